What follows belongs to an exercise in optimizing a design on an open flow for small area, a short achievable clock period and few clock cycles; a production flow would make more cautious choices. RTL that was checked went through simulation tests only; none was proved equivalent to the original. Order is by start time. A run may have started before the one above it ended, and the first run may already hold edits. Not every run is shown, and edits may drop behaviour that the tests do not exercise. The RTL of run 4 was laid out without a check of its function.

==> flow/constraint.sdc <==
create_clock -name core_clock -period 19.0 [get_ports {clock}]
set_input_delay 3.8000 -clock core_clock [delete_from_list [all_inputs] [get_ports {clock}]]
set_output_delay 3.8000 -clock core_clock [all_outputs]
set_load 0.01 [all_outputs]
==> flow/config.mk <==
export PLATFORM = sky130hd
export DESIGN_NAME = cpu
export DESIGN_NICKNAME = cpu
export VERILOG_FILES = /design/flow/design.v
export SDC_FILE = /design/flow/constraint.sdc
export NUM_CORES = 4
export LEC_CHECK = 0
export CAP_MARGIN = 20
export CORE_MARGIN = 2
export CORE_UTILIZATION = 40
export SLEW_MARGIN = 20
==> flow/run.sh <==
#!/bin/bash
# synth_recipe.tcl (not shown) runs the flow's synth.tcl, then flattens the netlist and writes it again
# the make line also repeats each setting of config.mk as NAME=value (left out here)
make -C /OpenROAD-flow-scripts/flow DESIGN_CONFIG=/design/flow/config.mk WORK_HOME=/design/flow/orfs CLKGATE_MAP_FILE= SYNTH_SCRIPT=/design/flow/synth_recipe.tcl finish
==> flow/design.v <==
module ula32(
    input wire [31:0] A,
    input wire [31:0] B,
    input wire [2:0] Seletor,
    output reg [31:0] S,
    output wire Overflow,
    output wire Negativo,
    output wire z,
    output wire Igual,
    output wire Maior,
    output wire Menor
);
    reg [31:0] novo_B;
    wire [31:0] soma_temp;
    wire [31:0] carry_temp;
    wire overflow_temp;
    wire igual_temp;
    always @(*) begin
        case (Seletor)
            3'b001: novo_B = B;
            3'b100: novo_B = 32'd1;
            default: novo_B = ~B;
        endcase
    end
    assign soma_temp[0] = A[0] ^ novo_B[0] ^ Seletor[1];
    assign carry_temp[0] = (Seletor[1] & (A[0] | novo_B[0])) | (A[0] & novo_B[0]);
    genvar k;
    generate
        for (k = 1; k < 32; k = k + 1) begin : adder
            assign soma_temp[k] = A[k] ^ novo_B[k] ^ carry_temp[k-1];
            assign carry_temp[k] = (carry_temp[k-1] & (A[k] | novo_B[k])) | (A[k] & novo_B[k]);
        end
    endgenerate
    always @(*) begin
        case (Seletor)
            3'b000: S = A;
            3'b001: S = soma_temp;
            3'b010: S = soma_temp;
            3'b011: S = A & B;
            3'b110: S = A ^ B;
            3'b101: S = ~A;
            3'b100: S = soma_temp;
            default: S = 32'd0;
        endcase
    end
    assign Negativo = S[31];
    assign z = (S == 32'd0);
    assign overflow_temp = carry_temp[31] ^ carry_temp[30];
    assign Overflow = overflow_temp;
    assign igual_temp = (soma_temp == 32'd0) ? ~overflow_temp : 1'b0;
    assign Igual = igual_temp;
    assign Maior = ((~soma_temp[31] & ~overflow_temp) | (overflow_temp & ~A[31])) & ~igual_temp;
    assign Menor = (soma_temp[31] & ~overflow_temp) | (overflow_temp & A[31]);
endmodule
module Registrador(
    input wire Clk,
    input wire Reset,
    input wire Load,
    input wire [31:0] Entrada,
    output reg [31:0] Saida
);
    always @(posedge Clk) begin
        if (Reset)
            Saida <= 32'd0;
        else if (Load)
            Saida <= Entrada;
    end
endmodule
module Instr_Reg(
    input wire Clk,
    input wire Reset,
    input wire Load_ir,
    input wire [31:0] Entrada,
    output reg [5:0] Instr31_26,
    output reg [4:0] Instr25_21,
    output reg [4:0] Instr20_16,
    output reg [15:0] Instr15_0
);
    always @(posedge Clk) begin
        if (Reset) begin
            Instr31_26 <= 6'd0;
            Instr25_21 <= 5'd0;
            Instr20_16 <= 5'd0;
            Instr15_0 <= 16'd0;
        end else if (Load_ir) begin
            Instr31_26 <= Entrada[31:26];
            Instr25_21 <= Entrada[25:21];
            Instr20_16 <= Entrada[20:16];
            Instr15_0 <= Entrada[15:0];
        end
    end
endmodule
module Banco_reg(
    input wire Clk,
    input wire Reset,
    input wire RegWrite,
    input wire [4:0] ReadReg1,
    input wire [4:0] ReadReg2,
    input wire [4:0] WriteReg,
    input wire [31:0] WriteData,
    output wire [31:0] ReadData1,
    output wire [31:0] ReadData2
);
    reg [31:0] Cluster [0:31];
    integer i;
    assign ReadData1 = Cluster[ReadReg1];
    assign ReadData2 = Cluster[ReadReg2];
    always @(posedge Clk) begin
        if (Reset) begin
            for (i = 0; i < 32; i = i + 1)
                Cluster[i] <= 32'd0;
        end else if (RegWrite) begin
            Cluster[WriteReg] <= WriteData;
        end
    end
endmodule
module RegDesloc(
    input wire Clk,
    input wire Reset,
    input wire [2:0] Shift,
    input wire [4:0] N,
    input wire [31:0] Entrada,
    output wire [31:0] Saida
);
    reg [31:0] temp;
    reg [4:0] n_shift;
    assign Saida = temp;
    always @(posedge Clk) begin
        if (Reset) begin
            temp <= 32'd0;
        end else begin
            case (Shift)
                3'b001: begin
                    temp <= Entrada;
                    n_shift <= N;
                end
                3'b010: temp <= temp << n_shift;
                3'b011: temp <= temp >> n_shift;
                3'b100: temp <= $signed(temp) >>> n_shift;
                3'b101: temp <= (temp >> n_shift) | (temp << (6'd32 - {1'b0, n_shift}));
                3'b110: temp <= (temp << n_shift) | (temp >> (6'd32 - {1'b0, n_shift}));
                default: temp <= temp;
            endcase
        end
    end
endmodule
module LoadSize(
    input wire [1:0] LScontrol,
    input wire [31:0] MemDataReg_out,
    output reg [31:0] LScontrol_output
);
    always @(*) begin
        case (LScontrol)
            2'b01:  
                LScontrol_output <= MemDataReg_out;
            2'b10:  
                LScontrol_output <= {16'd0, MemDataReg_out[15:0]};
            2'b11:  
                LScontrol_output <= {24'd0, MemDataReg_out[7:0]};
            default:
                LScontrol_output <= MemDataReg_out;
        endcase
    end
endmodule
module StoreSize(
    input wire [1:0] SScontrol,
    input wire [31:0] B_output,
    input wire [31:0] MemDataReg_out,
    output reg [31:0] SScontrol_output
);
    always @(*) begin
        case (SScontrol)
            2'b01:  
                SScontrol_output <= B_output;
            2'b10:  
                SScontrol_output <= {MemDataReg_out[31:16], B_output[15:0]};
            2'b11:  
                SScontrol_output <= {MemDataReg_out[31:8], B_output[7:0]};
            default:
                SScontrol_output <= B_output;
        endcase
    end
endmodule
module SL_16to32(
    input wire [15:0] OFFSET,
    output wire [31:0] SL_16to32_output
);
    wire [31:0] A1;
    assign A1 = {{16{1'b0}}, OFFSET};
    assign SL_16to32_output = A1 << 16; 
endmodule
module SL_26to28_PC(
    input wire [25:21] RS,
    input wire [20:16] RT,
    input wire [15:0] OFFSET,
    input wire [31:0] PC_output,
    output wire [31:0] conc_SL26_PC_output
);
    assign conc_SL26_PC_output = {PC_output[31:28], RT, RS, OFFSET, 2'b00};
endmodule
module sign_extend8_32 (
    input wire [31:0] mem_output,
    output wire [31:0] se8_32_output
);
    assign se8_32_output = {{24{1'b0}}, mem_output[7:0]};
endmodule
module shift_left_2(
    input wire [31:0] sign_extend_out,
    output wire [31:0] shiftLft2_output
);
    assign shiftLft2_output = sign_extend_out << 2; 
endmodule
module sign_extend1_32(
    input wire lt_out,
    output wire [31:0] extend_out1
);
    assign extend_out1 = {{32{1'b0}}, lt_out};
endmodule
module sign_extend_1(
    input  wire [15:0] data_in,
    output wire [31:0] data_out
);
    assign data_out = (data_in[15]) ? {{16{1'b1}}, data_in} : {{16{1'b0}}, data_in};
endmodule
module ulasrcA(
    input wire srcA_selector,
    input wire [31:0] PC_output,  
    input wire [31:0] A_output,  
    output wire [31:0] srcA_output
);
    assign srcA_output = (srcA_selector) ? A_output : PC_output;
endmodule
module ulasrcB(
    input wire [1:0] srcB_selector,
    input wire [31:0] B_output,  
    input wire [31:0] extend_16,  
    input wire [31:0] shift_left_2_output,  
    output wire [31:0] srcB_output 
);
    assign srcB_output = (srcB_selector[1]) ? (srcB_selector[0] ? shift_left_2_output : extend_16) : (srcB_selector[0] ? 32'd4 : B_output);
endmodule
module excpCtrl (
    input wire [1:0] excp,
    output wire [31:0] excpCtrl_output
);
    assign excpCtrl_output = excp == 2'b00 ? 32'd253 : excp == 2'b001 ? 32'd254 : 32'd255;
endmodule
module excpCtrl2 (
    input wire [1:0] excp2,
    output wire [31:0] excpCtrl2_output
);
    assign excpCtrl2_output = excp2 == 2'b00 ? 32'd1 : excp2 == 2'b001 ? 32'd2 : 32'd3;
endmodule
module iord(
    input wire [1:0] iord_selector,
    input wire [31:0] PC_output,         
    input wire [31:0] ULAresult,         
    input wire [31:0] ULAout,            
    input wire [31:0] excpCtrl_output,   
    output wire [31:0] iord_output
);
    assign iord_output = (iord_selector[1]) ? (iord_selector[0] ? excpCtrl_output : ULAout) : (iord_selector[0] ? ULAresult : PC_output);
endmodule
module mem_to_reg(
    input wire [3:0] MEMtoREG_SELETOR,
    input wire [31:0] ULA_output,          
    input wire [31:0] sign_extend1_32_output,  
    input wire [31:0] shift_reg_output,    
    input wire [31:0] HI_output,  
    input wire [31:0] LO_output,      
    input wire [31:0] SL_16to32_output,               
    input wire [31:0] LScontrol_output,                  
    input wire [31:0] excpCtrl2_output,                  
    output wire [31:0] MEMtoREG_output
);
    assign MEMtoREG_output = MEMtoREG_SELETOR[2] ? (MEMtoREG_SELETOR[1] ? (MEMtoREG_SELETOR[0] ? excpCtrl2_output : LScontrol_output) : (MEMtoREG_SELETOR[0] ? SL_16to32_output : LO_output)) : (MEMtoREG_SELETOR[1] ? (MEMtoREG_SELETOR[0] ? HI_output : shift_reg_output) : (MEMtoREG_SELETOR[0] ? sign_extend1_32_output : ULA_output));
endmodule
module pcsrc(
    input wire [2:0] pcsrc_selector,
    input wire [31:0] ULAresult,                             
    input wire [31:0] conc_SL26_PC_output,                   
    input wire [31:0] RegULAout,                             
    input wire [31:0] EPC_output,                            
    input wire [31:0] sign_extend8_32_output,                
    output wire [31:0] PCSrc_output
);
    assign PCSrc_output = pcsrc_selector[2] ? sign_extend8_32_output : (pcsrc_selector[1] ? (pcsrc_selector[0] ? EPC_output : RegULAout) : (pcsrc_selector[0] ? conc_SL26_PC_output : ULAresult));
endmodule
module reg_destination(
    input wire [1:0] seletor_regdest,
    input wire [20:16] RT,               
    input wire [15:11] OFFSET,          
    output wire [4:0] regDest_output
);
    assign regDest_output = seletor_regdest[1] ? (seletor_regdest[0] ? 5'd30 : 5'd31) : (seletor_regdest[0] ? OFFSET : RT);
endmodule
module shift_amount(
    input  wire seletor,
    input wire [31:0] B_output,           
    input wire [10:6] entrada_1,           
    output wire [4:0] saida
);
    assign saida = (seletor ? entrada_1 : B_output);
endmodule
module shift_src(
    input  wire seletor,
    input wire [31:0] A_output,           
    input wire [31:0] B_output,           
    output wire [31:0] saida
);
    assign saida = (seletor ? B_output : A_output);
endmodule
module control(
    input wire clock,
    input wire reset,
    input wire [31:26] OPCODE,
    input wire [15:0] OFFSET,
    output reg PC_control,
    output reg ReadWrite,
    output reg IRWrite,
    output reg RegWrite,
    output reg AWrite,
    output reg BWrite,
    output reg ULAout_ctrl,
    output reg [2:0] ULAop,
    output reg srcA_selector,
    output reg [1:0] srcB_selector,
    output reg HI_write,
    output reg LO_write,
    output reg [1:0] REGDEST_SELETOR,
    output reg [3:0] MEMtoREG_SELETOR,
    output reg [2:0] pcsrc_selector,
    output reg [1:0] iord_selector,
    output reg [1:0] SScontrol,
    output reg [1:0] LScontrol,
    output reg MemDataReg_write,
    output reg shiftAmt,
    output reg shiftSrc,
    output reg [2:0] shiftCtrl,
    input wire EQ,
    input wire GT,
    input wire Overflow,
    output reg [1:0] excpCtrl,
    output reg [1:0] excpCtrl2,
    output reg EPCCtrl,
    output reg reset_out,
    input wire reset_ext
);
reg [6:0] state;
reg [2:0] counter;
parameter common_st = 7'b0000000;
parameter add_st = 7'b0000101;
parameter addi_st = 7'b0000110;
parameter sub_st = 7'b0000111;
parameter and_st = 7'b0001000;
parameter sll_st = 7'b0001001;
parameter slt_st = 7'b0001010;
parameter sra_st = 7'b0001011;
parameter srl_st = 7'b0001100;
parameter sllv_st = 7'b0001101;
parameter srav_st = 7'b0001110;
parameter slti_st = 7'b0001111;
parameter reset_st = 7'b1111111;
parameter j_st = 7'b0101001;
parameter jal_st = 7'b0111101;
parameter jr_st = 7'b0111001;
parameter beq_st = 7'b0010000;
parameter bne_st = 7'b0010001;
parameter mfhi_st = 7'b0011001;
parameter mflo_st = 7'b0011101;
parameter break_st = 7'b1000000;
parameter lui_st = 7'b1011101;
parameter ble_st = 7'b0010010;
parameter bgt_st = 7'b0010011;
parameter addiu_st = 7'b0010100;
parameter loads_st = 7'b0110001;
parameter lw_st = 7'b1011001;
parameter lh_st = 7'b1001001;
parameter lb_st = 7'b1001011;
parameter stores_st = 7'b0110011;
parameter sw_st = 7'b1111001;
parameter sh_st = 7'b1101001;
parameter sb_st = 7'b1101011;
parameter overflow_st = 7'b0010101;
parameter rte_st = 7'b0010110;
parameter R = 6'b000000;
parameter addi_op = 6'b001000;
parameter addiu_op = 6'b001001;
parameter j_op = 6'b000010;
parameter jal_op = 6'b000011;
parameter slti_op = 6'b001010;
parameter beq_op = 6'b000100;
parameter bne_op = 6'b000101;
parameter ble_op = 6'b000110;
parameter bgt_op = 6'b000111;
parameter reset_op = 6'b111111;
parameter lui_op = 6'b001111;
parameter lw_op = 6'b100011;
parameter lh_op = 6'b100001;
parameter lb_op = 6'b100000;
parameter sw_op = 6'b101011;
parameter sh_op = 6'b101001;
parameter sb_op = 6'b101000;
parameter add_funct = 6'b100000;
parameter sub_funct = 6'b100010;
parameter and_funct = 6'b100100;
parameter sll_funct = 6'b000000;
parameter slt_funct = 6'b101010;
parameter sra_funct = 6'b000011;
parameter srl_funct = 6'b000010;
parameter sllv_funct = 6'b000100;
parameter srav_funct = 6'b000111;
parameter jr_funct = 6'b001000;
parameter mfhi_funct = 6'b010000;
parameter mflo_funct = 6'b010010;
parameter break_funct = 6'b001101;
parameter rte_funct = 6'b010011;
always @(posedge clock) begin
    if (reset == 1'b1) begin
        if (reset_ext == 1'b0 && state  != reset_st) begin
            state <= reset_st;
            PC_control <= 1'b0;
            ReadWrite <= 1'b0;
            IRWrite <= 1'b0;
            RegWrite <= 1'b0;
            AWrite <= 1'b0;
            BWrite <= 1'b0;
            ULAop <= 3'b000;
            ULAout_ctrl <= 1'b0;
            srcA_selector <= 1'b0;
            srcB_selector <= 2'b00;
            HI_write <= 1'b0;
            LO_write <= 1'b0;
            REGDEST_SELETOR <= 2'b00;
            MEMtoREG_SELETOR <= 4'b0000;
            pcsrc_selector <= 3'b000;
            iord_selector <= 2'b00;
            SScontrol <= 2'b00;
            LScontrol <= 2'b00;
            MemDataReg_write <= 1'b0;
            shiftAmt <= 1'b0;
            shiftSrc <= 1'b0;
            shiftCtrl <= 3'b000;
            excpCtrl <= 2'b00;
            excpCtrl2 <= 2'b00;
            EPCCtrl <= 1'b0;
            reset_out <= 1'b1;  
            counter <= 3'b000;
        end
        else begin
            state <= common_st;
            PC_control <= 1'b0;
            ReadWrite <= 1'b0;
            IRWrite <= 1'b0;
            RegWrite <= 1'b0;
            AWrite <= 1'b0;
            BWrite <= 1'b0;
            ULAop <= 3'b000;
            ULAout_ctrl <= 1'b0;
            srcA_selector <= 1'b0;
            srcB_selector <= 2'b00;
            HI_write <= 1'b0;
            LO_write <= 1'b0;
            REGDEST_SELETOR <= 2'b00;
            MEMtoREG_SELETOR <= 4'b0000;
            pcsrc_selector <= 3'b000;
            iord_selector <= 2'b00;
            SScontrol <= 2'b00;
            LScontrol <= 2'b00;
            MemDataReg_write <= 1'b0;
            shiftAmt <= 1'b0;
            shiftSrc <= 1'b0;
            shiftCtrl <= 3'b000;
            excpCtrl <= 2'b00;
            excpCtrl2 <= 2'b00;
            EPCCtrl <= 1'b0;
            reset_out <= 1'b0;  
            counter <= 3'b000;
        end
    end
    else begin
        case (state)
            common_st: begin
                if (counter == 3'b000 || counter == 3'b001 || counter == 3'b010) begin
                    state <= common_st;
                    PC_control <= 1'b0;
                    ReadWrite <= 1'b0;      
                    IRWrite <= 1'b0;
                    RegWrite <= 1'b0;
                    AWrite <= 1'b0;
                    BWrite <= 1'b0;
                    ULAop <= 3'b001;  
                    ULAout_ctrl <= 1'b0;
                    srcA_selector <= 1'b0;       
                    srcB_selector <= 2'b01;      
                    HI_write <= 1'b0;
                    LO_write <= 1'b0;
                    REGDEST_SELETOR <= 2'b00;
                    MEMtoREG_SELETOR <= 4'b0000;
                    pcsrc_selector <= 3'b000;
                    iord_selector <= 2'b00;
                    SScontrol <= 2'b00;
                    LScontrol <= 2'b00;
                    MemDataReg_write <= 1'b0;
                    shiftAmt <= 1'b0;
                    shiftSrc <= 1'b0;
                    shiftCtrl <= 3'b000;
                    excpCtrl <= 2'b00;
                    excpCtrl2 <= 2'b00;
                    EPCCtrl <= 1'b0;
                    reset_out <= 1'b0;
                    counter <= counter + 1;
                end
                else if (counter == 3'b011) begin
                    state <= common_st;
                    PC_control <= 1'b1;       
                    ReadWrite <= 1'b0;
                    IRWrite <= 1'b1;       
                    RegWrite <= 1'b0;
                    AWrite <= 1'b0;
                    BWrite <= 1'b0;
                    ULAop <= 3'b001;
                    ULAout_ctrl <= 1'b0;
                    srcA_selector <= 1'b0;
                    srcB_selector <= 2'b01;
                    HI_write <= 1'b0;
                    LO_write <= 1'b0;
                    REGDEST_SELETOR <= 2'b00;
                    MEMtoREG_SELETOR <= 4'b0000;
                    pcsrc_selector <= 3'b000;
                    iord_selector <= 2'b00;
                    SScontrol <= 2'b00;
                    LScontrol <= 2'b00;
                    MemDataReg_write <= 1'b0;
                    shiftAmt <= 1'b0;
                    shiftSrc <= 1'b0;
                    shiftCtrl <= 3'b000;
                    excpCtrl <= 2'b00;
                    excpCtrl2 <= 2'b00;
                    EPCCtrl <= 1'b0;
                    reset_out <= 1'b0;
                    counter <= counter + 1;
                end
                else if (counter == 3'b100) begin
                    state <= common_st;
                    PC_control <= 1'b0;       
                    ReadWrite <= 1'b0;
                    IRWrite <= 1'b0;       
                    RegWrite <= 1'b0;       
                    AWrite <= 1'b1;        
                    BWrite <= 1'b1;        
                    ULAop <= 3'b001;  
                    ULAout_ctrl <= 1'b1;
                    srcA_selector <= 1'b0;
                    srcB_selector <= 2'b11;
                    HI_write <= 1'b0;
                    LO_write <= 1'b0;
                    REGDEST_SELETOR <= 2'b00;
                    MEMtoREG_SELETOR <= 4'b0000;
                    pcsrc_selector <= 3'b000;
                    iord_selector <= 2'b00;
                    SScontrol <= 2'b00;
                    LScontrol <= 2'b00;
                    MemDataReg_write <= 1'b0;
                    shiftAmt <= 1'b0;
                    shiftSrc <= 1'b0;
                    shiftCtrl <= 3'b000;
                    excpCtrl <= 2'b00;
                    excpCtrl2 <= 2'b00;
                    EPCCtrl <= 1'b0;
                    reset_out <= 1'b0;
                    counter <= counter + 1;
                end
                else if (counter == 3'b101) begin
                    case (OPCODE)
                        R: begin
                            case (OFFSET[5:0])
                                add_funct: begin
                                    state <= add_st;
                                end
                                sub_funct: begin
                                    state <= sub_st;
                                end
                                and_funct: begin
                                    state <= and_st;
                                end
                                sll_funct: begin
                                    state <= sll_st;
                                end
                                slt_funct: begin
                                    state <= slt_st;
                                end
                                sra_funct: begin
                                    state <= sra_st;
                                end
                                srl_funct: begin
                                    state <= srl_st;
                                end
                                sllv_funct: begin
                                    state <= sllv_st;
                                end
                                srav_funct: begin
                                    state <= srav_st;
                                end
                                jr_funct: begin
                                    state <= jr_st;
                                end
                                mfhi_funct: begin
                                    state <= mfhi_st;
                                end
                                mflo_funct: begin
                                    state <= mflo_st;
                                end
                                break_funct: begin
                                    state <= break_st;
                                end
                                rte_funct: begin
                                    state <= rte_st;
                                end
                            endcase
                        end
                        reset_op: begin
                            state <= reset_st;
                        end
                        addi_op: begin
                            state <= addi_st;
                        end
                        addiu_op: begin
                            state <= addiu_st;
                        end
                        j_op: begin
                            state <= j_st;
                        end
                        jal_op: begin
                            state <= jal_st;
                        end
                        slti_op: begin
                            state <= slti_st;
                        end
                        beq_op: begin
                            state <= beq_st;
                        end
                        bne_op: begin
                            state <= bne_st;
                        end
                        ble_op: begin
                            state <= ble_st;
                        end
                        bgt_op: begin
                            state <= bgt_st;
                        end
                        lui_op: begin
                            state <= lui_st;
                        end
                        lw_op: begin
                            state <= loads_st;
                        end
                        lh_op: begin
                            state <= loads_st;
                        end
                        lb_op: begin
                            state <= loads_st;
                        end
                        sw_op: begin
                            state <= stores_st;
                        end
                        sh_op: begin
                            state <= stores_st;
                        end
                        sb_op: begin
                            state <= stores_st;
                        end
                    endcase
                    PC_control <= 1'b0;
                    ReadWrite <= 1'b0;
                    IRWrite <= 1'b0;      
                    RegWrite <= 1'b0;       
                    AWrite <= 1'b0;        
                    BWrite <= 1'b0;       
                    ULAop <= 3'b000;  
                    ULAout_ctrl <= 1'b0;
                    srcA_selector <= 1'b0;
                    srcB_selector <= 2'b00;
                    HI_write <= 1'b0;
                    LO_write <= 1'b0;
                    REGDEST_SELETOR <= 2'b00;
                    MEMtoREG_SELETOR <= 4'b0000;
                    pcsrc_selector <= 3'b000;
                    iord_selector <= 2'b00;
                    SScontrol <= 2'b00;
                    LScontrol <= 2'b00;
                    MemDataReg_write <= 1'b0;
                    shiftAmt <= 1'b0;
                    shiftSrc <= 1'b0;
                    shiftCtrl <= 3'b000;
                    excpCtrl <= 2'b00;
                    excpCtrl2 <= 2'b00;
                    EPCCtrl <= 1'b0;
                    reset_out <= 1'b0;
                    counter <= 3'b000;
                end
            end
            add_st: begin
                if (counter == 3'b000) begin
                    state <= add_st;
                    PC_control <= 1'b0;
                    ReadWrite <= 1'b0;
                    IRWrite <= 1'b0;
                    RegWrite <= 1'b0;
                    AWrite <= 1'b0;
                    BWrite <= 1'b0;
                    ULAop <= 3'b001;
                    ULAout_ctrl <= 1'b1;
                    srcA_selector <= 1'b1;
                    srcB_selector <= 2'b00;
                    HI_write <= 1'b0;
                    LO_write <= 1'b0;
                    REGDEST_SELETOR <= 2'b00;
                    MEMtoREG_SELETOR <= 4'b0000;
                    pcsrc_selector <= 3'b000;
                    iord_selector <= 2'b00;
                    SScontrol <= 2'b00;
                    LScontrol <= 2'b00;
                    MemDataReg_write <= 1'b0;
                    shiftAmt <= 1'b0;
                    shiftSrc <= 1'b0;
                    shiftCtrl <= 3'b000;
                    excpCtrl <= 2'b00;
                    excpCtrl2 <= 2'b00;
                    EPCCtrl <= 1'b0;
                    reset_out <= 1'b0;
                    counter <= counter + 1;
                end
                else if (counter == 3'b001) begin
                    if (Overflow) begin
                        state <= overflow_st;
                    end else begin
                        state <= common_st;   
                    end
                    PC_control <= 1'b0;
                    ReadWrite <= 1'b0;
                    IRWrite <= 1'b0;
                    RegWrite <= 1'b1;
                    AWrite <= 1'b0;
                    BWrite <= 1'b0;
                    ULAop <= 3'b001;
                    ULAout_ctrl <= 1'b1;
                    srcA_selector <= 1'b1;
                    srcB_selector <= 2'b00;
                    HI_write <= 1'b0;
                    LO_write <= 1'b0;
                    REGDEST_SELETOR <= 2'b01;
                    MEMtoREG_SELETOR <= 4'b0000;
                    pcsrc_selector <= 3'b000;
                    iord_selector <= 2'b00;
                    SScontrol <= 2'b00;
                    LScontrol <= 2'b00;
                    MemDataReg_write <= 1'b0;
                    shiftAmt <= 1'b0;
                    shiftSrc <= 1'b0;
                    shiftCtrl <= 3'b000;
                    excpCtrl <= 2'b00;
                    excpCtrl2 <= 2'b00;
                    EPCCtrl <= 1'b0;
                    reset_out <= 1'b0;
                    counter <= 3'b000;
                end
            end
            reset_st: begin
                if (counter == 3'b000) begin
                    state <= reset_st;
                    PC_control <= 1'b0;
                    ReadWrite <= 1'b0;
                    IRWrite <= 1'b0;
                    RegWrite <= 1'b0;
                    AWrite <= 1'b0;
                    BWrite <= 1'b0;
                    ULAop <= 3'b000;
                    ULAout_ctrl <= 1'b0;
                    srcA_selector <= 1'b0;
                    srcB_selector <= 2'b00;
                    HI_write <= 1'b0;
                    LO_write <= 1'b0;
                    REGDEST_SELETOR <= 2'b00;
                    MEMtoREG_SELETOR <= 4'b0000;
                    pcsrc_selector <= 3'b000;
                    iord_selector <= 2'b00;
                    SScontrol <= 2'b00;
                    LScontrol <= 2'b00;
                    MemDataReg_write <= 1'b0;
                    shiftAmt <= 1'b0;
                    shiftSrc <= 1'b0;
                    shiftCtrl <= 3'b000;
                    excpCtrl <= 2'b00;
                    excpCtrl2 <= 2'b00;
                    EPCCtrl <= 1'b0;
                    reset_out <= 1'b1;
                    counter <= 3'b000;
                end
            end
            addi_st: begin
                if (counter == 3'b000) begin
                    state <= addi_st;
                    PC_control <= 1'b0;
                    ReadWrite <= 1'b0;
                    IRWrite <= 1'b0;
                    RegWrite <= 1'b0;
                    AWrite <= 1'b0;
                    BWrite <= 1'b0;
                    ULAop <= 3'b001;
                    ULAout_ctrl <= 1'b1;
                    srcA_selector <= 1'b1;
                    srcB_selector <= 2'b10;
                    HI_write <= 1'b0;
                    LO_write <= 1'b0;
                    REGDEST_SELETOR <= 2'b00;
                    MEMtoREG_SELETOR <= 4'b0000;
                    pcsrc_selector <= 3'b000;
                    iord_selector <= 2'b00;
                    SScontrol <= 2'b00;
                    LScontrol <= 2'b00;
                    MemDataReg_write <= 1'b0;
                    shiftAmt <= 1'b0;
                    shiftSrc <= 1'b0;
                    shiftCtrl <= 3'b000;
                    excpCtrl <= 2'b00;
                    excpCtrl2 <= 2'b00;
                    EPCCtrl <= 1'b0;
                    reset_out <= 1'b0;
                    counter <= counter + 1;
                end
                else if (counter == 3'b001) begin
                    if (Overflow) begin
                        state <= overflow_st;
                    end else begin
                        state <= common_st;   
                    end
                    PC_control <= 1'b0;
                    ReadWrite <= 1'b0;
                    IRWrite <= 1'b0;
                    RegWrite <= 1'b1;
                    AWrite <= 1'b0;
                    BWrite <= 1'b0;
                    ULAop <= 3'b001;
                    ULAout_ctrl <= 1'b0;
                    srcA_selector <= 1'b1;
                    srcB_selector <= 2'b00;
                    HI_write <= 1'b0;
                    LO_write <= 1'b0;
                    REGDEST_SELETOR <= 2'b00;
                    MEMtoREG_SELETOR <= 4'b0000;
                    pcsrc_selector <= 3'b000;
                    iord_selector <= 2'b00;
                    SScontrol <= 2'b00;
                    LScontrol <= 2'b00;
                    MemDataReg_write <= 1'b0;
                    shiftAmt <= 1'b0;
                    shiftSrc <= 1'b0;
                    shiftCtrl <= 3'b000;
                    excpCtrl <= 2'b00;
                    excpCtrl2 <= 2'b00;
                    EPCCtrl <= 1'b0;
                    reset_out <= 1'b0;
                    counter <= 3'b000;
                end
            end
            addiu_st: begin
                if (counter == 3'b000) begin
                    state <= addiu_st;
                    PC_control <= 1'b0;
                    ReadWrite <= 1'b0;
                    IRWrite <= 1'b0;
                    RegWrite <= 1'b0;
                    AWrite <= 1'b0;
                    BWrite <= 1'b0;
                    ULAop <= 3'b001;
                    ULAout_ctrl <= 1'b1;
                    srcA_selector <= 1'b1;
                    srcB_selector <= 2'b10;
                    HI_write <= 1'b0;
                    LO_write <= 1'b0;
                    REGDEST_SELETOR <= 2'b00;
                    MEMtoREG_SELETOR <= 4'b0000;
                    pcsrc_selector <= 3'b000;
                    iord_selector <= 2'b00;
                    SScontrol <= 2'b00;
                    LScontrol <= 2'b00;
                    MemDataReg_write <= 1'b0;
                    shiftAmt <= 1'b0;
                    shiftSrc <= 1'b0;
                    shiftCtrl <= 3'b000;
                    excpCtrl <= 2'b00;
                    excpCtrl2 <= 2'b00;
                    EPCCtrl <= 1'b0;
                    reset_out <= 1'b0;
                    counter <= counter + 1;
                end
                else if (counter == 3'b001) begin
                    state <= common_st;
                    PC_control <= 1'b0;
                    ReadWrite <= 1'b0;
                    IRWrite <= 1'b0;
                    RegWrite <= 1'b1;
                    AWrite <= 1'b0;
                    BWrite <= 1'b0;
                    ULAop <= 3'b001;
                    ULAout_ctrl <= 1'b0;
                    srcA_selector <= 1'b1;
                    srcB_selector <= 2'b00;
                    HI_write <= 1'b0;
                    LO_write <= 1'b0;
                    REGDEST_SELETOR <= 2'b00;
                    MEMtoREG_SELETOR <= 4'b0000;
                    pcsrc_selector <= 3'b000;
                    iord_selector <= 2'b00;
                    SScontrol <= 2'b00;
                    LScontrol <= 2'b00;
                    MemDataReg_write <= 1'b0;
                    shiftAmt <= 1'b0;
                    shiftSrc <= 1'b0;
                    shiftCtrl <= 3'b000;
                    excpCtrl <= 2'b00;
                    excpCtrl2 <= 2'b00;
                    EPCCtrl <= 1'b0;
                    reset_out <= 1'b0;
                    counter <= 3'b000;
                end
            end
            sub_st: begin
                if (counter == 3'b000) begin
                    state <= sub_st;
                    PC_control <= 1'b0;
                    ReadWrite <= 1'b0;
                    IRWrite <= 1'b0;
                    RegWrite <= 1'b0;
                    AWrite <= 1'b0;
                    BWrite <= 1'b0;
                    ULAop <= 3'b010;
                    ULAout_ctrl <= 1'b1;
                    srcA_selector <= 1'b1;
                    srcB_selector <= 2'b00;
                    HI_write <= 1'b0;
                    LO_write <= 1'b0;
                    REGDEST_SELETOR <= 2'b00;
                    MEMtoREG_SELETOR <= 4'b0000;
                    pcsrc_selector <= 3'b000;
                    iord_selector <= 2'b00;
                    SScontrol <= 2'b00;
                    LScontrol <= 2'b00;
                    MemDataReg_write <= 1'b0;
                    shiftAmt <= 1'b0;
                    shiftSrc <= 1'b0;
                    shiftCtrl <= 3'b000;
                    excpCtrl <= 2'b00;
                    excpCtrl2 <= 2'b00;
                    EPCCtrl <= 1'b0;
                    reset_out <= 1'b0;
                    counter <= counter + 1;
                end
                else if (counter == 3'b001) begin
                    if (Overflow) begin
                        state <= overflow_st;
                    end else begin
                        state <= common_st;   
                    end
                    PC_control <= 1'b0;
                    ReadWrite <= 1'b0;
                    IRWrite <= 1'b0;
                    RegWrite <= 1'b1;
                    AWrite <= 1'b0;
                    BWrite <= 1'b0;
                    ULAop <= 3'b010;
                    ULAout_ctrl <= 1'b1;
                    srcA_selector <= 1'b1;
                    srcB_selector <= 2'b00;
                    HI_write <= 1'b0;
                    LO_write <= 1'b0;
                    REGDEST_SELETOR <= 2'b01;
                    MEMtoREG_SELETOR <= 4'b0000;
                    pcsrc_selector <= 3'b000;
                    iord_selector <= 2'b00;
                    SScontrol <= 2'b00;
                    LScontrol <= 2'b00;
                    MemDataReg_write <= 1'b0;
                    shiftAmt <= 1'b0;
                    shiftSrc <= 1'b0;
                    shiftCtrl <= 3'b000;
                    excpCtrl <= 2'b00;
                    excpCtrl2 <= 2'b00;
                    EPCCtrl <= 1'b0;
                    reset_out <= 1'b0;
                    counter <= 3'b000;
                end
            end
            and_st: begin
                if (counter == 3'b000) begin
                    state <= and_st;
                    PC_control <= 1'b0;
                    ReadWrite <= 1'b0;
                    IRWrite <= 1'b0;
                    RegWrite <= 1'b0;
                    AWrite <= 1'b0;
                    BWrite <= 1'b0;
                    ULAop <= 3'b011;
                    ULAout_ctrl <= 1'b1;
                    srcA_selector <= 1'b1;
                    srcB_selector <= 2'b00;
                    HI_write <= 1'b0;
                    LO_write <= 1'b0;
                    REGDEST_SELETOR <= 2'b00;
                    MEMtoREG_SELETOR <= 4'b0000;
                    pcsrc_selector <= 3'b000;
                    iord_selector <= 2'b00;
                    SScontrol <= 2'b00;
                    LScontrol <= 2'b00;
                    MemDataReg_write <= 1'b0;
                    shiftAmt <= 1'b0;
                    shiftSrc <= 1'b0;
                    shiftCtrl <= 3'b000;
                    excpCtrl <= 2'b00;
                    excpCtrl2 <= 2'b00;
                    EPCCtrl <= 1'b0;
                    reset_out <= 1'b0;
                    counter <= counter + 1;
                end
                else if (counter == 3'b001) begin
                    state <= common_st;
                    PC_control <= 1'b0;
                    ReadWrite <= 1'b0;
                    IRWrite <= 1'b0;
                    RegWrite <= 1'b1;
                    AWrite <= 1'b0;
                    BWrite <= 1'b0;
                    ULAop <= 3'b011;
                    ULAout_ctrl <= 1'b1;
                    srcA_selector <= 1'b1;
                    srcB_selector <= 2'b00;
                    HI_write <= 1'b0;
                    LO_write <= 1'b0;
                    REGDEST_SELETOR <= 2'b01;
                    MEMtoREG_SELETOR <= 4'b0000;
                    pcsrc_selector <= 3'b000;
                    iord_selector <= 2'b00;
                    SScontrol <= 2'b00;
                    LScontrol <= 2'b00;
                    MemDataReg_write <= 1'b0;
                    shiftAmt <= 1'b0;
                    shiftSrc <= 1'b0;
                    shiftCtrl <= 3'b000;
                    excpCtrl <= 2'b00;
                    excpCtrl2 <= 2'b00;
                    EPCCtrl <= 1'b0;
                    reset_out <= 1'b0;
                    counter <= 3'b000;
                end
            end
            sll_st: begin
                if (counter == 3'b000) begin
                    state <= sll_st;
                    PC_control <= 1'b0;
                    ReadWrite <= 1'b0;
                    IRWrite <= 1'b0;
                    RegWrite <= 1'b0;
                    AWrite <= 1'b0;
                    BWrite <= 1'b0;
                    ULAop <= 3'b000;
                    ULAout_ctrl <= 1'b0;
                    srcA_selector <= 1'b0;
                    srcB_selector <= 2'b00;
                    HI_write <= 1'b0;
                    LO_write <= 1'b0;
                    REGDEST_SELETOR <= 2'b01;
                    MEMtoREG_SELETOR <= 4'b1000;
                    pcsrc_selector <= 3'b000;
                    iord_selector <= 2'b00;
                    SScontrol <= 2'b00;
                    LScontrol <= 2'b00;
                    MemDataReg_write <= 1'b0;
                    shiftAmt <= 1'b1;
                    shiftSrc <= 1'b1;
                    shiftCtrl <= 3'b001;
                    excpCtrl <= 2'b00;
                    excpCtrl2 <= 2'b00;
                    EPCCtrl <= 1'b0;
                    reset_out <= 1'b0;
                    counter <= counter + 1;
                end
                else if (counter == 3'b001) begin
                    state <= sll_st;
                    PC_control <= 1'b0;
                    ReadWrite <= 1'b0;
                    IRWrite <= 1'b0;
                    RegWrite <= 1'b0;
                    AWrite <= 1'b0;
                    BWrite <= 1'b0;
                    ULAop <= 3'b000;
                    ULAout_ctrl <= 1'b0;
                    srcA_selector <= 1'b0;
                    srcB_selector <= 2'b00;
                    HI_write <= 1'b0;
                    LO_write <= 1'b0;
                    REGDEST_SELETOR <= 2'b01;
                    MEMtoREG_SELETOR <= 4'b1000;
                    pcsrc_selector <= 3'b000;
                    iord_selector <= 2'b00;
                    SScontrol <= 2'b00;
                    LScontrol <= 2'b00;
                    MemDataReg_write <= 1'b0;
                    shiftAmt <= 1'b0;
                    shiftSrc <= 1'b0;
                    shiftCtrl <= 3'b010;
                    excpCtrl <= 2'b00;
                    excpCtrl2 <= 2'b00;
                    EPCCtrl <= 1'b0;
                    reset_out <= 1'b0;
                    counter <= counter + 1;
                end
                else if (counter == 3'b010) begin
                    state <= common_st;
                    PC_control <= 1'b0;
                    ReadWrite <= 1'b0;
                    IRWrite <= 1'b0;
                    RegWrite <= 1'b1;
                    AWrite <= 1'b0;
                    BWrite <= 1'b0;
                    ULAop <= 3'b000;
                    ULAout_ctrl <= 1'b0;
                    srcA_selector <= 1'b0;
                    srcB_selector <= 2'b00;
                    HI_write <= 1'b0;
                    LO_write <= 1'b0;
                    REGDEST_SELETOR <= 2'b01;
                    MEMtoREG_SELETOR <= 4'b0010;
                    pcsrc_selector <= 3'b000;
                    iord_selector <= 2'b00;
                    SScontrol <= 2'b00;
                    LScontrol <= 2'b00;
                    MemDataReg_write <= 1'b0;
                    shiftAmt <= 1'b0;
                    shiftSrc <= 1'b0;
                    shiftCtrl <= 3'b010;
                    excpCtrl <= 2'b00;
                    excpCtrl2 <= 2'b00;
                    EPCCtrl <= 1'b0;
                    reset_out <= 1'b0;
                    counter <= 3'b000;
                end
            end
            slt_st: begin
                state <= common_st;
                PC_control <= 1'b0;
                ReadWrite <= 1'b0;
                IRWrite <= 1'b0;
                RegWrite <= 1'b1;
                AWrite <= 1'b0;
                BWrite <= 1'b0;
                ULAop <= 3'b111;
                ULAout_ctrl <= 1'b0;
                srcA_selector <= 1'b1;
                srcB_selector <= 2'b00;
                HI_write <= 1'b0;
                LO_write <= 1'b0;
                REGDEST_SELETOR <= 2'b01;
                MEMtoREG_SELETOR <= 4'b0001;
                pcsrc_selector <= 3'b000;
                iord_selector <= 2'b00;
                SScontrol <= 2'b00;
                LScontrol <= 2'b00;
                MemDataReg_write <= 1'b0;
                shiftAmt <= 1'b0;
                shiftSrc <= 1'b0;
                shiftCtrl <= 3'b000;
                excpCtrl <= 2'b00;
                excpCtrl2 <= 2'b00;
                EPCCtrl <= 1'b0;
                reset_out <= 1'b0;
                counter <= 3'b000;
            end
            sra_st: begin
                if (counter == 3'b000) begin
                    state <= sra_st;
                    PC_control <= 1'b0;
                    ReadWrite <= 1'b0;
                    IRWrite <= 1'b0;
                    RegWrite <= 1'b0;
                    AWrite <= 1'b0;
                    BWrite <= 1'b0;
                    ULAop <= 3'b000;
                    ULAout_ctrl <= 1'b0;
                    srcA_selector <= 1'b0;
                    srcB_selector <= 2'b00;
                    HI_write <= 1'b0;
                    LO_write <= 1'b0;
                    REGDEST_SELETOR <= 2'b01;
                    MEMtoREG_SELETOR <= 4'b1000;
                    pcsrc_selector <= 3'b000;
                    iord_selector <= 2'b00;
                    SScontrol <= 2'b00;
                    LScontrol <= 2'b00;
                    MemDataReg_write <= 1'b0;
                    shiftAmt <= 1'b1;
                    shiftSrc <= 1'b1;
                    shiftCtrl <= 3'b001;
                    excpCtrl <= 2'b00;
                    excpCtrl2 <= 2'b00;
                    EPCCtrl <= 1'b0;
                    reset_out <= 1'b0;
                    counter <= counter + 1;
                end
                else if (counter == 3'b001) begin
                    state <= sra_st;
                    PC_control <= 1'b0;
                    ReadWrite <= 1'b0;
                    IRWrite <= 1'b0;
                    RegWrite <= 1'b0;
                    AWrite <= 1'b0;
                    BWrite <= 1'b0;
                    ULAop <= 3'b000;
                    ULAout_ctrl <= 1'b0;
                    srcA_selector <= 1'b0;
                    srcB_selector <= 2'b00;
                    HI_write <= 1'b0;
                    LO_write <= 1'b0;
                    REGDEST_SELETOR <= 2'b01;
                    MEMtoREG_SELETOR <= 4'b1000;
                    pcsrc_selector <= 3'b000;
                    iord_selector <= 2'b00;
                    SScontrol <= 2'b00;
                    LScontrol <= 2'b00;
                    MemDataReg_write <= 1'b0;
                    shiftAmt <= 1'b0;
                    shiftSrc <= 1'b0;
                    shiftCtrl <= 3'b100;
                    excpCtrl <= 2'b00;
                    excpCtrl2 <= 2'b00;
                    EPCCtrl <= 1'b0;
                    reset_out <= 1'b0;
                    counter <= counter + 1;
                end
                else if (counter == 3'b010) begin
                    state <= common_st;
                    PC_control <= 1'b0;
                    ReadWrite <= 1'b0;
                    IRWrite <= 1'b0;
                    RegWrite <= 1'b1;
                    AWrite <= 1'b0;
                    BWrite <= 1'b0;
                    ULAop <= 3'b000;
                    ULAout_ctrl <= 1'b0;
                    srcA_selector <= 1'b0;
                    srcB_selector <= 2'b00;
                    HI_write <= 1'b0;
                    LO_write <= 1'b0;
                    REGDEST_SELETOR <= 2'b01;
                    MEMtoREG_SELETOR <= 4'b0010;
                    pcsrc_selector <= 3'b000;
                    iord_selector <= 2'b00;
                    SScontrol <= 2'b00;
                    LScontrol <= 2'b00;
                    MemDataReg_write <= 1'b0;
                    shiftAmt <= 1'b0;
                    shiftSrc <= 1'b0;
                    shiftCtrl <= 3'b010;
                    excpCtrl <= 2'b00;
                    excpCtrl2 <= 2'b00;
                    EPCCtrl <= 1'b0;
                    reset_out <= 1'b0;
                    counter <= 3'b000;
                end
            end
            srl_st: begin
                if (counter == 3'b000) begin
                    state <= srl_st;
                    PC_control <= 1'b0;
                    ReadWrite <= 1'b0;
                    IRWrite <= 1'b0;
                    RegWrite <= 1'b0;
                    AWrite <= 1'b0;
                    BWrite <= 1'b0;
                    ULAop <= 3'b000;
                    ULAout_ctrl <= 1'b0;
                    srcA_selector <= 1'b0;
                    srcB_selector <= 2'b00;
                    HI_write <= 1'b0;
                    LO_write <= 1'b0;
                    REGDEST_SELETOR <= 2'b01;
                    MEMtoREG_SELETOR <= 4'b1000;
                    pcsrc_selector <= 3'b000;
                    iord_selector <= 2'b00;
                    SScontrol <= 2'b00;
                    LScontrol <= 2'b00;
                    MemDataReg_write <= 1'b0;
                    shiftAmt <= 1'b1;
                    shiftSrc <= 1'b1;
                    shiftCtrl <= 3'b001;
                    excpCtrl <= 2'b00;
                    excpCtrl2 <= 2'b00;
                    EPCCtrl <= 1'b0;
                    reset_out <= 1'b0;
                    counter <= counter + 1;
                end
                else if (counter == 3'b001) begin
                    state <= srl_st;
                    PC_control <= 1'b0;
                    ReadWrite <= 1'b0;
                    IRWrite <= 1'b0;
                    RegWrite <= 1'b0;
                    AWrite <= 1'b0;
                    BWrite <= 1'b0;
                    ULAop <= 3'b000;
                    ULAout_ctrl <= 1'b0;
                    srcA_selector <= 1'b0;
                    srcB_selector <= 2'b00;
                    HI_write <= 1'b0;
                    LO_write <= 1'b0;
                    REGDEST_SELETOR <= 2'b01;
                    MEMtoREG_SELETOR <= 4'b1000;
                    pcsrc_selector <= 3'b000;
                    iord_selector <= 2'b00;
                    SScontrol <= 2'b00;
                    LScontrol <= 2'b00;
                    MemDataReg_write <= 1'b0;
                    shiftAmt <= 1'b0;
                    shiftSrc <= 1'b0;
                    shiftCtrl <= 3'b011;
                    excpCtrl <= 2'b00;
                    excpCtrl2 <= 2'b00;
                    EPCCtrl <= 1'b0;
                    reset_out <= 1'b0;
                    counter <= counter + 1;
                end
                else if (counter == 3'b010) begin
                    state <= common_st;
                    PC_control <= 1'b0;
                    ReadWrite <= 1'b0;
                    IRWrite <= 1'b0;
                    RegWrite <= 1'b1;
                    AWrite <= 1'b0;
                    BWrite <= 1'b0;
                    ULAop <= 3'b000;
                    ULAout_ctrl <= 1'b0;
                    srcA_selector <= 1'b0;
                    srcB_selector <= 2'b00;
                    HI_write <= 1'b0;
                    LO_write <= 1'b0;
                    REGDEST_SELETOR <= 2'b01;
                    MEMtoREG_SELETOR <= 4'b0010;
                    pcsrc_selector <= 3'b000;
                    iord_selector <= 2'b00;
                    SScontrol <= 2'b00;
                    LScontrol <= 2'b00;
                    MemDataReg_write <= 1'b0;
                    shiftAmt <= 1'b0;
                    shiftSrc <= 1'b0;
                    shiftCtrl <= 3'b010;
                    excpCtrl <= 2'b00;
                    excpCtrl2 <= 2'b00;
                    EPCCtrl <= 1'b0;
                    reset_out <= 1'b0;
                    counter <= 3'b000;
                end
            end
            sllv_st: begin
                if (counter == 3'b000) begin
                    state <= sllv_st;
                    PC_control <= 1'b0;
                    ReadWrite <= 1'b0;
                    IRWrite <= 1'b0;
                    RegWrite <= 1'b0;
                    AWrite <= 1'b0;
                    BWrite <= 1'b0;
                    ULAop <= 3'b000;
                    ULAout_ctrl <= 1'b0;
                    srcA_selector <= 1'b0;
                    srcB_selector <= 2'b00;
                    HI_write <= 1'b0;
                    LO_write <= 1'b0;
                    REGDEST_SELETOR <= 2'b01;
                    MEMtoREG_SELETOR <= 4'b1000;
                    pcsrc_selector <= 3'b000;
                    iord_selector <= 2'b00;
                    SScontrol <= 2'b00;
                    LScontrol <= 2'b00;
                    MemDataReg_write <= 1'b0;
                    shiftAmt <= 1'b0;
                    shiftSrc <= 1'b0;
                    shiftCtrl <= 3'b001;
                    excpCtrl <= 2'b00;
                    excpCtrl2 <= 2'b00;
                    EPCCtrl <= 1'b0;
                    reset_out <= 1'b0;
                    counter <= counter + 1;
                end
                else if (counter == 3'b001) begin
                    state <= sllv_st;
                    PC_control <= 1'b0;
                    ReadWrite <= 1'b0;
                    IRWrite <= 1'b0;
                    RegWrite <= 1'b0;
                    AWrite <= 1'b0;
                    BWrite <= 1'b0;
                    ULAop <= 3'b000;
                    ULAout_ctrl <= 1'b0;
                    srcA_selector <= 1'b0;
                    srcB_selector <= 2'b00;
                    HI_write <= 1'b0;
                    LO_write <= 1'b0;
                    REGDEST_SELETOR <= 2'b01;
                    MEMtoREG_SELETOR <= 4'b1000;
                    pcsrc_selector <= 3'b000;
                    iord_selector <= 2'b00;
                    SScontrol <= 2'b00;
                    LScontrol <= 2'b00;
                    MemDataReg_write <= 1'b0;
                    shiftAmt <= 1'b0;
                    shiftSrc <= 1'b0;
                    shiftCtrl <= 3'b010;
                    excpCtrl <= 2'b00;
                    excpCtrl2 <= 2'b00;
                    EPCCtrl <= 1'b0;
                    reset_out <= 1'b0;
                    counter <= counter + 1;
                end
                else if (counter == 3'b010) begin
                    state <= common_st;
                    PC_control <= 1'b0;
                    ReadWrite <= 1'b0;
                    IRWrite <= 1'b0;
                    RegWrite <= 1'b1;
                    AWrite <= 1'b0;
                    BWrite <= 1'b0;
                    ULAop <= 3'b000;
                    ULAout_ctrl <= 1'b0;
                    srcA_selector <= 1'b0;
                    srcB_selector <= 2'b00;
                    HI_write <= 1'b0;
                    LO_write <= 1'b0;
                    REGDEST_SELETOR <= 2'b01;
                    MEMtoREG_SELETOR <= 4'b0010;
                    pcsrc_selector <= 3'b000;
                    iord_selector <= 2'b00;
                    SScontrol <= 2'b00;
                    LScontrol <= 2'b00;
                    MemDataReg_write <= 1'b0;
                    shiftAmt <= 1'b0;
                    shiftSrc <= 1'b0;
                    shiftCtrl <= 3'b010;
                    excpCtrl <= 2'b00;
                    excpCtrl2 <= 2'b00;
                    EPCCtrl <= 1'b0;
                    reset_out <= 1'b0;
                    counter <= 3'b000;
                end
            end
            srav_st: begin
                if (counter == 3'b000) begin
                    state <= srav_st;
                    PC_control <= 1'b0;
                    ReadWrite <= 1'b0;
                    IRWrite <= 1'b0;
                    RegWrite <= 1'b0;
                    AWrite <= 1'b0;
                    BWrite <= 1'b0;
                    ULAop <= 3'b000;
                    ULAout_ctrl <= 1'b0;
                    srcA_selector <= 1'b0;
                    srcB_selector <= 2'b00;
                    HI_write <= 1'b0;
                    LO_write <= 1'b0;
                    REGDEST_SELETOR <= 2'b01;
                    MEMtoREG_SELETOR <= 4'b1000;
                    pcsrc_selector <= 3'b000;
                    iord_selector <= 2'b00;
                    SScontrol <= 2'b00;
                    LScontrol <= 2'b00;
                    MemDataReg_write <= 1'b0;
                    shiftAmt <= 1'b0;
                    shiftSrc <= 1'b0;
                    shiftCtrl <= 3'b001;
                    excpCtrl <= 2'b00;
                    excpCtrl2 <= 2'b00;
                    EPCCtrl <= 1'b0;
                    reset_out <= 1'b0;
                    counter <= counter + 1;
                end
                else if (counter == 3'b001) begin
                    state <= srav_st;
                    PC_control <= 1'b0;
                    ReadWrite <= 1'b0;
                    IRWrite <= 1'b0;
                    RegWrite <= 1'b0;
                    AWrite <= 1'b0;
                    BWrite <= 1'b0;
                    ULAop <= 3'b000;
                    ULAout_ctrl <= 1'b0;
                    srcA_selector <= 1'b0;
                    srcB_selector <= 2'b00;
                    HI_write <= 1'b0;
                    LO_write <= 1'b0;
                    REGDEST_SELETOR <= 2'b01;
                    MEMtoREG_SELETOR <= 4'b1000;
                    pcsrc_selector <= 3'b000;
                    iord_selector <= 2'b00;
                    SScontrol <= 2'b00;
                    LScontrol <= 2'b00;
                    MemDataReg_write <= 1'b0;
                    shiftAmt <= 1'b0;
                    shiftSrc <= 1'b0;
                    shiftCtrl <= 3'b100;
                    excpCtrl <= 2'b00;
                    excpCtrl2 <= 2'b00;
                    EPCCtrl <= 1'b0;
                    reset_out <= 1'b0;
                    counter <= counter + 1;
                end
                else if (counter == 3'b010) begin
                    state <= common_st;
                    PC_control <= 1'b0;
                    ReadWrite <= 1'b0;
                    IRWrite <= 1'b0;
                    RegWrite <= 1'b1;
                    AWrite <= 1'b0;
                    BWrite <= 1'b0;
                    ULAop <= 3'b000;
                    ULAout_ctrl <= 1'b0;
                    srcA_selector <= 1'b0;
                    srcB_selector <= 2'b00;
                    HI_write <= 1'b0;
                    LO_write <= 1'b0;
                    REGDEST_SELETOR <= 2'b01;
                    MEMtoREG_SELETOR <= 4'b0010;
                    pcsrc_selector <= 3'b000;
                    iord_selector <= 2'b00;
                    SScontrol <= 2'b00;
                    LScontrol <= 2'b00;
                    MemDataReg_write <= 1'b0;
                    shiftAmt <= 1'b0;
                    shiftSrc <= 1'b0;
                    shiftCtrl <= 3'b010;
                    excpCtrl <= 2'b00;
                    excpCtrl2 <= 2'b00;
                    EPCCtrl <= 1'b0;
                    reset_out <= 1'b0;
                    counter <= 3'b000;
                end
            end
            slti_st: begin
                state <= common_st;
                PC_control <= 1'b0;
                ReadWrite <= 1'b0;
                IRWrite <= 1'b0;
                RegWrite <= 1'b1;
                AWrite <= 1'b0;
                BWrite <= 1'b0;
                ULAop <= 3'b111;
                ULAout_ctrl <= 1'b0;
                srcA_selector <= 1'b1;
                srcB_selector <= 2'b10;
                HI_write <= 1'b0;
                LO_write <= 1'b0;
                REGDEST_SELETOR <= 2'b00;
                MEMtoREG_SELETOR <= 4'b0001;
                pcsrc_selector <= 3'b000;
                iord_selector <= 2'b00;
                SScontrol <= 2'b00;
                LScontrol <= 2'b00;
                MemDataReg_write <= 1'b0;
                shiftAmt <= 1'b0;
                shiftSrc <= 1'b0;
                shiftCtrl <= 3'b000;
                excpCtrl <= 2'b00;
                excpCtrl2 <= 2'b00;
                EPCCtrl <= 1'b0;
                reset_out <= 1'b0;
                counter <= 3'b000;
            end
            j_st: begin
                state <= common_st;
                PC_control <= 1'b1;              
                ReadWrite <= 1'b0;
                IRWrite <= 1'b0;
                RegWrite <= 1'b0;
                AWrite <= 1'b0;
                BWrite <= 1'b0;
                ULAop <= 3'b000;
                ULAout_ctrl <= 1'b0;
                srcA_selector <= 1'b0;
                srcB_selector <= 2'b00;
                HI_write <= 1'b0;
                LO_write <= 1'b0;
                REGDEST_SELETOR <= 2'b00;
                MEMtoREG_SELETOR <= 4'b0000;
                pcsrc_selector <= 3'b001;          
                iord_selector <= 2'b00;
                SScontrol <= 2'b00;
                LScontrol <= 2'b00;
                MemDataReg_write <= 1'b0;
                shiftAmt <= 1'b0;
                shiftSrc <= 1'b0;
                shiftCtrl <= 3'b000;
                excpCtrl <= 2'b00;
                excpCtrl2 <= 2'b00;
                EPCCtrl <= 1'b0;
                reset_out <= 1'b0;
                counter <= 3'b000;
            end
            jal_st: begin
                if (counter == 3'b000) begin
                    state <= jal_st;
                    PC_control <= 1'b0;
                    ReadWrite <= 1'b0;
                    IRWrite <= 1'b0;
                    RegWrite <= 1'b0;
                    AWrite <= 1'b0;
                    BWrite <= 1'b0;
                    ULAop <= 3'b000;
                    ULAout_ctrl <= 1'b1;     
                    srcA_selector <= 1'b0;   
                    srcB_selector <= 2'b00;
                    HI_write <= 1'b0;
                    LO_write <= 1'b0;
                    REGDEST_SELETOR <= 2'b00;
                    MEMtoREG_SELETOR <= 4'b0000;
                    pcsrc_selector <= 3'b000;
                    iord_selector <= 2'b00;
                    SScontrol <= 2'b00;
                    LScontrol <= 2'b00;
                    MemDataReg_write <= 1'b0;
                    shiftAmt <= 1'b0;
                    shiftSrc <= 1'b0;
                    shiftCtrl <= 3'b000;
                    excpCtrl <= 2'b00;
                    excpCtrl2 <= 2'b00;
                    EPCCtrl <= 1'b0;
                    reset_out <= 1'b0;
                    counter <= counter + 1;
                end
                else if (3'b001) begin
                    state <= common_st;    
                    PC_control <= 1'b1;    
                    ReadWrite <= 1'b0;
                    IRWrite <= 1'b0;
                    RegWrite <= 1'b1;      
                    AWrite <= 1'b0;
                    BWrite <= 1'b0;
                    ULAop <= 3'b000;
                    ULAout_ctrl <= 1'b0; 
                    srcA_selector <= 1'b0;
                    srcB_selector <= 2'b00;
                    HI_write <= 1'b0;
                    LO_write <= 1'b0;
                    REGDEST_SELETOR <= 2'b10;    
                    MEMtoREG_SELETOR <= 4'b0000; 
                    pcsrc_selector <= 3'b001;     
                    iord_selector <= 2'b00;
                    SScontrol <= 2'b00;
                    LScontrol <= 2'b00;
                    MemDataReg_write <= 1'b0;
                    shiftAmt <= 1'b0;
                    shiftSrc <= 1'b0;
                    shiftCtrl <= 3'b000;
                    excpCtrl <= 2'b00;
                    excpCtrl2 <= 2'b00;
                    EPCCtrl <= 1'b0;
                    reset_out <= 1'b0;
                    counter <= 3'b000;  
                end
            end
            jr_st: begin
                state <= common_st;
                PC_control <= 1'b1;              
                ReadWrite <= 1'b0;
                IRWrite <= 1'b0;
                RegWrite <= 1'b0;
                AWrite <= 1'b0;
                BWrite <= 1'b0;
                ULAop <= 3'b000;                 
                ULAout_ctrl <= 1'b0;
                srcA_selector <= 1'b1;           
                srcB_selector <= 2'b00;
                HI_write <= 1'b0;
                LO_write <= 1'b0;
                REGDEST_SELETOR <= 2'b00;
                MEMtoREG_SELETOR <= 4'b0000;
                pcsrc_selector <= 3'b000;          
                iord_selector <= 2'b00;
                SScontrol <= 2'b00;
                LScontrol <= 2'b00;
                MemDataReg_write <= 1'b0;
                shiftAmt <= 1'b0;
                shiftSrc <= 1'b0;
                shiftCtrl <= 3'b000;
                excpCtrl <= 2'b00;
                excpCtrl2 <= 2'b00;
                EPCCtrl <= 1'b0;
                reset_out <= 1'b0;
                counter <= 3'b000;
            end
            beq_st: begin
                if (counter == 3'b000) begin
                    state <= beq_st;
                    PC_control <= 1'b0;
                    ReadWrite <= 1'b0;
                    IRWrite <= 1'b0;
                    RegWrite <= 1'b0;
                    AWrite <= 1'b0;
                    BWrite <= 1'b0;
                    ULAop <= 3'b111;
                    ULAout_ctrl <= 1'b0;
                    srcA_selector <= 1'b1;
                    srcB_selector <= 2'b00;
                    REGDEST_SELETOR <= 2'b00;
                    MEMtoREG_SELETOR <= 4'b0000;
                    pcsrc_selector <= 3'b010;
                    iord_selector <= 2'b00;
                    SScontrol <= 2'b00;
                    LScontrol <= 2'b00;
                    MemDataReg_write <= 1'b0;
                    shiftAmt <= 1'b0;
                    shiftSrc <= 1'b0;
                    shiftCtrl <= 3'b000;
                    excpCtrl <= 2'b00;
                    excpCtrl2 <= 2'b00;
                    EPCCtrl <= 1'b0;
                    reset_out <= 1'b0;
                    counter <= counter + 1;
                end
                else if (counter == 3'b001) begin
                    state <= common_st;
                    PC_control <= 1'b0;
                    ReadWrite <= 1'b0;
                    IRWrite <= 1'b0;
                    RegWrite <= 1'b0;
                    AWrite <= 1'b0;
                    BWrite <= 1'b0;
                    ULAop <= 3'b111;
                    ULAout_ctrl <= 1'b0;
                    srcA_selector <= 1'b1;
                    srcB_selector <= 2'b00;
                    REGDEST_SELETOR <= 2'b00;
                    MEMtoREG_SELETOR <= 4'b0000;
                    pcsrc_selector <= 3'b010;
                    iord_selector <= 2'b00;
                    SScontrol <= 2'b00;
                    LScontrol <= 2'b00;
                    MemDataReg_write <= 1'b0;
                    shiftAmt <= 1'b0;
                    shiftSrc <= 1'b0;
                    shiftCtrl <= 3'b000;
                    excpCtrl <= 2'b00;
                    excpCtrl2 <= 2'b00;
                    EPCCtrl <= 1'b0;
                    reset_out <= 1'b0;
                    counter <= 3'b000;
                    if (EQ == 1'b1) begin
                        PC_control <= 1'b1;
                    end
                    else if (EQ == 1'b0) begin
                        PC_control <= 1'b0;
                    end
                end
            end
            bne_st: begin
                if (counter == 3'b000) begin
                    state <= bne_st;
                    PC_control <= 1'b0;
                    ReadWrite <= 1'b0;
                    IRWrite <= 1'b0;
                    RegWrite <= 1'b0;
                    AWrite <= 1'b0;
                    BWrite <= 1'b0;
                    ULAop <= 3'b111;
                    ULAout_ctrl <= 1'b0;
                    srcA_selector <= 1'b1;
                    srcB_selector <= 2'b00;
                    REGDEST_SELETOR <= 2'b00;
                    MEMtoREG_SELETOR <= 4'b0000;
                    pcsrc_selector <= 3'b010;
                    iord_selector <= 2'b00;
                    SScontrol <= 2'b00;
                    LScontrol <= 2'b00;
                    MemDataReg_write <= 1'b0;
                    shiftAmt <= 1'b0;
                    shiftSrc <= 1'b0;
                    shiftCtrl <= 3'b000;
                    excpCtrl <= 2'b00;
                    excpCtrl2 <= 2'b00;
                    EPCCtrl <= 1'b0;
                    reset_out <= 1'b0;
                    counter <= counter + 1;
                end
                else if (counter == 3'b001) begin
                    state <= common_st;
                    PC_control <= 1'b0;
                    ReadWrite <= 1'b0;
                    IRWrite <= 1'b0;
                    RegWrite <= 1'b0;
                    AWrite <= 1'b0;
                    BWrite <= 1'b0;
                    ULAop <= 3'b111;
                    ULAout_ctrl <= 1'b0;
                    srcA_selector <= 1'b1;
                    srcB_selector <= 2'b00;
                    REGDEST_SELETOR <= 2'b00;
                    MEMtoREG_SELETOR <= 4'b0000;
                    pcsrc_selector <= 3'b010;
                    iord_selector <= 2'b00;
                    SScontrol <= 2'b00;
                    LScontrol <= 2'b00;
                    MemDataReg_write <= 1'b0;
                    shiftAmt <= 1'b0;
                    shiftSrc <= 1'b0;
                    shiftCtrl <= 3'b000;
                    excpCtrl <= 2'b00;
                    excpCtrl2 <= 2'b00;
                    EPCCtrl <= 1'b0;
                    reset_out <= 1'b0;
                    counter <= 3'b000;
                    if (EQ == 1'b0) begin
                        PC_control <= 1'b1;
                    end
                    else if (EQ == 1'b1) begin
                        PC_control <= 1'b0;
                    end
                end
            end
            ble_st: begin
                if (counter == 3'b000) begin
                    state <= ble_st;
                    PC_control <= 1'b0;
                    ReadWrite <= 1'b0;
                    IRWrite <= 1'b0;
                    RegWrite <= 1'b0;
                    AWrite <= 1'b0;
                    BWrite <= 1'b0;
                    ULAop <= 3'b111;
                    ULAout_ctrl <= 1'b0;
                    srcA_selector <= 1'b1;
                    srcB_selector <= 2'b00;
                    REGDEST_SELETOR <= 2'b00;
                    MEMtoREG_SELETOR <= 4'b0000;
                    pcsrc_selector <= 3'b010;
                    iord_selector <= 2'b00;
                    SScontrol <= 2'b00;
                    LScontrol <= 2'b00;
                    MemDataReg_write <= 1'b0;
                    shiftAmt <= 1'b0;
                    shiftSrc <= 1'b0;
                    shiftCtrl <= 3'b000;
                    excpCtrl <= 2'b00;
                    excpCtrl2 <= 2'b00;
                    EPCCtrl <= 1'b0;
                    reset_out <= 1'b0;
                    counter <= counter + 1;
                end
                else if (counter == 3'b001) begin
                    state <= common_st;
                    PC_control <= 1'b0;
                    ReadWrite <= 1'b0;
                    IRWrite <= 1'b0;
                    RegWrite <= 1'b0;
                    AWrite <= 1'b0;
                    BWrite <= 1'b0;
                    ULAop <= 3'b111;
                    ULAout_ctrl <= 1'b0;
                    srcA_selector <= 1'b1;
                    srcB_selector <= 2'b00;
                    REGDEST_SELETOR <= 2'b00;
                    MEMtoREG_SELETOR <= 4'b0000;
                    pcsrc_selector <= 3'b010;
                    iord_selector <= 2'b00;
                    SScontrol <= 2'b00;
                    LScontrol <= 2'b00;
                    MemDataReg_write <= 1'b0;
                    shiftAmt <= 1'b0;
                    shiftSrc <= 1'b0;
                    shiftCtrl <= 3'b000;
                    excpCtrl <= 2'b00;
                    excpCtrl2 <= 2'b00;
                    EPCCtrl <= 1'b0;
                    reset_out <= 1'b0;
                    counter <= 3'b000;
                    if (GT == 1'b0) begin
                        PC_control <= 1'b1;
                    end
                    else if (GT == 1'b1) begin
                        PC_control <= 1'b0;
                    end
                end
            end
            bgt_st: begin
                if (counter == 3'b000) begin
                    state <= bgt_st;
                    PC_control <= 1'b0;
                    ReadWrite <= 1'b0;
                    IRWrite <= 1'b0;
                    RegWrite <= 1'b0;
                    AWrite <= 1'b0;
                    BWrite <= 1'b0;
                    ULAop <= 3'b111;
                    ULAout_ctrl <= 1'b0;
                    srcA_selector <= 1'b1;
                    srcB_selector <= 2'b00;
                    REGDEST_SELETOR <= 2'b00;
                    MEMtoREG_SELETOR <= 4'b0000;
                    pcsrc_selector <= 3'b010;
                    iord_selector <= 2'b00;
                    SScontrol <= 2'b00;
                    LScontrol <= 2'b00;
                    MemDataReg_write <= 1'b0;
                    shiftAmt <= 1'b0;
                    shiftSrc <= 1'b0;
                    shiftCtrl <= 3'b000;
                    excpCtrl <= 2'b00;
                    excpCtrl2 <= 2'b00;
                    EPCCtrl <= 1'b0;
                    reset_out <= 1'b0;
                    counter <= counter + 1;
                end
                else if (counter == 3'b001) begin
                    state <= common_st;
                    PC_control <= 1'b0;
                    ReadWrite <= 1'b0;
                    IRWrite <= 1'b0;
                    RegWrite <= 1'b0;
                    AWrite <= 1'b0;
                    BWrite <= 1'b0;
                    ULAop <= 3'b111;
                    ULAout_ctrl <= 1'b0;
                    srcA_selector <= 1'b1;
                    srcB_selector <= 2'b00;
                    REGDEST_SELETOR <= 2'b00;
                    MEMtoREG_SELETOR <= 4'b0000;
                    pcsrc_selector <= 3'b010;
                    iord_selector <= 2'b00;
                    SScontrol <= 2'b00;
                    LScontrol <= 2'b00;
                    MemDataReg_write <= 1'b0;
                    shiftAmt <= 1'b0;
                    shiftSrc <= 1'b0;
                    shiftCtrl <= 3'b000;
                    excpCtrl <= 2'b00;
                    excpCtrl2 <= 2'b00;
                    EPCCtrl <= 1'b0;
                    reset_out <= 1'b0;
                    counter <= 3'b000;
                    if (GT == 1'b1) begin
                        PC_control <= 1'b1;
                    end
                    else if (GT == 1'b0) begin
                        PC_control <= 1'b0;
                    end
                end
            end
            mfhi_st: begin
                state <= common_st;
                PC_control <= 1'b0;
                ReadWrite <= 1'b0;
                IRWrite <= 1'b0;
                RegWrite <= 1'b1; 
                AWrite <= 1'b0;
                BWrite <= 1'b0;
                ULAop <= 3'b000;
                ULAout_ctrl <= 1'b0;
                srcA_selector <= 1'b0;
                srcB_selector <= 2'b00;
                HI_write <= 1'b0;
                LO_write <= 1'b0;
                REGDEST_SELETOR <= 2'b01; 
                MEMtoREG_SELETOR <= 4'b0011; 
                pcsrc_selector <= 3'b000;
                iord_selector <= 2'b00;
                SScontrol <= 2'b00;
                LScontrol <= 2'b00;
                MemDataReg_write <= 1'b0;
                shiftAmt <= 1'b0;
                shiftSrc <= 1'b0;
                shiftCtrl <= 3'b000;
                excpCtrl <= 2'b00;
                excpCtrl2 <= 2'b00;
                EPCCtrl <= 1'b0;
                reset_out <= 1'b0;
                counter <= 3'b000;
            end
            mflo_st: begin
                state <= common_st;
                PC_control <= 1'b0;
                ReadWrite <= 1'b0;
                IRWrite <= 1'b0;
                RegWrite <= 1'b1; 
                AWrite <= 1'b0;
                BWrite <= 1'b0;
                ULAop <= 3'b000;
                ULAout_ctrl <= 1'b0;
                srcA_selector <= 1'b0;
                srcB_selector <= 2'b00;
                HI_write <= 1'b0;
                LO_write <= 1'b0;
                REGDEST_SELETOR <= 2'b01; 
                MEMtoREG_SELETOR <= 4'b0100; 
                pcsrc_selector <= 3'b000;
                iord_selector <= 2'b00;
                SScontrol <= 2'b00;
                LScontrol <= 2'b00;
                MemDataReg_write <= 1'b0;
                shiftAmt <= 1'b0;
                shiftSrc <= 1'b0;
                shiftCtrl <= 3'b000;
                excpCtrl <= 2'b00;
                excpCtrl2 <= 2'b00;
                EPCCtrl <= 1'b0;
                reset_out <= 1'b0;
                counter <= 3'b000;
            end
            break_st: begin
                if (counter == 3'b000) begin
                    state <= break_st;
                    PC_control <= 1'b1; 
                    ReadWrite <= 1'b0;
                    IRWrite <= 1'b0;
                    RegWrite <= 1'b0;
                    AWrite <= 1'b0;
                    BWrite <= 1'b0;
                    ULAop <= 3'b010; 
                    ULAout_ctrl <= 1'b0;
                    srcA_selector <= 1'b0;
                    srcB_selector <= 2'b01; 
                    HI_write <= 1'b0;
                    LO_write <= 1'b0;
                    REGDEST_SELETOR <= 2'b00;
                    MEMtoREG_SELETOR <= 4'b0000;
                    pcsrc_selector <= 3'b000;
                    iord_selector <= 2'b00;
                    SScontrol <= 2'b00;
                    LScontrol <= 2'b00;
                    MemDataReg_write <= 1'b0;
                    shiftAmt <= 1'b0;
                    shiftSrc <= 1'b0;
                    shiftCtrl <= 3'b000;
                    excpCtrl <= 2'b00;
                    excpCtrl2 <= 2'b00;
                    EPCCtrl <= 1'b0;
                    reset_out <= 1'b0;
                    counter <= counter + 1;
                end
                else if (counter == 3'b001) begin
                    state <= break_st;
                    PC_control <= 1'b0; 
                    ReadWrite <= 1'b0;
                    IRWrite <= 1'b0;
                    RegWrite <= 1'b0;
                    AWrite <= 1'b0;
                    BWrite <= 1'b0;
                    ULAop <= 3'b000; 
                    ULAout_ctrl <= 1'b0;
                    srcA_selector <= 1'b0;
                    srcB_selector <= 2'b00; 
                    HI_write <= 1'b0;
                    LO_write <= 1'b0;
                    REGDEST_SELETOR <= 2'b00;
                    MEMtoREG_SELETOR <= 4'b0000;
                    pcsrc_selector <= 3'b000;
                    iord_selector <= 2'b00;
                    SScontrol <= 2'b00;
                    LScontrol <= 2'b00;
                    MemDataReg_write <= 1'b0;
                    shiftAmt <= 1'b0;
                    shiftSrc <= 1'b0;
                    shiftCtrl <= 3'b000;
                    excpCtrl <= 2'b00;
                    excpCtrl2 <= 2'b00;
                    EPCCtrl <= 1'b0;
                    reset_out <= 1'b0;
                end
            end
            lui_st: begin
                state <= common_st;
                PC_control <= 1'b0;  
                ReadWrite <= 1'b0;
                IRWrite <= 1'b0;
                RegWrite <= 1'b1; 
                AWrite <= 1'b0;
                BWrite <= 1'b0;
                ULAop <= 3'b000;  
                ULAout_ctrl <= 1'b0;
                srcA_selector <= 1'b0;
                srcB_selector <= 2'b00;
                HI_write <= 1'b0;
                LO_write <= 1'b0;
                REGDEST_SELETOR <= 2'b00; 
                MEMtoREG_SELETOR <= 4'b0101; 
                pcsrc_selector <= 3'b000; 
                iord_selector <= 2'b00;
                SScontrol <= 2'b00;
                LScontrol <= 2'b00;
                MemDataReg_write <= 1'b0;
                shiftAmt <= 1'b0;
                shiftSrc <= 1'b0;
                shiftCtrl <= 3'b000;
                excpCtrl <= 2'b00;
                excpCtrl2 <= 2'b00;
                EPCCtrl <= 1'b0;
                reset_out <= 1'b0;
                counter <= 3'b000;
            end
            loads_st: begin
                if (counter == 3'b000) begin
                    state <= loads_st;
                    PC_control <= 1'b0;
                    ReadWrite <= 1'b0; 
                    IRWrite <= 1'b0;
                    RegWrite <= 1'b0;
                    AWrite <= 1'b0;
                    BWrite <= 1'b0;
                    ULAop <= 3'b001;  
                    ULAout_ctrl <= 1'b1; 
                    srcA_selector <= 1'b1; 
                    srcB_selector <= 2'b10; 
                    HI_write <= 1'b0;
                    LO_write <= 1'b0;
                    REGDEST_SELETOR <= 2'b00;
                    MEMtoREG_SELETOR <= 4'b0000;
                    pcsrc_selector <= 3'b000;
                    iord_selector <= 2'b00;
                    SScontrol <= 2'b00;
                    LScontrol <= 2'b00;
                    MemDataReg_write <= 1'b0;
                    shiftAmt <= 1'b0;
                    shiftSrc <= 1'b0;
                    shiftCtrl <= 3'b000;
                    excpCtrl <= 2'b00;
                    excpCtrl2 <= 2'b00;
                    EPCCtrl <= 1'b0;
                    reset_out <= 1'b0;
                    counter <= counter + 1;
                end
                else if (counter == 3'b001) begin
                    state <= loads_st;
                    PC_control <= 1'b0;
                    ReadWrite <= 1'b0; 
                    IRWrite <= 1'b0;
                    RegWrite <= 1'b0;
                    AWrite <= 1'b0;
                    BWrite <= 1'b0;
                    ULAop <= 3'b000;
                    ULAout_ctrl <= 1'b0; 
                    srcA_selector <= 1'b0;
                    srcB_selector <= 2'b00;
                    HI_write <= 1'b0;
                    LO_write <= 1'b0;
                    REGDEST_SELETOR <= 2'b00;
                    MEMtoREG_SELETOR <= 4'b0000;
                    pcsrc_selector <= 3'b000;
                    iord_selector <= 2'b10; 
                    SScontrol <= 2'b00;
                    LScontrol <= 2'b00;
                    MemDataReg_write <= 1'b1; 
                    shiftAmt <= 1'b0;
                    shiftSrc <= 1'b0;
                    shiftCtrl <= 3'b000;
                    excpCtrl <= 2'b00;
                    excpCtrl2 <= 2'b00;
                    EPCCtrl <= 1'b0;
                    reset_out <= 1'b0;
                    counter <= counter + 1;
                end
                else if (counter == 3'b010) begin
                    case(OPCODE)
                        lw_op : begin
                            state <= lw_st;
                        end
                        lh_op: begin
                            state <= lh_st;
                        end
                        lb_op: begin
                            state <= lb_st;
                        end
                    endcase
                    PC_control <= 1'b0;
                    ReadWrite <= 1'b0; 
                    IRWrite <= 1'b0;
                    RegWrite <= 1'b0;
                    AWrite <= 1'b0;
                    BWrite <= 1'b0;
                    ULAop <= 3'b000;
                    ULAout_ctrl <= 1'b0; 
                    srcA_selector <= 1'b0;
                    srcB_selector <= 2'b00;
                    HI_write <= 1'b0;
                    LO_write <= 1'b0;
                    REGDEST_SELETOR <= 2'b00;
                    MEMtoREG_SELETOR <= 4'b0000;
                    pcsrc_selector <= 3'b000;
                    iord_selector <= 2'b10; 
                    SScontrol <= 2'b00;
                    LScontrol <= 2'b00;
                    MemDataReg_write <= 1'b1; 
                    shiftAmt <= 1'b0;
                    shiftSrc <= 1'b0;
                    shiftCtrl <= 3'b000;
                    excpCtrl <= 2'b00;
                    excpCtrl2 <= 2'b00;
                    EPCCtrl <= 1'b0;
                    reset_out <= 1'b0;
                    counter <= 3'b000;
                end
            end
            lw_st: begin
                if (counter == 3'b000) begin
                    state <= lw_st;
                    PC_control <= 1'b0;
                    ReadWrite <= 1'b0;
                    IRWrite <= 1'b0;
                    RegWrite <= 1'b1; 
                    AWrite <= 1'b0;
                    BWrite <= 1'b0;
                    ULAop <= 3'b000;
                    ULAout_ctrl <= 1'b0;
                    srcA_selector <= 1'b0;
                    srcB_selector <= 2'b00;
                    HI_write <= 1'b0;
                    LO_write <= 1'b0;
                    REGDEST_SELETOR <= 2'b00; 
                    MEMtoREG_SELETOR <= 4'b0110; 
                    pcsrc_selector <= 3'b000;
                    iord_selector <= 2'b00; 
                    SScontrol <= 2'b00;
                    LScontrol <= 2'b01; 
                    MemDataReg_write <= 1'b1;  
                    shiftAmt <= 1'b0;
                    shiftSrc <= 1'b0;
                    shiftCtrl <= 3'b000;
                    excpCtrl <= 2'b00;
                    excpCtrl2 <= 2'b00;
                    EPCCtrl <= 1'b0;
                    reset_out <= 1'b0;
                    counter <= counter + 1;
                end
                else if (counter == 3'b001) begin
                    state <= common_st;
                    PC_control <= 1'b0;
                    ReadWrite <= 1'b0;
                    IRWrite <= 1'b0;
                    RegWrite <= 1'b1; 
                    AWrite <= 1'b0;
                    BWrite <= 1'b0;
                    ULAop <= 3'b000;
                    ULAout_ctrl <= 1'b0;
                    srcA_selector <= 1'b0;
                    srcB_selector <= 2'b00;
                    HI_write <= 1'b0;
                    LO_write <= 1'b0;
                    REGDEST_SELETOR <= 2'b00; 
                    MEMtoREG_SELETOR <= 4'b0110; 
                    pcsrc_selector <= 3'b000;
                    iord_selector <= 2'b00; 
                    SScontrol <= 2'b00;
                    LScontrol <= 2'b01; 
                    MemDataReg_write <= 1'b0; 
                    shiftAmt <= 1'b0;
                    shiftSrc <= 1'b0;
                    shiftCtrl <= 3'b000;
                    excpCtrl <= 2'b00;
                    excpCtrl2 <= 2'b00;
                    EPCCtrl <= 1'b0;
                    reset_out <= 1'b0;
                    counter <= 3'b000;
                end
            end
            lh_st: begin
                if (counter == 3'b000) begin
                    state <= lh_st;
                    PC_control <= 1'b0;
                    ReadWrite <= 1'b0;
                    IRWrite <= 1'b0;
                    RegWrite <= 1'b1; 
                    AWrite <= 1'b0;
                    BWrite <= 1'b0;
                    ULAop <= 3'b000;
                    ULAout_ctrl <= 1'b0;
                    srcA_selector <= 1'b0;
                    srcB_selector <= 2'b00;
                    HI_write <= 1'b0;
                    LO_write <= 1'b0;
                    REGDEST_SELETOR <= 2'b00; 
                    MEMtoREG_SELETOR <= 4'b0110; 
                    pcsrc_selector <= 3'b000;
                    iord_selector <= 2'b00; 
                    SScontrol <= 2'b00;
                    LScontrol <= 2'b10; 
                    MemDataReg_write <= 1'b1;  
                    shiftAmt <= 1'b0;
                    shiftSrc <= 1'b0;
                    shiftCtrl <= 3'b000;
                    excpCtrl <= 2'b00;
                    excpCtrl2 <= 2'b00;
                    EPCCtrl <= 1'b0;
                    reset_out <= 1'b0;
                    counter <= counter + 1;
                end
                else if (counter == 3'b001) begin
                    state <= common_st;
                    PC_control <= 1'b0;
                    ReadWrite <= 1'b0;
                    IRWrite <= 1'b0;
                    RegWrite <= 1'b1; 
                    AWrite <= 1'b0;
                    BWrite <= 1'b0;
                    ULAop <= 3'b000;
                    ULAout_ctrl <= 1'b0;
                    srcA_selector <= 1'b0;
                    srcB_selector <= 2'b00;
                    HI_write <= 1'b0;
                    LO_write <= 1'b0;
                    REGDEST_SELETOR <= 2'b00; 
                    MEMtoREG_SELETOR <= 4'b0110; 
                    pcsrc_selector <= 3'b000;
                    iord_selector <= 2'b00; 
                    SScontrol <= 2'b00;
                    LScontrol <= 2'b10; 
                    MemDataReg_write <= 1'b0; 
                    shiftAmt <= 1'b0;
                    shiftSrc <= 1'b0;
                    shiftCtrl <= 3'b000;
                    excpCtrl <= 2'b00;
                    excpCtrl2 <= 2'b00;
                    EPCCtrl <= 1'b0;
                    reset_out <= 1'b0;
                    counter <= 3'b000;
                end
            end
            lb_st: begin
                if (counter == 3'b000) begin
                    state <= lb_st;
                    PC_control <= 1'b0;
                    ReadWrite <= 1'b0;
                    IRWrite <= 1'b0;
                    RegWrite <= 1'b1; 
                    AWrite <= 1'b0;
                    BWrite <= 1'b0;
                    ULAop <= 3'b000;
                    ULAout_ctrl <= 1'b0;
                    srcA_selector <= 1'b0;
                    srcB_selector <= 2'b00;
                    HI_write <= 1'b0;
                    LO_write <= 1'b0;
                    REGDEST_SELETOR <= 2'b00; 
                    MEMtoREG_SELETOR <= 4'b0110; 
                    pcsrc_selector <= 3'b000;
                    iord_selector <= 2'b00; 
                    SScontrol <= 2'b00;
                    LScontrol <= 2'b11; 
                    MemDataReg_write <= 1'b1;  
                    shiftAmt <= 1'b0;
                    shiftSrc <= 1'b0;
                    shiftCtrl <= 3'b000;
                    excpCtrl <= 2'b00;
                    excpCtrl2 <= 2'b00;
                    EPCCtrl <= 1'b0;
                    reset_out <= 1'b0;
                    counter <= counter + 1;
                end
                else if (counter == 3'b001) begin
                    state <= common_st;
                    PC_control <= 1'b0;
                    ReadWrite <= 1'b0;
                    IRWrite <= 1'b0;
                    RegWrite <= 1'b1; 
                    AWrite <= 1'b0;
                    BWrite <= 1'b0;
                    ULAop <= 3'b000;
                    ULAout_ctrl <= 1'b0;
                    srcA_selector <= 1'b0;
                    srcB_selector <= 2'b00;
                    HI_write <= 1'b0;
                    LO_write <= 1'b0;
                    REGDEST_SELETOR <= 2'b00; 
                    MEMtoREG_SELETOR <= 4'b0110; 
                    pcsrc_selector <= 3'b000;
                    iord_selector <= 2'b00; 
                    SScontrol <= 2'b00;
                    LScontrol <= 2'b11; 
                    MemDataReg_write <= 1'b0; 
                    shiftAmt <= 1'b0;
                    shiftSrc <= 1'b0;
                    shiftCtrl <= 3'b000;
                    excpCtrl <= 2'b00;
                    excpCtrl2 <= 2'b00;
                    EPCCtrl <= 1'b0;
                    reset_out <= 1'b0;
                    counter <= 3'b000;
                end
            end
            stores_st: begin
                if (counter == 3'b000) begin
                    state <= stores_st;
                    PC_control <= 1'b0;
                    ReadWrite <= 1'b0; 
                    IRWrite <= 1'b0;
                    RegWrite <= 1'b0;
                    AWrite <= 1'b0;
                    BWrite <= 1'b0;
                    ULAop <= 3'b001; 
                    ULAout_ctrl <= 1'b1; 
                    srcA_selector <= 1'b1; 
                    srcB_selector <= 2'b10; 
                    HI_write <= 1'b0;
                    LO_write <= 1'b0;
                    REGDEST_SELETOR <= 2'b00;
                    MEMtoREG_SELETOR <= 4'b0000;
                    pcsrc_selector <= 3'b000;
                    iord_selector <= 2'b10; 
                    SScontrol <= 2'b00;
                    LScontrol <= 2'b00;
                    MemDataReg_write <= 1'b0;
                    shiftAmt <= 1'b0;
                    shiftSrc <= 1'b0;
                    shiftCtrl <= 3'b000;
                    excpCtrl <= 2'b00;
                    excpCtrl2 <= 2'b00;
                    EPCCtrl <= 1'b0;
                    reset_out <= 1'b0;
                    counter <= counter + 1;
                end
                else if (counter == 3'b001) begin
                    state <= stores_st;
                    PC_control <= 1'b0;
                    ReadWrite <= 1'b0; 
                    IRWrite <= 1'b0;
                    RegWrite <= 1'b0;
                    AWrite <= 1'b0;
                    BWrite <= 1'b0;
                    ULAop <= 3'b001; 
                    ULAout_ctrl <= 1'b0; 
                    srcA_selector <= 1'b1; 
                    srcB_selector <= 2'b10; 
                    HI_write <= 1'b0;
                    LO_write <= 1'b0;
                    REGDEST_SELETOR <= 2'b00;
                    MEMtoREG_SELETOR <= 4'b0000;
                    pcsrc_selector <= 3'b000;
                    iord_selector <= 2'b10; 
                    SScontrol <= 2'b00;
                    LScontrol <= 2'b00;
                    MemDataReg_write <= 1'b0;
                    shiftAmt <= 1'b0;
                    shiftSrc <= 1'b0;
                    shiftCtrl <= 3'b000;
                    excpCtrl <= 2'b00;
                    excpCtrl2 <= 2'b00;
                    EPCCtrl <= 1'b0;
                    reset_out <= 1'b0;
                    counter <= counter + 1;
                end
                else if (counter == 3'b010) begin
                    state <= stores_st;
                    PC_control <= 1'b0;
                    ReadWrite <= 1'b0; 
                    IRWrite <= 1'b0;
                    RegWrite <= 1'b0;
                    AWrite <= 1'b0;
                    BWrite <= 1'b0;
                    ULAop <= 3'b001; 
                    ULAout_ctrl <= 1'b0;
                    srcA_selector <= 1'b1; 
                    srcB_selector <= 2'b10; 
                    HI_write <= 1'b0;
                    LO_write <= 1'b0;
                    REGDEST_SELETOR <= 2'b00;
                    MEMtoREG_SELETOR <= 4'b0000;
                    pcsrc_selector <= 3'b000;
                    iord_selector <= 2'b10; 
                    SScontrol <= 2'b00;
                    LScontrol <= 2'b00;
                    MemDataReg_write <= 1'b0;
                    shiftAmt <= 1'b0;
                    shiftSrc <= 1'b0;
                    shiftCtrl <= 3'b000;
                    excpCtrl <= 2'b00;
                    excpCtrl2 <= 2'b00;
                    EPCCtrl <= 1'b0;
                    reset_out <= 1'b0;
                    counter <= counter + 1;
                end
                else if (counter == 3'b011) begin
                    case(OPCODE)
                        sw_op : begin
                            state <= sw_st;
                        end
                        sh_op: begin
                            state <= sh_st;
                        end
                        sb_op: begin
                            state <= sb_st;
                        end
                    endcase
                    PC_control <= 1'b0;
                    ReadWrite <= 1'b0; 
                    IRWrite <= 1'b0;
                    RegWrite <= 1'b0;
                    AWrite <= 1'b0;
                    BWrite <= 1'b0;
                    ULAop <= 3'b001; 
                    ULAout_ctrl <= 1'b0;
                    srcA_selector <= 1'b1; 
                    srcB_selector <= 2'b10; 
                    HI_write <= 1'b0;
                    LO_write <= 1'b0;
                    REGDEST_SELETOR <= 2'b00;
                    MEMtoREG_SELETOR <= 4'b0000;
                    pcsrc_selector <= 3'b000;
                    iord_selector <= 2'b10; 
                    SScontrol <= 2'b00;
                    LScontrol <= 2'b00;
                    MemDataReg_write <= 1'b1; 
                    shiftAmt <= 1'b0;
                    shiftSrc <= 1'b0;
                    shiftCtrl <= 3'b000;
                    excpCtrl <= 2'b00;
                    excpCtrl2 <= 2'b00;
                    EPCCtrl <= 1'b0;
                    reset_out <= 1'b0;
                    counter <= 3'b000;
                end
            end
            sw_st: begin
                state <= common_st;
                PC_control <= 1'b0;
                ReadWrite <= 1'b1; 
                IRWrite <= 1'b0;
                RegWrite <= 1'b0;
                AWrite <= 1'b0;
                BWrite <= 1'b0;
                ULAop <= 3'b000; 
                ULAout_ctrl <= 1'b0;
                srcA_selector <= 1'b0;
                srcB_selector <= 2'b00;
                HI_write <= 1'b0;
                LO_write <= 1'b0;
                REGDEST_SELETOR <= 2'b00;
                MEMtoREG_SELETOR <= 4'b0000;
                pcsrc_selector <= 3'b000;
                iord_selector <= 2'b10; 
                SScontrol <= 2'b01; 
                LScontrol <= 2'b00;
                MemDataReg_write <= 1'b0;
                shiftAmt <= 1'b0;
                shiftSrc <= 1'b0;
                shiftCtrl <= 3'b000;
                excpCtrl <= 2'b00;
                excpCtrl2 <= 2'b00;
                EPCCtrl <= 1'b0;
                reset_out <= 1'b0;
                counter <= 3'b000;
            end
            sh_st: begin
                state <= common_st;
                PC_control <= 1'b0;
                ReadWrite <= 1'b1; 
                IRWrite <= 1'b0;
                RegWrite <= 1'b0;
                AWrite <= 1'b0;
                BWrite <= 1'b0;
                ULAop <= 3'b000; 
                ULAout_ctrl <= 1'b0;
                srcA_selector <= 1'b0;
                srcB_selector <= 2'b00;
                HI_write <= 1'b0;
                LO_write <= 1'b0;
                REGDEST_SELETOR <= 2'b00;
                MEMtoREG_SELETOR <= 4'b0000;
                pcsrc_selector <= 3'b000;
                iord_selector <= 2'b10; 
                SScontrol <= 2'b10; 
                LScontrol <= 2'b00;
                MemDataReg_write <= 1'b0;
                shiftAmt <= 1'b0;
                shiftSrc <= 1'b0;
                shiftCtrl <= 3'b000;
                excpCtrl <= 2'b00;
                excpCtrl2 <= 2'b00;
                EPCCtrl <= 1'b0;
                reset_out <= 1'b0;
                counter <= 3'b000;
            end
            sb_st: begin
                state <= common_st;
                PC_control <= 1'b0;
                ReadWrite <= 1'b1; 
                IRWrite <= 1'b0;
                RegWrite <= 1'b0;
                AWrite <= 1'b0;
                BWrite <= 1'b0;
                ULAop <= 3'b000; 
                ULAout_ctrl <= 1'b0;
                srcA_selector <= 1'b0;
                srcB_selector <= 2'b00;
                HI_write <= 1'b0;
                LO_write <= 1'b0;
                REGDEST_SELETOR <= 2'b00;
                MEMtoREG_SELETOR <= 4'b0000;
                pcsrc_selector <= 3'b000;
                iord_selector <= 2'b10; 
                SScontrol <= 2'b11; 
                LScontrol <= 2'b00;
                MemDataReg_write <= 1'b0;
                shiftAmt <= 1'b0;
                shiftSrc <= 1'b0;
                shiftCtrl <= 3'b000;
                excpCtrl <= 2'b00;
                excpCtrl2 <= 2'b00;
                EPCCtrl <= 1'b0;
                reset_out <= 1'b0;
                counter <= 3'b000;
            end
            overflow_st: begin
                if (counter == 3'b000) begin
                    state <= overflow_st;
                    PC_control <= 1'b0;
                    ReadWrite <= 1'b0; 
                    IRWrite <= 1'b0;
                    RegWrite <= 1'b1;
                    AWrite <= 1'b0;
                    BWrite <= 1'b0;
                    ULAop <= 3'b010; 
                    ULAout_ctrl <= 1'b0;
                    srcA_selector <= 1'b0;
                    srcB_selector <= 2'b01;
                    HI_write <= 1'b0;
                    LO_write <= 1'b0;
                    REGDEST_SELETOR <= 2'b11;
                    MEMtoREG_SELETOR <= 4'b0111;
                    pcsrc_selector <= 3'b000;
                    iord_selector <= 2'b11; 
                    SScontrol <= 2'b11; 
                    LScontrol <= 2'b00;
                    MemDataReg_write <= 1'b0;
                    shiftAmt <= 1'b0;
                    shiftSrc <= 1'b0;
                    shiftCtrl <= 3'b000;
                    excpCtrl <= 2'b01;
                    excpCtrl2 <= 2'b01;
                    EPCCtrl <= 1'b1;
                    reset_out <= 1'b0;
                    counter <= counter + 1;
                end
                else if (counter == 3'b001) begin
                    state <= common_st;
                    PC_control <= 1'b1;
                    ReadWrite <= 1'b1; 
                    IRWrite <= 1'b0;
                    RegWrite <= 1'b0;
                    AWrite <= 1'b0;
                    BWrite <= 1'b0;
                    ULAop <= 3'b010; 
                    ULAout_ctrl <= 1'b0;
                    srcA_selector <= 1'b0;
                    srcB_selector <= 2'b01;
                    HI_write <= 1'b0;
                    LO_write <= 1'b0;
                    REGDEST_SELETOR <= 2'b11;
                    MEMtoREG_SELETOR <= 4'b0111;
                    pcsrc_selector <= 3'b100;
                    iord_selector <= 2'b11; 
                    SScontrol <= 2'b11; 
                    LScontrol <= 2'b00;
                    MemDataReg_write <= 1'b0;
                    shiftAmt <= 1'b0;
                    shiftSrc <= 1'b0;
                    shiftCtrl <= 3'b000;
                    excpCtrl <= 2'b01;
                    excpCtrl2 <= 2'b01;
                    EPCCtrl <= 1'b0;
                    reset_out <= 1'b0;
                    counter <= 3'b000;
                end
            end
            rte_st: begin
                state <= common_st; 
                PC_control <= 1'b1; 
                ReadWrite <= 1'b0; 
                IRWrite <= 1'b0;
                RegWrite <= 1'b0;
                AWrite <= 1'b0;
                BWrite <= 1'b0;
                ULAop <= 3'b000; 
                ULAout_ctrl <= 1'b0;
                srcA_selector <= 1'b0;
                srcB_selector <= 2'b00;
                HI_write <= 1'b0;
                LO_write <= 1'b0;
                REGDEST_SELETOR <= 2'b00;
                MEMtoREG_SELETOR <= 4'b0000;
                pcsrc_selector <= 3'b011; 
                iord_selector <= 2'b00;
                SScontrol <= 2'b00;
                LScontrol <= 2'b00;
                MemDataReg_write <= 1'b0;
                shiftAmt <= 1'b0;
                shiftSrc <= 1'b0;
                shiftCtrl <= 3'b000;
                excpCtrl <= 2'b00;
                excpCtrl2 <= 2'b00;
                EPCCtrl <= 1'b0; 
                reset_out <= 1'b0;
                counter <= 3'b000; 
            end
        endcase
    end
end
endmodule
module cpu(
    input wire clock,
    input wire reset,
    output wire [31:0] mem_addr,
    output wire mem_wr,
    output wire [31:0] mem_wdata,
    input wire [31:0] mem_rdata
);
    wire reset_out;
    wire rst;
    assign rst = reset | reset_out;
    wire Overflow;
    wire Neg;
    wire Zero;
    wire EQ;
    wire GT;
    wire LT;
    wire PC_control;
    wire ReadWrite;
    wire IRWrite;
    wire RegWrite;
    wire AWrite;
    wire BWrite;
    wire ULAout_ctrl;
    wire [2:0] ULAop;
    wire srcA_selector;
    wire [1:0] srcB_selector;
    wire HI_write;
    wire LO_write;
    wire [31:0] PCSrc_output;
    wire [31:0] ULAout;
    wire [31:0] PC_output;
    wire [31:0] Mem_output;
    wire [31:26] OPCODE;
    wire [25:21] RS;
    wire [20:16] RT;
    wire [15:0] OFFSET;
    wire [31:0] ReadDataA;
    wire [31:0] ReadDataB;
    wire [31:0] A_output;
    wire [31:0] B_output;
    wire [31:0] sign_extend_1_out;
    wire [31:0] scrA_output;
    wire [31:0] srcB_output;
    wire [1:0] REGDEST_SELETOR;    
    wire [4:0] regDest_output;
    wire [3:0] MEMtoREG_SELETOR;
    wire [31:0] memToReg_output;
    wire [2:0] shiftCtrl;
    wire [31:0] shiftReg_output;
    wire shiftAmt;
    wire [4:0] shiftAmt_output;
    wire shiftSrc;
    wire [31:0] shiftSrc_output;
    wire [31:0] sign_extend1_32_output;
    wire [2:0] pcsrc_selector;
    wire [31:0] conc_SL26_PC_output;
    wire [31:0] ULAresult;
    wire [31:0] MultDiv_output;
    wire [31:0] HI_output;
    wire [31:0] LO_output;
    wire [31:0] SL_16to32_output;
    wire [1:0] iord_selector;
    wire [31:0] iord_output;
    wire [1:0] SScontrol;
    wire [31:0] MemDataReg_out;
    wire [31:0] SScontrol_output;
    wire [1:0] LScontrol;
    wire [31:0] LScontrol_output;
    wire MemDataReg_write;
    wire EPCCtrl;
    wire [31:0] EPC_output;
    wire [1:0] excpCtrl;
    wire [31:0] excpCtrl_output;
    wire [1:0] excpCtrl2;
    wire [31:0] excpCtrl2_output;
    wire [31:0] sign_extend8_32_output;
    wire [31:0] shift_left_2_output;
    Registrador PC_(
        clock,
        rst,
        PC_control,
        PCSrc_output,
        PC_output
    );
    iord IorD(
        iord_selector,
        PC_output,
        ULAresult,
        ULAout,
        excpCtrl_output,
        iord_output
    );
    StoreSize SS(
        SScontrol,
        B_output,
        MemDataReg_out,
        SScontrol_output
    );
    LoadSize LS(
        LScontrol,
        MemDataReg_out,
        LScontrol_output
    );
    assign mem_addr = iord_output;
    assign mem_wr = ReadWrite;
    assign mem_wdata = SScontrol_output;
    assign Mem_output = mem_rdata;
    assign MultDiv_output = 32'd0;
    sign_extend8_32 sign_extend8_32_(
        Mem_output,
        sign_extend8_32_output
    );
    Instr_Reg IR_(
        clock,
        rst,
        IRWrite,
        Mem_output,
        OPCODE,
        RS,
        RT,
        OFFSET
    );
    reg_destination reg_destination_(
        REGDEST_SELETOR,
        RT,
        OFFSET[15:11],
        regDest_output
    );
    shift_amount shift_amount_(
        shiftAmt,
        B_output,
        OFFSET[10:6],
        shiftAmt_output
    );
    shift_src shift_src_(
        shiftSrc,
        A_output,
        B_output,
        shiftSrc_output
    );
    RegDesloc shift_reg_(
        clock,
        rst,
        shiftCtrl,
        shiftAmt_output,
        shiftSrc_output,
        shiftReg_output
    );
    Banco_reg Registradores_(
        clock,
        rst,
        RegWrite,
        RS,
        RT,
        regDest_output,
        memToReg_output,
        ReadDataA,
        ReadDataB
    );
    Registrador HI(
        clock,
        rst,
        HI_write,
        MultDiv_output,
        HI_output
    );
    Registrador LO(
        clock,
        rst,
        LO_write,
        MultDiv_output,
        LO_output
    );
    Registrador A_(
        clock,
        rst,
        AWrite,
        ReadDataA,
        A_output
    );
    shift_left_2 SL2_(
        sign_extend_1_out,
        shift_left_2_output
    );
    Registrador B_(
        clock,
        rst,
        BWrite,
        ReadDataB,
        B_output
    );
    Registrador ULAoutput_(
        clock,
        rst,
        ULAout_ctrl,
        ULAresult,
        ULAout
    );
    Registrador MemDataReg(
        clock,
        rst,
        MemDataReg_write,
        Mem_output,
        MemDataReg_out
    );
    Registrador EPC(
        clock,
        rst,
        EPCCtrl,
        ULAresult,
        EPC_output
    );
    sign_extend_1 Sign_extend_1(
        OFFSET,
        sign_extend_1_out
    );
    sign_extend1_32 sign_extend1_32_(
        LT,
        sign_extend1_32_output
    );
    mem_to_reg mem_to_reg_(
        MEMtoREG_SELETOR,
        ULAout,
        sign_extend1_32_output,
        shiftReg_output,
        HI_output,
        LO_output,
        SL_16to32_output,
        LScontrol_output,
        excpCtrl2_output,
        memToReg_output
    );
    ulasrcA ulasrcA(
        srcA_selector,
        PC_output,
        A_output,
        scrA_output
    );
    ulasrcB ulasrcB(
        srcB_selector,
        B_output,
        sign_extend_1_out,
        shift_left_2_output,
        srcB_output
    );
    ula32 ULA_(
        scrA_output,
        srcB_output,
        ULAop,
        ULAresult,
        Overflow,
        Neg,
        Zero,
        EQ,
        GT,
        LT
    );
    SL_26to28_PC concatenacao(
        RS,
        RT,
        OFFSET,
        PC_output,
        conc_SL26_PC_output
    );
    SL_16to32 shiftleft16(
        OFFSET,
        SL_16to32_output
    );
    pcsrc PcSrc_(
        pcsrc_selector,
        ULAresult,
        conc_SL26_PC_output,
        ULAout,
        EPC_output,
        sign_extend8_32_output,
        PCSrc_output
    );
    excpCtrl excpCtrl_(
        excpCtrl,
        excpCtrl_output
    );
    excpCtrl2 excpCtrl2_(
        excpCtrl2,
        excpCtrl2_output
    );
    control control(
        clock,
        rst,
        OPCODE,
        OFFSET,
        PC_control,
        ReadWrite,
        IRWrite,
        RegWrite,
        AWrite,
        BWrite,
        ULAout_ctrl,
        ULAop,
        srcA_selector,
        srcB_selector,
        HI_write,
        LO_write,
        REGDEST_SELETOR,
        MEMtoREG_SELETOR,
        pcsrc_selector,
        iord_selector,
        SScontrol,
        LScontrol,
        MemDataReg_write,
        shiftAmt,
        shiftSrc,
        shiftCtrl,
        EQ,
        GT,
        Overflow,
        excpCtrl,
        excpCtrl2,
        EPCCtrl,
        reset_out,
        reset
    );
endmodule
==> results.yml, run 1 <==
placement:
  gp_congestion: 1.057
  portBuffers: 98
  dp_hpwl_um: 217400
  dp_slack_ps: -136.6
  placed_cells: 9131
critical_path:
  rr_endpoint: "control.PC_control"
  rr_worst_depth: 50
  critPathMaxStageDelay_ps: 460
  endpoint_kind: "primary output"
  crit_type: "register to primary output"
  worstPathMaxFanout: 2
  worst_ep_required_time_ps: 15200
  rrSetupSlack_ps: 3680
  cp_common_cell: "fa_2"
  r2r_start: "control.srcB_selector[1]"
  start_kind: "register"
  crit_arrival_ps: 14600
  crit_slowest_cell: "fa_1"
min_path:
  holdPathEnd: "PC_.Saida[1]"
  min_from: "EPC.Saida[1]"
  whs_path_depth: 2
  hold_path_class: "register to register"
floorplanning:
  die_h_um: 452.0
  ios: 99
  start_util_pct: 40.21
  fp.dieArea_mm2: 0.2043
  rows: 164
  die_x_um: 452.0
  fp.coreArea_mm2: 0.1997
timing:
  tns_ps: 0
  skew_ps: 42.01
  fin_crit_sh_pct: 96.84
  drv_slew: 0
  fmax_ghz: 0.05435
  setup_violations: 0
  slew_headroom_pct: 12.61
  worstMarginPinSlew_ps: 1274
  min_period_ps: 18400
  hold_viol: 0
  setup_ws_ps: 601.0
flow_run:
  maxCapViolCount: 0
clock_network:
  clk_latency_ps: 820
  h-tree-depth: 4
  clock-sinks: 1330
  cts_hold_buffers: 0
  root_buffer: "clkbuf_16"
  cts_tree: "done"
  clkTransAtPathRegs_ps: 60
  cts_buffers: 152
  ctsLongestPathBuffers: 3
synth:
  dominantRegCellSynth: "edfxtp_1"
  syn-num-nets: 6941
  syn_inst: 6836
  yosysTopAreaCell: "edfxtp_1"
  synth_area_mm2: 0.08029
  synth_edf_count: 1037
  synthArstFlopShare_pct: 0
  syn_area_per_cell_um2: 11.75
  yosysSeqAreaShare_pct: 46.09
  ys_seq_elements: 1330
  ys.warnings.count: 8
  synth.distinct_cells: 95
  synth_top_area_share_pct: 38.78
  synthTopCellsByArea: "edfxtp_1, mux4_2, dfxtp_1"
detailed_routing:
  routedWlPerCell_um: 36.28
  finalWirelength_um: 341700
  num_vias: 63331
  dr.pass1.iters: 5
  drt-vias-per-instance: 6.724
  drc: 0
  drt_iter0_drc: 10150
  ant_nets: 0
grt:
  grt_pass1_vias: 61477
  overflow: 0
  grt_max_degree: 130
  grt_usage_pct: 32.92
  antenna_found_initial: 14
  grt_first_pass_wirelength_um: 476500
finish:
  fin_cells: 9418
  final_layout_size_suffix_gt1_share_pct: 22.93
  mostFrequentLayoutCell: "nor2_1"
  area_growth_pct: 11.15
  num-fill-cells: 18121
  fin_nets: 6735
  layout_common_cells: "nor2_1, edfxtp_1, mux4_2"
status:
  outcome: "complete, no violations"
final cells by class:
| cell class | instances | area [um^2] | area share (%) |
|---|---|---|---|
| multi-input cells | 4713 | 40530 | 45.42 |
| flip-flops and latches | 1330 | 37070 | 41.54 |
| clock buffers | 198 | 4113 | 4.609 |
| well taps | 2656 | 3323 | 3.724 |
| repair buffers | 365 | 3065 | 3.435 |
| clock inverters | 77 | 853.3 | 0.9562 |
| inverters | 68 | 260.3 | 0.2916 |
| diodes | 11 | 27.53 | 0.03085 |
worst max-delay path: cells and delay by family, from the launching register on:
| family | cells | cell delay, ps |
|---|---|---|
| buffers and inverters | 9 | 820 |
| and+or+nand+nor | 2 | 220 |
| DFF | 1 | 350 |
| adders and majority gates | 32 | 11250 |
| AOI/OAI and AO/OA | 5 | 680 |
| muxes | 2 | 450 |
worst max path at each step:
| stage | startpoint | endpoint | cells after the start | slack [ps] |
|---|---|---|---|---|
| 3_3_place_gp | control.srcB_selector[1] | mem_addr[31] | 51 | -220 |
| 5_1_grt | control.srcB_selector[1] | mem_addr[31] | 50 | -5 |
| 2_1_floorplan | control.ULAop[2] | mem_addr[31] | 51 | 330 |
| 6_report | control.srcB_selector[1] | mem_addr[31] | 50 | 600 |
| 4_1_cts | control.srcB_selector[1] | mem_addr[31] | 50 | 9 |
| 3_5_place_dp | control.srcB_selector[1] | mem_addr[31] | 50 | -140 |
metrics by stage:
stage / util [%] / cell area [um^2] / hold WS, ps
after floorplan: - / 80290 / 431.9
after global placement: 42.14 / 84140 / 464.5
after detailed placement: 42.16 / 84170 / 453.5
after CTS: 44.67 / 89190 / 482.2
after global routing: 44.68 / 89210 / 507.3
final: 44.70 / 89240 / 479.7
cells by family after synthesis:
group / share of synthesized area (%)
compound gates: 8.591
flops: 46.09
buf+inv: 3.950
mux: 28.41
fa+ha+maj: 1.415
xor+xnor: 0.1403
simple gates: 11.40
flip-flops by register name, indices dropped and copies added (netlist names), 6 cells and up:
name,count
MemDataReg.Saida,32
shift_reg_.temp,32
IR_.Instr31_26,6
EPC.Saida,32
ULAoutput_.Saida,32
IR_.Instr15_0,16
B_.Saida,32
control.state,7
Registradores_.Cluster,1024
PC_.Saida,32
A_.Saida,32
metal layers:
metal,vias to the layer above,global-route usage (%),wire length (um)
li1,25483,-,-
met3,961,8.434,42210
met1,32256,42.95,124100
met2,4625,50.06,153300
met4,6,18.37,22020
met5,-,0,33
cells in the mapped netlist, types with 13 or more instances:
cell type	n
a211oi_1	68
a21o_1	36
a21oi_1	312
a221o_1	14
a22o_1	22
a22oi_1	37
a311oi_1	23
a31oi_1	41
and2_1	13
buf_1	83
buf_2	72
buf_4	22
clkbuf_1	545
dfxtp_1	293
edfxtp_1	1037
fa_1	33
ha_1	38
inv_1	63
mux2_2	149
mux2i_1	496
mux4_2	718
nand2_1	364
nand2b_1	50
nand3_1	57
nand4_1	23
nor2_1	1459
nor2b_1	39
nor3_1	81
nor4_1	15
o211ai_1	33
o21ai_0	260
o221ai_1	37
o22ai_1	23
o31ai_1	20
or2_2	21
repair_timing:
| action | in CTS | in global routing |
|---|---|---|
| pin swaps | 2 | 5 |
| buffers inserted | 1 | 0 |
| endpoints found under the setup margin | 4 | 4 |
| resized for setup | 20 | 11 |
Testbench counts, summed over its fixed seeds: cycles 159,565.
Power of run 1 is not shown: the default activity estimate is doubtful for this run.
==> inputs of run 2 (changes only) <==
==> flow/design.v (replaced) <==
module cpu(
    input wire clock,
    input wire reset,
    output wire [31:0] mem_addr,
    output wire mem_wr,
    output wire [31:0] mem_wdata,
    input wire [31:0] mem_rdata
);
    localparam K_NONE  = 3'd0;
    localparam K_FETCH = 3'd1;
    localparam K_LOAD  = 3'd2;
    localparam K_SWOLD = 3'd3;    
    localparam K_SHOLD = 3'd4;    
    localparam K_EXCB  = 3'd5;    
    localparam X_RUN  = 3'd0;
    localparam X_SH1  = 3'd1;
    localparam X_SH2  = 3'd2;
    localparam X_E1   = 3'd3;
    localparam X_E2   = 3'd4;
    localparam X_HALT = 3'd5;
    reg [31:0] mar;
    reg        mwr;
    reg [31:0] mwd;
    reg [2:0]  mk, rk;
    reg [4:0]  mrt, rrt;
    reg [1:0]  msz, rsz;
    reg [31:0] pma;           
    reg [31:0] fp;            
    reg [31:0] ir;
    reg        irv;
    reg [31:0] p4;            
    reg [31:0] epc;
    reg [31:8] mdr;
    reg [2:0]  xs;
    reg [31:0] rf [0:31];
    reg [31:0] rfv;           
    assign mem_addr  = mar;
    assign mem_wr    = mwr;
    assign mem_wdata = mwd;
    wire [5:0]  op  = ir[31:26];
    wire [4:0]  rs  = ir[25:21];
    wire [4:0]  rt  = ir[20:16];
    wire [4:0]  rd  = ir[15:11];
    wire [4:0]  sha = ir[10:6];
    wire [5:0]  fn  = ir[5:0];
    wire [15:0] imm = ir[15:0];
    wire [31:0] sext = {{16{imm[15]}}, imm};
    wire isR    = (op == 6'h00);
    wire f_add  = isR & (fn == 6'h20);
    wire f_sub  = isR & (fn == 6'h22);
    wire f_and  = isR & (fn == 6'h24);
    wire f_sll  = isR & (fn == 6'h00);
    wire f_srl  = isR & (fn == 6'h02);
    wire f_sra  = isR & (fn == 6'h03);
    wire f_sllv = isR & (fn == 6'h04);
    wire f_srav = isR & (fn == 6'h07);
    wire f_slt  = isR & (fn == 6'h2a);
    wire f_jr   = isR & (fn == 6'h08);
    wire f_mfhi = isR & (fn == 6'h10);
    wire f_mflo = isR & (fn == 6'h12);
    wire f_brk  = isR & (fn == 6'h0d);
    wire f_rte  = isR & (fn == 6'h13);
    wire o_addi  = (op == 6'h08);
    wire o_addiu = (op == 6'h09);
    wire o_slti  = (op == 6'h0a);
    wire o_lui   = (op == 6'h0f);
    wire o_beq   = (op == 6'h04);
    wire o_bne   = (op == 6'h05);
    wire o_ble   = (op == 6'h06);
    wire o_bgt   = (op == 6'h07);
    wire o_j     = (op == 6'h02);
    wire o_jal   = (op == 6'h03);
    wire o_lw    = (op == 6'h23);
    wire o_lh    = (op == 6'h21);
    wire o_lb    = (op == 6'h20);
    wire o_sw    = (op == 6'h2b);
    wire o_sh    = (op == 6'h29);
    wire o_sb    = (op == 6'h28);
    wire o_rst   = (op == 6'h3f);
    wire isBr    = o_beq | o_bne | o_ble | o_bgt;
    wire isLoad  = o_lw | o_lh | o_lb;
    wire isShSb  = o_sh | o_sb;
    wire [31:0] A = rfv[rs] ? rf[rs] : 32'd0;
    wire [31:0] B = rfv[rt] ? rf[rt] : 32'd0;
    wire useB = isR | isBr;
    wire inv  = f_sub | f_slt | o_slti | isBr;
    wire [31:0] Y  = useB ? B : sext;
    wire [31:0] Yx = inv ? ~Y : Y;
    wire [31:0] sum = A + Yx + {31'd0, inv};
    wire ovf = (A[31] == Yx[31]) & (sum[31] != A[31]);
    wire lt  = sum[31] ^ ovf;
    wire eq  = (A == B);
    wire gt  = ~lt & ~eq;
    wire shv = f_sllv | f_srav;
    wire [31:0] shsrc = shv ? A : B;
    wire [4:0]  shamt = shv ? B[4:0] : sha;
    wire [31:0] shl = shsrc << shamt;
    wire signed [31:0] shsrc_s = shsrc;
    wire [31:0] sra_v = shsrc_s >>> shamt;
    wire [31:0] srl_v = shsrc >> shamt;
    wire [31:0] shr = (f_sra | f_srav) ? sra_v : srl_v;
    reg [31:0] res;
    always @(*) begin
        if (f_and)                 res = A & B;
        else if (f_slt | o_slti)   res = {31'd0, lt};
        else if (o_lui)            res = {imm, 16'd0};
        else if (f_sll | f_sllv)   res = shl;
        else if (f_srl | f_sra | f_srav) res = shr;
        else if (f_mfhi | f_mflo)  res = 32'd0;
        else if (o_jal)            res = p4;
        else                       res = sum;
    end
    wire wr_instr = f_add | f_sub | f_and | f_sll | f_srl | f_sra | f_sllv | f_srav |
                    f_slt | f_mfhi | f_mflo | o_addi | o_addiu | o_slti | o_lui | o_jal;
    wire [4:0] dest = o_jal ? 5'd31 : (isR ? rd : rt);
    wire [11:0] d_ir = mar[11:0] - p4[11:0] + 12'd7;     
    wire [11:0] d_rd = mar[11:0] - pma[11:0] + 12'd3;    
    wire ovl_ir = mwr & irv & (d_ir < 12'd7);
    wire ovl_rd = mwr & (d_rd < 12'd7);
    wire hazard = (mk == K_LOAD) &
                  ((mrt == rs) | (mrt == rt) | (isR & (mrt == rd)) | (o_jal & (mrt == 5'd31)));
    wire ex = irv & (xs == X_RUN) & (rk != K_LOAD) & ~hazard & ~ovl_ir;
    wire taken = (o_beq & eq) | (o_bne & ~eq) | (o_ble & ~gt) | (o_bgt & gt);
    wire x_exc   = ex & (f_add | f_sub | o_addi) & ovf;
    wire x_redir = ex & (taken | o_j | o_jal | f_jr | f_rte);
    wire x_halt  = ex & f_brk;
    wire x_rst   = ex & o_rst;
    wire x_load  = ex & isLoad;
    wire x_sw    = ex & o_sw;
    wire x_shsb  = ex & isShSb;
    wire [31:0] br_tgt = p4 + {sext[29:0], 2'b00};
    wire [31:0] j_tgt  = {p4[31:28], ir[20:16], ir[25:21], ir[15:0], 2'b00};
    wire [31:0] x_tgt  = (o_j | o_jal) ? j_tgt : f_jr ? A : f_rte ? epc : br_tgt;
    wire e2 = (xs == X_E2);
    wire [31:0] handler = {24'd0, mem_rdata[7:0]};
    wire redirect = x_redir | e2;
    wire [31:0] r_tgt = e2 ? handler : x_tgt;
    wire consumed = ex;      
    wire seq_on   = ~irv | (ex & ~x_redir & ~x_exc & ~x_halt & ~x_rst);
    wire acc      = (rk == K_FETCH) & ~ovl_rd & seq_on & ~ovl_ir;
    wire drop     = (rk == K_FETCH) & ~acc & ~redirect & ~x_exc;
    wire rewind   = ovl_ir | drop;
    wire [31:0] raddr = ovl_ir ? (p4 - 32'd4) : pma;
    wire kill     = redirect | x_exc | rewind;
    wire x_mem = x_load | x_sw | x_shsb | x_exc | (xs == X_SH1) | (xs == X_SH2) | (xs == X_E1);
    wire [31:0] fa = redirect ? r_tgt : rewind ? raddr : fp;
    wire [31:8] mdr_n = ((rk == K_LOAD) | (rk == K_SWOLD) | (rk == K_SHOLD)) ? mem_rdata[31:8] : mdr;
    wire rst = reset | x_rst;
    wire wb_load = (rk == K_LOAD);
    reg [31:0] ld_val;
    always @(*) begin
        case (rsz)
            2'b10:   ld_val = {16'd0, mem_rdata[15:0]};
            2'b11:   ld_val = {24'd0, mem_rdata[7:0]};
            default: ld_val = mem_rdata;
        endcase
    end
    wire        rf_we = wb_load | e2 | (ex & wr_instr);
    wire [4:0]  rf_wa = wb_load ? rrt : e2 ? 5'd30 : dest;
    wire [31:0] rf_wd = wb_load ? ld_val : e2 ? 32'd2 : res;
    always @(posedge clock) begin
        if (rf_we)
            rf[rf_wa] <= rf_wd;
    end
    always @(posedge clock) begin
        if (rst)
            rfv <= 32'd0;
        else if (rf_we)
            rfv[rf_wa] <= 1'b1;
    end
    always @(posedge clock) begin
        pma <= mar;
        rrt <= mrt;
        rsz <= msz;
        if (acc) begin
            ir <= mem_rdata;
            p4 <= pma + 32'd4;
        end
        if (x_mem) begin
            mwr <= 1'b0;
            mk  <= K_NONE;
            if (x_load) begin
                mar <= sum;
                mk  <= K_LOAD;
                mrt <= rt;
                msz <= o_lw ? 2'b01 : o_lh ? 2'b10 : 2'b11;
            end else if (x_sw) begin
                mar <= sum;
                mwr <= 1'b1;
                mwd <= B;
                mk  <= K_SWOLD;
            end else if (x_shsb) begin
                mar <= sum;
                mwd <= B;
                mk  <= K_SHOLD;
                msz <= o_sh ? 2'b10 : 2'b11;
            end else if (x_exc) begin
                mar <= 32'd254;
                mwd[7:0] <= B[7:0];
                mk  <= K_EXCB;
            end else if (xs == X_SH2) begin
                mwr <= 1'b1;
                mwd <= (rsz == 2'b10) ? {mem_rdata[31:16], mwd[15:0]} : {mem_rdata[31:8], mwd[7:0]};
            end else if (xs == X_E1) begin
                mwr <= 1'b1;
                mwd[31:8] <= mdr_n;
            end
            if (rewind)
                fp <= raddr;
        end else begin
            mar <= fa;
            mwr <= 1'b0;
            mk  <= K_FETCH;
            fp  <= fa + 32'd4;
        end
        rk <= (kill & (mk == K_FETCH)) ? K_NONE : mk;
        if (x_exc)
            epc <= p4 - 32'd4;
        mdr <= mdr_n;
        if (acc)
            irv <= 1'b1;
        else if (consumed | ovl_ir)
            irv <= 1'b0;
        case (xs)
            X_RUN:  xs <= x_exc ? X_E1 : x_shsb ? X_SH1 : x_halt ? X_HALT : X_RUN;
            X_SH1:  xs <= X_SH2;
            X_SH2:  xs <= X_RUN;
            X_E1:   xs <= X_E2;
            X_E2:   xs <= X_RUN;
            default: xs <= X_HALT;
        endcase
        if (rst) begin
            mar <= 32'd0;
            mwr <= 1'b0;
            mk  <= K_FETCH;
            rk  <= K_NONE;
            fp  <= 32'd4;
            irv <= 1'b0;
            xs  <= X_RUN;
            epc <= 32'd0;
            mdr <= 24'd0;
        end
    end
endmodule
==> results.yml, run 2 <==
status:
  outcome: "complete, no violations"
detailed_routing:
  dr.pass1.iters: 7
  ant_nets: 0
  finalWirelength_um: 280200
  routedWlPerCell_um: 35.43
  drc: 0
  drt_iter0_drc: 7443
  drt-vias-per-instance: 6.578
  num_vias: 52015
finish:
  area_growth_pct: 12.93
  largest_reg_flops: 1024
  final_layout_size_suffix_gt1_share_pct: 21.42
  top_register: "rf"
  postLayoutCoreUtil_pct: 45.44
  layout_common_cells: "edfxtp_1, mux4_2, nand2_1"
  num-fill-cells: 15888
  fin_nets: 5594
  fin_cells: 7908
  mostFrequentLayoutCell: "edfxtp_1"
timing:
  drv_slew: 0
  min_period_ps: 10710
  fin_crit_sh_pct: 56.36
  tns_ps: 0
  skew_ps: 86.86
  slew_headroom_pct: 16.10
  setup_violations: 0
  rsz0062_at_grt: "no"
  fmax_ghz: 0.09338
  worstMarginPinSlew_ps: 1254
  hold_viol: 0
floorplanning:
  die_h_um: 430.2
  ios: 99
  fp.dieArea_mm2: 0.1850
  fp.coreArea_mm2: 0.1805
  rows: 156
  die_x_um: 430.2
  start_util_pct: 40.24
grt:
  grt_first_pass_wirelength_um: 390700
  grt_usage_pct: 29.88
  antenna_found_initial: 10
  grt_max_degree: 122
  overflow: 0
  grt_pass1_vias: 50172
critical_path:
  cp_top_family: "simple AND/OR/NAND/NOR gates"
  start_kind: "register"
  rrSetupSlack_ps: 8290
  crit_buf_inv: 3
  crit_type: "register to register"
  critPathMaxStageDelay_ps: 860
  crit_arrival_ps: 11340
  rr_worst_depth: 25
  crit_slowest_cell: "dfxtp_4"
  worst_ep_required_time_ps: 19630
  worstPathMaxFanout: 102
  endpoint_kind: "register"
  rr_endpoint: "fp[31]"
synth:
  synth_area_mm2: 0.07265
  synthTopCellsByArea: "edfxtp_1, mux4_2, dfxtp_1"
  syn_area_per_cell_um2: 13.55
  ys.warnings.count: 1
  synth_top_area_share_pct: 46.59
  synth_most_common_cell: "edfxtp_1"
  synthArstFlopShare_pct: 0
  syn_inst: 5362
  dominantRegCellSynth: "edfxtp_1"
  synth_commonest_cells: "edfxtp_1, mux4_2, nand2_1"
  yosysTopAreaCell: "edfxtp_1"
  yosysSeqAreaShare_pct: 52.43
  synth_edf_count: 1127
  ys_seq_elements: 1339
  syn-num-nets: 5540
  synth.distinct_cells: 97
placement:
  dp_hpwl_um: 182300
  gp_congestion: 1.086
  placed_cells: 7633
  portBuffers: 98
clock_network:
  postCtsSetupRepairBufs: 0
  cts_hold_buffers: 0
  clock-sinks: 1339
  ctsLongestPathBuffers: 3
  h-tree-depth: 4
  cts_tree: "done"
  root_buffer: "clkbuf_16"
  clk_latency_ps: 840
  cts_buffers: 146
  cts_resized: 0
  clkTransAtPathRegs_ps: 60
min_path:
  whs_path_depth: 0
  min_from: "mar[22]"
  holdPathEnd: "pma[22]"
  hold_path_class: "register to register"
flow_run:
  maxCapViolCount: 0
==> run 2: final cells by class <==
| class | instances | area [um^2] | area share (%) |
|---|---|---|---|
| Sequential cell | 1339 | 38120 | 46.46 |
| Multi-Input combinational cell | 3572 | 33290 | 40.57 |
| Clock buffer | 194 | 4010 | 4.888 |
| Tap cell | 2370 | 2965 | 3.615 |
| Timing Repair Buffer | 269 | 2301 | 2.805 |
| Clock inverter | 74 | 1018 | 1.241 |
| Inverter | 88 | 336.6 | 0.4103 |
| Antenna cell | 2 | 5.005 | 0.006100 |
==> run 2: metrics by stage <==
stage                     hold slack, ps  cell area (um^2)  setup WS, ps
after floorplan                    323.3             72650         10420
after CTS                          360.3             81960          8322
after global placement             336.1             76920          8399
after global routing               376.3             82030          7620
final                              362.6             82040          8291
after detailed placement           344.6             76930          8404
==> run 2: layer usage <==
metal	share of wire, %	routed length, um	global-route usage (%)	up-vias
met4	6.4	18060	16.67	4
met3	9.8	27530	5.971	676
met2	45	126500	45.74	3329
met5	0.0089	25	0	-
met1	39	108000	39.94	26704
li1	-	-	-	21302
==> run 2: how the worst max path moves through the flow <==
stage	slack [ps]	depth (start not counted)	endpoint
finish	8290	25	fp[31]
global route	7620	25	fp[28]
CTS	8320	25	fp[28]
detailed placement	8400	25	fp[28]
global placement	8400	25	fp[28]
floorplan	10420	29	rf[0][22]
==> run 2: cells by family after synthesis <==
group	after synthesis	share of synthesized area, %
AO/OA/AOI/OAI	983	8.570
XOR/XNOR	200	2.411
adder cells (fa/ha/maj)	145	2.537
buffers and inverters	451	2.489
flip-flops	1339	52.43
multiplexers	869	23.11
AND/OR/NAND/NOR	1375	8.451
Testbench counts for the RTL of run 2, summed over its fixed seeds: cycles 26,961.
Power of run 2 is not shown: the default activity estimate is doubtful for this run.
==> inputs of run 3 (changes only) <==
==> flow/flow/run.sh (new file) <==
#!/bin/bash
set -euo pipefail
bash standard.sh SETUP_SLACK_MARGIN=12 finish > make_finish.log 2>&1
==> flow/standard.sh (new file) <==
#!/bin/bash
# synth_recipe.tcl (not shown) runs the flow's synth.tcl, then flattens the netlist and writes it again
# the make line also repeats each setting of config.mk as NAME=value (left out here)
make -C /OpenROAD-flow-scripts/flow DESIGN_CONFIG=/design/flow/config.mk WORK_HOME=/design/flow/orfs CLKGATE_MAP_FILE= SYNTH_SCRIPT=/design/flow/synth_recipe.tcl "${@:-finish}"
removed: flow/run.sh
==> results.yml, run 3 <==
critical_path:
  rrSetupSlack_ps: 11830
  crit_type: "register to register"
  endpoint_kind: "register"
  crit_arrival_ps: 7810
  rr_endpoint: "fp[29]"
  worst_ep_required_time_ps: 19650
  crit_slowest_cell: "mux4_2"
  worstPathMaxFanout: 6
  start_kind: "register"
  critPathMaxStageDelay_ps: 510
  rr_worst_depth: 33
timing:
  slew_headroom_pct: 8.532
  rsz0062_at_grt: "yes"
  worstMarginPinSlew_ps: 1372
  min_period_ps: 7165
  hold_viol: 0
  setup_ws_ps: 11830
  fin_crit_sh_pct: 37.71
  setup_violations: 0
  tns_ps: 0
  skew_ps: 65.76
  fmax_ghz: 0.1396
  drv_slew: 0
clock_network:
  clock-sinks: 1339
  root_buffer: "clkbuf_16"
  clk_latency_ps: 860
  h-tree-depth: 4
  cts_buffers: 151
  cts_hold_buffers: 0
  ctsLongestPathBuffers: 3
  clkTransAtPathRegs_ps: 60
  cts_tree: "done"
detailed_routing:
  drc: 0
  finalWirelength_um: 315900
  drt_iter0_drc: 8103
  drt-vias-per-instance: 6.694
  ant_nets: 0
  num_vias: 55188
  routedWlPerCell_um: 38.32
  dr.pass1.iters: 8
grt:
  grt.busiest_layer: "met2"
  use_met2_pct: 50.99
  overflow: 0
  grt_max_degree: 73
  met1_usage_pct: 44.86
  grt_first_pass_wirelength_um: 428900
  antenna_found_initial: 13
  grt_usage_pct: 33.35
  grt_use_met3_pct: 6.544
  grt_pass1_vias: 52792
finish:
  num-fill-cells: 15487
  postLayoutCoreUtil_pct: 48.99
  top_register: "rf"
  largest_reg_flops: 1024
  final_layout_size_suffix_gt1_share_pct: 29.74
  fin_nets: 5920
  mostFrequentLayoutCell: "edfxtp_1"
  layout_common_cells: "edfxtp_1, mux4_2, nand2_1"
  area_growth_pct: 21.76
floorplanning:
  fp.dieArea_mm2: 0.1850
  fp.coreArea_mm2: 0.1805
  ios: 99
  die_x_um: 430.2
  start_util_pct: 40.24
  rows: 156
  die_h_um: 430.2
min_path:
  hold_path_class: "register to register"
  whs_path_depth: 0
  min_from: "msz[0]"
  holdPathEnd: "rsz[0]"
placement:
  dp_hpwl_um: 196700
  dp_slack_ps: 8574
  portBuffers: 98
  gp_congestion: 1.047
synth:
  synth_edf_count: 1127
  synth_top_area_share_pct: 46.59
  ys_seq_elements: 1339
  dominantRegCellSynth: "edfxtp_1"
  ys.warnings.count: 1
  yosysTopAreaCell: "edfxtp_1"
  synth.distinct_cells: 97
  syn_inst: 5362
  syn_area_per_cell_um2: 13.55
  yosysSeqAreaShare_pct: 52.43
  syn-num-nets: 5540
  synth_most_common_cell: "edfxtp_1"
  synthArstFlopShare_pct: 0
  synth_area_mm2: 0.07265
  synthTopCellsByArea: "edfxtp_1, mux4_2, dfxtp_1"
  synth_commonest_cells: "edfxtp_1, mux4_2, nand2_1"
status:
  outcome: "complete, no violations"
flow_run:
  maxCapViolCount: 0
run 3: stage by stage:
step	hold WS (ps)	cell area [um^2]	cells
6_report	342.5	88460	8245
5_1_grt	363.0	88440	8238
4_1_cts	343.1	86680	8140
3_5_place_dp	334.8	77200	7656
3_3_place_gp	327.5	77150	7654
2_1_floorplan	323.3	72980	5362
run 3: worst max path at each step:
stage | start | endpoint | slack (ps)
after global placement | register | fp[21] | 8530
after global routing | register | fp[31] | 11610
final | register | fp[29] | 11830
after detailed placement | register | fp[31] | 8570
after floorplan | register | fp[28] | 12000
after CTS | register | fp[29] | 11900
run 3: worst max-delay path: cells and delay by family, from the launching register on:
kind / cells / cell delay (ps)
flip-flops: 1 / 370
buffers and inverters: 11 / 1500
AO/OA/AOI/OAI: 7 / 1570
multiplexers: 3 / 1310
XOR/XNOR: 2 / 360
adder cells (fa/ha/maj): 1 / 320
AND/OR/NAND/NOR: 9 / 1550
run 3: final cells by class:
class	count	area [um^2]	area share, %
Clock inverter	87	889.6	1.006
Multi-Input combinational cell	3587	35460	40.08
Sequential cell	1339	38120	43.09
Timing Repair Buffer	574	6648	7.515
Tap cell	2370	2965	3.352
Timing Repair inverter	1	8.758	0.009901
Inverter	88	371.6	0.4201
Clock buffer	192	3984	4.504
Antenna cell	7	17.52	0.01980
run 3: what timing repair did:
| action | CTS | global route |
|---|---|---|
| endpoints found under the setup margin | 1209 | 969 |
| gates resized for setup | 400 | 154 |
| cloned | 48 | 11 |
| buffers inserted | 157 | 87 |
| pin swaps | 90 | 97 |
run 3: cells by family after synthesis:
family          Yosys count  synth area share [%]
mux                     869                 23.11
flops                  1339                 52.43
buf+inv                 451                 2.489
xor+xnor                200                 2.411
compound gates          983                 8.570
simple gates           1375                 8.451
fa+ha+maj               145                 2.537
run 3: per-layer routing:
metal	wire length, um	vias to the layer above
met4	21120	6
met5	41	-
met3	31730	815
met2	142300	3790
met1	120700	28517
li1	-	22060
Power of run 3 is not shown: the default activity estimate is doubtful for this run.
==> inputs of run 4 (changes only) <==
--- a/flow/design.v
+++ b/flow/design.v
@@ -18,14 +18,15 @@
     localparam X_E1   = 3'd3;
     localparam X_E2   = 3'd4;
     localparam X_HALT = 3'd5;
+    localparam X_E0   = 3'd6;
     reg [31:0] mar;
     reg        mwr;
     reg [31:0] mwd;
     reg [2:0]  mk, rk;
     reg [4:0]  mrt, rrt;
     reg [1:0]  msz, rsz;
-    reg [31:0] pma;           
-    reg [31:0] fp;            
+    reg [31:0] fpm4;          
+    wire [31:0] fp = fpm4 + 32'd4;
     reg [31:0] ir;
     reg        irv;
     reg [31:0] p4;            
@@ -80,8 +81,21 @@
     wire isBr    = o_beq | o_bne | o_ble | o_bgt;
     wire isLoad  = o_lw | o_lh | o_lb;
     wire isShSb  = o_sh | o_sb;
-    wire [31:0] A = rfv[rs] ? rf[rs] : 32'd0;
-    wire [31:0] B = rfv[rt] ? rf[rt] : 32'd0;
+    wire [4:0] n_rs = mem_rdata[25:21];
+    wire [4:0] n_rt = mem_rdata[20:16];
+    wire [31:0] rs_oh = (32'd1 << n_rs) & rfv;
+    wire [31:0] rt_oh = (32'd1 << n_rt) & rfv;
+    reg [31:0] rA, rB;
+    integer k;
+    always @(*) begin
+        rA = 32'd0;
+        rB = 32'd0;
+        for (k = 0; k < 32; k = k + 1) begin
+            rA = rA | (rf[k] & {32{rs_oh[k]}});
+            rB = rB | (rf[k] & {32{rt_oh[k]}});
+        end
+    end
+    reg [31:0] A, B;
     wire useB = isR | isBr;
     wire inv  = f_sub | f_slt | o_slti | isBr;
     wire [31:0] Y  = useB ? B : sext;
@@ -94,18 +108,27 @@
     wire shv = f_sllv | f_srav;
     wire [31:0] shsrc = shv ? A : B;
     wire [4:0]  shamt = shv ? B[4:0] : sha;
-    wire [31:0] shl = shsrc << shamt;
-    wire signed [31:0] shsrc_s = shsrc;
-    wire [31:0] sra_v = shsrc_s >>> shamt;
-    wire [31:0] srl_v = shsrc >> shamt;
-    wire [31:0] shr = (f_sra | f_srav) ? sra_v : srl_v;
+    wire shleft = f_sll | f_sllv;
+    wire [31:0] shsrc_r, shout_r;
+    genvar g;
+    generate
+        for (g = 0; g < 32; g = g + 1) begin : rev
+            assign shsrc_r[g] = shsrc[31 - g];
+            assign shout_r[g] = shout[31 - g];
+        end
+    endgenerate
+    wire [31:0] shin = shleft ? shsrc_r : shsrc;
+    wire shfill = (f_sra | f_srav) & shsrc[31];
+    wire signed [32:0] shin_s = {shfill, shin};
+    wire [32:0] shout_w = shin_s >>> shamt;
+    wire [31:0] shout = shout_w[31:0];
+    wire [31:0] shres = shleft ? shout_r : shout;
     reg [31:0] res;
     always @(*) begin
         if (f_and)                 res = A & B;
         else if (f_slt | o_slti)   res = {31'd0, lt};
         else if (o_lui)            res = {imm, 16'd0};
-        else if (f_sll | f_sllv)   res = shl;
-        else if (f_srl | f_sra | f_srav) res = shr;
+        else if (f_sll | f_sllv | f_srl | f_sra | f_srav) res = shres;
         else if (f_mfhi | f_mflo)  res = 32'd0;
         else if (o_jal)            res = p4;
         else                       res = sum;
@@ -114,7 +137,8 @@
                     f_slt | f_mfhi | f_mflo | o_addi | o_addiu | o_slti | o_lui | o_jal;
     wire [4:0] dest = o_jal ? 5'd31 : (isR ? rd : rt);
     wire [11:0] d_ir = mar[11:0] - p4[11:0] + 12'd7;     
-    wire [11:0] d_rd = mar[11:0] - pma[11:0] + 12'd3;    
+    wire [31:0] rp4 = (mk == K_FETCH) ? mar : fp;
+    wire [11:0] d_rd = mar[11:0] - rp4[11:0] + 12'd7;
     wire ovl_ir = mwr & irv & (d_ir < 12'd7);
     wire ovl_rd = mwr & (d_rd < 12'd7);
     wire hazard = (mk == K_LOAD) &
@@ -134,15 +158,17 @@
     wire e2 = (xs == X_E2);
     wire [31:0] handler = {24'd0, mem_rdata[7:0]};
     wire redirect = x_redir | e2;
+    wire e0 = (xs == X_E0);
     wire [31:0] r_tgt = e2 ? handler : x_tgt;
     wire consumed = ex;      
-    wire seq_on   = ~irv | (ex & ~x_redir & ~x_exc & ~x_halt & ~x_rst);
+    wire seq_on   = ~irv | (ex & ~x_redir & ~x_halt & ~x_rst);
     wire acc      = (rk == K_FETCH) & ~ovl_rd & seq_on & ~ovl_ir;
-    wire drop     = (rk == K_FETCH) & ~acc & ~redirect & ~x_exc;
+    wire drop     = (rk == K_FETCH) & ~acc & ~redirect & ~e0;
     wire rewind   = ovl_ir | drop;
-    wire [31:0] raddr = ovl_ir ? (p4 - 32'd4) : pma;
-    wire kill     = redirect | x_exc | rewind;
-    wire x_mem = x_load | x_sw | x_shsb | x_exc | (xs == X_SH1) | (xs == X_SH2) | (xs == X_E1);
+    wire [31:0] raddr = (ovl_ir ? p4 : rp4) - 32'd4;
+    wire [31:0] raddr4 = (ovl_ir ? p4 : rp4) - 32'd8;
+    wire kill     = redirect | e0 | rewind;
+    wire x_mem = x_load | x_sw | x_shsb | e0 | (xs == X_SH1) | (xs == X_SH2) | (xs == X_E1);
     wire [31:0] fa = redirect ? r_tgt : rewind ? raddr : fp;
     wire [31:8] mdr_n = ((rk == K_LOAD) | (rk == K_SWOLD) | (rk == K_SHOLD)) ? mem_rdata[31:8] : mdr;
     wire rst = reset | x_rst;
@@ -169,12 +195,19 @@
             rfv[rf_wa] <= 1'b1;
     end
     always @(posedge clock) begin
-        pma <= mar;
         rrt <= mrt;
         rsz <= msz;
+        if (acc)
+            A <= (rf_we & (rf_wa == n_rs)) ? rf_wd : rA;
+        else if (rf_we & (rf_wa == rs))
+            A <= rf_wd;
+        if (acc)
+            B <= (rf_we & (rf_wa == n_rt)) ? rf_wd : rB;
+        else if (rf_we & (rf_wa == rt))
+            B <= rf_wd;
         if (acc) begin
             ir <= mem_rdata;
-            p4 <= pma + 32'd4;
+            p4 <= rp4;
         end
         if (x_mem) begin
             mwr <= 1'b0;
@@ -194,9 +227,8 @@
                 mwd <= B;
                 mk  <= K_SHOLD;
                 msz <= o_sh ? 2'b10 : 2'b11;
-            end else if (x_exc) begin
+            end else if (e0) begin
                 mar <= 32'd254;
-                mwd[7:0] <= B[7:0];
                 mk  <= K_EXCB;
             end else if (xs == X_SH2) begin
                 mwr <= 1'b1;
@@ -206,23 +238,28 @@
                 mwd[31:8] <= mdr_n;
             end
             if (rewind)
-                fp <= raddr;
+                fpm4 <= raddr4;
         end else begin
             mar <= fa;
             mwr <= 1'b0;
             mk  <= K_FETCH;
-            fp  <= fa + 32'd4;
+            fpm4 <= fa;
         end
         rk <= (kill & (mk == K_FETCH)) ? K_NONE : mk;
-        if (x_exc)
+        if (x_exc) begin
             epc <= p4 - 32'd4;
+            mwd[7:0] <= B[7:0];
+        end
         mdr <= mdr_n;
-        if (acc)
+        if (e0)
+            irv <= 1'b0;
+        else if (acc)
             irv <= 1'b1;
         else if (consumed | ovl_ir)
             irv <= 1'b0;
         case (xs)
-            X_RUN:  xs <= x_exc ? X_E1 : x_shsb ? X_SH1 : x_halt ? X_HALT : X_RUN;
+            X_RUN:  xs <= x_exc ? X_E0 : x_shsb ? X_SH1 : x_halt ? X_HALT : X_RUN;
+            X_E0:   xs <= X_E1;
             X_SH1:  xs <= X_SH2;
             X_SH2:  xs <= X_RUN;
             X_E1:   xs <= X_E2;
@@ -234,7 +271,7 @@
             mwr <= 1'b0;
             mk  <= K_FETCH;
             rk  <= K_NONE;
-            fp  <= 32'd4;
+            fpm4 <= 32'd0;
             irv <= 1'b0;
             xs  <= X_RUN;
             epc <= 32'd0;
==> flow/flow/run.sh (replaced) <==
#!/bin/bash
set -euo pipefail
bash standard.sh SETUP_SLACK_MARGIN=14.5 finish > make_finish.log 2>&1
--- a/flow/config.mk
+++ b/flow/config.mk
@@ -5,7 +5,8 @@
 export SDC_FILE = /design/flow/constraint.sdc
 export NUM_CORES = 4
 export LEC_CHECK = 0
+export ABC_AREA = 1
 export CAP_MARGIN = 20
 export CORE_MARGIN = 2
-export CORE_UTILIZATION = 40
+export CORE_UTILIZATION = 45
 export SLEW_MARGIN = 20
==> results.yml, run 4 <==
status:
  outcome: "aborted with a tool error"
  stop_stage: "global routing"
  error_line: "[ERROR GRT-0232] Routing congestion too high. Check the congestion heatmap in the GUI."
clock_network:
  cts_buffers: 153
  root_buffer: "clkbuf_16"
  clock-sinks: 1361
  ctsLongestPathBuffers: 3
  h-tree-depth: 4
synth:
  yosysSeqAreaShare_pct: 53.63
  syn-num-nets: 8150
  yosysTopAreaCell: "edfxtp_1"
  dominantRegCellSynth: "edfxtp_1"
  synth_commonest_cells: "nand2_1, edfxtp_1, inv_1"
  synth_edf_count: 1191
  synth_top_area_share_pct: 48.97
  syn_area_per_cell_um2: 9.164
  synth.distinct_cells: 68
  syn_inst: 7969
  ys_seq_elements: 1361
  synthArstFlopShare_pct: 0
  synth_most_common_cell: "nand2_1"
  ys.warnings.count: 1
  synth_area_mm2: 0.07303
  synthTopCellsByArea: "edfxtp_1, nand2_1, inv_1"
placement:
  portBuffers: 98
  dp_hpwl_um: 286800
  gp_congestion: 1.137
  placed_cell_area_mm2: 0.07870
floorplanning:
  die_h_um: 406.8
  die_x_um: 406.8
  ios: 99
  rows: 147
  start_util_pct: 45.38
grt:
  grt_usage_pct: 60.94
  grt_max_degree: 77
  overflow: 2
run 4: what timing repair did:
item / in CTS
hold buffers: 0
resized for setup: 2090
buffers inserted: 568
gates cloned: 136
pin swaps: 365
endpoints found under the setup margin: 2527
run 4: per-stage QoR:
stage | hold slack [ps] | std cells | setup WS, ps | util (%)
2_1_floorplan | 323.3 | 7969 | 13240 | -
3_5_place_dp | 330.2 | 10089 | 9329 | 48.90
4_1_cts | 366.3 | 11078 | 12670 | 61.57
3_3_place_gp | 346.7 | 10082 | 7547 | 48.83
run 4: worst max-delay path by stage:
stage          endpoint  cells after the start           from  slack (ps)
3_5_place_dp      A[24]                     15  mem_rdata[22]        9330
2_1_floorplan     B[12]                     14  mem_rdata[19]       13240
3_3_place_gp       A[1]                     13  mem_rdata[22]        7550
4_1_cts           A[24]                     13  mem_rdata[21]       12670
run 4: cells by family after synthesis:
group / count (synthesis) / synth area share (%)
mux: 20 / 0.2741
fa+ha+maj: 147 / 2.560
compound gates: 2024 / 17.51
xor+xnor: 176 / 2.140
flops: 1361 / 53.63
simple gates: 2883 / 16.67
buf+inv: 1358 / 7.213
run 4: metal layers:
layer | GRT overflow | track usage [%]
met3 | 0 | 38.77
met4 | 0 | 60.42
met1 | 0 | 61.77
met5 | 0 | 15.70
met2 | 2 | 81.64
==> inputs of run 5 (changes only) <==
--- a/flow/design.v
+++ b/flow/design.v
@@ -27,12 +27,18 @@
     reg [1:0]  msz, rsz;
     reg [31:0] fpm4;          
     wire [31:0] fp = fpm4 + 32'd4;
-    reg [31:0] ir;
+    reg [31:0] ir0;           
+    reg        v0;
+    reg [31:0] p40;
+    reg        jq;            
+    reg        jx;            
+    reg [31:0] ir;            
     reg        irv;
     reg [31:0] p4;            
     reg [31:0] epc;
     reg [31:8] mdr;
     reg [2:0]  xs;
+    reg [31:0] daddr;         
     reg [31:0] rf [0:31];
     reg [31:0] rfv;           
     assign mem_addr  = mar;
@@ -81,8 +87,8 @@
     wire isBr    = o_beq | o_bne | o_ble | o_bgt;
     wire isLoad  = o_lw | o_lh | o_lb;
     wire isShSb  = o_sh | o_sb;
-    wire [4:0] n_rs = mem_rdata[25:21];
-    wire [4:0] n_rt = mem_rdata[20:16];
+    wire [4:0] n_rs = ir0[25:21];
+    wire [4:0] n_rt = ir0[20:16];
     wire [31:0] rs_oh = (32'd1 << n_rs) & rfv;
     wire [31:0] rt_oh = (32'd1 << n_rt) & rfv;
     reg [31:0] rA, rB;
@@ -140,13 +146,21 @@
     wire [31:0] rp4 = (mk == K_FETCH) ? mar : fp;
     wire [11:0] d_rd = mar[11:0] - rp4[11:0] + 12'd7;
     wire ovl_ir = mwr & irv & (d_ir < 12'd7);
+    wire [11:0] d_q = mar[11:0] - p40[11:0] + 12'd7;
+    wire ovl_q = mwr & v0 & (d_q < 12'd7);
     wire ovl_rd = mwr & (d_rd < 12'd7);
     wire hazard = (mk == K_LOAD) &
                   ((mrt == rs) | (mrt == rt) | (isR & (mrt == rd)) | (o_jal & (mrt == 5'd31)));
-    wire ex = irv & (xs == X_RUN) & (rk != K_LOAD) & ~hazard & ~ovl_ir;
+    wire shp = (xs == X_SH1) | (xs == X_SH2);
+    wire [11:0] d_pd = daddr[11:0] - p4[11:0] + 12'd7;
+    wire ovl_pend = d_pd < 12'd7;
+    wire complex_op = isLoad | o_sw | isShSb | isBr | o_j | o_jal | f_jr | f_rte |
+                      f_brk | o_rst | f_add | f_sub | o_addi;
+    wire ex = irv & ((xs == X_RUN) | (shp & ~complex_op & ~ovl_pend)) &
+              (rk != K_LOAD) & ~hazard & ~ovl_ir;
     wire taken = (o_beq & eq) | (o_bne & ~eq) | (o_ble & ~gt) | (o_bgt & gt);
     wire x_exc   = ex & (f_add | f_sub | o_addi) & ovf;
-    wire x_redir = ex & (taken | o_j | o_jal | f_jr | f_rte);
+    wire x_redir = ex & (taken | ((o_j | o_jal) & ~jx) | f_jr | f_rte);
     wire x_halt  = ex & f_brk;
     wire x_rst   = ex & o_rst;
     wire x_load  = ex & isLoad;
@@ -161,15 +175,21 @@
     wire e0 = (xs == X_E0);
     wire [31:0] r_tgt = e2 ? handler : x_tgt;
     wire consumed = ex;      
-    wire seq_on   = ~irv | (ex & ~x_redir & ~x_halt & ~x_rst);
-    wire acc      = (rk == K_FETCH) & ~ovl_rd & seq_on & ~ovl_ir;
+    wire x_free   = ~irv | (ex & ~x_redir & ~x_halt & ~x_rst);
+    wire flush_q  = redirect | e0 | ovl_ir | ovl_q;
+    wire mv       = v0 & x_free & ~flush_q;
+    wire acc      = (rk == K_FETCH) & ~ovl_rd & (~v0 | mv) & ~flush_q & ~jearly & ~(v0 & q_j & ~jq);
     wire drop     = (rk == K_FETCH) & ~acc & ~redirect & ~e0;
-    wire rewind   = ovl_ir | drop;
-    wire [31:0] raddr = (ovl_ir ? p4 : rp4) - 32'd4;
-    wire [31:0] raddr4 = (ovl_ir ? p4 : rp4) - 32'd8;
-    wire kill     = redirect | e0 | rewind;
-    wire x_mem = x_load | x_sw | x_shsb | e0 | (xs == X_SH1) | (xs == X_SH2) | (xs == X_E1);
-    wire [31:0] fa = redirect ? r_tgt : rewind ? raddr : fp;
+    wire rewind   = ovl_ir | ovl_q | drop;
+    wire [31:0] rbase = ovl_ir ? p4 : ovl_q ? p40 : rp4;
+    wire [31:0] raddr = rbase - 32'd4;
+    wire [31:0] raddr4 = rbase - 32'd8;
+    wire kill     = redirect | e0 | rewind | jearly;
+    wire x_mem = x_load | x_sw | x_shsb | e0 | (xs == X_SH2) | (xs == X_E1);
+    wire q_j = (ir0[31:27] == 5'b00001);
+    wire [31:0] q_tgt = {p40[31:28], ir0[20:16], ir0[25:21], ir0[15:0], 2'b00};
+    wire jearly = v0 & q_j & ~jq & ~flush_q & ~x_mem;
+    wire [31:0] fa = redirect ? r_tgt : jearly ? q_tgt : rewind ? raddr : fp;
     wire [31:8] mdr_n = ((rk == K_LOAD) | (rk == K_SWOLD) | (rk == K_SHOLD)) ? mem_rdata[31:8] : mdr;
     wire rst = reset | x_rst;
     wire wb_load = (rk == K_LOAD);
@@ -197,18 +217,31 @@
     always @(posedge clock) begin
         rrt <= mrt;
         rsz <= msz;
-        if (acc)
+        if (mv)
             A <= (rf_we & (rf_wa == n_rs)) ? rf_wd : rA;
         else if (rf_we & (rf_wa == rs))
             A <= rf_wd;
-        if (acc)
+        if (mv)
             B <= (rf_we & (rf_wa == n_rt)) ? rf_wd : rB;
         else if (rf_we & (rf_wa == rt))
             B <= rf_wd;
+        if (mv) begin
+            ir <= ir0;
+            p4 <= p40;
+            jx <= jq | jearly;
+        end
+        if (acc)
+            jq <= 1'b0;
+        else if (jearly)
+            jq <= 1'b1;
         if (acc) begin
-            ir <= mem_rdata;
-            p4 <= rp4;
-        end
+            ir0 <= mem_rdata;
+            p40 <= rp4;
+        end
+        if (acc)
+            v0 <= 1'b1;
+        else if (mv | flush_q)
+            v0 <= 1'b0;
         if (x_mem) begin
             mwr <= 1'b0;
             mk  <= K_NONE;
@@ -224,6 +257,7 @@
                 mk  <= K_SWOLD;
             end else if (x_shsb) begin
                 mar <= sum;
+                daddr <= sum;
                 mwd <= B;
                 mk  <= K_SHOLD;
                 msz <= o_sh ? 2'b10 : 2'b11;
@@ -231,6 +265,7 @@
                 mar <= 32'd254;
                 mk  <= K_EXCB;
             end else if (xs == X_SH2) begin
+                mar <= daddr;
                 mwr <= 1'b1;
                 mwd <= (rsz == 2'b10) ? {mem_rdata[31:16], mwd[15:0]} : {mem_rdata[31:8], mwd[7:0]};
             end else if (xs == X_E1) begin
@@ -253,7 +288,7 @@
         mdr <= mdr_n;
         if (e0)
             irv <= 1'b0;
-        else if (acc)
+        else if (mv)
             irv <= 1'b1;
         else if (consumed | ovl_ir)
             irv <= 1'b0;
@@ -273,6 +308,7 @@
             rk  <= K_NONE;
             fpm4 <= 32'd0;
             irv <= 1'b0;
+            v0  <= 1'b0;
             xs  <= X_RUN;
             epc <= 32'd0;
             mdr <= 24'd0;
==> flow/flow/run.sh (replaced) <==
#!/bin/bash
set -euo pipefail
bash standard.sh SETUP_SLACK_MARGIN=13.5 finish > make_finish.log 2>&1
--- a/flow/config.mk
+++ b/flow/config.mk
@@ -8,5 +8,5 @@
 export ABC_AREA = 1
 export CAP_MARGIN = 20
 export CORE_MARGIN = 2
-export CORE_UTILIZATION = 45
+export CORE_UTILIZATION = 35
 export SLEW_MARGIN = 20
==> results.yml, run 5 <==
critical_path:
  rr_worst_depth: 20
  rrSetupSlack_ps: 13300
  worstPathMaxFanout: 35
  start_kind: "register"
  crit_arrival_ps: 6240
  worst_ep_required_time_ps: 19540
  crit_type: "register to register"
  endpoint_kind: "register"
finish:
  top_register: "rf"
  num-fill-cells: 21759
  fin_nets: 8888
  layout_common_cells: "nand2_1, edfxtp_1, inv_1"
  area_growth_pct: 17.64
  final-seq-area_mm2: 0.04217
  largest_reg_flops: 1024
  multiInputGateArea_mm2: 0.03206
  mostFrequentLayoutCell: "nand2_1"
  final_layout_size_suffix_gt1_share_pct: 12.40
  fin_cells: 11803
synth:
  synthTopCellsByArea: "edfxtp_1, nand2_1, inv_1"
  syn_area_per_cell_um2: 9.376
  ys_seq_elements: 1460
  synth_area_mm2: 0.07833
  synth_most_common_cell: "nand2_1"
  dominantRegCellSynth: "edfxtp_1"
  synth_commonest_cells: "nand2_1, edfxtp_1, inv_1"
  syn_inst: 8354
  synth.distinct_cells: 74
  ys.warnings.count: 1
  synth_top_area_share_pct: 49.38
  syn-num-nets: 8578
  yosysTopAreaCell: "edfxtp_1"
  yosysSeqAreaShare_pct: 53.78
  synthArstFlopShare_pct: 0
  synth_edf_count: 1288
floorplanning:
  start_util_pct: 35.23
  die_x_um: 477.1
  die_h_um: 477.1
  fp.dieArea_mm2: 0.2276
  fp.coreArea_mm2: 0.2223
  rows: 173
  ios: 99
detailed_routing:
  drt_iter0_drc: 13530
  drt-vias-per-instance: 6.473
  drt-met1-wl_um: 147500
  dr.pass1.iters: 11
  num_vias: 76400
  dr.max_layer_used: "met5"
  finalWirelength_um: 441000
  routedWlPerCell_um: 37.36
  wl_met2_um: 183300
  ant_nets: 0
  met3WireLength_um: 62770
  drc: 0
clock_network:
  clock-sinks: 1460
  root_buffer: "clkbuf_16"
  h-tree-depth: 4
  cts_buffers: 158
  clk_latency_ps: 860
  cts_tree: "done"
  ctsLongestPathBuffers: 3
  clkTransAtPathRegs_ps: 60
placement:
  dp_slack_ps: 11900
  placed_cells: 11328
  portBuffers: 98
  gp_congestion: 1.037
  dp_hpwl_um: 292400
timing:
  hold_viol: 0
  fin_crit_sh_pct: 30.01
  worstMarginPinSlew_ps: 1336
  setup_ws_ps: 13300
  fmax_ghz: 0.1754
  setup_violations: 0
  drv_slew: 0
  tns_ps: 0
  skew_ps: 74.80
  slew_headroom_pct: 10.81
  whs_ps: 350.4
  rsz0062_at_grt: "yes"
  min_period_ps: 5702
grt:
  grt_pass1_vias: 69972
  antenna_found_initial: 41
  grt_usage_pct: 37.06
  grt_max_degree: 68
  grt_first_pass_wirelength_um: 583900
  overflow: 0
min_path:
  hold_path_class: "register to register"
  whs_path_depth: 0
status:
  outcome: "complete, no violations"
flow_run:
  maxCapViolCount: 0
==> run 5: worst paths after layout <==
path                from     end
setup reg to reg  ir[14]   B[17]
hold reg to reg   msz[0]  rsz[0]
hold / removal    msz[0]  rsz[0]
setup / recovery  ir[14]   B[17]
==> run 5: critical path, stage by stage, from the launching register on <==
cell and delay [ps]:
edfxtp_1 940, inv_1 520, o21ai_0 430, xor2_1 240, ha_1 330, a21oi_1 260
nand2_4 120, nand2_2 150, nand3_2 120, nand4_1 130, nand3_1 110, nand2_2 110
nand3_2 120, nor2_4 190, inv_4 90, nor2_4 130, buf_12 140, nand2_8 140
buf_8 240, nor4_4 650, a21oi_2 130
==> run 5: area by class of cell <==
type / count / area share, %
Multi-Input combinational cell: 5436 / 34.79
Sequential cell: 1460 / 45.76
Clock inverter: 94 / 1.233
Timing Repair inverter: 5 / 0.04074
Timing Repair Buffer: 509 / 4.929
Inverter: 1094 / 4.571
Tap cell: 2975 / 4.040
Antenna cell: 33 / 0.08962
Clock buffer: 197 / 4.539
==> run 5: metrics by stage <==
stage                     util [%]  instance area, um^2
final                        41.45                92140
after floorplan                  -                78340
after global placement       37.88                84210
after CTS                    40.87                90850
after global routing         41.42                92070
after detailed placement     37.89                84240
==> run 5: cells by family (layout without fill, tap and decap cells) <==
| logic type | count (synthesis) | count (layout) | synth area share [%] |
|---|---|---|---|
| and+or+nand+nor | 2850 | 2856 | 15.80 |
| DFF | 1460 | 1460 | 53.78 |
| muxes | 30 | 30 | 0.3834 |
| other | 0 | 33 | 0 |
| AOI/OAI and AO/OA | 2155 | 2157 | 17.45 |
| buffers and inverters | 1466 | 1899 | 7.219 |
| xor gates and xnor gates | 203 | 203 | 2.280 |
| adders and majority gates | 190 | 190 | 3.093 |
==> run 5: repair_timing <==
item / 4_1_cts / 5_1_grt
gates resized for setup: 235 / 131
hold buffers: 0 / 0
gates cloned: 16 / 5
setup endpoints to repair: 1497 / 1861
pin swaps: 25 / 35
setup buffers: 55 / 74
==> run 5: metal layers <==
metal | global-route usage, % | vias up
met2 | 54.45 | 7117
met5 | 0 | -
met3 | 14.18 | 2174
met4 | 30.80 | 32
met1 | 42.64 | 36480
li1 | - | 30597
Testbench counts for the RTL of run 5, summed over its fixed seeds: cycles 26,980.
Power of run 5 is not shown: the default activity estimate is doubtful for this run.
==> inputs of run 6 (changes only) <==
--- a/flow/design.v
+++ b/flow/design.v
@@ -102,8 +102,13 @@
         end
     end
     reg [31:0] A, B;
-    wire useB = isR | isBr;
-    wire inv  = f_sub | f_slt | o_slti | isBr;
+    reg useB, inv;
+    wire [5:0] q_op = ir0[31:26];
+    wire [5:0] q_fn = ir0[5:0];
+    wire q_isR  = (q_op == 6'h00);
+    wire q_isBr = (q_op[5:2] == 4'b0001);
+    wire q_useB = q_isR | q_isBr;
+    wire q_inv  = (q_isR & ((q_fn == 6'h22) | (q_fn == 6'h2a))) | (q_op == 6'h0a) | q_isBr;
     wire [31:0] Y  = useB ? B : sext;
     wire [31:0] Yx = inv ? ~Y : Y;
     wire [31:0] sum = A + Yx + {31'd0, inv};
@@ -175,10 +180,10 @@
     wire e0 = (xs == X_E0);
     wire [31:0] r_tgt = e2 ? handler : x_tgt;
     wire consumed = ex;      
-    wire x_free   = ~irv | (ex & ~x_redir & ~x_halt & ~x_rst);
+    wire x_free   = ~irv | ex;
     wire flush_q  = redirect | e0 | ovl_ir | ovl_q;
-    wire mv       = v0 & x_free & ~flush_q;
-    wire acc      = (rk == K_FETCH) & ~ovl_rd & (~v0 | mv) & ~flush_q & ~jearly & ~(v0 & q_j & ~jq);
+    wire mv       = v0 & x_free;
+    wire acc      = (rk == K_FETCH) & ~ovl_rd & (~v0 | mv) & ~(v0 & q_j & ~jq);
     wire drop     = (rk == K_FETCH) & ~acc & ~redirect & ~e0;
     wire rewind   = ovl_ir | ovl_q | drop;
     wire [31:0] rbase = ovl_ir ? p4 : ovl_q ? p40 : rp4;
@@ -226,6 +231,8 @@
         else if (rf_we & (rf_wa == rt))
             B <= rf_wd;
         if (mv) begin
+            useB <= q_useB;
+            inv <= q_inv;
             ir <= ir0;
             p4 <= p40;
             jx <= jq | jearly;
@@ -238,7 +245,7 @@
             ir0 <= mem_rdata;
             p40 <= rp4;
         end
-        if (acc)
+        if (acc & ~flush_q)
             v0 <= 1'b1;
         else if (mv | flush_q)
             v0 <= 1'b0;
@@ -289,7 +296,7 @@
         if (e0)
             irv <= 1'b0;
         else if (mv)
-            irv <= 1'b1;
+            irv <= ~flush_q;
         else if (consumed | ovl_ir)
             irv <= 1'b0;
         case (xs)
==> flow/flow/run.sh (replaced) <==
#!/bin/bash
set -euo pipefail
bash standard.sh SETUP_SLACK_MARGIN=13.7 finish > make_finish.log 2>&1
--- a/flow/config.mk
+++ b/flow/config.mk
@@ -8,5 +8,5 @@
 export ABC_AREA = 1
 export CAP_MARGIN = 20
 export CORE_MARGIN = 2
-export CORE_UTILIZATION = 35
+export CORE_UTILIZATION = 40
 export SLEW_MARGIN = 20
==> results.yml, run 6 <==
clock_network:
  cts_buffers: 164
  clk_latency_ps: 900
  clkTransAtPathRegs_ps: 60
  cts_tree: "done"
  root_buffer: "clkbuf_16"
  cts_hold_buffers: 0
  h-tree-depth: 4
  clock-sinks: 1462
  ctsLongestPathBuffers: 3
floorplanning:
  die_h_um: 450.5
  fp.dieArea_mm2: 0.2029
  ios: 99
  start_util_pct: 40.35
  fp.coreArea_mm2: 0.1976
  rows: 163
  die_x_um: 450.5
critical_path:
  rr_endpoint: "B[17]"
  cp_top_family: "simple AND/OR/NAND/NOR gates"
  endpoint_kind: "register"
  crit_buf_inv: 6
  worst_ep_required_time_ps: 19520
  r2r_start: "ir0[16]"
  cp_num_cells: 16
  cp_cell_sequence: "inv_1 > nor3_1 > inv_1 > nor2_1 > inv_1 > nor3_4 > buf_4 > inv_1 > buf_4 > o22ai_1 > a211oi_1 > nand4_1 > nor4_1 > nand4_1 > nor2_1 > a31oi_1"
  worstSetupStartpoint: "ir0[16]"
  rrSetupSlack_ps: 13490
  rr_worst_depth: 16
  start_kind: "register"
  crit_end: "B[17]"
  cp_common_cell: "inv_1"
  crit_slowest_cell: "nor4_1"
  crit_arrival_ps: 6030
  critPathMaxStageDelay_ps: 870
  worstPathMaxFanout: 19
  crit_type: "register to register"
synth:
  syn_inst: 8756
  synth_edf_count: 1290
  synth_most_common_cell: "nand2_1"
  synthArstFlopShare_pct: 0
  yosysSeqAreaShare_pct: 52.90
  synthTopCellsByArea: "edfxtp_1, nand2_1, inv_1"
  ys_seq_elements: 1462
  synth_top_area_share_pct: 48.58
  synth_commonest_cells: "nand2_1, edfxtp_1, inv_1"
  syn_area_per_cell_um2: 9.106
  dominantRegCellSynth: "edfxtp_1"
  synth_area_mm2: 0.07974
  yosysTopAreaCell: "edfxtp_1"
  syn-num-nets: 8981
  synth.distinct_cells: 80
  ys.warnings.count: 1
flow_run:
  maxCapViolCount: 0
timing:
  fin_crit_sh_pct: 29.01
  fmax_ghz: 0.1814
  slew_headroom_pct: 12.56
  drv_slew: 0
  min_period_ps: 5511
  skew_ps: 89.53
  tns_ps: 0
  setup_violations: 0
  worstMarginPinSlew_ps: 1279
  rsz0062_at_grt: "yes"
  whs_ps: 327.1
  hold_viol: 0
grt:
  grt.busiest_layer: "met2"
  grt_max_degree: 83
  grt_first_pass_wirelength_um: 594100
  use_met2_pct: 61.94
  grt_use_met3_pct: 14.99
  grt_pass1_vias: 72108
  overflow: 0
  met1_usage_pct: 49.60
  grt_usage_pct: 42.26
  antenna_found_initial: 49
status:
  outcome: "complete, no violations"
detailed_routing:
  num_vias: 78997
  routedWlPerCell_um: 37.46
  drc: 0
  dr.pass1.iters: 10
  drt_iter0_drc: 14503
  ant_nets: 0
  finalWirelength_um: 445200
  drt-vias-per-instance: 6.646
finish:
  final-seq-area_mm2: 0.04225
  num-fill-cells: 18693
  top_register: "rf"
  multiInputGateArea_mm2: 0.03388
  largest_reg_flops: 1024
  mostFrequentLayoutCell: "nand2_1"
  final_layout_size_suffix_gt1_share_pct: 13.87
  layout_common_cells: "nand2_1, edfxtp_1, inv_1"
  fin_cells: 11886
  fin_nets: 9301
  postLayoutCoreUtil_pct: 47.38
  area_growth_pct: 17.42
placement:
  portBuffers: 98
  gp_congestion: 1.058
  dp_hpwl_um: 297900
  placed_cells: 11373
min_path:
  min_from: "msz[1]"
  hold_path_class: "register to register"
==> run 6: final cells by class <==
type | instances | share of cell area (%)
Clock inverter | 100 | 1.205
Timing Repair Buffer | 501 | 4.667
Inverter | 1093 | 4.526
Antenna cell | 32 | 0.08553
Timing Repair inverter | 4 | 0.04276
Clock buffer | 204 | 4.630
Sequential cell | 1462 | 45.13
Multi-Input combinational cell | 5850 | 36.19
Tap cell | 2640 | 3.528
==> run 6: per-stage QoR <==
stage | setup WS, ps | area [um^2]
after global routing | 13460 | 93560
final | 13490 | 93630
after floorplan | 13960 | 79750
after detailed placement | 11590 | 84920
after CTS | 13570 | 91950
after global placement | 11490 | 84910
==> run 6: repair_timing <==
item	4_1_cts	5_1_grt
setup endpoints to repair	2427	966
resized for setup	413	282
buffers inserted	87	58
pin swaps	54	83
cloned	24	5
hold endpoints to repair	0	0
==> run 6: kinds of logic after synthesis <==
family,Yosys count,share of synthesized area (%)
xor+xnor,170,1.867
fa+ha+maj,191,3.063
compound gates,1986,15.87
buf+inv,1465,7.236
mux,24,0.3013
simple gates,3458,18.76
flops,1462,52.90
==> run 6: how the worst min path moves through the flow <==
stage / cells after the start / endpoint
after detailed placement: 0 / rsz[0]
after global placement: 0 / rsz[1]
after global routing: 0 / rsz[1]
after CTS: 0 / rsz[1]
final: 0 / rsz[1]
after floorplan: 0 / rsz[0]
==> run 6: metal layers <==
layer  vias up  wire (um)
li1      31821          -
met3      2313      62300
met5         -        352
met4        46      48190
met2      7267     185100
met1     37550     149300
Testbench counts for the RTL of run 6, summed over its fixed seeds: cycles 26,980.
Power of run 6 is not shown: the default activity estimate is doubtful for this run.
==> inputs of run 7 (changes only) <==
--- a/flow/design.v
+++ b/flow/design.v
@@ -161,8 +161,9 @@
     wire ovl_pend = d_pd < 12'd7;
     wire complex_op = isLoad | o_sw | isShSb | isBr | o_j | o_jal | f_jr | f_rte |
                       f_brk | o_rst | f_add | f_sub | o_addi;
+    wire wb_ok = ~wr_instr & (rs != rrt) & (rt != rrt);
     wire ex = irv & ((xs == X_RUN) | (shp & ~complex_op & ~ovl_pend)) &
-              (rk != K_LOAD) & ~hazard & ~ovl_ir;
+              ((rk != K_LOAD) | wb_ok) & ~hazard & ~ovl_ir;
     wire taken = (o_beq & eq) | (o_bne & ~eq) | (o_ble & ~gt) | (o_bgt & gt);
     wire x_exc   = ex & (f_add | f_sub | o_addi) & ovf;
     wire x_redir = ex & (taken | ((o_j | o_jal) & ~jx) | f_jr | f_rte);
--- a/flow/config.mk
+++ b/flow/config.mk
@@ -8,5 +8,5 @@
 export ABC_AREA = 1
 export CAP_MARGIN = 20
 export CORE_MARGIN = 2
-export CORE_UTILIZATION = 40
+export CORE_UTILIZATION = 45
 export SLEW_MARGIN = 20
==> results.yml, run 7 <==
synth:
  synthArstFlopShare_pct: 0
  ys.warnings.count: 1
  synth_most_common_cell: "nand2_1"
  synthTopCellsByArea: "edfxtp_1, nand2_1, inv_1"
  synth_commonest_cells: "nand2_1, edfxtp_1, inv_1"
  syn_inst: 8774
  dominantRegCellSynth: "edfxtp_1"
  yosysTopAreaCell: "edfxtp_1"
  yosysSeqAreaShare_pct: 53.17
  syn-num-nets: 8999
  synth_area_mm2: 0.07933
  synth.distinct_cells: 74
  synth_edf_count: 1290
  ys_seq_elements: 1462
  synth_top_area_share_pct: 48.83
  syn_area_per_cell_um2: 9.042
critical_path:
  rr_endpoint: "fpm4[14]"
  endpoint_kind: "register"
  worstPathMaxFanout: 10
  crit_slowest_cell: "a211oi_4"
  rr_worst_depth: 36
  r2r_start: "useB"
  crit_type: "register to register"
  crit_end: "fpm4[14]"
  start_kind: "register"
  crit_arrival_ps: 6110
  worst_ep_required_time_ps: 19760
  critPathMaxStageDelay_ps: 400
  worstSetupStartpoint: "useB"
  rrSetupSlack_ps: 13650
  cp_common_cell: "nand2_1"
finish:
  area_growth_pct: 16.58
  mostFrequentLayoutCell: "nand2_1"
  multiInputGateArea_mm2: 0.03362
  fin_nets: 9290
  top_register: "rf"
  layout_common_cells: "nand2_1, edfxtp_1, inv_1"
  final-seq-area_mm2: 0.04225
  num-fill-cells: 16261
  largest_reg_flops: 1024
  final_layout_size_suffix_gt1_share_pct: 12.44
status:
  outcome: "complete, no violations"
timing:
  skew_ps: 67.81
  fmax_ghz: 0.1869
  setup_violations: 0
  drv_slew: 0
  worstMarginPinSlew_ps: 1271
  hold_viol: 0
  rsz0062_at_grt: "yes"
  fin_crit_sh_pct: 28.16
  min_period_ps: 5350
  slew_headroom_pct: 15.01
  tns_ps: 0
detailed_routing:
  drc: 0
  drt-vias-per-instance: 6.775
  num_vias: 78282
  routedWlPerCell_um: 36.72
  finalWirelength_um: 424300
  drt_iter0_drc: 14991
  dr.pass1.iters: 11
  ant_nets: 0
min_path:
  whs_path_depth: 0
  hold_path_class: "register to register"
floorplanning:
  start_util_pct: 45.15
  fp.coreArea_mm2: 0.1757
  die_h_um: 423.9
  die_x_um: 423.9
  rows: 154
  fp.dieArea_mm2: 0.1797
  ios: 99
grt:
  overflow: 0
  antenna_found_initial: 32
  grt_first_pass_wirelength_um: 567200
  grt_pass1_vias: 71263
  grt_max_degree: 83
  grt_usage_pct: 45.43
clock_network:
  clkTransAtPathRegs_ps: 70
  clk_latency_ps: 860
  clock-sinks: 1462
  root_buffer: "clkbuf_16"
  ctsLongestPathBuffers: 3
  cts_tree: "done"
  cts_buffers: 162
  h-tree-depth: 4
placement:
  portBuffers: 98
  gp_congestion: 1.087
  dp_hpwl_um: 276800
flow_run:
  maxCapViolCount: 0
[run 7: cell types whose count changed in the layout (fill, tap and decap cells not counted), sizes merged, moves of 17 or more]
cell / delta
buf: -27
clkinv: -32
o22ai: -65
a21oi: -18
inv: -49
xor2: +17
a221oi: -26
nand2: +137
nand4: +43
nand3: -33
a22oi: +22
[run 7: per-stage QoR]
stage,cell area [um^2],hold slack [ps],utilization (%),setup WS (ps),std cells
2_1_floorplan,79330,323.3,-,12680,8774
3_3_place_gp,84130,362.4,47.87,11100,11073
3_5_place_dp,84190,376.7,47.91,11000,11075
4_1_cts,90860,391.9,51.71,13690,11449
5_1_grt,92450,398.1,52.61,13550,11539
6_report,92490,390.0,52.63,13650,11554
[run 7: cell families (layout without fill, tap and decap cells)]
logic type / Yosys count / after routing / share of synthesized area [%]
AND/OR/NAND/NOR: 3633 / 3645 / 19.54
other: 0 / 19 / 0
XOR/XNOR: 180 / 180 / 1.997
flip-flops: 1462 / 1462 / 53.17
adder cells (fa/ha/maj): 191 / 191 / 3.079
AO/OA/AOI/OAI: 1876 / 1877 / 14.99
multiplexers: 24 / 24 / 0.3028
buffers and inverters: 1408 / 1816 / 6.920
[run 7: final cells by class]
class                           count  area share (%)
Timing Repair inverter              6         0.07847
Clock buffer                      211           4.684
Timing Repair Buffer              493           4.786
Sequential cell                  1462           45.69
Inverter                         1023           4.287
Clock inverter                     83          0.9078
Multi-Input combinational cell   5917           36.35
Tap cell                         2340           3.166
Antenna cell                       19         0.05141
[run 7: how the worst min path moves through the flow]
stage                   to    from
floorplan           rsz[0]  msz[0]
global placement    rsz[1]  msz[1]
detailed placement  rsz[0]  msz[0]
CTS                 rsz[0]  msz[0]
global route        rsz[0]  msz[0]
finish              rsz[0]  msz[0]
[run 7: critical path: cells and delay by family, from the launching register on]
| family | cells | cell delay, ps |
|---|---|---|
| simple gates | 16 | 1440 |
| buf+inv | 9 | 1370 |
| xor+xnor | 1 | 200 |
| flops | 1 | 380 |
| compound gates | 8 | 1180 |
| fa+ha+maj | 2 | 620 |
[run 7: what timing repair did]
item                       in CTS  in global routing
resized for setup             390                229
cloned                         13                 10
setup endpoints to repair    2439               1639
setup buffers                  67                 75
hold buffers                    0                  0
pin swaps                      39                 57
[run 7: routing by layer]
layer | vias to the layer above | global-route usage [%] | wire (um)
met5 | - | 0.5376 | 402
met4 | 30 | 39.40 | 47770
met3 | 2315 | 15.73 | 61500
met2 | 7146 | 65.53 | 173400
met1 | 37150 | 53.86 | 141200
li1 | 31641 | - | -
Testbench counts for the RTL of run 7, summed over its fixed seeds: cycles 26,894.
Power of run 7 is not shown: the default activity estimate is doubtful for this run.
==> inputs of run 8 (changes only) <==
==> flow/design.v: back to that of run 5 <==
==> flow/flow/run.sh (replaced) <==
#!/bin/bash
set -euo pipefail
bash standard.sh SETUP_SLACK_MARGIN=13.0 finish > make_finish.log 2>&1
--- a/flow/config.mk
+++ b/flow/config.mk
@@ -8,5 +8,5 @@
 export ABC_AREA = 1
 export CAP_MARGIN = 20
 export CORE_MARGIN = 2
-export CORE_UTILIZATION = 45
+export CORE_UTILIZATION = 35
 export SLEW_MARGIN = 20
==> results.yml, run 8 <==
timing:
  fmax_ghz: 0.1682
  min_period_ps: 5946
  slew_headroom_pct: 12.11
  drv_slew: 0
  skew_ps: 96.36
  setup_violations: 0
  worstMarginPinSlew_ps: 1310
  fin_crit_sh_pct: 31.29
  tns_ps: 0
  rsz0062_at_grt: "yes"
  hold_viol: 0
  setup_ws_ps: 13050
critical_path:
  rr_worst_depth: 21
  crit_type: "register to primary output"
  crit_slowest_cell: "clkdlybuf4s50_1"
  worstPathMaxFanout: 4
  worst_ep_required_time_ps: 15200
  cp_top_family: "buffers and inverters"
  critPathMaxStageDelay_ps: 650
  crit_arrival_ps: 2150
  crit_buf_inv: 1
  cp_num_cells: 1
  cp_cell_sequence: "clkdlybuf4s50_1"
  start_kind: "register"
  endpoint_kind: "primary output"
clock_network:
  clkTransAtPathRegs_ps: 70
  h-tree-depth: 4
  ctsLongestPathBuffers: 3
  clk_latency_ps: 880
  cts_tree: "done"
  cts_buffers: 160
  clock-sinks: 1460
  root_buffer: "clkbuf_16"
synth:
  synthTopCellsByArea: "edfxtp_1, nand2_1, inv_1"
  synth_commonest_cells: "nand2_1, edfxtp_1, inv_1"
  synth_edf_count: 1288
  synthArstFlopShare_pct: 0
  synth_top_area_share_pct: 49.38
  syn-num-nets: 8578
  syn_inst: 8354
  dominantRegCellSynth: "edfxtp_1"
  yosysSeqAreaShare_pct: 53.78
  synth.distinct_cells: 74
  synth_most_common_cell: "nand2_1"
  yosysTopAreaCell: "edfxtp_1"
  ys_seq_elements: 1460
  syn_area_per_cell_um2: 9.376
  ys.warnings.count: 1
  synth_area_mm2: 0.07833
finish:
  fin_cells: 11671
  mostFrequentLayoutCell: "nand2_1"
  layout_common_cells: "nand2_1, edfxtp_1, inv_1"
  fin_nets: 8752
  largest_reg_flops: 1024
  area_growth_pct: 15.02
  num-fill-cells: 21806
  top_register: "rf"
  final_layout_size_suffix_gt1_share_pct: 9.911
grt:
  antenna_found_initial: 57
  grt_usage_pct: 35.53
  grt_first_pass_wirelength_um: 563700
  grt_max_degree: 95
  grt_pass1_vias: 69010
  overflow: 0
placement:
  gp_congestion: 1.075
  dp_hpwl_um: 278800
  dp_slack_ps: 12620
  portBuffers: 98
  placed_cells: 11319
detailed_routing:
  num_vias: 75442
  drc: 0
  routedWlPerCell_um: 36.25
  dr.pass1.iters: 8
  drt_iter0_drc: 14516
  finalWirelength_um: 423100
  ant_nets: 0
  drt-vias-per-instance: 6.464
floorplanning:
  rows: 173
  die_h_um: 477.1
  fp.coreArea_mm2: 0.2223
  start_util_pct: 35.23
  ios: 99
  fp.dieArea_mm2: 0.2276
  die_x_um: 477.1
flow_run:
  maxCapViolCount: 0
min_path:
  hold_path_class: "register to register"
  whs_path_depth: 0
status:
  outcome: "complete, no violations"
-- run 8: final timing paths --
path / start / end / slack (ps)
hold / removal: msz[0] / rsz[0] / 350
setup / recovery: mwr / mem_wr / 13050
setup reg to reg: ir[4] / B[8] / 13140
hold reg to reg: msz[0] / rsz[0] / 350
-- run 8: stage by stage --
stage | util (%) | hold slack [ps] | area, um^2
final | 40.53 | 351.2 | 90090
after global routing | 40.49 | 351.6 | 90020
after CTS | 40.27 | 351.2 | 89520
after detailed placement | 37.88 | 345.1 | 84220
after global placement | 37.84 | 332.4 | 84110
after floorplan | - | 323.3 | 78330
-- run 8: what timing repair did --
action	in CTS	in global routing
cloned	0	5
pin swaps	1	3
endpoints found under the hold margin	0	0
setup endpoints to repair	458	1750
gates resized for setup	22	80
buffers inserted	1	16
hold buffers	0	0
-- run 8: routing by layer --
metal | wire, um | share of wire, % | track usage [%]
met2 | 173900 | 41 | 51.69
met5 | 482 | 0.11 | 0.5672
met4 | 43300 | 10 | 28.24
met3 | 65960 | 16 | 15.32
met1 | 139400 | 33 | 40.67
-- run 8: kinds of logic after synthesis --
logic type / after synthesis / share of synthesized area, %
AND/OR/NAND/NOR: 2850 / 15.80
AO/OA/AOI/OAI: 2155 / 17.45
flip-flops: 1460 / 53.78
multiplexers: 30 / 0.3834
XOR/XNOR: 203 / 2.280
buffers and inverters: 1466 / 7.219
adder cells (fa/ha/maj): 190 / 3.093
-- run 8: final cells by class --
class | count | area, um^2 | share of cell area [%]
Inverter | 1094 | 4139 | 4.594
Timing Repair Buffer | 379 | 3324 | 3.690
Sequential cell | 1460 | 42120 | 46.76
Clock buffer | 202 | 4275 | 4.746
Multi-Input combinational cell | 5431 | 31460 | 34.91
Clock inverter | 89 | 942.2 | 1.046
Tap cell | 2975 | 3722 | 4.132
Timing Repair inverter | 2 | 12.51 | 0.01389
Antenna cell | 39 | 97.59 | 0.1083
Testbench counts for the RTL of run 8, summed over its fixed seeds: cycles 26,980.
Power of run 8 is not shown: the default activity estimate is doubtful for this run.

## afterwards: timing with drivers on the ports
How much do the figures lean on ideal ports? The routed layouts below were timed once more, with nothing changed but the port constraints.
Step 1 (the two cells are an assumption about what drives the block):
set clk [get_ports {clock}]
set_driving_cell -lib_cell sky130_fd_sc_hd__clkbuf_16 $clk
set_driving_cell -lib_cell sky130_fd_sc_hd__buf_2 [delete_from_list [all_inputs] $clk]
Step 2 also shifts input and output timing later by t, the mid clock arrival at the registers, as if the neighbouring blocks saw the same clock.
a / b / c = ideal ports / drivers / drivers and shift; a / b = the first two.
run | t (ns) | setup WS [ns] | hold slack, ns | worst setup path after step 2 | worst slew at a driven data input, ns
run 1 | 0.887 | 0.601 / 0.514 / 1.401 | 0.480 / 0.480 / 0.480 | register to output | 0.07
run 2 | 0.887 | 8.291 / 8.291 / 8.291 | 0.363 / 0.363 / 0.363 | register to register | 0.06
run 3 | 0.911 | 11.835 / 11.835 / 11.835 | 0.343 / 0.343 / 0.343 | register to register | 0.04
run 5 | 0.919 | 13.298 / 13.298 / 12.771 | 0.350 / 0.350 / 0.350 | input to register | 0.06
run 6 | 0.952 | 13.489 / 13.489 / 12.890 | 0.327 / 0.327 / 0.327 | input to register | 0.06
run 7 | 0.912 | 13.650 / 13.612 / 12.832 | 0.390 / 0.390 / 0.390 | input to register | 0.06
run 8 | 0.929 | 13.054 / 12.962 / 12.806 | 0.351 / 0.351 / 0.351 | input to register | 0.18
After both steps every run listed still meets setup and hold. For run 7, which loses most, drivers alone change the setup slack by -0.038 ns; drivers and shift together by -0.818 ns.
